Background: an optimization exercise with open tools, aiming at small area. Do not read the settings as production practice.
Where RTL was checked, it was by simulation tests only, not by an equivalence proof against the original.
Runs are listed by start time; runs that overlapped did not see each other's results, and the first one shown may already differ from the original design.
Not every run is shown, and edits may drop behaviour that the tests do not exercise.
For runs 3 and 5 to 7, only the layout was checked, not whether the RTL still works.
In runs 11, 12, 15, 16 and 18 the design's own scripts or RTL, not TritonCTS, make the clock network.
No driver is modelled on the clock port, so clock power and skew are understated where the tree is cut down; a real chip needs a root buffer or a tree.

==> design/flow/design.v <==
`timescale  1 ns / 1 ns
module debounce (
	input				clk,				 
	input				rst,				 
	input 		[4:0]	pbtn_in,			 
	input 		[7:0]	switch_in,			 
	output reg	[4:0]	pbtn_db, 	 
	output reg	[7:0]	swtch_db		 
);
	parameter simulate = 0;
    localparam debounce_cnt = simulate ? 22'd5           
                                       : 22'd4_000_000;  
	reg [21:0]	db_count;	 
	reg [4:0]	shift_pb0, shift_pb1, shift_pb2, shift_pb3, shift_pb4;
	reg [3:0]	shift_swtch0, shift_swtch1, shift_swtch2, shift_swtch3;	
    reg [3:0]	shift_swtch4, shift_swtch5, shift_swtch6, shift_swtch7;
	always @(posedge clk)
	begin 
		if (rst || db_count == debounce_cnt)
			db_count <= 1'b0;	 
		else
			db_count <= db_count + 1'b1;
	end
	always @(posedge clk) 
	if (rst) begin
		pbtn_db <= 5'h0;
		swtch_db <= 8'h0;
		shift_pb0 <= 5'h0; shift_pb1 <= 5'h0; shift_pb2 <= 5'h0; shift_pb3 <= 5'h0; shift_pb4 <= 5'h0;
		shift_swtch0 <= 4'h0; shift_swtch1 <= 4'h0; shift_swtch2 <= 4'h0; shift_swtch3 <= 4'h0;
		shift_swtch4 <= 4'h0; shift_swtch5 <= 4'h0; shift_swtch6 <= 4'h0; shift_swtch7 <= 4'h0;
	end
	else begin
		if (db_count == debounce_cnt) begin	 
			shift_pb0	<= (shift_pb0 << 1) | pbtn_in[0];		
			shift_pb1	<= (shift_pb1 << 1) | pbtn_in[1];		
			shift_pb2	<= (shift_pb2 << 1) | pbtn_in[2];		
			shift_pb3	<= (shift_pb3 << 1) | pbtn_in[3];
			shift_pb4 	<= (shift_pb4 << 1) | pbtn_in[4]; 
			shift_swtch0 <= (shift_swtch0 << 1) | switch_in[0];
			shift_swtch1 <= (shift_swtch1 << 1) | switch_in[1];
			shift_swtch2 <= (shift_swtch2 << 1) | switch_in[2];
			shift_swtch3 <= (shift_swtch3 << 1) | switch_in[3];
			shift_swtch4 <= (shift_swtch4 << 1) | switch_in[4];
			shift_swtch5 <= (shift_swtch5 << 1) | switch_in[5];
			shift_swtch6 <= (shift_swtch6 << 1) | switch_in[6];
			shift_swtch7 <= (shift_swtch7 << 1) | switch_in[7];
		end
		case(shift_pb0) 4'b0000: pbtn_db[0] <= 0; 4'b1111: pbtn_db[0] <= 1; endcase
		case(shift_pb1) 4'b0000: pbtn_db[1] <= 0; 4'b1111: pbtn_db[1] <= 1; endcase
		case(shift_pb2) 4'b0000: pbtn_db[2] <= 0; 4'b1111: pbtn_db[2] <= 1; endcase
		case(shift_pb3) 4'b0000: pbtn_db[3] <= 0; 4'b1111: pbtn_db[3] <= 1; endcase
		case(shift_pb4) 4'b0000: pbtn_db[4] <= 0; 4'b1111: pbtn_db[4] <= 1; endcase
		case(shift_swtch0) 4'b0000: swtch_db[0] <= 0;  4'b1111: swtch_db[0] <= 1; endcase
		case(shift_swtch1) 4'b0000: swtch_db[1] <= 0;  4'b1111: swtch_db[1] <= 1; endcase
		case(shift_swtch2) 4'b0000: swtch_db[2] <= 0;  4'b1111: swtch_db[2] <= 1; endcase
		case(shift_swtch3) 4'b0000: swtch_db[3] <= 0;  4'b1111: swtch_db[3] <= 1; endcase	
		case(shift_swtch4) 4'b0000: swtch_db[4] <= 0;  4'b1111: swtch_db[4] <= 1; endcase
		case(shift_swtch5) 4'b0000: swtch_db[5] <= 0;  4'b1111: swtch_db[5] <= 1; endcase
		case(shift_swtch6) 4'b0000: swtch_db[6] <= 0;  4'b1111: swtch_db[6] <= 1; endcase
		case(shift_swtch7) 4'b0000: swtch_db[7] <= 0;  4'b1111: swtch_db[7] <= 1; endcase
	end
endmodule
module sevensegment (
	input 				clk,					 
	input 				rst,					 
	input 				reset,					 
	input		[4:0]	d0, d1, d2, d3,			 
	input		[3:0]	dp,						 
	output reg	[7:0]	seg,		 
	output reg	[3:0]	an,			 
	output	    [31:0]	digits_out		 
);
	reg [17:0]		clk_cnt;
	assign digits_out = 32'b0;	
	wire [7:0]		dig0, dig1, dig2, dig3;			 
    parameter simulate = 0;
    localparam clock_cnt = simulate ? 18'd5			 
                                    : 18'd200_000;	 
	localparam digit1 = 4'b1110;
	localparam digit2 = 4'b1101;
	localparam digit3 = 4'b1011;
	localparam digit4 = 4'b0111;
	always @ (posedge clk) begin
		if (rst || reset || (clk_cnt == clock_cnt))
			clk_cnt <= 1'b0;
		else 
			clk_cnt <= clk_cnt + 1'b1 ;
	end
	always @ (posedge clk) begin
		if (rst || reset) 
			an <= digit1;
		else if (clk_cnt == clock_cnt)
			case (an)
				digit1: an <= digit2;
				digit2: an <= digit3;
				digit3: an <= digit4;
				digit4: an <= digit1;
				default: an <= digit1;
			endcase
	end
	always @ (posedge clk) begin
		if (rst)
			seg <= 8'b11111111;
		else
		case (an) 
			digit1: seg <= dig0;
			digit2: seg <= dig1;
			digit3: seg <= dig2;
			digit4: seg <= dig3;
			default: seg <= 8'b0;
		endcase
	end
Digit Digit0 (
	.clk(clk),
	.rst(rst),
	.d(d0),
	.dp(dp[0]),
	.seg(dig0)
);
Digit Digit1 (
	.clk(clk),
	.rst(rst),
	.d(d1),
	.dp(dp[1]),
	.seg(dig1)
);
Digit Digit2 (
	.clk(clk),
	.rst(rst),
	.d(d2),
	.dp(dp[2]),
	.seg(dig2)
);
Digit Digit3 (
	.clk(clk),
	.rst(rst),
	.d(d3),
	.dp(dp[3]),
	.seg(dig3)
);
endmodule
module Digit (
	input 				clk,
	input 				rst,		 
	input 		[4:0]	d,			 
	input				dp,			 
	output reg	[7:0]	seg 		 
);
localparam zero	= 7'b1000000;
localparam one	= 7'b1111001;
localparam two	= 7'b0100100;
localparam three = 7'b0110000;
localparam four = 7'b0011001;
localparam five = 7'b0010010;
localparam six = 7'b0000010;
localparam seven = 7'b1111000;
localparam eight = 7'b0000000;
localparam nine = 7'b0010000;
localparam A = 7'b0001000;
localparam B = 7'b0000011;
localparam C = 7'b1000110;
localparam D = 7'b0100001;
localparam E = 7'b0000110;
localparam F = 7'b0001110;
localparam seg_a = 7'b1111110;
localparam seg_b = 7'b1111101;
localparam seg_c = 7'b1111011;
localparam seg_d = 7'b1110111;
localparam seg_e = 7'b1101111;
localparam seg_f = 7'b1011111;
localparam seg_g = 7'b0111111;
localparam upH = 7'b0001001;
localparam upL = 7'b1000111;
localparam upR = 7'b0001000;
localparam lol = 7'b1001111;
localparam lor = 7'b0101111;
localparam  blank = 7'b1111111;
always @ (posedge clk) begin
	if (rst)
		seg <= 8'b0;
	else
	case (d)
		5'd00: seg <= {~dp,zero};
		5'd01: seg <= {~dp,one};
		5'd02: seg <= {~dp,two};
		5'd03: seg <= {~dp,three};
		5'd04: seg <= {~dp,four};
		5'd05: seg <= {~dp,five};
		5'd06: seg <= {~dp,six};
		5'd07: seg <= {~dp,seven};
		5'd08: seg <= {~dp,eight};
		5'd09: seg <= {~dp,nine};
		5'd10: seg <= {~dp,A};
		5'd11: seg <= {~dp,B};
		5'd12: seg <= {~dp,C};
		5'd13: seg <= {~dp,D};
		5'd14: seg <= {~dp,E};
		5'd15: seg <= {~dp,F};
		5'd16: seg <= {~dp,seg_a};
		5'd17: seg <= {~dp,seg_b};
		5'd18: seg <= {~dp,seg_c};
		5'd19: seg <= {~dp,seg_d};
		5'd20: seg <= {~dp,seg_e};
		5'd21: seg <= {~dp,seg_f};
		5'd22: seg <= {~dp,seg_g};
		5'd24: seg <= {~dp,upH};
		5'd25: seg <= {~dp,upL};
		5'd26: seg <= {~dp,upR};
		5'd27: seg <= {~dp,lol};
		5'd28: seg <= {~dp,lor};		
		default: seg <= {~dp,blank};
	endcase
end
endmodule
`timescale  1 ns / 1 ns
module code_converter(
    input clk, rst, reset, left_fwd, left_rev, right_fwd, right_rev,
    output reg [2:0] motion_mode
    );
  parameter  STOP = 3'b000;
  parameter  R_1X = 3'b001;
  parameter  R_2X = 3'b010;
  parameter  L_1X = 3'b011;
  parameter  L_2X = 3'b100;
  parameter  FWD  = 3'b101;
  parameter  REV  = 3'b110;
  parameter  simulate = 0;
  localparam rojobot_cnt = simulate ? 26'd5			 
                                      : 26'd19_999_999;  
	reg [25:0]	ck_count;	 
	reg 		tick5hz;		 
	always @(posedge clk) begin
		if (rst) begin
		    tick5hz <= 1'b0;
		    ck_count <= 0;
		end
		else if (ck_count == rojobot_cnt) begin
		    tick5hz <= 1'b1;
		    ck_count <= 0;
		end
		else begin
		    ck_count <= ck_count + 1'b1;
		    tick5hz <= 0;
    end
  end    
	always @(posedge clk) begin
		if (rst || reset) begin
			motion_mode <= 3'b000;
		end
		else begin
			if (tick5hz) 
			begin
			  case ({left_fwd, left_rev, right_fwd, right_rev})					
						4'b0000: motion_mode <= STOP; 
						4'b1000: motion_mode <= R_1X;
						4'b0001: motion_mode <= R_1X;
						4'b1001: motion_mode <= R_2X;
						4'b0010: motion_mode <= L_1X;
						4'b0100: motion_mode <= L_1X;
						4'b0110: motion_mode <= L_2X;
						4'b1010: motion_mode <= FWD;
						4'b0101: motion_mode <= REV;
						default: motion_mode <= STOP;
				endcase
			end	 
	  end 
  end  
endmodule
`timescale  1 ns / 1 ns
module compass_indicator(
    input clk, rst, reset, 
    input [2:0] motion_mode , 
    output reg [4:0] d1,d2,d3    
    );
  parameter  STOP = 3'b000;
  parameter  R_1X = 3'b001;
  parameter  R_2X = 3'b010;
  parameter  L_1X = 3'b011;
  parameter  L_2X = 3'b100;
  parameter  FWD  = 3'b101;
  parameter  REV  = 3'b110;
  parameter  simulate = 0;
  localparam rojobot_cnt_5 = simulate ? 26'd5			 
                                      : 26'd19_999_999;  
  localparam rojobot_cnt_10 = simulate ? 26'd10			 
                                      : 26'd9_999_999;  
	reg [25:0]	ck_count;	 
	reg [25:0]	ck_count_2;
	reg 		tick5hz;		 
	reg 		tick10hz;		 
	always @(posedge clk) begin
		if (rst) begin
		    tick5hz <= 1'b0;
		    ck_count <= 0;
		end
		else if (ck_count == rojobot_cnt_5) begin
		    tick5hz <= 1'b1;
		    ck_count <= 0;
		end
		else begin
		    ck_count <= ck_count + 1'b1;
		    tick5hz <= 0;
    end
  end
	always @(posedge clk) begin
		if (rst) begin
		    tick10hz <= 1'b0;
		    ck_count_2 <= 0;
		end
		else if (ck_count_2 == rojobot_cnt_10) begin
		    tick10hz <= 1'b1;
		    ck_count_2 <= 0;
		end
		else begin
		    ck_count_2 <= ck_count_2 + 1'b1;
		    tick10hz <= 0;
    end 
  end
	always @(posedge clk) begin
		if (rst || reset) begin
			d1 <= 3'b000;
			d2 <= 3'b000;
			d3 <= 3'b000;
		end
		else begin			
				case (motion_mode)
					STOP | FWD | REV : begin
					      d1 <= d1;
					      d2 <= d2;
					      d3 <= d3;  
					  end
					R_1X : begin 
					   if (tick5hz) begin  
					     if (d1 == 0 && d2 == 0 && d3 == 0) begin
				           d3 <= 5'd3;
				           d2 <= 5'd5;
				           d1 <= 5'd9;
					       end
					      else begin
					         if (d1 == 0 && d2 == 0) begin
					           d3 <= d3 - 1'b1;
					           d2 <= 5'd9;
					           d1 <= 5'd9;
					         end
					         else begin
					           if(d1 == 0) begin
					             d3 <= d3;
					             d2 <= d2 - 1'b1;
					             d1 <= 5'd9;
					           end
					           else begin
					             d3 <= d3;
					             d2 <= d2;
					             d1<= d1 - 1'b1;
					           end
					          end
					      end
					   end
					end
					L_1X : begin
					  if (tick5hz) begin
					     if (d1 == 9 && d2 == 5 && d3 == 3) begin
				           d3 <= 5'd0;
				           d2 <= 5'd0;
				           d1 <= 5'd0;
					       end
					     else begin
					         if (d1 == 9 && d2 == 9) begin
					           d3 <= d3 + 1'b1;
					           d2 <= 5'd0;
					           d1 <= 5'd0;
					         end
					         else begin
					           if(d1 == 9) begin
					             d3 <= d3;
					             d2 <= d2 + 1'b1;
					             d1 <= 5'd0;
					           end
					           else begin
					             d3 <= d3;
					             d2 <= d2;
					             d1<= d1 + 1'b1;
					           end
					         end
					     end
					  end
					end				  
					R_2X : begin
					   if (tick10hz) begin   
					     if (d1 == 0 && d2 == 0 && d3 == 0) begin
				           d3 <= 5'd3;
				           d2 <= 5'd5;
				           d1 <= 5'd9;
					      end
					      else begin
					         if (d1 == 0 && d2 == 0) begin
					           d3 <= d3 - 1'b1;
					           d2 <= 5'd9;
					           d1 <= 5'd9;
					         end
					         else begin
					           if(d1 == 0) begin
					             d3 <= d3;
					             d2 <= d2 - 1'b1;
					             d1 <= 5'd9;
					           end
					           else begin
					             d3 <= d3;
					             d2 <= d2;
					             d1<= d1 - 1'b1;
					           end
					         end
					      end
					   end
					end
					L_2X : begin
					  if (tick10hz) begin
					     if (d1 == 9 && d2 == 5 && d3 == 3) begin
				           d3 <= 5'd0;
				           d2 <= 5'd0;
				           d1 <= 5'd0;
					       end
					     else begin
					         if (d1 == 9 && d2 == 9) begin
					           d3 <= d3 + 1'b1;
					           d2 <= 5'd0;
					           d1 <= 5'd0;
					         end
					         else begin
					           if(d1 == 9) begin
					             d3 <= d3;
					             d2 <= d2 + 1'b1;
					             d1 <= 5'd0;
					           end
					           else begin
					             d3 <= d3;
					             d2 <= d2;
					             d1<= d1 + 1'b1;
					           end
					         end
					     end
					  end
					end			  
				endcase				  
   	end
	end
	endmodule
`timescale  1 ns / 1 ns
module motion_FSM(
    input [2:0] motion_mode,
    input clk, rst, reset,
	output reg [4:0] LED
    );
  parameter  STOP = 3'b000;
  parameter  RIGHT_1x = 3'b001;
  parameter  RIGHT_2x = 3'b010;
  parameter  LEFT_1x = 3'b011;
  parameter  LEFT_2x = 3'b100;
  parameter  FORWARD  = 3'b101;
  parameter  REVERSE  = 3'b110;
  parameter simulate = 0;
	reg [25:0]	ck_count;	 
	reg [26:0] ck_count_2;
	reg 		tick5hz;		 
	reg 		tick2hz;		 
	reg [7:0] State, NextState;
localparam bot_cnt_5 = simulate ? 26'd5					 
                                  : 26'd19_999_999;		 
localparam bot_cnt_2 = simulate ? 26'd5					
                                  : 26'd49_999_999;		 
parameter 
		A 		= 5'd16,
		B 		= 5'd17,
		C 		= 5'd18,
		D 		= 5'd19,
		E 		= 5'd20,
		F 		= 5'd21,
		G 		= 5'd22,								  
		BLANK 	= 5'd23,
		segment_a 	=	8'b00000001,
		segment_b 	=	8'b00000010,
		segment_c 	=	8'b00000100,
		segment_d 	=	8'b00001000,
		segment_e 	=	8'b00010000,
		segment_f 	=	8'b00100000,
		segment_g 	=	8'b01000000,
		no_segment =	8'b10000000;
always @(posedge clk)
begin
if (rst)
	State <= 8'b0;
else if (reset)
	State <= no_segment;
else
	State <= NextState;
end	
	always @(posedge clk)
		if (rst) begin
		    tick5hz <= 1'b0;
		    ck_count <= 0;
		end
		else if (ck_count == bot_cnt_5) begin
		    tick5hz <= 1'b1;
		    ck_count <= 0;
		end
		else 
		begin
		    ck_count <= ck_count + 1'b1;
		    tick5hz <= 0;
      end
	always @(posedge clk)
		if (rst) begin
		    tick2hz <= 1'b0;
		    ck_count_2 <= 0;
		end
		else if (ck_count_2 == bot_cnt_2) begin
		    tick2hz <= 1'b1;
		    ck_count_2 <= 0;
		end
		else begin
		    ck_count_2 <= ck_count_2 + 1'b1;
		    tick2hz <= 0;
      end
	always @*
	begin
		case (State)
			segment_a: 	LED = A;
			segment_b: 	LED = B;
			segment_c: 	LED = C;
			segment_d: 	LED = D;
			segment_e: 	LED = E;
			segment_f: 	LED = F;
			segment_g: 	LED = G;
			no_segment: LED = BLANK;
			default:    LED = BLANK;
	  endcase
	end
	always @ (posedge clk)
	begin
		if (rst)
			NextState <= 8'b0;
		else
		case (State)
			segment_a:
			begin
				if		(STOP) 					NextState <= segment_g;
				else if (RIGHT_1x && tick5hz) 	NextState <= segment_b;
				else if (RIGHT_2x)				NextState <= segment_b;
				else if (LEFT_1x  && tick5hz) 	NextState <= segment_f;			
				else if (LEFT_2x)				NextState <= segment_f;
				else if (FORWARD) begin
					 if (tick2hz)    	NextState <= no_segment;
                     else                    	NextState <= segment_a;
            end
				else if (REVERSE) begin
                     if (tick2hz)  		NextState <= no_segment;
                     else                  		NextState <= segment_d;
                     end
				else 							NextState <= no_segment;	
			end
			segment_b:
			begin
				if		(STOP) 					NextState <= segment_g;
				else if (RIGHT_1x && tick5hz) 	NextState <= segment_c;
				else if (RIGHT_2x)				NextState <= segment_c;
				else if (LEFT_1x  && tick5hz) 	NextState <= segment_a;			
				else if (LEFT_2x)				NextState <= segment_a;
				else if (FORWARD) begin
					 if (tick2hz)    	NextState <= no_segment;
                     else                    	NextState <= segment_a;
              end
				else if (REVERSE) begin
                     if (tick2hz)  		NextState <= no_segment;
                     else                  		NextState <= segment_d;
                     end
				else 							NextState <= no_segment;	
			end
			segment_c:
			begin
				if		(STOP) 					NextState <= segment_g;
				else if (RIGHT_1x && tick5hz) 	NextState <= segment_d;
				else if (RIGHT_2x)				NextState <= segment_d;
				else if (LEFT_1x  && tick5hz) 	NextState <= segment_b;			
				else if (LEFT_2x)				NextState <= segment_b;
				else if (FORWARD) begin
					 if (tick2hz)    	NextState <= no_segment;
                     else                    	NextState <= segment_a;
              end
				else if (REVERSE) begin
                     if (tick2hz)  		NextState <= no_segment;
                     else                  		NextState <= segment_d;
                       end
				else 							NextState <= no_segment;	
			end
			segment_d:
			begin
				if		(STOP) 					NextState <= segment_g;
				else if (RIGHT_1x && tick5hz) 	NextState <= segment_e;
				else if (RIGHT_2x)				NextState <= segment_e;
				else if (LEFT_1x  && tick5hz) 	NextState <= segment_c;			
				else if (LEFT_2x)				NextState <= segment_c;
				else if (FORWARD) begin
					 if (tick2hz)    	NextState <= no_segment;
                     else                    	NextState <= segment_a;
              end
				else if (REVERSE) begin
                     if (tick2hz)  		NextState <= no_segment;
                     else                  		NextState <= segment_d;
                       end
				else 							NextState <= no_segment;
			end
			segment_e:
			begin
				if		(STOP) 					NextState <= segment_g;
				else if (RIGHT_1x && tick5hz) 	NextState <= segment_f;
				else if (RIGHT_2x)				NextState <= segment_f;
				else if (LEFT_1x  && tick5hz) 	NextState <= segment_d;			
				else if (LEFT_2x)				NextState <= segment_d;
				else if (FORWARD) begin
					 if (tick2hz)    	NextState <= no_segment;
                     else                    	NextState <= segment_a;
              end
				else if (REVERSE) begin
                     if (tick2hz)  		NextState <= no_segment;
                     else                  		NextState <= segment_d;
                       end
				else 							NextState <= no_segment;	
			end
			segment_f:
			begin
				if		(STOP) 					NextState <= segment_g;
				else if (RIGHT_1x && tick5hz) 	NextState <= segment_a;
				else if (RIGHT_2x)				NextState <= segment_a;
				else if (LEFT_1x  && tick5hz) 	NextState <= segment_e;			
				else if (LEFT_2x)				NextState <= segment_e;
				else if (FORWARD) begin
					 if (tick2hz)    	NextState <= no_segment;
                     else                    	NextState <= segment_a;
              end
				else if (REVERSE) begin
                     if (tick2hz)  		NextState <= no_segment;
                     else                  		NextState <= segment_d;
                       end
				else 							NextState <= no_segment;	
			end
			segment_g:
			begin
				if		(STOP) 					NextState <= segment_g;
				else if (RIGHT_1x && tick5hz) 	NextState <= segment_b;
				else if (RIGHT_2x)				NextState <= segment_b;
				else if (LEFT_1x  && tick5hz) 	NextState <= segment_f;			
				else if (LEFT_2x)				NextState <= segment_f;
				else if (FORWARD) begin
					 if (tick2hz)    	NextState <= no_segment;
                     else                    	NextState <= segment_a;
              end
				else if (REVERSE) begin
                     if (tick2hz)  		NextState <= no_segment;
                     else                  		NextState <= segment_d;
                       end
				else 							NextState <= no_segment;	
			end
			no_segment:
			begin
				if		(STOP) 					NextState <= segment_g;
				else if (RIGHT_1x && tick5hz) 	NextState <= segment_a;
				else if (RIGHT_2x)				NextState <= segment_a;
				else if (LEFT_1x  && tick5hz) 	NextState <= segment_f;			
				else if (LEFT_2x)				NextState <= segment_f;
				else if (FORWARD) begin
					 if (tick2hz)    	NextState <= no_segment;
                     else                    	NextState <= segment_a;
            end
				else if (REVERSE) begin
                     if (tick2hz)  		NextState <= no_segment;
                     else                  		NextState <= segment_d;
                     end
				else 							NextState <= no_segment;	
			end
	endcase
	end
endmodule	
module Nexys3fpga (
	input 				clk100,          		 
	input				rst,					 
	input				btnl, btnr,				 
	input				btnu, btnd,				 
	input				btns,					 
	input	[7:0]		sw,						 
	output	[7:0]		led,  					 
	output 	[7:0]		seg,					 
	output	[3:0]		an						 
); 
	wire 	[7:0]		db_sw;					 
	wire 	[4:0]		db_btns;				 
	wire				sysclk;					 
	wire				sysreset;				 
	wire 	[4:0]		dig3, dig2, 
						dig1, dig0;				 
	wire 	[3:0]		decpts;					 
	wire 	[7:0]		chase_segs;				 
  wire [2:0] motion_mode;
	wire 	[31:0]		digits_out;				 
	assign	decpts = 4'b0100;					 
	assign	led = db_sw;					 
	assign	sysclk = clk100;
	assign 	sysreset = db_btns[0];
	debounce 	#(.simulate(1)) DB (
		.clk(sysclk),
		.rst(rst),	
		.pbtn_in({btnl,btnu,btnr,btnd,btns}),
		.switch_in(sw),
		.pbtn_db(db_btns),
		.swtch_db(db_sw)
	);	
	sevensegment #(.simulate(1)) SSB (
		.d0(dig0),
		.d1(dig1),
 		.d2(dig2),
		.d3(dig3),
		.dp(decpts),
		.seg(seg),			
		.an(an),				
		.clk(sysclk),
		.rst(rst),
		.reset(sysreset),
		.digits_out(digits_out)
	);
		code_converter #(.simulate(1)) CC(
      .clk(sysclk),
      .rst(rst),
		  .reset(sysreset),
		  .left_fwd(db_btns[4]),
      .left_rev(db_btns[3]), 
      .right_fwd(db_btns[2]),
      .right_rev(db_btns[1]),
      .motion_mode (motion_mode)  
    );
    compass_indicator #(.simulate(1)) CI(
     .clk(sysclk),
     .rst(rst),
		 .reset(sysreset),
     .motion_mode (motion_mode),
  		 .d1(dig1),
 		 .d2(dig2),
		 .d3(dig3)
    );
    motion_FSM #(.simulate(1)) MS(
    .clk(sysclk),
    .rst(rst),
		 .reset(sysreset),
     .motion_mode (motion_mode),
  		 .LED(dig0)    
    );
endmodule
==> design/flow/run.sh <==
#!/bin/bash
# synth_recipe.tcl (not shown) runs the flow's synth.tcl, then flattens the netlist and writes it again
# the make line also repeats each setting of config.mk as NAME=value (left out here)
make -C /OpenROAD-flow-scripts/flow DESIGN_CONFIG=/design/flow/config.mk WORK_HOME=/design/flow/orfs CLKGATE_MAP_FILE= SYNTH_SCRIPT=/design/flow/synth_recipe.tcl finish
==> design/flow/config.mk <==
export PLATFORM = sky130hd
export DESIGN_NAME = Nexys3fpga
export DESIGN_NICKNAME = Nexys3fpga
export VERILOG_FILES = /design/flow/design.v
export SDC_FILE = /design/flow/constraint.sdc
export NUM_CORES = 4
export LEC_CHECK = 0
export CAP_MARGIN = 20
export CORE_MARGIN = 2
export CORE_UTILIZATION = 40
export SLEW_MARGIN = 20
==> design/flow/constraint.sdc <==
create_clock -name core_clock -period 10.0 [get_ports {clk100}]
set_input_delay 2.0000 -clock core_clock [delete_from_list [all_inputs] [get_ports {clk100}]]
set_output_delay 2.0000 -clock core_clock [all_outputs]
set_load 0.01 [all_outputs]
==> results of run 1 <==
sequential cells by signal, summed over array words and instances, names as in the netlist, 8 cells and up:
| name | count |
|---|---|
| SSB.clk_cnt | 18 |
| CC.ck_count | 26 |
| SSB.seg | 8 |
| DB.db_count | 22 |
| CI.ck_count | 26 |
| CI.ck_count_2 | 26 |
| DB.swtch_db | 8 |
| SSB.Digit3.seg | 8 |
through the flow:
stage	utilization (%)	instance area, sq um	cells
detailed placement	42.3	13400	1908
global placement	42.2	13400	1907
floorplan	-	12900	1555
finish	45.3	14300	1958
CTS	45.3	14300	1958
global route	45.3	14300	1958
area by class of cell:
cell class              count  area (sq um)
well taps                 402           503
multi-input cells        1158          7040
repair buffers             44           417
clock buffers              42           825
inverters                  41           154
flip-flops and latches    263          5270
fillers                  3039         17300
clock inverters             8           144
routing by layer:
layer / part of all wire [%] / global-route usage, % / up-vias
met4: 2.2 / 4.70 / 0
met1: 50 / 22.1 / 4868
li1: - / - / 5459
met5: 0 / 0 / -
met2: 44 / 26.0 / 201
met3: 3.9 / 2.26 / 48
cells in the final DEF (no fill, tap or decap), drive strengths merged, types with 41 or more instances in the layout:
master	netlist	final
o21ai	66	66
dfxtp	263	263
nand3	55	55
nand2	191	191
nor3	41	41
xor2	71	71
a21oi	119	119
xnor2	44	44
nor2	182	182
clkbuf	68	42
cell families after synthesis:
kind of cell	after synthesis
flip-flops	263
AO/OA/AOI/OAI	336
XOR/XNOR	115
multiplexers	7
adder cells (fa/ha/maj)	31
AND/OR/NAND/NOR	669
buffers and inverters	134
worst max-delay path by stage:
stage / cells after the start / slack (ps) / from / endpoint
4_1_cts: 1 / 6340 / SSB.an[2] / an[2]
2_1_floorplan: 5 / 6820 / rst / CI.ck_count_2[18]
3_3_place_gp: 4 / 6280 / rst / DB.db_count[19]
5_1_grt: 1 / 6280 / SSB.an[2] / an[2]
3_5_place_dp: 4 / 6260 / rst / DB.db_count[10]
6_report: 1 / 6350 / SSB.an[2] / an[2]
==> notes.md, run 1 <==
Worst Tran Pin Value: 1050 ps
Synth top area cells: dfxtp_1, nor2_1, nand2_1
Layout Area Growth over Synthesis: 11.5%
Minimum clock period: 3650 ps
# clock sinks: 263
Status: no timing/DRC/antenna violations
Hold depth: 2
Slew HR: 29.5%
Final Wtd Congestion: 0.836
Fraction of layout cells with a size suffix above 1: 7.46%
Die H: 183 um
HP Class: reg2reg
Setup TNS: 0 ps
Fin Hold WS: 450 ps
Die Wd: 183 um
Cell taking the most area after synthesis: dfxtp_1
Post-synth EDFFs: 0
Crit-path max FO: 8
R2R setup slack: 7120 ps
Initial antenna violation count: 0
RSZ-0062 raised after global routing: false
Largest family of logic cells by synthesized area: simple AND/OR/NAND/NOR gates
CTS H-tree depth: 1
R2R depth: 6
Fin crit share: 36.5%
Worst r2r src: DB.db_count[8]
Largest net degree at the start of global routing: 74
CTS tree: built
Delay-heaviest family, CP: buffers and inverters
TritonCTS Buffers: 28
Clk root buf: clkbuf_16
CTS clk-pin slew, worst paths: 60 ps
Syn. warnings: 6
Worst EP arrival: 1650 ps
Routed WL per cell: 13.9 um
Remaining Overflow, GRT: 0
Register area share after synthesis: 40.9%
Final setup margin: 6350 ps
HPWL after DPL: 17,800 um
Flops & latches, synth: 263
ANT cells: 0
Max_cap viols: 0
Ys flop type: dfxtp_1
Vias in the first global route: 9,764
WHS Endpoint: DB.shift_swtch1[3]
Post-CTS Setup Inserts: 0
Starting density of the core: 40.7%
Post-Route Skew: 13.3 ps
Fin. max-slew vios: 0
Pre-CTS setup slack: 6260 ps
Mapped Cells: 1,555
Yosys top cell area share: 40.9%
Core area: 31,600 sq um
Worst path slowest cell: clkdlybuf4s50_1
Simple-gate portion of the synthesized area: 26.1%
Req. time, crit path: 8000 ps
Drt first-iter violations: 768
FP Rows: 65
Final setup vio count: 0
Final-stage net count: 1,582
Gates resized, CTS repair: 0
Vias: 10,600
Reg2reg end: DB.db_count[2]
Endpoint type of the worst setup path: primary output
First-pass GRT wire length: 46,500 um
Cts hold-fix bufs: 0
Routed Wire Length: 27,300 um
Mapped Area: 12,900 sq um
Syn_area_per_cell: 8.27 sq um
Synth unique cells: 78
Fmax: 274 MHz
Vias per cell: 5.40
Complex-gate fraction of the synthesized area: 17.0%
Max Root-Sink Buffers: 3
Critical path class: reg2out
Remaining antenna violation count: 0
Syn Nets: 1,601
GRT Total Usage: 16.0%
Final Hold Viols: 0
Synth Area in Adders: 3.02%
Crit-path cells: clkdlybuf4s50_1
Port Buffers: 34
Drt pass-1 iters: 6
Worst skew pair latency: 540 ps
WP buf/inv: 1
Post-synth top cells: dfxtp_1, nor2_1, nand2_1
I/O Pins: 35
DRC: 0
Synth Area in XOR/XNOR: 7.83%
Asr flop ratio synth: 0%
Full die area: 33,600 sq um
Multiplexer share of the synthesized area: 0.652%
Startpoint type of the worst setup path: register
Most common cell in the netlist: dfxtp_1
Largest stage delay, worst path: 610 ps
Min-delay src: DB.shift_swtch1[3]
Power of run 1 is not shown: the default activity estimate is doubtful for this run.
==> run 2: changes to the inputs <==
==> design/flow/design.v (replaced) <==
module db_cell #(parameter HI = 4, parameter LO = 4) (
	input      clk,
	input      rst,
	input      samp,        
	input      apply,       
	input      in,
	output reg out
);
	reg [2:0] run;
	wire due = out ? (run == LO) : (run == HI);
	always @(posedge clk)
		if (rst) begin
			out <= 1'b0;
			run <= 3'd0;
		end else if (samp)
			run <= (in != out) ? run + 3'd1 : 3'd0;
		else if (apply && due) begin
			out <= ~out;
			run <= 3'd0;
		end
endmodule
module Nexys3fpga (
	input 				clk100,
	input				rst,
	input				btnl, btnr,
	input				btnu, btnd,
	input				btns,
	input	[7:0]		sw,
	output	[7:0]		led,
	output 	[7:0]		seg,
	output	[3:0]		an
);
	localparam X0 = 3'd6, X1 = 3'd7;
	reg [2:0] dc;
	always @(posedge clk100)
		if (rst)            dc <= X0;
		else case (dc)
			3'd5:    dc <= 3'd0;
			X0:      dc <= X1;
			X1:      dc <= 3'd2;
			default: dc <= dc + 3'd1;
		endcase
	wire samp  = (dc == 3'd5);       
	wire c0    = (dc == 3'd0);       
	wire c1    = (dc == 3'd1);       
	wire x0    = (dc == X0);         
	localparam E0 = 4'd14, E1 = 4'd15;
	reg [3:0] ec;
	always @(posedge clk100)
		if (rst)            ec <= E0;
		else case (ec)
			4'd10:   ec <= 4'd0;
			E0:      ec <= E1;
			E1:      ec <= 4'd2;
			default: ec <= ec + 4'd1;
		endcase
	wire t10_1 = (ec == 4'd1);       
	wire [7:0] sw_db;
	wire       b_s;                  
	wire       b_l, b_u, b_r, b_d;
	genvar gi;
	generate for (gi = 0; gi < 8; gi = gi + 1) begin : SWD
		db_cell #(.HI(4), .LO(4)) u (.clk(clk100), .rst(rst), .samp(samp),
			.apply(1'b1), .in(sw[gi]), .out(sw_db[gi]));
	end endgenerate
	db_cell #(.HI(4), .LO(5)) UBS (.clk(clk100), .rst(rst), .samp(samp),
		.apply(1'b1), .in(btns), .out(b_s));
	db_cell #(.HI(4), .LO(5)) UBL (.clk(clk100), .rst(rst), .samp(samp),
		.apply(~c0), .in(btnl), .out(b_l));
	db_cell #(.HI(4), .LO(5)) UBU (.clk(clk100), .rst(rst), .samp(samp),
		.apply(~c0), .in(btnu), .out(b_u));
	db_cell #(.HI(4), .LO(5)) UBR (.clk(clk100), .rst(rst), .samp(samp),
		.apply(~c0), .in(btnr), .out(b_r));
	db_cell #(.HI(4), .LO(5)) UBD (.clk(clk100), .rst(rst), .samp(samp),
		.apply(~c0), .in(btnd), .out(b_d));
	assign led = sw_db;
	reg rd, started;
	always @(posedge clk100)
		if (rst) begin
			rd <= 1'b0;
			started <= 1'b0;
		end else begin
			rd <= b_s;
			started <= started | b_s;
		end
	reg m_dn, m_up, m_fast;
	reg n_dn, n_up, n_fast;
	always @* begin
		{n_dn, n_up, n_fast} = 3'b000;
		case ({b_l, b_u, b_r, b_d})
			4'b1000, 4'b0001: {n_dn, n_up, n_fast} = 3'b100;
			4'b1001:          {n_dn, n_up, n_fast} = 3'b101;
			4'b0010, 4'b0100: {n_dn, n_up, n_fast} = 3'b010;
			4'b0110:          {n_dn, n_up, n_fast} = 3'b011;
			default:          {n_dn, n_up, n_fast} = 3'b000;
		endcase
	end
	always @(posedge clk100)
		if (rst || rd)
			{m_dn, m_up, m_fast} <= 3'b000;
		else if (c1)
			{m_dn, m_up, m_fast} <= {n_dn, n_up, n_fast};
	reg [1:0] h3;
	reg [3:0] h2, h1;
	wire step = (m_fast ? t10_1 : c1) & (m_dn | m_up);
	wire h1z = (h1 == 4'd0), h2z = (h2 == 4'd0), h3z = (h3 == 2'd0);
	wire h1n = h1[3] & h1[0];                    
	wire h2n = h2[3] & h2[0];                    
	wire top = h3[1] & h3[0] & h2[2] & h2[0] & h1n;    
	always @(posedge clk100)
		if (rst || rd) begin
			h3 <= 2'd0; h2 <= 4'd0; h1 <= 4'd0;
		end else if (step) begin
			if (m_dn) begin
				if (h1z & h2z & h3z) begin
					h3 <= 2'd3; h2 <= 4'd5; h1 <= 4'd9;
				end else if (h1z & h2z) begin
					h3 <= h3 - 2'd1; h2 <= 4'd9; h1 <= 4'd9;
				end else if (h1z) begin
					h2 <= h2 - 4'd1; h1 <= 4'd9;
				end else
					h1 <= h1 - 4'd1;
			end else begin
				if (top) begin
					h3 <= 2'd0; h2 <= 4'd0; h1 <= 4'd0;
				end else if (h1n & h2n) begin
					h3 <= h3 + 2'd1; h2 <= 4'd0; h1 <= 4'd0;
				end else if (h1n) begin
					h2 <= h2 + 4'd1; h1 <= 4'd0;
				end else
					h1 <= h1 + 4'd1;
			end
		end
	reg [1:0] di;
	wire adv = started ? c0 : samp;
	always @(posedge clk100)
		if (rst || b_s)
			di <= 2'd0;
		else if (adv)
			di <= di + 2'd1;
	assign an = ~(4'b0001 << di);
	reg [2:0] mg;
	reg [2:0] mg_n;
	always @* begin
		mg_n = 3'd0;
		if (started && !rd)
			case ({di, dc})
				{2'd0, 3'd1}: mg_n = 3'd4;           
				{2'd0, 3'd2}: mg_n = 3'd1;           
				{2'd0, 3'd3}: mg_n = 3'd1;           
				{2'd0, 3'd4}: mg_n = 3'd2;           
				{2'd0, 3'd5}: mg_n = 3'd2;           
				{2'd1, 3'd1}: mg_n = 3'd3;           
				{2'd2, 3'd1}: mg_n = 3'd4;           
				{2'd3, 3'd1}: mg_n = 3'd3;           
				{2'd3, 3'd0}: mg_n = 3'd4;           
				default:      mg_n = 3'd0;
			endcase
	end
	always @(posedge clk100)
		if (rst) mg <= 3'd0;
		else     mg <= mg_n;
	reg [3:0] code;
	always @* begin
		case (di)
			2'd0: code = {1'b1, mg};       
			2'd1: code = h1;
			2'd2: code = h2;
			default: code = {2'b00, h3};
		endcase
	end
	reg [6:0] gl;
	always @* begin
		case (code)
			4'd0:  gl = 7'b1000000;
			4'd1:  gl = 7'b1111001;
			4'd2:  gl = 7'b0100100;
			4'd3:  gl = 7'b0110000;
			4'd4:  gl = 7'b0011001;
			4'd5:  gl = 7'b0010010;
			4'd6:  gl = 7'b0000010;
			4'd7:  gl = 7'b1111000;
			4'd9:  gl = (di == 2'd0) ? 7'b1111110 : 7'b0010000;
			4'd10: gl = 7'b1111101;
			4'd11: gl = 7'b1111011;
			4'd12: gl = 7'b1011111;
			4'd8:  gl = (di == 2'd0) ? 7'b1111111 : 7'b0000000;
			default: gl = 7'b1111111;
		endcase
	end
	reg [7:0] sg;
	always @(posedge clk100)
		if (rst)     sg <= 8'hFF;
		else if (x0) sg <= 8'h00;
		else         sg <= {di != 2'd2, gl};
	assign seg = sg;
endmodule
==> notes.md, run 2 <==
Status: no timing/DRC/antenna violations
Clk root buf: clkbuf_16
Vias per cell: 5.47 (+1.3%)
Gates resized, CTS repair: 0 (unchanged)
Worst r2r src: di[0]
Register area share after synthesis: 35.5% (-5.5 points)
Drt pass-1 iters: 5 (-1)
Synth unique cells: 61 (-22%)
Final non-filler cell total: 767 (-61%)
Starting density of the core: 40.9% (+0.21 points)
Final setup vio count: 0 (unchanged)
Flops & latches, synth: 87 (-67%)
Slew HR: 28.4% (-1.1 points)
Fin. max-slew vios: 0 (unchanged)
Crit-path cells: inv_1, ha_1, inv_1, clkdlybuf4s50_1
Layout Area Growth over Synthesis: 14.4%
Layout filler cell count: 1,202 (-60%)
Hold depth: 2 (unchanged)
Max_cap viols: 0 (unchanged)
Syn Nets: 660 (-59%)
Die Wd: 115 um (-37%)
I/O Pins: 35 (unchanged)
# clock sinks: 87 (-67%)
Final Hold Viols: 0 (unchanged)
Syn. warnings: 3 (-3)
Fraction of layout cells with a size suffix above 1: 5.16% (-2.3 points)
Final-stage net count: 670 (-58%)
Fmax: 253 MHz (-7.6%)
HPWL after DPL: 6870 um (-62%)
Top Registers: SWD.u.run x24, SWD.u.out x8, sg x8
Post-Route Skew: 9.56 ps (-3.79 ps)
Crit-path max FO: 9 (+1)
Ys flop type: dfxtp_1
TritonCTS Buffers: 9 (-68%)
Largest register FFs: 24
Die H: 115 um (-37%)
Core area: 12,000 sq um (-62%)
GRT Total Usage: 16.1% (+0.12 points)
Mapped Cells: 605 (-61%)
DRC: 0 (unchanged)
Largest net degree at the start of global routing: 72 (-2.7%)
Mapped Area: 4910 sq um (-62%)
Yosys top cell area share: 35.5% (-5.5 points)
Routed Wire Length: 10,200 um (-62%)
Worst path slowest cell: clkdlybuf4s50_1
Critical path class: reg2out
Min-delay src: SWD[6].u.run[2]
Initial antenna violation count: 0 (unchanged)
Syn_area_per_cell: 8.12 sq um (-1.9%)
Delay-heaviest family, CP: buffers and inverters
Worst Tran Pin Value: 1070 ps (+26.3 ps)
FP Rows: 40 (-38%)
Most common cell after layout, fill and taps aside: dfxtp_1
Setup TNS: 0 ps (unchanged)
Synth top area cells: dfxtp_1, ha_1, a21oi_1
Asr flop ratio synth: 0% (unchanged)
Cts hold-fix bufs: 0 (unchanged)
CTS H-tree depth: 3 (+2)
Largest Register: SWD.u.run
R2R setup slack: 7540 ps (+420 ps)
CTS clk-pin slew, worst paths: 70 ps (about the same)
HP Class: reg2reg
Vias in the first global route: 3,851 (-61%)
First-pass GRT wire length: 17,300 um (-63%)
Cell taking the most area after synthesis: dfxtp_1
Routed WL per cell: 13.4 um (-4.1%)
Vias: 4,195 (-60%)
Post-synth EDFFs: 0 (unchanged)
Endpoint type of the worst setup path: primary output
Most frequent cells in the layout: dfxtp_1, nor2_1, nand2_1, a21oi_1, ha_1
Most common cell in the netlist: dfxtp_1
Post-CTS Setup Inserts: 0 (unchanged)
Fin crit share: 39.6% (+3.0 points)
Minimum clock period: 3960 ps (+303 ps)
Most used cell along the critical path: inv_1
Final Util: 46.8% (+1.4 points)
Placed insts: 749 (-61%)
Max Root-Sink Buffers: 2 (-1)
Remaining Overflow, GRT: 0 (unchanged)
Worst EP arrival: 1960 ps (+310 ps)
WHS Endpoint: SWD[6].u.run[2]
Req. time, crit path: 8000 ps (about the same)
Remaining antenna violation count: 0 (unchanged)
Full die area: 13,200 sq um (-61%)
R2R depth: 8 (+2)
CTS tree: built
WP buf/inv: 3 (+2)
ANT cells: 0 (unchanged)
Post-synth top cells: dfxtp_1, nor2_1, a21oi_1, nand2_1, ha_1
Drt first-iter violations: 262 (-66%)
Port Buffers: 34 (unchanged)
Final Wtd Congestion: 0.835 (about the same)
Startpoint type of the worst setup path: register
Largest stage delay, worst path: 540 ps (-70 ps)
Reg2reg end: sg[5]
RSZ-0062 raised after global routing: false
Worst skew pair latency: 340 ps (-200 ps)
[run 2: final cells by class]
cell class | instances | area, sq um | share of cell area (%)
multi-input combinational | 442 | 2840 | 50.5
sequential | 87 | 1740 | 31.0
timing repair buffer | 37 | 363 | 6.46
clock buffer | 10 | 229 | 4.08
tap | 147 | 184 | 3.28
inverter | 38 | 143 | 2.54
clock inverter | 6 | 118 | 2.09
[run 2: logic make-up after synthesis]
| logic type | after synthesis | synth area share, % |
|---|---|---|
| buf+inv | 76 | 6.75 |
| mux | 5 | 1.15 |
| xor+xnor | 22 | 3.92 |
| simple gates | 209 | 20.9 |
| compound gates | 166 | 21.6 |
| fa+ha+maj | 40 | 10.2 |
| flops | 87 | 35.5 |
[run 2: how the worst max path moves through the flow]
stage          endpoint  depth (start not counted)  start
6_report          an[0]                          4  di[0]
5_1_grt           an[0]                          4  di[0]
4_1_cts           an[0]                          4  di[0]
3_5_place_dp      an[0]                          4  di[0]
3_3_place_gp      an[0]                          4  di[0]
2_1_floorplan     an[0]                          4  di[0]
[run 2: worst min-delay path: stages (launching register included)]
cell     delay (ps)
dfxtp_1         320
nand2_1          50
a21oi_1          50
[run 2: layer usage]
metal / global-route usage [%] / routed length [um]
met3: 4.06 / 336
met2: 28.3 / 5020
met5: 0 / 0
met1: 19.2 / 4820
met4: 5.62 / 74
[run 2: stage by stage]
stage | cell area, sq um | setup slack, ps | hold WS (ps)
finish | 5620 | 6040 | 468
global route | 5620 | 5940 | 486
CTS | 5600 | 6060 | 470
detailed placement | 5250 | 6440 | 460
global placement | 5250 | 6500 | 448
floorplan | 4910 | 6990 | 440
Power of run 2 is not shown: the default activity estimate is doubtful for this run.
==> run 3: changes to the inputs <==
==> design/flow/design.v (replaced) <==
module db_sw (input clk, input rst, input samp, input in, output reg out);
	reg oe;
	reg [1:0] r;
	wire d = in ^ oe;
	always @(posedge clk) begin
		out <= oe & ~rst;
		if (rst) begin
			oe <= 1'b0; r <= 2'b00;
		end else if (samp) begin
			r <= d ? {r[0], ~r[1]} : 2'b00;
			if (d & r[1] & ~r[0]) oe <= ~oe;
		end
	end
endmodule
module db_btn (input clk, input rst, input samp, input apply, input in, output reg out);
	reg [2:0] j;
	wire S = samp | rst;
	wire d = (in ^ out) & ~rst;
	wire o = out & ~rst;
	wire due = out ? (j == 3'b111) : (j == 3'b110);
	wire flip = due & apply;
	always @(posedge clk) begin
		out <= (out ^ flip) & ~rst;
		if (S) j <= d ? {j[1:0], ~j[2]} : {o, o, 1'b0};
		else if (flip & out) j <= 3'b000;        
	end
endmodule
module Nexys3fpga (
	input 				clk100,
	input				rst,
	input				btnl, btnr,
	input				btnu, btnd,
	input				btns,
	input	[7:0]		sw,
	output	[7:0]		led,
	output 	[7:0]		seg,
	output	[3:0]		an
);
	reg [2:0] q;
	always @(posedge clk100) begin
		q[2] <= rst | q[1];
		q[1] <= ~rst & q[0];
		q[0] <= rst | (~q[2] & (~q[1] | q[0]));
	end
	wire samp = ~q[2] &  q[1] &  q[0];       
	wire c0   =  q[2] &  q[1] &  q[0];       
	wire c1   =  q[2] &  q[1] & ~q[0];       
	wire x0   =  q[2] & ~q[1] &  q[0];       
	wire s2   =  q[2] & ~q[1] & ~q[0];       
	wire s3   = ~q[2] & ~q[1] & ~q[0];       
	wire s4   = ~q[2] & ~q[1] &  q[0];       
	localparam E0 = 4'd14, E1 = 4'd15;
	reg [3:0] ec;
	always @(posedge clk100)
		if (rst)            ec <= E0;
		else case (ec)
			4'd0:  ec <= 4'd1;
			4'd1:  ec <= 4'd2;
			4'd2:  ec <= 4'd3;
			4'd3:  ec <= 4'd4;
			4'd4:  ec <= 4'd5;
			4'd5:  ec <= 4'd6;
			4'd6:  ec <= 4'd7;
			4'd7:  ec <= 4'd8;
			4'd8:  ec <= 4'd9;
			4'd9:  ec <= 4'd10;
			4'd10: ec <= 4'd0;
			E0:    ec <= E1;
			E1:    ec <= 4'd2;
			default: ec <= 4'd0;
		endcase
	wire t10_1 = (ec == 4'd1);       
	wire b_s, b_l, b_u, b_r, b_d;
	genvar gi;
	generate for (gi = 0; gi < 8; gi = gi + 1) begin : SWD
		db_sw u (.clk(clk100), .rst(rst), .samp(samp), .in(sw[gi]), .out(led[gi]));
	end endgenerate
	db_btn UBS (.clk(clk100), .rst(rst), .samp(samp), .apply(1'b1), .in(btns), .out(b_s));
	db_btn UBL (.clk(clk100), .rst(rst), .samp(samp), .apply(~c0), .in(btnl), .out(b_l));
	db_btn UBU (.clk(clk100), .rst(rst), .samp(samp), .apply(~c0), .in(btnu), .out(b_u));
	db_btn UBR (.clk(clk100), .rst(rst), .samp(samp), .apply(~c0), .in(btnr), .out(b_r));
	db_btn UBD (.clk(clk100), .rst(rst), .samp(samp), .apply(~c0), .in(btnd), .out(b_d));
	reg rd, started;
	always @(posedge clk100) begin
		rd      <= ~rst & b_s;
		started <= ~rst & (started | b_s);
	end
	reg m_dn, m_up, m_fast;
	reg n_dn, n_up, n_fast;
	always @* begin
		case ({b_l, b_u, b_r, b_d})
			4'b1000, 4'b0001: {n_dn, n_up, n_fast} = 3'b100;
			4'b1001:          {n_dn, n_up, n_fast} = 3'b101;
			4'b0010, 4'b0100: {n_dn, n_up, n_fast} = 3'b010;
			4'b0110:          {n_dn, n_up, n_fast} = 3'b011;
			default:          {n_dn, n_up, n_fast} = 3'b000;
		endcase
	end
	always @(posedge clk100)
		if (rst || rd)
			{m_dn, m_up, m_fast} <= 3'b000;
		else if (c1)
			{m_dn, m_up, m_fast} <= {n_dn, n_up, n_fast};
	reg [1:0] h3;
	reg [3:0] h2, h1;
	wire step = (m_fast ? t10_1 : c1) & (m_dn | m_up);
	wire h1z = ~|h1, h2z = ~|h2, h3z = ~|h3;
	wire h1n = h1[3] & h1[0];                    
	wire h2n = h2[3] & h2[0];                    
	wire top = h3[1] & h3[0] & h2[2] & h2[0];    
	always @(posedge clk100)
		if (rst || rd) begin
			h3 <= 2'd0; h2 <= 4'd0; h1 <= 4'd0;
		end else if (step) begin
			if (m_dn) begin
				h1 <= h1z ? 4'd9 : h1 - 4'd1;
				if (h1z) begin
					h2 <= h2z ? (h3z ? 4'd5 : 4'd9) : h2 - 4'd1;
					if (h2z) h3 <= h3 - 2'd1;
				end
			end else begin
				h1 <= h1n ? 4'd0 : h1 + 4'd1;
				if (h1n) begin
					h2 <= (h2n | top) ? 4'd0 : h2 + 4'd1;
					if (h2n | top) h3 <= top ? 2'd0 : h3 + 2'd1;
				end
			end
		end
	reg [1:0] di;
	wire adv = started ? c0 : samp;
	always @(posedge clk100)
		if (rst || b_s)
			di <= 2'd0;
		else if (adv)
			di <= di + 2'd1;
	assign an = ~(4'b0001 << di);
	localparam G_BLANK = 3'b010, G_A = 3'b011, G_B = 3'b100, G_C = 3'b101, G_F = 3'b110;
	reg [2:0] mg, mg_n;
	always @* begin
		if (!started || rd)       mg_n = G_BLANK;
		else if (c0)              mg_n = G_F;                  
		else if (c1)              mg_n = di[0] ? G_C : G_F;    
		else if (s2 || s3)        mg_n = G_A;                  
		else                      mg_n = G_B;                  
	end
	always @(posedge clk100)
		mg <= mg_n;
	reg [3:0] cr;
	reg       dpr;
	always @(posedge clk100)
		if (rst) begin
			cr <= 4'b1010; dpr <= 1'b1;          
		end else if (x0) begin
			cr <= 4'd8;    dpr <= 1'b0;          
		end else begin
			case (di)
				2'd0:    cr <= {1'b1, mg};
				2'd1:    cr <= h1;
				2'd2:    cr <= h2;
				default: cr <= {2'b00, h3};
			endcase
			dpr <= ~(di[1] & ~di[0]);
		end
	reg [6:0] gl;
	always @* begin
		case (cr)
			4'd0:  gl = 7'b1000000;
			4'd1:  gl = 7'b1111001;
			4'd2:  gl = 7'b0100100;
			4'd3:  gl = 7'b0110000;
			4'd4:  gl = 7'b0011001;
			4'd5:  gl = 7'b0010010;
			4'd6:  gl = 7'b0000010;
			4'd7:  gl = 7'b1111000;
			4'd8:  gl = 7'b0000000;
			4'd9:  gl = 7'b0010000;
			4'd10: gl = 7'b1111111;      
			4'd11: gl = 7'b1111110;      
			4'd12: gl = 7'b1111101;      
			4'd13: gl = 7'b1111011;      
			4'd14: gl = 7'b1011111;      
			default: gl = 7'b1111111;
		endcase
	end
	assign seg = {dpr, gl};
endmodule
--- a/design/flow/config.mk
+++ b/design/flow/config.mk
@@ -7,5 +7,7 @@
 export LEC_CHECK = 0
 export CAP_MARGIN = 20
 export CORE_MARGIN = 2
-export CORE_UTILIZATION = 40
+export CORE_UTILIZATION = 75
+export CTS_BUF_LIST = sky130_fd_sc_hd__clkbuf_8
+export PLACE_DENSITY = 0.8
 export SLEW_MARGIN = 20
==> notes.md, run 3 <==
Status: no timing/DRC/antenna violations
HPWL after DPL: 5730 um (-17%)
Crit-path cells: inv_1, ha_1, nand2b_1, o21ai_0, nor2_1, a31oi_1, clkdlybuf4s50_1
Syn. warnings: 3 (unchanged)
Die H: 80.4 um (-30%)
GRT Total Usage: 29.3% (+13 points)
# clock sinks: 84 (-3.4%)
Startpoint type of the worst setup path: register
Vias: 3,458 (-18%)
CTS clk-pin slew, worst paths: 90 ps (+20 ps)
Drt pass-1 iters: 5 (unchanged)
Endpoint type of the worst setup path: primary output
Full die area: 6460 sq um (-51%)
Req. time, crit path: 8000 ps (about the same)
Fin. max-slew vios: 0 (unchanged)
Final Wtd Congestion: 0.805 (-3.6%)
Most common cell in the netlist: dfxtp_1
Max_cap viols: 0 (unchanged)
R2R setup slack: 7800 ps (+260 ps)
Die Wd: 80.4 um (-30%)
Post-Route Skew: 12.0 ps (+2.44 ps)
Syn_area_per_cell: 9.06 sq um (+12%)
Minimum clock period: 4280 ps (+325 ps)
Cts hold-fix bufs: 0 (unchanged)
CTS H-tree depth: 3 (unchanged)
Slew HR: 33.8% (+5.3 points)
Routed WL per cell: 14.9 um (+12%)
Worst EP arrival: 2280 ps (+320 ps)
DRC: 0 (unchanged)
Cell taking the most area after synthesis: dfxtp_1
Fraction of layout cells with a size suffix above 1: 6.06% (+0.90 points)
WP buf/inv: 2 (-1)
Largest register FFs: 16 (-33%)
First-pass GRT wire length: 14,800 um (-14%)
Fin crit share: 42.8% (+3.3 points)
Critical path class: reg2out
Core area: 5570 sq um (-54%)
Worst skew pair latency: 360 ps (+20 ps)
Largest stage delay, worst path: 550 ps (about the same)
Post-CTS Setup Inserts: 0 (unchanged)
Fmax: 234 MHz (-7.6%)
Top Registers: SWD.u.r x16, SWD.u.oe x8, SWD.u.out x8
Worst path slowest cell: clkdlybuf4s50_1
Largest net degree at the start of global routing: 62 (-14%)
Post-synth top cells: dfxtp_1, nor2_1, a21oi_1
ANT cells: 0 (unchanged)
Asr flop ratio synth: 0% (unchanged)
CTS tree: built
Flops & latches, synth: 84 (-3.4%)
Setup TNS: 0 ps (unchanged)
Final setup vio count: 0 (unchanged)
Register area share after synthesis: 41.9% (+6.4 points)
Drt first-iter violations: 225 (-14%)
Worst Tran Pin Value: 994 ps (-80.0 ps)
Most common cell after layout, fill and taps aside: dfxtp_1
Yosys top cell area share: 31.6% (-3.9 points)
Max Root-Sink Buffers: 2 (unchanged)
Initial antenna violation count: 0 (unchanged)
I/O Pins: 35 (unchanged)
RSZ-0062 raised after global routing: false
Layout Area Growth over Synthesis: 9.55%
Mapped Cells: 483 (-20%)
Gates resized, CTS repair: 0 (unchanged)
Synth unique cells: 61 (unchanged)
Routed Wire Length: 8470 um (-17%)
Final-stage net count: 534 (-20%)
Delay-heaviest family, CP: buffers and inverters
Syn Nets: 527 (-20%)
Largest Register: SWD.u.r
Ys flop type: dfxtp_1
Remaining Overflow, GRT: 0 (unchanged)
TritonCTS Buffers: 9 (unchanged)
Crit-path max FO: 8 (-1)
HP Class: reg2reg
Vias in the first global route: 3,278 (-15%)
Mapped Area: 4370 sq um (-11%)
Most frequent cells in the layout: dfxtp_1, nor2_1, a21oi_1, clkdlybuf4s50_1, ha_1
Port Buffers: 34 (unchanged)
Final Hold Viols: 0 (unchanged)
Remaining antenna violation count: 0 (unchanged)
Post-synth EDFFs: 15 (+15)
Vias per cell: 6.10 (+12%)
Starting density of the core: 78.5% (+38 points)
FP Rows: 27 (-33%)
Clk root buf: clkbuf_8
Synth top area cells: dfxtp_1, edfxtp_1, ha_1
## run 3: cell count changes in the layout (fill, tap and decap cells not counted), sizes merged, moves of 11 or more
cell / change
nand2: -29
a21oi: -21
nor3: +19
dfxtp: -18
edfxtp: +15
inv: -13
nor2b: +13
nand3: -12
nor2: -12
xor2: -12
ha: -11
o21ai: -11
## run 3: area by class of cell
| cell class | count | area (sq um) |
|---|---|---|
| clock inverters | 7 | 78.8 |
| well taps | 72 | 90.1 |
| fillers | 330 | 782 |
| inverters | 21 | 78.8 |
| repair buffers | 35 | 343 |
| flip-flops and latches | 84 | 1830 |
| clock buffers | 9 | 124 |
| multi-input cells | 339 | 2250 |
## run 3: stage by stage
stage	hold slack [ps]	cell area, sq um	util (%)	setup WS [ps]	instances
6_report	496	4790	86.0	5720	567
5_1_grt	514	4790	86.0	5570	567
4_1_cts	497	4790	86.0	5720	567
3_5_place_dp	481	4590	82.3	6110	551
3_3_place_gp	468	4590	82.3	6240	551
2_1_floorplan	458	4370	-	6750	483
## run 3: cell families (layout without fill, tap and decap cells)
group                      count (synthesis)  count (layout)  share of synthesized area, %
DFF                                       84              84                          41.9
adders and majority gates                 29              29                          8.30
and+or+nand+nor                          169             169                          19.6
xor gates and xnor gates                  20              20                          4.00
buffers and inverters                     60              72                          6.78
AOI/OAI and AO/OA                        107             107                          16.0
muxes                                     14              14                          3.49
## run 3: routing by layer
layer  up-vias  global-route usage [%]  share of wire [%]
li1       1705                       -                  -
met1      1641                    35.1                 43
met2        96                    51.3                 51
met3        16                    5.73                4.5
met4         0                    11.7                2.0
met5         -                       0                  0
## run 3: final timing paths
kind / from / endpoint / cells after the start
setup / recovery: cr[1] / seg[4] / 7
hold / removal: SWD[2].u.oe / SWD[2].u.out / 1
setup reg to reg: h2[0] / h2[3] / 6
hold reg to reg: SWD[2].u.oe / SWD[2].u.out / 1
Power of run 3 is not shown: the default activity estimate is doubtful for this run.
==> run 4: changes to the inputs <==
==> design/flow/design.v (replaced) <==
`default_nettype none
module db_sw (input wire clk, input wire rst, input wire samp, input wire in, output reg out);
	reg oe;
	reg [1:0] r;
	wire d = in ^ oe;
	always @(posedge clk) begin
		out  <= oe & ~rst;
		oe   <= ~rst & (oe ^ (samp & d & r[1] & ~r[0]));
		r[1] <= ~rst & (samp ? d & r[0] : r[1]);
		r[0] <= ~rst & (samp ? d & ~r[1] : r[0]);
	end
endmodule
module db_btn (input wire clk, input wire rst, input wire samp, input wire apply, input wire in, output reg out);
	reg [2:0] j;
	wire d = in ^ out;
	wire due = j[2] & ~j[0] & (out ? ~j[1] : j[1]);
	wire flip = due & apply;
	always @(posedge clk) begin
		out  <= ~rst & (out ^ flip);
		j[0] <= ~rst & (samp ? d & ~j[2] : j[0]);
		j[1] <= ~rst & (samp ? d & j[0] : j[1] & ~flip);
		j[2] <= ~rst & (samp ? d & j[1] : j[2] & ~flip);
	end
endmodule
`default_nettype none
module glyph (input wire [3:0] c, output wire [6:0] g);
	assign g[0] = ~((c[1] & c[0]) | (~c[1] & ~c[0]) | (~c[3] & ~c[2] & ~c[0]) | (~c[3] & c[2] & c[0]));
	assign g[1] = (c[2] & c[0]) | (c[3] & c[1]);
	assign g[2] = (c[3] & c[1]) | (~c[2] & c[1] & c[0]) | (c[3] & ~c[2] & c[0]);
	assign g[3] = (c[3] & c[0]) | (c[3] & c[1]) | (~c[2] & ~c[1] & c[0]) | (~c[3] & c[2] & ~c[0]);
	assign g[4] = (c[3] & ~c[2]) | (c[2] & c[1]) | (c[3] & c[0]) | (c[1] & ~c[0]) | (~c[2] & ~c[1] & c[0]) | (~c[3] & c[2] & ~c[0]);
	assign g[5] = (c[3] & c[0]) | (~c[2] & c[0]) | (~c[2] & c[1]) | (~c[3] & c[2] & ~c[1] & ~c[0]);
	assign g[6] = ~((~c[3] & c[1]) | (~c[3] & c[2] & c[0]) | (c[3] & ~c[1] & ~c[0]));
endmodule
`default_nettype none
module dstep (input wire [3:0] h, input wire dn, output wire [3:0] t,
              output wire is0, output wire is5, output wire is9);
	assign t[0] = (~dn & ~h[2] & h[1] & h[0]) | (dn & ~h[2] & h[1] & ~h[0]) | (dn & h[2] & h[1] & h[0]) | (dn & ~h[2] & ~h[1] & h[0]) | (~dn & h[2] & ~h[1] & h[0]) | (~dn & h[2] & h[1] & ~h[0]) | (~dn & ~h[3] & ~h[2] & ~h[1] & ~h[0]) | (dn & ~h[3] & h[2] & ~h[1] & ~h[0]);
	assign t[1] = (~dn & ~h[2] & ~h[1] & h[0]) | (dn & h[2] & ~h[1] & h[0]) | (~dn & h[2] & h[1] & h[0]) | (dn & ~h[2] & h[1] & h[0]);
	assign t[2] = (dn & h[3] & ~h[2]) | (~dn & h[3] & h[2]) | (dn & h[2] & h[1] & ~h[0]) | (~dn & ~h[2] & h[1] & ~h[0]);
	assign t[3] = (~dn & h[3] & ~h[2]) | (dn & h[3] & h[2]) | (~dn & ~h[3] & h[2] & ~h[1] & ~h[0]) | (dn & ~h[3] & ~h[2] & ~h[1] & ~h[0]);
	assign is0 = (~h[3] & ~h[2] & ~h[1] & ~h[0]);
	assign is5 = (h[2] & h[1] & h[0]);
	assign is9 = (h[3] & ~h[2]);
endmodule
`default_nettype none
module Nexys3fpga (
	input 				clk100,
	input				rst,
	input				btnl, btnr,
	input				btnu, btnd,
	input				btns,
	input	[7:0]		sw,
	output	[7:0]		led,
	output 	[7:0]		seg,
	output	[3:0]		an
);
	reg [2:0] q;
	always @(posedge clk100) begin
		q[2] <= rst | q[1];
		q[1] <= ~rst & q[0];
		q[0] <= rst | (~q[2] & (~q[1] | q[0]));
	end
	wire samp = ~q[2] &  q[1] &  q[0];       
	wire c0   =  q[2] &  q[1] &  q[0];       
	wire c1   =  q[2] &  q[1] & ~q[0];       
	wire x0   =  q[2] & ~q[1] &  q[0];       
	wire s2   =  q[2] & ~q[1] & ~q[0];       
	wire s3   = ~q[2] & ~q[1] & ~q[0];       
	wire s4   = ~q[2] & ~q[1] &  q[0];       
	reg [3:0] ec;
	always @(posedge clk100) begin
		ec[3] <= rst | ec[2];
		ec[2] <= ~rst & ec[1];
		ec[1] <= rst | ec[0];
		ec[0] <= rst | (~ec[0] & ~ec[1] & ec[3]) | (~ec[2] & ~ec[3]);
	end
	wire t10_1 = ec[3] & ec[2] & ec[1];      
	wire b_s, b_l, b_u, b_r, b_d;
	genvar gi;
	generate for (gi = 0; gi < 8; gi = gi + 1) begin : SWD
		db_sw u (.clk(clk100), .rst(rst), .samp(samp), .in(sw[gi]), .out(led[gi]));
	end endgenerate
	db_btn UBS (.clk(clk100), .rst(rst), .samp(samp), .apply(1'b1), .in(btns), .out(b_s));
	db_btn UBL (.clk(clk100), .rst(rst), .samp(samp), .apply(~c0), .in(btnl), .out(b_l));
	db_btn UBU (.clk(clk100), .rst(rst), .samp(samp), .apply(~c0), .in(btnu), .out(b_u));
	db_btn UBR (.clk(clk100), .rst(rst), .samp(samp), .apply(~c0), .in(btnr), .out(b_r));
	db_btn UBD (.clk(clk100), .rst(rst), .samp(samp), .apply(~c0), .in(btnd), .out(b_d));
	reg rd, started;
	always @(posedge clk100) begin
		rd      <= ~rst & b_s;
		started <= ~rst & (started | b_s);
	end
	reg m_dn, m_up, m_fast;
	reg n_dn, n_up, n_fast;
	always @* begin
		case ({b_l, b_u, b_r, b_d})
			4'b1000, 4'b0001: {n_dn, n_up, n_fast} = 3'b100;
			4'b1001:          {n_dn, n_up, n_fast} = 3'b101;
			4'b0010, 4'b0100: {n_dn, n_up, n_fast} = 3'b010;
			4'b0110:          {n_dn, n_up, n_fast} = 3'b011;
			default:          {n_dn, n_up, n_fast} = 3'b000;
		endcase
	end
	always @(posedge clk100)
		if (rst || rd)
			{m_dn, m_up, m_fast} <= 3'b000;
		else if (c1)
			{m_dn, m_up, m_fast} <= {n_dn, n_up, n_fast};
	reg [1:0] h3;
	reg [3:0] h2, h1;
	wire [3:0] t1, t2;
	wire h1is0, h1is9, h2is0, h2is5, h2is9;
	dstep S1 (.h(h1), .dn(m_dn), .t(t1), .is0(h1is0), .is5(), .is9(h1is9));
	dstep S2 (.h(h2), .dn(m_dn), .t(t2), .is0(h2is0), .is5(h2is5), .is9(h2is9));
	wire h3z = ~h3[1] & ~h3[0];                  
	wire h3t =  h3[1] & ~h3[0];                  
	wire step = (m_fast ? t10_1 : c1) & (m_dn | m_up);
	wire en2  = step & (m_dn ? h1is0 : h1is9);
	wire wrap = m_dn ? (h2is0 & h3z) : (h2is5 & h3t);    
	wire en3  = en2 & (m_dn ? h2is0 : (h2is9 | wrap));
	wire [3:0] m2 = wrap ? 4'b0111 : t2;         
	wire [1:0] m3 = (h3[1] ^ h3[0] ^ m_dn) ? 2'b10 : 2'b01;
	wire hr = rst | rd;
	always @(posedge clk100) begin
		h1 <= {4{~hr}} & (h1 ^ ({4{step}} & t1));
		h2 <= {4{~hr}} & (h2 ^ ({4{en2}} & m2));
		h3 <= {2{~hr}} & (h3 ^ ({2{en3}} & m3));
	end
	reg [1:0] di;
	wire adv = started ? c0 : samp;
	always @(posedge clk100)
		if (rst || b_s)
			di <= 2'd0;
		else if (adv)
			di <= {di[1] ^ di[0], ~di[0]};
	assign an = ~(4'b0001 << di);
	localparam G_BLANK = 3'b010, G_A = 3'b011, G_B = 3'b001, G_C = 3'b101, G_F = 3'b110;
	reg [2:0] mg, mg_n;
	always @* begin
		if (!started || rd)       mg_n = G_BLANK;
		else if (c0)              mg_n = G_F;                  
		else if (c1)              mg_n = di[0] ? G_C : G_F;    
		else if (s2 || s3)        mg_n = G_A;                  
		else                      mg_n = G_B;                  
	end
	always @(posedge clk100)
		mg <= mg_n;
	reg [3:0] cr;
	reg       dpr;
	always @(posedge clk100)
		if (rst) begin
			cr <= 4'b1010; dpr <= 1'b1;          
		end else if (x0) begin
			cr <= 4'b1100; dpr <= 1'b0;          
		end else begin
			case (di)
				2'd0:    cr <= {1'b1, mg};
				2'd1:    cr <= h1;
				2'd2:    cr <= h2;
				default: cr <= {2'b00, h3};
			endcase
			dpr <= ~(di[1] & ~di[0]);
		end
	wire [6:0] gl;
	glyph GL (.c(cr), .g(gl));
	assign seg = {dpr, gl};
endmodule
`default_nettype wire
==> design/flow/flow/run.sh (new file) <==
#!/bin/bash
# The standard layout (standard.sh: the standard flow's config.mk, ORFS's own steps and
# synthesis script) with different arguments for three ORFS steps:
#  - synthesis leaves adders to abc (ADDER_MAP_FILE empty): Yosys's adder
#    extraction otherwise turns 2-input decodes into half-adder cells whose
#    sum output is unused.  Registers are untouched by this.
#  - port buffers use the smallest buffer, sky130_fd_sc_hd__buf_1 (every
#    input and output port still gets its own buffer);
#  - clock tree synthesis adds no dummy loads to balance the tree.
# Each tool's output is in the ORFS logs under orfs/logs/; make's output
# goes to standard.log.
set -euo pipefail
export ADDER_MAP_FILE=
export BUFFER_PORTS_ARGS="-buffer_cell sky130_fd_sc_hd__buf_1"
export CTS_ARGS="-sink_clustering_enable -repair_clock_nets -buf_list sky130_fd_sc_hd__clkbuf_8 -dont_use_dummy_load"
bash standard.sh finish > standard.log 2>&1
==> design/flow/standard.sh (new file) <==
#!/bin/bash
# synth_recipe.tcl (not shown) runs the flow's synth.tcl, then flattens the netlist and writes it again
# the make line also repeats each setting of config.mk as NAME=value (left out here)
make -C /OpenROAD-flow-scripts/flow DESIGN_CONFIG=/design/flow/config.mk WORK_HOME=/design/flow/orfs CLKGATE_MAP_FILE= SYNTH_SCRIPT=/design/flow/synth_recipe.tcl "${@:-finish}"
removed: design/flow/run.sh
==> notes.md, run 4 <==
Gates resized, CTS repair: 0 (unchanged)
Minimum clock period: 3520 ps (-760 ps)
Yosys top cell area share: 43.7% (+12 points)
ANT cells: 0 (unchanged)
Startpoint type of the worst setup path: register
Post-Route Skew: 21.9 ps (+9.92 ps)
Fin. max-slew vios: 0 (unchanged)
Final Wtd Congestion: 0.764 (-5.1%)
R2R setup slack: 7540 ps (-260 ps)
Slew HR: 39.8% (+6.1 points)
Crit-path cells: inv_1, nor2_1, nor2b_1, a221o_1, buf_1
Fraction of layout cells with a size suffix above 1: 5.66% (-0.40 points)
Cts hold-fix bufs: 0 (unchanged)
Max Root-Sink Buffers: 2 (unchanged)
Fin crit share: 35.2% (-7.6 points)
Post-synth top cells: dfxtp_1, nor2_1, a21oi_1
Drt pass-1 iters: 4 (-1)
HP Class: reg2reg
CTS tree: built
Asr flop ratio synth: 0% (unchanged)
Layout filler cell count: 369 (+12%)
Starting density of the core: 76.3% (-2.2 points)
GRT Total Usage: 23.9% (-5.4 points)
Req. time, crit path: 8000 ps (about the same)
Drt first-iter violations: 143 (-36%)
Synth unique cells: 47 (-23%)
# clock sinks: 84 (unchanged)
CTS clk-pin slew, worst paths: 70 ps (-20 ps)
Worst Tran Pin Value: 900 ps (-93.7 ps)
Die H: 75.6 um (-5.9%)
Remaining Overflow, GRT: 0 (unchanged)
Flops & latches, synth: 84 (unchanged)
Largest stage delay, worst path: 450 ps (-100 ps)
Mapped Area: 3840 sq um (-12%)
Critical path class: reg2out
CTS H-tree depth: 3 (unchanged)
Most frequent cells in the layout: dfxtp_1, nor2_1, a21oi_1, buf_1, nand2_1
Worst path slowest cell: dfxtp_1
Initial antenna violation count: 0 (unchanged)
RSZ-0062 raised after global routing: false
Syn_area_per_cell: 8.49 sq um (-6.3%)
Clk root buf: clkbuf_8
FP Rows: 26 (-3.7%)
Routed Wire Length: 6660 um (-21%)
Vias in the first global route: 2,548 (-22%)
Post-synth EDFFs: 0 (-15)
Syn. warnings: 3 (unchanged)
Final setup vio count: 0 (unchanged)
Crit-path max FO: 7 (-1)
Final Hold Viols: 0 (unchanged)
Remaining antenna violation count: 0 (unchanged)
Register area share after synthesis: 43.7% (+1.9 points)
HPWL after DPL: 4530 um (-21%)
Most common cell in the netlist: dfxtp_1
Full die area: 5720 sq um (-12%)
Core area: 5040 sq um (-9.5%)
Delay-heaviest family, CP: flip-flops
Largest net degree at the start of global routing: 70 (+13%)
Status: no timing/DRC/antenna violations
Final-stage net count: 476 (-11%)
Vias: 3,019 (-13%)
Mapped Cells: 453 (-6.2%)
Ys flop type: dfxtp_1
WP buf/inv: 2 (unchanged)
Worst EP arrival: 1520 ps (-760 ps)
Vias per cell: 5.71 (-6.4%)
I/O Pins: 35 (unchanged)
First-pass GRT wire length: 10,500 um (-29%)
Largest register FFs: 16 (unchanged)
Routed WL per cell: 12.6 um (-16%)
Largest Register: SWD.u.r
TritonCTS Buffers: 9 (unchanged)
Worst r2r src: q[1]
Endpoint type of the worst setup path: primary output
Syn Nets: 468 (-11%)
Synth top area cells: dfxtp_1, nor2_1, a21oi_1
Setup TNS: 0 ps (unchanged)
Max_cap viols: 0 (unchanged)
Fmax: 284 MHz (+22%)
R2R depth: 6 (unchanged)
Crit path from: cr[2]
Worst setup path end: seg[5]
Worst skew pair latency: 340 ps (-20 ps)
Reg2reg end: di[1]
Port Buffers: 34 (unchanged)
Layout Area Growth over Synthesis: 4.49%
Most common cell after layout, fill and taps aside: dfxtp_1
DRC: 0 (unchanged)
Cell taking the most area after synthesis: dfxtp_1
Post-CTS Setup Inserts: 0 (unchanged)
Top Registers: SWD.u.r x16, SWD.u.oe x8, SWD.u.out x8
Crit. path cell count: 5 (-2)
Die Wd: 75.6 um (-5.9%)
## run 4: changes by cell type after synthesis, moves of 5 or more
cell      delta
ha_1        -29
nor2_1      +19
dfxtp_1     +15
edfxtp_1    -15
inv_1       -12
nor3_1      -11
o21ai_0     -11
o211ai_1     +7
a21oi_1      +6
mux2i_1      +6
xnor2_1      +5
## run 4: layout make-up
type / instances / area [sq um] / area share [%]
flip-flops and latches: 84 / 1680 / 41.9
well taps: 70 / 87.6 / 2.18
multi-input cells: 321 / 1950 / 48.5
repair buffers: 36 / 144 / 3.58
clock buffers: 9 / 124 / 3.08
inverters: 9 / 33.8 / 0.841
## run 4: worst min path at each step
stage	startpoint	end	slack, ps	cells past startpoint
global route	ec[0]	ec[1]	490	1
detailed placement	ec[0]	ec[1]	440	1
CTS	ec[0]	ec[1]	460	1
global placement	ec[0]	ec[1]	420	1
floorplan	ec[0]	ec[1]	420	1
finish	ec[0]	ec[1]	450	1
## run 4: stage by stage
stage          instance area [sq um]  hold slack, ps  std cells  setup slack, ps  utilization (%)
6_report                        4020             453        529             6480             79.7
5_1_grt                         4020             486        529             6370             79.7
4_1_cts                         4020             458        529             6480             79.7
3_5_place_dp                    3890             439        520             6650             77.2
3_3_place_gp                    3890             421        520             6680             77.2
2_1_floorplan                   3840             415        453             6890                -
## run 4: kinds of logic (layout without fill, tap and decap cells)
kind of cell           after synthesis  in the layout  synth area share [%]
AND/OR/NAND/NOR                    182            182                  23.5
AO/OA/AOI/OAI                       91             91                  14.8
flip-flops                          84             84                  43.7
buffers and inverters               48             54                  5.63
XOR/XNOR                            26             26                  5.92
multiplexers                        22             22                  6.41
## run 4: per-layer routing
| layer | global-route usage [%] | wire length [um] |
|---|---|---|
| met5 | 0 | 0 |
| met4 | 10.5 | 72 |
| met3 | 6.08 | 226 |
| met2 | 39.9 | 3200 |
| met1 | 29.2 | 3150 |
Power of run 4 is not shown: the default activity estimate is doubtful for this run.
==> run 5: changes to the inputs <==
--- a/design/flow/design.v
+++ b/design/flow/design.v
@@ -24,24 +24,43 @@
 endmodule
 `default_nettype none
 module glyph (input wire [3:0] c, output wire [6:0] g);
-	assign g[0] = ~((c[1] & c[0]) | (~c[1] & ~c[0]) | (~c[3] & ~c[2] & ~c[0]) | (~c[3] & c[2] & c[0]));
-	assign g[1] = (c[2] & c[0]) | (c[3] & c[1]);
-	assign g[2] = (c[3] & c[1]) | (~c[2] & c[1] & c[0]) | (c[3] & ~c[2] & c[0]);
-	assign g[3] = (c[3] & c[0]) | (c[3] & c[1]) | (~c[2] & ~c[1] & c[0]) | (~c[3] & c[2] & ~c[0]);
-	assign g[4] = (c[3] & ~c[2]) | (c[2] & c[1]) | (c[3] & c[0]) | (c[1] & ~c[0]) | (~c[2] & ~c[1] & c[0]) | (~c[3] & c[2] & ~c[0]);
-	assign g[5] = (c[3] & c[0]) | (~c[2] & c[0]) | (~c[2] & c[1]) | (~c[3] & c[2] & ~c[1] & ~c[0]);
-	assign g[6] = ~((~c[3] & c[1]) | (~c[3] & c[2] & c[0]) | (c[3] & ~c[1] & ~c[0]));
+	assign g[0] = (c[3] & ~c[2]) | (~c[2] & c[1] & c[0]) | (c[3] & c[1] & ~c[0]);
+	assign g[1] = (c[3] & ~c[1]) | (c[3] & c[2] & ~c[0]) | (c[2] & ~c[1] & ~c[0]) | (~c[3] & c[2] & c[1] & c[0]);
+	assign g[2] = (c[3] & ~c[1]) | (~c[2] & c[1] & ~c[0]);
+	assign g[3] = ~((~c[3] & ~c[1]) | (c[2] & c[0]) | (~c[3] & ~c[2] & ~c[0]));
+	assign g[4] = (c[3]) | (c[2] & ~c[0]) | (~c[2] & c[0]);
+	assign g[5] = (c[1] & ~c[0]) | (c[3] & ~c[0]) | (~c[3] & ~c[2] & c[0]);
+	assign g[6] = (c[3] & ~c[0]) | (c[3] & ~c[1]) | (~c[2] & ~c[1] & ~c[0]) | (c[2] & c[1] & ~c[0]) | (~c[3] & ~c[2] & c[1] & c[0]);
 endmodule
 `default_nettype none
 module dstep (input wire [3:0] h, input wire dn, output wire [3:0] t,
               output wire is0, output wire is5, output wire is9);
-	assign t[0] = (~dn & ~h[2] & h[1] & h[0]) | (dn & ~h[2] & h[1] & ~h[0]) | (dn & h[2] & h[1] & h[0]) | (dn & ~h[2] & ~h[1] & h[0]) | (~dn & h[2] & ~h[1] & h[0]) | (~dn & h[2] & h[1] & ~h[0]) | (~dn & ~h[3] & ~h[2] & ~h[1] & ~h[0]) | (dn & ~h[3] & h[2] & ~h[1] & ~h[0]);
-	assign t[1] = (~dn & ~h[2] & ~h[1] & h[0]) | (dn & h[2] & ~h[1] & h[0]) | (~dn & h[2] & h[1] & h[0]) | (dn & ~h[2] & h[1] & h[0]);
-	assign t[2] = (dn & h[3] & ~h[2]) | (~dn & h[3] & h[2]) | (dn & h[2] & h[1] & ~h[0]) | (~dn & ~h[2] & h[1] & ~h[0]);
-	assign t[3] = (~dn & h[3] & ~h[2]) | (dn & h[3] & h[2]) | (~dn & ~h[3] & h[2] & ~h[1] & ~h[0]) | (dn & ~h[3] & ~h[2] & ~h[1] & ~h[0]);
-	assign is0 = (~h[3] & ~h[2] & ~h[1] & ~h[0]);
-	assign is5 = (h[2] & h[1] & h[0]);
-	assign is9 = (h[3] & ~h[2]);
+	assign t[0] = (~h[0]) | (~dn & h[1]) | (dn & ~h[3]);
+	assign t[1] = (~h[1]) | (h[3]) | (~dn & ~h[0]) | (dn & h[0]);
+	assign t[2] = (~dn & h[3]) | (dn & ~h[1] & ~h[0]);
+	assign t[3] = (h[3]) | (dn & ~h[1] & ~h[0]) | (~dn & ~h[1] & h[0]);
+	assign is0 = (~h[2] & ~h[1] & ~h[0]);
+	assign is5 = (h[2] & ~h[1] & ~h[0]);
+	assign is9 = (h[3] & h[2]);
+endmodule
+module dstep3 (input wire [1:0] h, input wire dn, output wire [1:0] t);
+	assign t[0] = 1'b1;
+	assign t[1] = (~dn & ~h[0]) | (dn & h[0]);
+endmodule
+module dcode3 (input wire [1:0] h, output wire is0, output wire is3);
+	assign is0 = h == 2'b00;
+	assign is3 = h == 2'b01;
+endmodule
+module dcodes (output wire [3:0] blank, output wire [3:0] seg_a, output wire [3:0] seg_b,
+               output wire [3:0] seg_c, output wire [3:0] seg_f, output wire [3:0] eight,
+               output wire [3:0] w05);
+	assign blank = 4'b1000;
+	assign seg_a = 4'b1100;
+	assign seg_b = 4'b1010;
+	assign seg_c = 4'b1110;
+	assign seg_f = 4'b1001;
+	assign eight = 4'b0101;
+	assign w05 = 4'b0100;
 endmodule
 `default_nettype none
 module Nexys3fpga (
@@ -107,20 +126,24 @@
 			{m_dn, m_up, m_fast} <= 3'b000;
 		else if (c1)
 			{m_dn, m_up, m_fast} <= {n_dn, n_up, n_fast};
+	wire [3:0] K_BLANK, K_A, K_B, K_C, K_F, K_EIGHT, K_W05;
+	dcodes DC (.blank(K_BLANK), .seg_a(K_A), .seg_b(K_B), .seg_c(K_C), .seg_f(K_F),
+	           .eight(K_EIGHT), .w05(K_W05));
 	reg [1:0] h3;
 	reg [3:0] h2, h1;
 	wire [3:0] t1, t2;
 	wire h1is0, h1is9, h2is0, h2is5, h2is9;
 	dstep S1 (.h(h1), .dn(m_dn), .t(t1), .is0(h1is0), .is5(), .is9(h1is9));
 	dstep S2 (.h(h2), .dn(m_dn), .t(t2), .is0(h2is0), .is5(h2is5), .is9(h2is9));
-	wire h3z = ~h3[1] & ~h3[0];                  
-	wire h3t =  h3[1] & ~h3[0];                  
+	wire h3z, h3t;                               
+	dcode3 D3 (.h(h3), .is0(h3z), .is3(h3t));
 	wire step = (m_fast ? t10_1 : c1) & (m_dn | m_up);
 	wire en2  = step & (m_dn ? h1is0 : h1is9);
 	wire wrap = m_dn ? (h2is0 & h3z) : (h2is5 & h3t);    
 	wire en3  = en2 & (m_dn ? h2is0 : (h2is9 | wrap));
-	wire [3:0] m2 = wrap ? 4'b0111 : t2;         
-	wire [1:0] m3 = (h3[1] ^ h3[0] ^ m_dn) ? 2'b10 : 2'b01;
+	wire [3:0] m2 = wrap ? K_W05 : t2;           
+	wire [1:0] m3;
+	dstep3 S3 (.h(h3), .dn(m_dn), .t(m3));
 	wire hr = rst | rd;
 	always @(posedge clk100) begin
 		h1 <= {4{~hr}} & (h1 ^ ({4{step}} & t1));
@@ -135,7 +158,8 @@
 		else if (adv)
 			di <= {di[1] ^ di[0], ~di[0]};
 	assign an = ~(4'b0001 << di);
-	localparam G_BLANK = 3'b010, G_A = 3'b011, G_B = 3'b001, G_C = 3'b101, G_F = 3'b110;
+	wire [2:0] G_BLANK = K_BLANK[2:0], G_A = K_A[2:0], G_B = K_B[2:0],
+	           G_C = K_C[2:0], G_F = K_F[2:0];
 	reg [2:0] mg, mg_n;
 	always @* begin
 		if (!started || rd)       mg_n = G_BLANK;
@@ -150,9 +174,9 @@
 	reg       dpr;
 	always @(posedge clk100)
 		if (rst) begin
-			cr <= 4'b1010; dpr <= 1'b1;          
+			cr <= K_BLANK;  dpr <= 1'b1;         
 		end else if (x0) begin
-			cr <= 4'b1100; dpr <= 1'b0;          
+			cr <= K_EIGHT;  dpr <= 1'b0;         
 		end else begin
 			case (di)
 				2'd0:    cr <= {1'b1, mg};
--- a/design/flow/flow/run.sh
+++ b/design/flow/flow/run.sh
@@ -12,5 +12,5 @@
 set -euo pipefail
 export ADDER_MAP_FILE=
 export BUFFER_PORTS_ARGS="-buffer_cell sky130_fd_sc_hd__buf_1"
-export CTS_ARGS="-sink_clustering_enable -repair_clock_nets -buf_list sky130_fd_sc_hd__clkbuf_8 -dont_use_dummy_load"
+export CTS_ARGS="-sink_clustering_enable -repair_clock_nets -buf_list sky130_fd_sc_hd__clkbuf_8 -dont_use_dummy_load -sink_clustering_size 25 -sink_clustering_max_diameter 100"
 bash standard.sh finish > standard.log 2>&1
--- a/design/flow/config.mk
+++ b/design/flow/config.mk
@@ -7,7 +7,6 @@
 export LEC_CHECK = 0
 export CAP_MARGIN = 20
 export CORE_MARGIN = 2
-export CORE_UTILIZATION = 75
-export CTS_BUF_LIST = sky130_fd_sc_hd__clkbuf_8
-export PLACE_DENSITY = 0.8
+export CORE_UTILIZATION = 85
+export PLACE_DENSITY = 0.88
 export SLEW_MARGIN = 20
==> notes.md, run 5 <==
Fraction of layout cells with a size suffix above 1: 6.26% (+0.60 points)
Syn Nets: 457 (-2.4%)
Ys flop type: dfxtp_1
Vias in the first global route: 3,121 (+22%)
FP Rows: 24 (-7.7%)
Startpoint type of the worst setup path: register
Post-synth top cells: dfxtp_1, nor2_1, a21oi_1
Endpoint type of the worst setup path: primary output
Worst skew pair latency: 360 ps (+20 ps)
HP Class: reg2reg
Routed WL per cell: 18.2 um (+44%)
Fin. max-slew vios: 0 (unchanged)
Port Buffers: 34 (unchanged)
Largest Register: SWD.u.r
Cts hold-fix bufs: 0 (unchanged)
Minimum clock period: 3660 ps (+138 ps)
Mapped Area: 3790 sq um (-1.4%)
HPWL after DPL: 5360 um (+18%)
Starting density of the core: 87.6% (+11 points)
Worst EP arrival: 1660 ps (+140 ps)
Crit-path max FO: 8 (+1)
Worst Tran Pin Value: 672 ps (-228 ps)
Final Hold Viols: 0 (unchanged)
Yosys top cell area share: 44.4% (+0.64 points)
ANT cells: 0 (unchanged)
Layout filler cell count: 190 (-49%)
Cell taking the most area after synthesis: dfxtp_1
Largest net degree at the start of global routing: 72 (+2.9%)
Asr flop ratio synth: 0% (unchanged)
CTS clk-pin slew, worst paths: 80 ps (about the same)
Critical path class: reg2out
Final setup vio count: 0 (unchanged)
Syn_area_per_cell: 8.57 sq um (+1.0%)
Final instance area: 3920 sq um (-2.5%)
Synth top area cells: dfxtp_1, nor2_1, mux2i_1
TritonCTS Buffers: 9 (unchanged)
# clock sinks: 84 (unchanged)
Post-synth EDFFs: 0 (unchanged)
Synth unique cells: 51 (+8.5%)
Largest register FFs: 16 (unchanged)
Dpl cell area: 3790 sq um (-2.5%)
Full die area: 5010 sq um (-12%)
Met1 wire length: 3320 um (+5.3%)
Fin crit share: 36.6% (+1.4 points)
Pre-CTS setup slack: 6540 ps (-116 ps)
Status: no timing/DRC/antenna violations
DR top layer: met4
Post-CTS Setup Inserts: 0 (unchanged)
Met3 routed WL: 566 um (+150%)
Worst r2r src: m_dn
Final setup margin: 6340 ps (-138 ps)
Drt pass-1 iters: 5 (+1)
Met2 wire length: 4610 um (+44%)
Flops & latches, synth: 84 (unchanged)
Area of the multi-input gates: 1870 sq um (-3.7%)
Vias: 3,244 (+7.5%)
Initial antenna violation count: 0 (unchanged)
Most common cell after layout, fill and taps aside: dfxtp_1
Register area share after synthesis: 44.4% (+0.64 points)
Placed insts: 490 (-5.8%)
Final non-filler cell total: 499 (-5.7%)
Req. time, crit path: 8000 ps (about the same)
Slew HR: 55.2% (+15 points)
GRT Total Usage: 37.0% (+13 points)
Post-Route Skew: 20.8 ps (-1.15 ps)
Remaining Overflow, GRT: 0 (unchanged)
I/O Pins: 35 (unchanged)
Fmax: 273 MHz (-3.8%)
Syn. warnings: 3 (unchanged)
Die Wd: 70.8 um (-6.4%)
Final Wtd Congestion: 0.794 (+3.9%)
Remaining antenna violation count: 0 (unchanged)
DRC: 0 (unchanged)
Drt first-iter violations: 425 (+200%)
Mapped Cells: 442 (-2.4%)
Max_cap viols: 0 (unchanged)
Setup TNS: 0 ps (unchanged)
Vias per cell: 6.50 (+14%)
Crit path from: cr[0]
Most frequent cells in the layout: dfxtp_1, nor2_1, buf_1, a21oi_1, nand2_1
RSZ-0062 raised after global routing: false
Top Registers: SWD.u.r x16, SWD.u.oe x8, SWD.u.out x8
First-pass GRT wire length: 14,500 um (+38%)
Gates resized, CTS repair: 0 (unchanged)
Die H: 70.8 um (-6.4%)
Most common cell in the netlist: dfxtp_1
Clk root buf: clkbuf_8
Max Root-Sink Buffers: 2 (unchanged)
Routed Wire Length: 9060 um (+36%)
Core area: 4320 sq um (-14%)
R2R setup slack: 7640 ps (+100 ps)
Final-stage net count: 464 (-2.5%)
Register Area: 1680 sq um (unchanged)
Min-delay src: ec[2]
Layout Area Growth over Synthesis: 3.40%
CTS H-tree depth: 3 (unchanged)
CTS tree: built
run 5: cell count changes after synthesis, sizes merged, moves of 3 or more:
| cell | before | now |
|---|---|---|
| o21ai | 11 | 16 |
| nand3b | 7 | 2 |
| a22oi | 8 | 13 |
| nand2 | 31 | 25 |
| o31ai | 0 | 3 |
| or3 | 5 | 8 |
| a21oi | 41 | 31 |
run 5: cell type report:
cell class	instances	area share (%)
flip-flops and latches	84	42.9
multi-input cells	310	47.8
clock buffers	9	3.16
repair buffers	36	3.67
well taps	52	1.66
inverters	8	0.766
run 5: metrics by stage:
step / hold WS (ps) / util, %
global route: 488 / 90.6
finish: 468 / 90.6
CTS: 469 / 90.6
detailed placement: 453 / 87.8
floorplan: 415 / -
global placement: 424 / 87.8
run 5: cell families after synthesis:
logic type | Yosys count | share of synthesized area (%)
AND/OR/NAND/NOR | 175 | 22.9
AO/OA/AOI/OAI | 93 | 15.8
flip-flops | 84 | 44.4
buffers and inverters | 48 | 6.17
XOR/XNOR | 22 | 5.08
multiplexers | 20 | 5.65
run 5: worst max-delay path: stages, from the launching register on:
cell	delay, ps
dfxtp_1	450
inv_1	130
or3_1	330
nand3_1	90
o31ai_1	60
o21ai_0	80
buf_1	170
run 5: worst paths after layout:
| path | end | depth (start not counted) |
|---|---|---|
| worst max-delay path | seg[6] | 6 |
| worst min register to register | ec[3] | 1 |
| worst min-delay path | ec[3] | 1 |
| worst max register to register | h3[1] | 5 |
run 5: routing by layer:
metal  track usage [%]  vias up
met1              38.4     1493
met4              23.3        0
met3              6.13       63
met2              68.4      178
met5                 0        -
li1                  -     1510
Power of run 5 is not shown: the default activity estimate is doubtful for this run.
==> run 6: changes to the inputs <==
--- a/design/flow/flow/run.sh
+++ b/design/flow/flow/run.sh
@@ -12,5 +12,5 @@
 set -euo pipefail
 export ADDER_MAP_FILE=
 export BUFFER_PORTS_ARGS="-buffer_cell sky130_fd_sc_hd__buf_1"
-export CTS_ARGS="-sink_clustering_enable -repair_clock_nets -buf_list sky130_fd_sc_hd__clkbuf_8 -dont_use_dummy_load -sink_clustering_size 25 -sink_clustering_max_diameter 100"
+export CTS_ARGS="-repair_clock_nets -buf_list sky130_fd_sc_hd__clkbuf_16 -dont_use_dummy_load"
 bash standard.sh finish > standard.log 2>&1
==> notes.md, run 6 <==
Layout filler cell count: 153 (-19%)
Remaining Overflow, GRT: 0 (unchanged)
Synth top area cells: dfxtp_1, nor2_1, mux2i_1
Port Buffers: 34 (unchanged)
Routed Wire Length: 10,700 um (+18%)
Die H: 70.8 um (unchanged)
Worst skew pair latency: 330 ps (-30 ps)
ANT cells: 0 (unchanged)
Cell taking the most area after synthesis: dfxtp_1
GRT Total Usage: 43.9% (+7.0 points)
Crit-path max FO: 8 (unchanged)
Synth unique cells: 51 (unchanged)
Yosys top cell area share: 44.4% (unchanged)
Syn Nets: 457 (unchanged)
Remaining antenna violation count: 0 (unchanged)
Vias in the first global route: 3,411 (+9.3%)
Post-CTS Setup Inserts: 0 (unchanged)
Register area share after synthesis: 44.4% (unchanged)
Largest Register: SWD.u.r
Cts hold-fix bufs: 0 (unchanged)
Ys flop type: dfxtp_1
Most common cell in the netlist: dfxtp_1
Syn_area_per_cell: 8.57 sq um (unchanged)
Post-Route Skew: 13.8 ps (-7.01 ps)
Final setup vio count: 0 (unchanged)
Fin. max-slew vios: 0 (unchanged)
TritonCTS Buffers: 9 (unchanged)
Setup TNS: 0 ps (unchanged)
CTS tree: built
HPWL after DPL: 5360 um (unchanged)
WP buf/inv: 2 (unchanged)
Full die area: 5010 sq um (unchanged)
Largest stage delay, worst path: 430 ps (-20 ps)
Critical path class: reg2out
Startpoint type of the worst setup path: register
Grt met3 use: 9.97% (+3.8 points)
Starting density of the core: 87.6% (unchanged)
Status: no timing/DRC/antenna violations
Gates resized, CTS repair: 0 (unchanged)
Flops & latches, synth: 84 (unchanged)
Largest net degree at the start of global routing: 72 (unchanged)
CTS H-tree depth: 3 (unchanged)
Core area: 4320 sq um (unchanged)
Post-synth top cells: dfxtp_1, nor2_1, a21oi_1
HP Class: reg2reg
Syn. warnings: 3 (unchanged)
FP Rows: 24 (unchanged)
Routed WL per cell: 21.5 um (+18%)
Largest register FFs: 16 (unchanged)
Top Registers: SWD.u.r x16, SWD.u.oe x8, SWD.u.out x8
First-pass GRT wire length: 17,100 um (+18%)
Worst EP arrival: 1620 ps (-40 ps)
Final Wtd Congestion: 0.794 (unchanged)
CTS clk-pin slew, worst paths: 60 ps (-20 ps)
Slew HR: 52.2% (-3.0 points)
Clk root buf: clkbuf_16
Final Hold Viols: 0 (unchanged)
Mapped Cells: 442 (unchanged)
Fraction of layout cells with a size suffix above 1: 6.26% (unchanged)
Crit-path cells: inv_1, or3_1, nand3_1, o31ai_1, o21ai_0, buf_1
Initial antenna violation count: 0 (unchanged)
Worst Tran Pin Value: 717 ps (+45.3 ps)
Most frequent cells in the layout: dfxtp_1, nor2_1, buf_1, a21oi_1, nand2_1
Worst path slowest cell: dfxtp_1
GR Layer Usage met2: 75.6% (+7.2 points)
Req. time, crit path: 8000 ps (about the same)
Fmax: 277 MHz (+1.2%)
Endpoint type of the worst setup path: primary output
Max_cap viols: 0 (unchanged)
Delay-heaviest family, CP: simple AND/OR/NAND/NOR gates
RSZ-0062 raised after global routing: false
I/O Pins: 35 (unchanged)
Drt pass-1 iters: 7 (+2)
# clock sinks: 84 (unchanged)
Mapped Area: 3790 sq um (unchanged)
Most common cell after layout, fill and taps aside: dfxtp_1
Vias: 3,499 (+7.9%)
Drt first-iter violations: 489 (+15%)
Post-synth EDFFs: 0 (unchanged)
Gr busiest metal: met2
Asr flop ratio synth: 0% (unchanged)
Layout Area Growth over Synthesis: 6.07%
Vias per cell: 7.01 (+7.9%)
Max Root-Sink Buffers: 2 (unchanged)
Final-stage net count: 464 (unchanged)
Minimum clock period: 3620 ps (-42.1 ps)
Die Wd: 70.8 um (unchanged)
Fin crit share: 36.2% (-0.42 points)
Met1 usage: 48.2% (+9.8 points)
DRC: 0 (unchanged)
-- run 6: changes by cell type in the layout (fill, tap and decap cells not counted) --
cell	delta
clkbuf_16	+9
clkbuf_8	-9
-- run 6: area by class of cell --
cell class	count	area (sq um)	share of cell area [%]
multi-input combinational	310	1870	46.6
sequential	84	1680	41.8
tap	52	65.1	1.62
clock buffer	9	225	5.60
timing repair buffer	36	144	3.58
inverter	8	30.0	0.747
-- run 6: worst register-to-register path, cell delays in order (launching register included) --
cell,delay [ps]
dfxtp_1,730
or4b_1,510
o21ai_1,170
nand3_1,220
or4_1,520
a21oi_1,180
-- run 6: stage by stage --
| step | cells | cell area [sq um] | setup slack (ps) | utilization [%] | hold slack (ps) |
|---|---|---|---|---|---|
| after global routing | 499 | 4020 | 6240 | 93.0 | 493 |
| after detailed placement | 490 | 3790 | 6540 | 87.8 | 453 |
| final | 499 | 4020 | 6380 | 93.0 | 486 |
| after global placement | 490 | 3790 | 6620 | 87.8 | 424 |
| after CTS | 499 | 4020 | 6400 | 93.0 | 488 |
| after floorplan | 442 | 3790 | 6910 | - | 415 |
-- run 6: layer usage --
| layer | part of all wire (%) | vias to the layer above |
|---|---|---|
| met5 | 0 | - |
| met4 | 7.3 | 0 |
| met1 | 36 | 1597 |
| met3 | 8.5 | 93 |
| li1 | - | 1518 |
| met2 | 49 | 291 |
-- run 6: logic make-up (layout without fill, tap and decap cells) --
group,count (synthesis),in the layout,synth area share [%]
simple gates,175,175,22.9
compound gates,93,93,15.8
flops,84,84,44.4
buf+inv,48,53,6.17
xor+xnor,22,22,5.08
mux,20,20,5.65
-- run 6: final timing paths --
check / start / to / slack (ps) / cells past startpoint
max: cr[0] / seg[6] / 6380 / 6
min: ec[0] / ec[1] / 490 / 1
max reg2reg: m_dn / h3[1] / 7600 / 5
min reg2reg: ec[0] / ec[1] / 490 / 1
Power of run 6 is not shown: the default activity estimate is doubtful for this run.
==> run 7: changes to the inputs <==
--- a/design/flow/flow/run.sh
+++ b/design/flow/flow/run.sh
@@ -12,5 +12,5 @@
 set -euo pipefail
 export ADDER_MAP_FILE=
 export BUFFER_PORTS_ARGS="-buffer_cell sky130_fd_sc_hd__buf_1"
-export CTS_ARGS="-repair_clock_nets -buf_list sky130_fd_sc_hd__clkbuf_16 -dont_use_dummy_load"
+export CTS_ARGS="-sink_clustering_enable -repair_clock_nets -buf_list sky130_fd_sc_hd__clkbuf_16 -dont_use_dummy_load -sink_clustering_size 50 -sink_clustering_max_diameter 300"
 bash standard.sh finish > standard.log 2>&1
==> notes.md, run 7 <==
CTS H-tree depth: 3 (unchanged)
Endpoint type of the worst setup path: primary output
Starting density of the core: 87.6% (unchanged)
Largest register FFs: 16 (unchanged)
Flops & latches, synth: 84 (unchanged)
Post-Route Skew: 13.8 ps (unchanged)
Fmax: 277 MHz (unchanged)
Register area share after synthesis: 44.4% (unchanged)
Top Registers: SWD.u.r x16, SWD.u.oe x8, SWD.u.out x8
Gates resized, CTS repair: 0 (unchanged)
Final Util: 93.0% (unchanged)
Synth top area cells: dfxtp_1, nor2_1, mux2i_1
Layout Area Growth over Synthesis: 6.07% (unchanged)
Minimum clock period: 3620 ps (unchanged)
Die H: 70.8 um (unchanged)
Yosys top cell area share: 44.4% (unchanged)
Drt first-iter violations: 489 (unchanged)
Routed WL per cell: 21.5 um (unchanged)
Req. time, crit path: 8000 ps (about the same)
Port Buffers: 34 (unchanged)
Final setup vio count: 0 (unchanged)
Vias per cell: 7.01 (unchanged)
Clk root buf: clkbuf_16
Syn. warnings: 3 (unchanged)
Post-CTS Setup Inserts: 0 (unchanged)
Largest Register: SWD.u.r
Fin crit share: 36.2% (unchanged)
Crit-path max FO: 8 (unchanged)
Register Area: 1680 sq um (unchanged)
Remaining Overflow, GRT: 0 (unchanged)
Initial antenna violation count: 0 (unchanged)
Most common cell after layout, fill and taps aside: dfxtp_1
RSZ-0062 raised after global routing: false
Die Wd: 70.8 um (unchanged)
Critical path class: reg2out
Asr flop ratio synth: 0% (unchanged)
Status: no timing/DRC/antenna violations
# clock sinks: 84 (unchanged)
Vias: 3,499 (unchanged)
Largest net degree at the start of global routing: 72 (unchanged)
ANT cells: 0 (unchanged)
Startpoint type of the worst setup path: register
Drt pass-1 iters: 7 (unchanged)
HPWL after DPL: 5360 um (unchanged)
Most common cell in the netlist: dfxtp_1
Synth unique cells: 51 (unchanged)
Ys flop type: dfxtp_1
Most frequent cells in the layout: dfxtp_1, nor2_1, buf_1, a21oi_1, nand2_1
Worst Tran Pin Value: 717 ps (unchanged)
TritonCTS Buffers: 9 (unchanged)
Syn Nets: 457 (unchanged)
CTS clk-pin slew, worst paths: 60 ps (about the same)
Cell taking the most area after synthesis: dfxtp_1
Fraction of layout cells with a size suffix above 1: 6.26% (unchanged)
HP Class: reg2reg
Final-stage net count: 464 (unchanged)
Worst path slowest cell: dfxtp_1
Area of the multi-input gates: 1870 sq um (unchanged)
Final Wtd Congestion: 0.794 (unchanged)
Full die area: 5010 sq um (unchanged)
Crit-path cells: inv_1, or3_1, nand3_1, o31ai_1, o21ai_0, buf_1
Worst skew pair latency: 330 ps (about the same)
GRT Total Usage: 43.9% (unchanged)
Syn_area_per_cell: 8.57 sq um (unchanged)
Setup TNS: 0 ps (unchanged)
DRC: 0 (unchanged)
Final Hold Viols: 0 (unchanged)
Layout filler cell count: 153 (unchanged)
Largest stage delay, worst path: 430 ps (about the same)
Max Root-Sink Buffers: 2 (unchanged)
Cts hold-fix bufs: 0 (unchanged)
Post-synth EDFFs: 0 (unchanged)
Mapped Cells: 442 (unchanged)
FP Rows: 24 (unchanged)
CTS tree: built
Core area: 4320 sq um (unchanged)
Slew HR: 52.2% (unchanged)
Post-synth top cells: dfxtp_1, nor2_1, a21oi_1
Worst EP arrival: 1620 ps (about the same)
Max_cap viols: 0 (unchanged)
Remaining antenna violation count: 0 (unchanged)
Fin. max-slew vios: 0 (unchanged)
Vias in the first global route: 3,411 (unchanged)
Routed Wire Length: 10,700 um (unchanged)
First-pass GRT wire length: 17,100 um (unchanged)
I/O Pins: 35 (unchanged)
Mapped Area: 3790 sq um (unchanged)
run 7: worst paths after layout:
path | startpoint | endpoint | slack (ps) | cells past startpoint
max | cr[0] | seg[6] | 6380 | 6
min | ec[0] | ec[1] | 490 | 1
max reg2reg | m_dn | h3[1] | 7600 | 5
min reg2reg | ec[0] | ec[1] | 490 | 1
run 7: area by class of cell:
cell class | instances | share of cell area (%)
repair buffers | 36 | 3.58
clock buffers | 9 | 5.60
inverters | 8 | 0.747
well taps | 52 | 1.62
flip-flops and latches | 84 | 41.8
multi-input cells | 310 | 46.6
run 7: logic make-up (layout without fill, tap and decap cells):
group                     Yosys count  in the layout  share of synthesized area, %
xor gates and xnor gates           22             22                          5.08
muxes                              20             20                          5.65
buffers and inverters              48             53                          6.17
and+or+nand+nor                   175            175                          22.9
AOI/OAI and AO/OA                  93             93                          15.8
DFF                                84             84                          44.4
run 7: per-layer routing:
metal  track usage, %  up-vias  share of wire, %
met2             75.6      291                49
met5                0        -                 0
met3             9.97       93               8.5
met1             48.2     1597                36
met4             29.6        0               7.3
li1                 -     1518                 -
run 7: critical path, delay by kind of cell, from the launching register on:
family | cells | cell delay, ps
DFF | 1 | 430
and+or+nand+nor | 2 | 430
AOI/OAI and AO/OA | 2 | 130
buffers and inverters | 2 | 290
run 7: through the flow:
stage                     hold slack [ps]  std cells  worst slack [ps]  cell area (sq um)
after CTS                             488        499              6400               4020
after detailed placement              453        490              6540               3790
final                                 486        499              6380               4020
after global placement                424        490              6620               3790
after floorplan                       415        442              6910               3790
after global routing                  493        499              6240               4020
Power of run 7 is not shown: the default activity estimate is doubtful for this run.
==> run 8: changes to the inputs <==
--- a/design/flow/design.v
+++ b/design/flow/design.v
@@ -24,13 +24,13 @@
 endmodule
 `default_nettype none
 module glyph (input wire [3:0] c, output wire [6:0] g);
-	assign g[0] = (c[3] & ~c[2]) | (~c[2] & c[1] & c[0]) | (c[3] & c[1] & ~c[0]);
-	assign g[1] = (c[3] & ~c[1]) | (c[3] & c[2] & ~c[0]) | (c[2] & ~c[1] & ~c[0]) | (~c[3] & c[2] & c[1] & c[0]);
-	assign g[2] = (c[3] & ~c[1]) | (~c[2] & c[1] & ~c[0]);
-	assign g[3] = ~((~c[3] & ~c[1]) | (c[2] & c[0]) | (~c[3] & ~c[2] & ~c[0]));
-	assign g[4] = (c[3]) | (c[2] & ~c[0]) | (~c[2] & c[0]);
-	assign g[5] = (c[1] & ~c[0]) | (c[3] & ~c[0]) | (~c[3] & ~c[2] & c[0]);
-	assign g[6] = (c[3] & ~c[0]) | (c[3] & ~c[1]) | (~c[2] & ~c[1] & ~c[0]) | (c[2] & c[1] & ~c[0]) | (~c[3] & ~c[2] & c[1] & c[0]);
+	assign g[0] = ~((~c[3] & ~c[0]) | (~c[3] & ~c[1]) | (c[2] & ~c[1] & ~c[0]) | (c[2] & c[1] & c[0]));
+	assign g[1] = (c[3] & ~c[1]) | (c[2] & ~c[1] & ~c[0]) | (~c[3] & c[2] & c[1] & c[0]);
+	assign g[2] = (c[3] & ~c[0]) | (c[3] & c[2] & ~c[1]) | (~c[2] & c[1] & ~c[0]);
+	assign g[3] = (c[3] & ~c[1]) | (~c[2] & c[1] & c[0]) | (c[2] & c[1] & ~c[0]);
+	assign g[4] = (c[3]) | (~c[2] & c[0]) | (c[2] & ~c[0]);
+	assign g[5] = ~((c[2] & c[0]) | (c[3] & c[1] & c[0]) | (~c[3] & ~c[1] & ~c[0]));
+	assign g[6] = (c[3] & ~c[1]) | (~c[2] & ~c[1] & ~c[0]) | (c[2] & c[1] & ~c[0]) | (~c[3] & ~c[2] & c[1] & c[0]);
 endmodule
 `default_nettype none
 module dstep (input wire [3:0] h, input wire dn, output wire [3:0] t,
@@ -38,7 +38,7 @@
 	assign t[0] = (~h[0]) | (~dn & h[1]) | (dn & ~h[3]);
 	assign t[1] = (~h[1]) | (h[3]) | (~dn & ~h[0]) | (dn & h[0]);
 	assign t[2] = (~dn & h[3]) | (dn & ~h[1] & ~h[0]);
-	assign t[3] = (h[3]) | (dn & ~h[1] & ~h[0]) | (~dn & ~h[1] & h[0]);
+	assign t[3] = (h[3]) | (~dn & ~h[1] & h[0]) | (dn & ~h[1] & ~h[0]);
 	assign is0 = (~h[2] & ~h[1] & ~h[0]);
 	assign is5 = (h[2] & ~h[1] & ~h[0]);
 	assign is9 = (h[3] & h[2]);
@@ -56,9 +56,9 @@
                output wire [3:0] w05);
 	assign blank = 4'b1000;
 	assign seg_a = 4'b1100;
-	assign seg_b = 4'b1010;
-	assign seg_c = 4'b1110;
-	assign seg_f = 4'b1001;
+	assign seg_b = 4'b1110;
+	assign seg_c = 4'b1001;
+	assign seg_f = 4'b1101;
 	assign eight = 4'b0101;
 	assign w05 = 4'b0100;
 endmodule
@@ -108,7 +108,7 @@
 	reg rd, started;
 	always @(posedge clk100) begin
 		rd      <= ~rst & b_s;
-		started <= ~rst & (started | b_s);
+		started <= ~rst & (started | rd);
 	end
 	reg m_dn, m_up, m_fast;
 	reg n_dn, n_up, n_fast;
@@ -153,23 +153,25 @@
 	reg [1:0] di;
 	wire adv = started ? c0 : samp;
 	always @(posedge clk100)
-		if (rst || b_s)
+		if (rst || rd)
 			di <= 2'd0;
 		else if (adv)
 			di <= {di[1] ^ di[0], ~di[0]};
-	assign an = ~(4'b0001 << di);
+	assign an = rd ? 4'b1110 : ~(4'b0001 << di);
+	wire [1:0] sel = rd ? 2'd0 : di;             
+	reg rd2;
+	always @(posedge clk100)
+		rd2 <= ~rst & rd;
 	wire [2:0] G_BLANK = K_BLANK[2:0], G_A = K_A[2:0], G_B = K_B[2:0],
 	           G_C = K_C[2:0], G_F = K_F[2:0];
-	reg [2:0] mg, mg_n;
+	reg [2:0] mg;
 	always @* begin
-		if (!started || rd)       mg_n = G_BLANK;
-		else if (c0)              mg_n = G_F;                  
-		else if (c1)              mg_n = di[0] ? G_C : G_F;    
-		else if (s2 || s3)        mg_n = G_A;                  
-		else                      mg_n = G_B;                  
+		if (rd && !rd2)               mg = !started ? G_BLANK : di[0] ? G_C : G_F;
+		else if (!started || rd || rd2) mg = G_BLANK;
+		else if (c1 || s2)            mg = G_F;
+		else if (s3 || s4)            mg = G_A;
+		else                          mg = G_B;
 	end
-	always @(posedge clk100)
-		mg <= mg_n;
 	reg [3:0] cr;
 	reg       dpr;
 	always @(posedge clk100)
@@ -178,13 +180,13 @@
 		end else if (x0) begin
 			cr <= K_EIGHT;  dpr <= 1'b0;         
 		end else begin
-			case (di)
+			case (sel)
 				2'd0:    cr <= {1'b1, mg};
 				2'd1:    cr <= h1;
 				2'd2:    cr <= h2;
 				default: cr <= {2'b00, h3};
 			endcase
-			dpr <= ~(di[1] & ~di[0]);
+			dpr <= ~(sel[1] & ~sel[0]);
 		end
 	wire [6:0] gl;
 	glyph GL (.c(cr), .g(gl));
--- a/design/flow/flow/run.sh
+++ b/design/flow/flow/run.sh
@@ -12,5 +12,5 @@
 set -euo pipefail
 export ADDER_MAP_FILE=
 export BUFFER_PORTS_ARGS="-buffer_cell sky130_fd_sc_hd__buf_1"
-export CTS_ARGS="-sink_clustering_enable -repair_clock_nets -buf_list sky130_fd_sc_hd__clkbuf_16 -dont_use_dummy_load -sink_clustering_size 50 -sink_clustering_max_diameter 300"
+export CTS_ARGS="-sink_clustering_enable -repair_clock_nets -buf_list sky130_fd_sc_hd__clkbuf_8 -dont_use_dummy_load -sink_clustering_size 30 -sink_clustering_max_diameter 200 -sink_buffer_max_cap_derate 1.0"
 bash standard.sh finish > standard.log 2>&1
==> notes.md, run 8 <==
Status: no timing/DRC/antenna violations
RSZ-0062 raised after global routing: false
ANT cells: 0 (unchanged)
CTS H-tree depth: 3 (unchanged)
Clk root buf: clkbuf_8
Gates resized, CTS repair: 0 (unchanged)
Final-stage net count: 473 (+1.9%)
Final instance area: 3910 sq um (-2.8%)
HP Class: reg2reg
Worst Tran Pin Value: 962 ps (+245 ps)
Asr flop ratio synth: 0% (unchanged)
Layout Area Growth over Synthesis: 3.41%
Setup TNS: 0 ps (unchanged)
Most frequent cells in the layout: dfxtp_1, nor2_1, a21oi_1, nand2_1, buf_1
Startpoint type of the worst setup path: register
Largest stage delay, worst path: 600 ps (+170 ps)
Synth top area cells: dfxtp_1, nor2_1, xnor2_1
Mapped Cells: 453 (+2.5%)
Routed WL per cell: 16.0 um (-26%)
Post-synth top cells: dfxtp_1, nor2_1, a21oi_1
I/O Pins: 35 (unchanged)
CTS clk-pin slew, worst paths: 70 ps (about the same)
Worst EP arrival: 1610 ps (about the same)
Largest register FFs: 16 (unchanged)
Cell taking the most area after synthesis: dfxtp_1
Fin. max-slew vios: 0 (unchanged)
First-pass GRT wire length: 13,200 um (-23%)
Req. time, crit path: 8000 ps (about the same)
Most common cell after layout, fill and taps aside: dfxtp_1
CTS tree: built
Die H: 70.7 um (-0.14%)
Crit-path cells: inv_1, or3_1, buf_1
Minimum clock period: 3610 ps (-10.8 ps)
Cts hold-fix bufs: 0 (unchanged)
Routed Wire Length: 8130 um (-24%)
Fin crit share: 36.1% (-0.11 points)
Remaining Overflow, GRT: 0 (unchanged)
Vias per cell: 6.25 (-11%)
Most common cell in the netlist: dfxtp_1
Drt first-iter violations: 289 (-41%)
Critical path class: reg2out
Register area share after synthesis: 43.4% (-0.93 points)
Yosys top cell area share: 43.4% (-0.93 points)
Initial antenna violation count: 0 (unchanged)
DRC: 0 (unchanged)
Mapped Area: 3780 sq um (-0.30%)
Largest Register: SWD.u.r
FP Rows: 24 (unchanged)
Endpoint type of the worst setup path: primary output
Post-synth EDFFs: 0 (unchanged)
Dpl cell area: 3780 sq um (-0.30%)
Worst path slowest cell: dfxtp_1
Drt pass-1 iters: 5 (-2)
Top Registers: SWD.u.r x16, SWD.u.oe x8, SWD.u.out x8
Port Buffers: 34 (unchanged)
Max_cap viols: 0 (unchanged)
Final Wtd Congestion: 0.852 (+7.3%)
Flops & latches, synth: 82 (-2.4%)
Remaining antenna violation count: 0 (unchanged)
Syn. warnings: 3 (unchanged)
Post-CTS Setup Inserts: 0 (unchanged)
Fmax: 277 MHz (+0.30%)
Post-Route Skew: 14.9 ps (+1.10 ps)
Crit-path max FO: 12 (+4)
HPWL after DPL: 4980 um (-7.0%)
Fraction of layout cells with a size suffix above 1: 4.39% (-1.9 points)
GRT Total Usage: 33.6% (-10 points)
Syn Nets: 468 (+2.4%)
Max Root-Sink Buffers: 2 (unchanged)
Final setup vio count: 0 (unchanged)
Slew HR: 35.9% (-16 points)
Core area: 4320 sq um (unchanged)
Largest net degree at the start of global routing: 70 (-2.8%)
Worst skew pair latency: 350 ps (+20 ps)
# clock sinks: 82 (-2.4%)
Final Hold Viols: 0 (unchanged)
Syn_area_per_cell: 8.34 sq um (-2.7%)
Full die area: 4990 sq um (-0.28%)
Die Wd: 70.7 um (-0.14%)
Synth unique cells: 52 (+2.0%)
Vias: 3,173 (-9.3%)
Ys flop type: dfxtp_1
Vias in the first global route: 2,883 (-15%)
TritonCTS Buffers: 9 (unchanged)
Starting density of the core: 87.4% (-0.26 points)
Layout filler cell count: 204 (+33%)
## run 8: cell count changes after synthesis, moves of 5 or more
cell	delta
nor3b_1	-8
a21oi_1	+8
nand3b_1	+9
nand2_1	+9
nor2b_1	+6
a22oi_1	-5
nor2_1	-5
## run 8: path summary, 6_finish.rpt
check	start	end	slack [ps]	cells after the start
max	di[0]	an[1]	6390	3
min	UBU.j[0]	UBU.j[1]	470	2
max reg2reg	q[0]	UBS.j[1]	7700	4
min reg2reg	UBU.j[0]	UBU.j[1]	470	2
## run 8: area by class of cell
cell class                 count  area (sq um)  area share (%)
tap                           52          65.1            1.67
multi-input combinational    325          1920            49.2
timing repair buffer          35           136            3.49
clock buffer                   9           124            3.17
sequential                    82          1640            42.0
inverter                       5          18.8           0.480
## run 8: per-layer routing
layer / vias to the layer above / global-route usage [%] / routed length (um)
met1: 1487 / 38.8 / 3300
li1: 1542 / - / -
met3: 32 / 4.84 / 346
met5: - / 0 / 0
met4: 0 / 19.5 / 351
met2: 112 / 59.3 / 4130
## run 8: stage by stage
step	setup slack, ps	hold slack, ps	cells	util [%]
after floorplan	6910	415	453	-
after global placement	6590	425	499	87.5
after detailed placement	6570	456	499	87.5
after CTS	6420	473	508	90.4
after global routing	6270	496	508	90.4
final	6390	472	508	90.4
## run 8: cell families after synthesis
| family | Yosys count | synth area share, % |
|---|---|---|
| AND/OR/NAND/NOR | 184 | 23.5 |
| AO/OA/AOI/OAI | 96 | 16.3 |
| flip-flops | 82 | 43.4 |
| buffers and inverters | 46 | 5.70 |
| XOR/XNOR | 27 | 6.26 |
| multiplexers | 18 | 4.80 |
## run 8: worst max-delay path: cells and delay by family (launching register included)
family                 cells  cell delay [ps]
buffers and inverters      2              290
flip-flops                 1              600
AND/OR/NAND/NOR            1              360
Power of run 8 is not shown: the default activity estimate is doubtful for this run.
==> run 9: changes to the inputs <==
--- a/design/flow/flow/run.sh
+++ b/design/flow/flow/run.sh
@@ -12,5 +12,5 @@
 set -euo pipefail
 export ADDER_MAP_FILE=
 export BUFFER_PORTS_ARGS="-buffer_cell sky130_fd_sc_hd__buf_1"
-export CTS_ARGS="-sink_clustering_enable -repair_clock_nets -buf_list sky130_fd_sc_hd__clkbuf_8 -dont_use_dummy_load -sink_clustering_size 30 -sink_clustering_max_diameter 200 -sink_buffer_max_cap_derate 1.0"
+export CTS_ARGS="-sink_clustering_enable -repair_clock_nets -buf_list sky130_fd_sc_hd__clkbuf_8 -dont_use_dummy_load -sink_clustering_size 30 -sink_clustering_max_diameter 200 -sink_clustering_levels 1"
 bash standard.sh finish > standard.log 2>&1
==> notes.md, run 9 <==
Final setup vio count: 0 (unchanged)
Req. time, crit path: 8000 ps (about the same)
Most frequent cells in the layout: dfxtp_1, nor2_1, a21oi_1, nand2_1, buf_1
Startpoint type of the worst setup path: register
Endpoint type of the worst setup path: primary output
Fmax: 277 MHz (unchanged)
Crit-path cells: inv_1, or3_1, buf_1
Initial antenna violation count: 0 (unchanged)
Setup TNS: 0 ps (unchanged)
WHS Endpoint: UBU.j[1]
Final-stage net count: 473 (unchanged)
HPWL after DPL: 4980 um (unchanged)
Met1 wire length: 3300 um (unchanged)
Most common cell after layout, fill and taps aside: dfxtp_1
Slew HR: 35.9% (unchanged)
Gates resized, CTS repair: 0 (unchanged)
Largest register FFs: 16 (unchanged)
Remaining Overflow, GRT: 0 (unchanged)
Fraction of layout cells with a size suffix above 1: 4.39% (unchanged)
Die Wd: 70.7 um (unchanged)
Worst path slowest cell: dfxtp_1
Mapped Cells: 453 (unchanged)
Reg2reg end: UBS.j[1]
Port Buffers: 34 (unchanged)
CTS clk-pin slew, worst paths: 70 ps (about the same)
Critical path class: reg2out
Drt pass-1 iters: 5 (unchanged)
RSZ-0062 raised after global routing: false
Yosys top cell area share: 43.4% (unchanged)
Synth unique cells: 52 (unchanged)
Mapped Area: 3780 sq um (unchanged)
CTS H-tree depth: 3 (unchanged)
First-pass GRT wire length: 13,200 um (unchanged)
Die H: 70.7 um (unchanged)
Full die area: 4990 sq um (unchanged)
ANT cells: 0 (unchanged)
Post-Route Skew: 14.9 ps (unchanged)
Clk root buf: clkbuf_8
Cts hold-fix bufs: 0 (unchanged)
Flops & latches, synth: 82 (unchanged)
Starting density of the core: 87.4% (unchanged)
I/O Pins: 35 (unchanged)
Remaining antenna violation count: 0 (unchanged)
Core area: 4320 sq um (unchanged)
Post-CTS Setup Inserts: 0 (unchanged)
Fin crit share: 36.1% (unchanged)
Ys flop type: dfxtp_1
Cell taking the most area after synthesis: dfxtp_1
Max_cap viols: 0 (unchanged)
Syn Nets: 468 (unchanged)
Synth top area cells: dfxtp_1, nor2_1, xnor2_1
Top Registers: SWD.u.r x16, SWD.u.oe x8, SWD.u.out x8
Vias: 3,173 (unchanged)
Largest stage delay, worst path: 600 ps (about the same)
CTS tree: built
Final Wtd Congestion: 0.852 (unchanged)
Most common cell in the netlist: dfxtp_1
Max Root-Sink Buffers: 2 (unchanged)
Drt first-iter violations: 289 (unchanged)
Worst Tran Pin Value: 962 ps (unchanged)
Crit-path max FO: 12 (unchanged)
Largest net degree at the start of global routing: 70 (unchanged)
# clock sinks: 82 (unchanged)
TritonCTS Buffers: 9 (unchanged)
Worst r2r src: q[0]
Syn_area_per_cell: 8.34 sq um (unchanged)
HP Class: reg2reg
Hold depth: 2 (unchanged)
Vias in the first global route: 2,883 (unchanged)
R2R depth: 4 (unchanged)
Post-synth EDFFs: 0 (unchanged)
DRC: 0 (unchanged)
Routed WL per cell: 16.0 um (unchanged)
Final Hold Viols: 0 (unchanged)
GRT Total Usage: 33.6% (unchanged)
Status: no timing/DRC/antenna violations
Fin. max-slew vios: 0 (unchanged)
Asr flop ratio synth: 0% (unchanged)
R2R setup slack: 7700 ps (about the same)
Post-synth top cells: dfxtp_1, nor2_1, a21oi_1
Worst skew pair latency: 350 ps (about the same)
Vias per cell: 6.25 (unchanged)
Register area share after synthesis: 43.4% (unchanged)
Largest Register: SWD.u.r
Minimum clock period: 3610 ps (unchanged)
Worst EP arrival: 1610 ps (about the same)
Met3 routed WL: 346 um (unchanged)
Layout Area Growth over Synthesis: 3.41% (unchanged)
DR top layer: met4
Routed Wire Length: 8130 um (unchanged)
Syn. warnings: 3 (unchanged)
Met2 wire length: 4130 um (unchanged)
Min-delay src: UBU.j[0]
FP Rows: 24 (unchanged)
## run 9: stage by stage
| stage | instances | area, sq um | hold WS (ps) | utilization (%) | setup slack [ps] |
|---|---|---|---|---|---|
| 2_1_floorplan | 453 | 3780 | 415 | - | 6910 |
| 3_3_place_gp | 499 | 3780 | 425 | 87.5 | 6590 |
| 3_5_place_dp | 499 | 3780 | 456 | 87.5 | 6570 |
| 4_1_cts | 508 | 3910 | 473 | 90.4 | 6420 |
| 5_1_grt | 508 | 3910 | 496 | 90.4 | 6270 |
| 6_report | 508 | 3910 | 472 | 90.4 | 6390 |
## run 9: kinds of logic after synthesis
group                  after synthesis  synth area share, %
AND/OR/NAND/NOR                    184                 23.5
AO/OA/AOI/OAI                       96                 16.3
flip-flops                          82                 43.4
buffers and inverters               46                 5.70
XOR/XNOR                            27                 6.26
multiplexers                        18                 4.80
## run 9: worst max-delay path, delay by kind of cell (launching register included)
family / cells / cell delay (ps)
flip-flops: 1 / 600
AND/OR/NAND/NOR: 1 / 360
buffers and inverters: 2 / 290
## run 9: worst max path at each step
stage / cells after the start / end / from
floorplan: 5 / seg[6] / cr[1]
global placement: 5 / h2[3] / rst
detailed placement: 5 / h2[3] / rst
CTS: 3 / an[1] / di[0]
global route: 5 / seg[6] / cr[0]
finish: 3 / an[1] / di[0]
## run 9: layout make-up
| class | count | area (sq um) |
|---|---|---|
| multi-input cells | 325 | 1920 |
| flip-flops and latches | 82 | 1640 |
| fillers | 204 | 417 |
| inverters | 5 | 18.8 |
| well taps | 52 | 65.1 |
| clock buffers | 9 | 124 |
| repair buffers | 35 | 136 |
## run 9: per-layer routing
layer | up-vias | GRT usage [%]
li1 | 1542 | -
met1 | 1487 | 38.8
met2 | 112 | 59.3
met3 | 32 | 4.84
met4 | 0 | 19.5
met5 | - | 0
Power of run 9 is not shown: the default activity estimate is doubtful for this run.
==> run 10: changes to the inputs <==
--- a/design/flow/flow/run.sh
+++ b/design/flow/flow/run.sh
@@ -12,5 +12,5 @@
 set -euo pipefail
 export ADDER_MAP_FILE=
 export BUFFER_PORTS_ARGS="-buffer_cell sky130_fd_sc_hd__buf_1"
-export CTS_ARGS="-sink_clustering_enable -repair_clock_nets -buf_list sky130_fd_sc_hd__clkbuf_8 -dont_use_dummy_load -sink_clustering_size 30 -sink_clustering_max_diameter 200 -sink_clustering_levels 1"
+export CTS_ARGS="-sink_clustering_enable -repair_clock_nets -buf_list sky130_fd_sc_hd__clkbuf_8 -dont_use_dummy_load"
 bash standard.sh finish > standard.log 2>&1
==> notes.md, run 10 <==
Final Util: 90.4% (unchanged)
Slew HR: 35.9% (unchanged)
Layout filler cell count: 204 (unchanged)
Hold depth: 2 (unchanged)
RSZ-0062 raised after global routing: false
FP Rows: 24 (unchanged)
Drt first-iter violations: 289 (unchanged)
Vias in the first global route: 2,883 (unchanged)
Largest register FFs: 16 (unchanged)
Fin. max-slew vios: 0 (unchanged)
Final setup vio count: 0 (unchanged)
GRT Total Usage: 33.6% (unchanged)
Core area: 4320 sq um (unchanged)
Most common cell after layout, fill and taps aside: dfxtp_1
Worst r2r src: q[0]
Post-synth EDFFs: 0 (unchanged)
CTS clk-pin slew, worst paths: 70 ps (about the same)
Syn. warnings: 3 (unchanged)
R2R depth: 4 (unchanged)
Most frequent cells in the layout: dfxtp_1, nor2_1, a21oi_1, nand2_1, buf_1
CTS H-tree depth: 3 (unchanged)
Post-CTS Setup Inserts: 0 (unchanged)
ANT cells: 0 (unchanged)
First-pass GRT wire length: 13,200 um (unchanged)
Post-Route Skew: 14.9 ps (unchanged)
HP Class: reg2reg
Flops & latches, synth: 82 (unchanged)
Final-stage net count: 473 (unchanged)
Endpoint type of the worst setup path: primary output
TritonCTS Buffers: 9 (unchanged)
Asr flop ratio synth: 0% (unchanged)
Starting density of the core: 87.4% (unchanged)
Layout Area Growth over Synthesis: 3.41% (unchanged)
Gates resized, CTS repair: 0 (unchanged)
Startpoint type of the worst setup path: register
I/O Pins: 35 (unchanged)
Vias per cell: 6.25 (unchanged)
R2R setup slack: 7700 ps (about the same)
Clk root buf: clkbuf_8
Max_cap viols: 0 (unchanged)
Final Wtd Congestion: 0.852 (unchanged)
Crit-path max FO: 12 (unchanged)
Min-delay src: UBU.j[0]
Port Buffers: 34 (unchanged)
Die Wd: 70.7 um (unchanged)
Req. time, crit path: 8000 ps (about the same)
Setup TNS: 0 ps (unchanged)
Max Root-Sink Buffers: 2 (unchanged)
Die H: 70.7 um (unchanged)
Final Hold Viols: 0 (unchanged)
Syn_area_per_cell: 8.34 sq um (unchanged)
CTS tree: built
Critical path class: reg2out
Minimum clock period: 3610 ps (unchanged)
# clock sinks: 82 (unchanged)
Synth unique cells: 52 (unchanged)
Register area share after synthesis: 43.4% (unchanged)
Fin crit share: 36.1% (unchanged)
Largest net degree at the start of global routing: 70 (unchanged)
Vias: 3,173 (unchanged)
Routed WL per cell: 16.0 um (unchanged)
GR Layer Usage met2: 59.3% (unchanged)
HPWL after DPL: 4980 um (unchanged)
Post-synth top cells: dfxtp_1, nor2_1, a21oi_1
Ys flop type: dfxtp_1
Largest Register: SWD.u.r
Drt pass-1 iters: 5 (unchanged)
Fraction of layout cells with a size suffix above 1: 4.39% (unchanged)
Grt met3 use: 4.84% (unchanged)
Mapped Cells: 453 (unchanged)
Status: no timing/DRC/antenna violations
Routed Wire Length: 8130 um (unchanged)
Mapped Area: 3780 sq um (unchanged)
Most common cell in the netlist: dfxtp_1
Initial antenna violation count: 0 (unchanged)
Register Area: 1640 sq um (unchanged)
Synth top area cells: dfxtp_1, nor2_1, xnor2_1
WHS Endpoint: UBU.j[1]
Remaining Overflow, GRT: 0 (unchanged)
Cts hold-fix bufs: 0 (unchanged)
Area of the multi-input gates: 1920 sq um (unchanged)
Yosys top cell area share: 43.4% (unchanged)
Reg2reg end: UBS.j[1]
Syn Nets: 468 (unchanged)
Top Registers: SWD.u.r x16, SWD.u.oe x8, SWD.u.out x8
Worst EP arrival: 1610 ps (about the same)
Worst skew pair latency: 350 ps (about the same)
Met1 usage: 38.8% (unchanged)
Worst Tran Pin Value: 962 ps (unchanged)
Fmax: 277 MHz (unchanged)
Full die area: 4990 sq um (unchanged)
DRC: 0 (unchanged)
Cell taking the most area after synthesis: dfxtp_1
Remaining antenna violation count: 0 (unchanged)
Gr busiest metal: met2
-- run 10: worst max path at each step --
stage | from | endpoint | slack [ps] | cells past startpoint
after global routing | cr[0] | seg[6] | 6270 | 5
final | di[0] | an[1] | 6390 | 3
after floorplan | cr[1] | seg[6] | 6910 | 5
after global placement | rst | h2[3] | 6590 | 5
after CTS | di[0] | an[1] | 6420 | 3
after detailed placement | rst | h2[3] | 6570 | 5
-- run 10: cell families after synthesis --
| logic type | Yosys count | synth area share (%) |
|---|---|---|
| flip-flops | 82 | 43.4 |
| AO/OA/AOI/OAI | 96 | 16.3 |
| buffers and inverters | 46 | 5.70 |
| XOR/XNOR | 27 | 6.26 |
| AND/OR/NAND/NOR | 184 | 23.5 |
| multiplexers | 18 | 4.80 |
-- run 10: final cells by class --
cell class	instances	share of cell area (%)
repair buffers	35	3.49
multi-input cells	325	49.2
well taps	52	1.67
clock buffers	9	3.17
inverters	5	0.480
flip-flops and latches	82	42.0
-- run 10: metrics by stage --
stage / instance area (sq um) / hold WS, ps / std cells / worst slack (ps)
after floorplan: 3780 / 415 / 453 / 6910
after global placement: 3780 / 425 / 499 / 6590
after detailed placement: 3780 / 456 / 499 / 6570
after CTS: 3910 / 473 / 508 / 6420
after global routing: 3910 / 496 / 508 / 6270
final: 3910 / 472 / 508 / 6390
-- run 10: per-layer routing --
layer	share of wire, %	vias up	routed length, um
met5	0	-	0
met1	41	1487	3300
met2	51	112	4130
met3	4.3	32	346
met4	4.3	0	351
li1	-	1542	-
-- run 10: critical path: stages, from the launching register on --
cell     delay (ps)
dfxtp_1         600
inv_1           160
or3_1           360
buf_1           130
Power of run 10 is not shown: the default activity estimate is doubtful for this run.
==> run 11: changes to the inputs <==
--- a/design/flow/flow/run.sh
+++ b/design/flow/flow/run.sh
@@ -12,5 +12,8 @@
 set -euo pipefail
 export ADDER_MAP_FILE=
 export BUFFER_PORTS_ARGS="-buffer_cell sky130_fd_sc_hd__buf_1"
-export CTS_ARGS="-sink_clustering_enable -repair_clock_nets -buf_list sky130_fd_sc_hd__clkbuf_8 -dont_use_dummy_load"
+export PRE_CTS_TCL="$PWD/flow/clock_buffers.tcl"
+export MY_CLOCK_PORT=clk100
+export MY_CLKBUF_CELL=sky130_fd_sc_hd__clkbuf_8
+export MY_CLKBUF_COUNT=4
 bash standard.sh finish > standard.log 2>&1
==> design/flow/flow/clock_buffers.tcl (new file) <==
set ::my_nbuf $::env(MY_CLKBUF_COUNT)
set ::my_buf $::env(MY_CLKBUF_CELL)
rename clock_tree_synthesis orfs_clock_tree_synthesis
proc clock_tree_synthesis { args } {
  set block [ord::get_db_block]
  set db [ord::get_db]
  set port [$block findBTerm $::env(MY_CLOCK_PORT)]
  set net [$port getNet]
  set master [$db findMaster $::my_buf]
  set sinks {}
  foreach it [$net getITerms] {
    set inst [$it getInst]
    set bb [$inst getBBox]
    lappend sinks [list $it [expr {([$bb xMin] + [$bb xMax]) / 2.0}] [expr {([$bb yMin] + [$bb yMax]) / 2.0}]]
  }
  set n [llength $sinks]
  set k $::my_nbuf
  # k-means on the register locations, started from sinks spread along x
  set sorted [lsort -real -index 1 $sinks]
  set cent {}
  for {set i 0} {$i < $k} {incr i} {
    set s [lindex $sorted [expr {int(($i + 0.5) * $n / $k)}]]
    lappend cent [list [lindex $s 1] [lindex $s 2]]
  }
  for {set iter 0} {$iter < 50} {incr iter} {
    set groups {}
    for {set i 0} {$i < $k} {incr i} { lappend groups {} }
    foreach s $sinks {
      set best 0; set bd 1e30
      for {set i 0} {$i < $k} {incr i} {
        set c [lindex $cent $i]
        set d [expr {abs([lindex $s 1] - [lindex $c 0]) + abs([lindex $s 2] - [lindex $c 1])}]
        if {$d < $bd} { set bd $d; set best $i }
      }
      lset groups $best [concat [lindex $groups $best] [list $s]]
    }
    set cent {}
    foreach g $groups {
      set sx 0.0; set sy 0.0
      foreach s $g { set sx [expr {$sx + [lindex $s 1]}]; set sy [expr {$sy + [lindex $s 2]}] }
      set m [expr {max(1, [llength $g])}]
      lappend cent [list [expr {$sx / $m}] [expr {$sy / $m}]]
    }
  }
  set i 0
  foreach g $groups c $cent {
    if {[llength $g] == 0} { continue }
    set inst [odb::dbInst_create $block $master "clkbuf_reg_$i"]
    set onet [odb::dbNet_create $block "clknet_reg_$i"]
    $onet setSigType CLOCK
    [$inst findITerm A] connect $net
    [$inst findITerm X] connect $onet
    foreach s $g {
      set it [lindex $s 0]
      $it disconnect
      $it connect $onet
    }
    $inst setLocation [expr {int([lindex $c 0])}] [expr {int([lindex $c 1])}]
    $inst setPlacementStatus PLACED
    puts "clock buffer clkbuf_reg_$i ($::my_buf) drives [llength $g] registers"
    incr i
  }
  $net setSigType CLOCK
  set_propagated_clock [all_clocks]
}
==> notes.md, run 11 <==
Post-CTS Setup Inserts: 0 (unchanged)
Worst skew pair latency: 170 ps (-180 ps)
Post-synth EDFFs: 0 (unchanged)
Cell taking the most area after synthesis: dfxtp_1
Endpoint type of the worst setup path: primary output
Slew HR: 37.0% (+1.1 points)
Largest family of logic cells by synthesized area: simple AND/OR/NAND/NOR gates
Register area share after synthesis: 43.4% (unchanged)
Final Wtd Congestion: 0.852 (unchanged)
Mapped Area: 3780 sq um (unchanged)
Port Buffers: 34 (unchanged)
Fin. max-slew vios: 0 (unchanged)
FP Rows: 24 (unchanged)
Met1 usage: 34.4% (-4.4 points)
Syn Nets: 468 (unchanged)
Drt first-iter violations: 249 (-14%)
Most frequent cells in the layout: dfxtp_1, nor2_1, a21oi_1, nand2_1, buf_1
Final Hold Viols: 0 (unchanged)
Gates resized, CTS repair: 0 (unchanged)
Syn_area_per_cell: 8.34 sq um (unchanged)
Simple-gate portion of the synthesized area: 23.5% (unchanged)
HPWL after DPL: 4980 um (unchanged)
RSZ-0062 raised after global routing: false
Routed WL per cell: 14.1 um (-12%)
Worst Tran Pin Value: 945 ps (-17.2 ps)
GR Layer Usage met2: 52.0% (-7.3 points)
First-pass GRT wire length: 11,900 um (-9.5%)
Asr flop ratio synth: 0% (unchanged)
Syn. warnings: 3 (unchanged)
Worst EP arrival: 1410 ps (-200 ps)
CTS clk-pin slew, worst paths: 120 ps (+50 ps)
Final-stage net count: 468 (-1.1%)
Final instance area: 3840 sq um (-1.8%)
Routed Wire Length: 7100 um (-13%)
Fin crit share: 34.1% (-1.9 points)
Die H: 70.7 um (unchanged)
R2R setup slack: 7790 ps (+90 ps)
Dpl cell area: 3780 sq um (unchanged)
Ys flop type: dfxtp_1
Multiplexer share of the synthesized area: 4.80% (unchanged)
Largest net degree at the start of global routing: 70 (unchanged)
Core area: 4320 sq um (unchanged)
Setup TNS: 0 ps (unchanged)
Vias: 2,995 (-5.6%)
Post-synth top cells: dfxtp_1, nor2_1, a21oi_1
ANT cells: 0 (unchanged)
Largest register FFs: 16 (unchanged)
Layout filler cell count: 226 (+11%)
Final setup vio count: 0 (unchanged)
Final non-filler cell total: 503 (-0.98%)
Mapped Cells: 453 (unchanged)
Most common cell after layout, fill and taps aside: dfxtp_1
Synth Area in XOR/XNOR: 6.26% (unchanged)
HP Class: reg2reg
Startpoint type of the worst setup path: register
Gr busiest metal: met2
I/O Pins: 35 (unchanged)
DRC: 0 (unchanged)
Most common cell in the netlist: dfxtp_1
Critical path class: reg2out
Vias per cell: 5.95 (-4.7%)
Reg2reg end: h2[2]
R2R depth: 5 (+1)
Top Registers: SWD.u.r x16, SWD.u.oe x8, SWD.u.out x8
Status: no timing/DRC/antenna violations
Crit-path max FO: 12 (unchanged)
Grt met3 use: 2.85% (-2.0 points)
Remaining antenna violation count: 0 (unchanged)
Max_cap viols: 0 (unchanged)
GRT Total Usage: 28.1% (-5.5 points)
Drt pass-1 iters: 5 (unchanged)
Register Area: 1640 sq um (unchanged)
Vias in the first global route: 2,792 (-3.2%)
Placed insts: 499 (unchanged)
Minimum clock period: 3410 ps (-191 ps)
Flops & latches, synth: 82 (unchanged)
Fin Hold WS: 480 ps (+8.77 ps)
Crit path from: di[0]
Post-Route Skew: 19.4 ps (+4.55 ps)
Worst r2r src: m_dn
Fmax: 293 MHz (+5.6%)
Die Wd: 70.7 um (unchanged)
Complex-gate fraction of the synthesized area: 16.3% (unchanged)
Fraction of layout cells with a size suffix above 1: 3.33% (-1.1 points)
Synth Area in Adders: 0% (unchanged)
Worst setup path end: an[1]
Min-delay src: UBU.j[0]
Initial antenna violation count: 0 (unchanged)
Starting density of the core: 87.4% (unchanged)
Synth top area cells: dfxtp_1, nor2_1, xnor2_1
Yosys top cell area share: 43.4% (unchanged)
Area of the multi-input gates: 1920 sq um (unchanged)
Layout Area Growth over Synthesis: 1.59%
Cts hold-fix bufs: 0 (unchanged)
Synth unique cells: 52 (unchanged)
Largest Register: SWD.u.r
Req. time, crit path: 8000 ps (about the same)
Remaining Overflow, GRT: 0 (unchanged)
Full die area: 4990 sq um (unchanged)
## run 11: cell counts after synthesis
No cell type changed its count.
## run 11: cell type report
| class | count | area share [%] |
|---|---|---|
| Tap cell | 52 | 1.69 |
| Multi-Input combinational cell | 325 | 50.1 |
| Timing Repair Buffer | 35 | 3.55 |
| Buffer | 4 | 1.43 |
| Inverter | 5 | 0.489 |
| Sequential cell | 82 | 42.8 |
## run 11: logic make-up after synthesis
logic type | count (synthesis)
buffers and inverters | 46
AND/OR/NAND/NOR | 184
XOR/XNOR | 27
AO/OA/AOI/OAI | 96
flip-flops | 82
multiplexers | 18
## run 11: worst max-delay path, stage by stage, from the launching register on
cell and delay [ps]:
dfxtp_1 600, inv_1 160, or3_1 360, buf_1 130
## run 11: how the worst min path moves through the flow
stage | cells past startpoint | end
2_1_floorplan | 1 | ec[1]
3_3_place_gp | 1 | ec[1]
3_5_place_dp | 1 | ec[1]
4_1_cts | 2 | UBU.j[1]
5_1_grt | 2 | UBL.j[1]
6_report | 2 | UBU.j[1]
## run 11: layer usage
metal	vias up	wire, um
met3	15	277
li1	1537	-
met5	-	0
met4	0	187
met2	78	3570
met1	1365	3060
## run 11: stage by stage
| stage | setup WS (ps) | utilization [%] |
|---|---|---|
| 3_5_place_dp | 6570 | 87.5 |
| 6_report | 6590 | 88.8 |
| 3_3_place_gp | 6590 | 87.5 |
| 5_1_grt | 6420 | 88.8 |
| 2_1_floorplan | 6910 | - |
| 4_1_cts | 6600 | 88.8 |
Power of run 11 is not shown: the default activity estimate is doubtful for this run.
==> run 12: changes to the inputs <==
--- a/design/flow/flow/run.sh
+++ b/design/flow/flow/run.sh
@@ -14,6 +14,6 @@
 export BUFFER_PORTS_ARGS="-buffer_cell sky130_fd_sc_hd__buf_1"
 export PRE_CTS_TCL="$PWD/flow/clock_buffers.tcl"
 export MY_CLOCK_PORT=clk100
-export MY_CLKBUF_CELL=sky130_fd_sc_hd__clkbuf_8
-export MY_CLKBUF_COUNT=4
+export MY_CLKBUF_CELL=sky130_fd_sc_hd__clkbuf_16
+export MY_CLKBUF_COUNT=3
 bash standard.sh finish > standard.log 2>&1
==> notes.md, run 12 <==
Layout Area Growth over Synthesis: 2.12%
Critical path class: reg2out
Core area: 4320 sq um (unchanged)
Cell taking the most area after synthesis: dfxtp_1
Flops & latches, synth: 82 (unchanged)
Post-synth EDFFs: 0 (unchanged)
Full die area: 4990 sq um (unchanged)
R2R depth: 5 (unchanged)
Reg2reg end: h2[2]
Status: no timing/DRC/antenna violations
R2R setup slack: 7780 ps (about the same)
Vias in the first global route: 2,791 (-0.036%)
Syn_area_per_cell: 8.34 sq um (unchanged)
Delay-heaviest family, CP: flip-flops
Die Wd: 70.7 um (unchanged)
Worst Tran Pin Value: 949 ps (+4.23 ps)
Final setup vio count: 0 (unchanged)
Startpoint type of the worst setup path: register
Largest net degree at the start of global routing: 70 (unchanged)
Most common cell in the netlist: dfxtp_1
Area of the multi-input gates: 1920 sq um (unchanged)
Register Area: 1640 sq um (unchanged)
Largest stage delay, worst path: 590 ps (about the same)
DRC: 0 (unchanged)
Port Buffers: 34 (unchanged)
Endpoint type of the worst setup path: primary output
Final-stage net count: 467 (-0.21%)
Layout filler cell count: 218 (-3.5%)
Drt first-iter violations: 220 (-12%)
Initial antenna violation count: 0 (unchanged)
Fin. max-slew vios: 0 (unchanged)
Largest register FFs: 16 (unchanged)
Vias per cell: 6.09 (+2.3%)
Drt pass-1 iters: 5 (unchanged)
HPWL after DPL: 4980 um (unchanged)
Remaining Overflow, GRT: 0 (unchanged)
Remaining antenna violation count: 0 (unchanged)
Vias: 3,057 (+2.1%)
Req. time, crit path: 8000 ps (about the same)
Fraction of layout cells with a size suffix above 1: 3.11% (-0.21 points)
RSZ-0062 raised after global routing: false
Post-synth top cells: dfxtp_1, nor2_1, a21oi_1
Setup TNS: 0 ps (unchanged)
I/O Pins: 35 (unchanged)
Asr flop ratio synth: 0% (unchanged)
Starting density of the core: 87.4% (unchanged)
First-pass GRT wire length: 12,000 um (+1.0%)
FP Rows: 24 (unchanged)
Yosys top cell area share: 43.4% (unchanged)
Die H: 70.7 um (unchanged)
Worst EP arrival: 1400 ps (about the same)
CTS clk-pin slew, worst paths: 100 ps (-20 ps)
Ys flop type: dfxtp_1
Mapped Cells: 453 (unchanged)
Slew HR: 36.7% (-0.28 points)
Largest Register: SWD.u.r
Worst path slowest cell: dfxtp_1
Minimum clock period: 3400 ps (-18.4 ps)
Routed WL per cell: 14.2 um (+0.27%)
Synth top area cells: dfxtp_1, nor2_1, xnor2_1
WHS Endpoint: ec[1]
HP Class: reg2reg
Syn. warnings: 3 (unchanged)
Top Registers: SWD.u.r x16, SWD.u.oe x8, SWD.u.out x8
Register area share after synthesis: 43.4% (unchanged)
Post-CTS Setup Inserts: 0 (unchanged)
Final Wtd Congestion: 0.852 (unchanged)
Cts hold-fix bufs: 0 (unchanged)
Syn Nets: 468 (unchanged)
GRT Total Usage: 28.2% (+0.13 points)
Fmax: 294 MHz (+0.54%)
Synth unique cells: 52 (unchanged)
Final Hold Viols: 0 (unchanged)
Worst r2r src: m_dn
ANT cells: 0 (unchanged)
WP buf/inv: 2 (unchanged)
Post-Route Skew: 21.5 ps (+2.08 ps)
Worst skew pair latency: 170 ps (about the same)
Mapped Area: 3780 sq um (unchanged)
Hold depth: 1 (-1)
Max_cap viols: 0 (unchanged)
Crit-path max FO: 12 (unchanged)
Crit-path cells: inv_1, or3_1, buf_1
Routed Wire Length: 7110 um (about the same)
Most common cell after layout, fill and taps aside: dfxtp_1
Most frequent cells in the layout: dfxtp_1, nor2_1, a21oi_1, nand2_1, buf_1
Min-delay src: ec[0]
Gates resized, CTS repair: 0 (unchanged)
Fin crit share: 34.0% (-0.18 points)
Crit path from: di[0]
-- run 12: cell counts after synthesis --
No cell type changed its count.
-- run 12: through the flow --
step                area [sq um]  setup slack, ps  utilization [%]  hold WS, ps  std cells
floorplan                   3780             6910                -          415        453
global placement            3780             6590             87.5          425        499
detailed placement          3780             6570             87.5          456        499
CTS                         3860             6620             89.2          476        502
global route                3860             6440             89.2          498        502
finish                      3860             6600             89.2          469        502
-- run 12: kinds of logic after synthesis --
family	Yosys count	synth area share, %
xor gates and xnor gates	27	6.26
buffers and inverters	46	5.70
and+or+nand+nor	184	23.5
muxes	18	4.80
DFF	82	43.4
AOI/OAI and AO/OA	96	16.3
-- run 12: layout make-up --
type	count	share of cell area [%]
Sequential cell	82	42.5
Buffer	3	1.95
Multi-Input combinational cell	325	49.8
Timing Repair Buffer	35	3.53
Inverter	5	0.486
Tap cell	52	1.69
-- run 12: how the worst max path moves through the flow --
| stage | cells after the start | to |
|---|---|---|
| after floorplan | 5 | seg[6] |
| after CTS | 5 | seg[6] |
| after global routing | 5 | seg[6] |
| final | 3 | an[1] |
| after detailed placement | 5 | h2[3] |
| after global placement | 5 | h2[3] |
-- run 12: layer usage --
| metal | GRT usage [%] | share of wire [%] | wire, um |
|---|---|---|---|
| met5 | 0 | 0 | 0 |
| met4 | 7.97 | 2.5 | 178 |
| met3 | 2.28 | 4.3 | 309 |
| met2 | 51.6 | 50 | 3570 |
| met1 | 36.1 | 43 | 3050 |
Power of run 12 is not shown: the default activity estimate is doubtful for this run.
==> run 13: changes to the inputs <==
--- a/design/flow/config.mk
+++ b/design/flow/config.mk
@@ -7,6 +7,6 @@
 export LEC_CHECK = 0
 export CAP_MARGIN = 20
 export CORE_MARGIN = 2
-export CORE_UTILIZATION = 85
-export PLACE_DENSITY = 0.88
+export CORE_UTILIZATION = 90
+export PLACE_DENSITY = 0.92
 export SLEW_MARGIN = 20
==> notes.md, run 13 <==
Die Wd: 68.8 um (-2.7%)
Asr flop ratio synth: 0% (unchanged)
Starting density of the core: 93.8% (+6.4 points)
Die H: 68.8 um (-2.7%)
Stage reached: 3_1_place_gp_skip_io
Status: aborted with a tool error
Register area share after synthesis: 43.4% (unchanged)
Syn. warnings: 3 (unchanged)
Mapped Cells: 453 (unchanged)
Mapped Area: 3780 sq um (unchanged)
Yosys top cell area share: 43.4% (unchanged)
Syn_area_per_cell: 8.34 sq um (unchanged)
Synth unique cells: 52 (unchanged)
Syn Nets: 468 (unchanged)
FP Rows: 23 (-4.2%)
Most common cell in the netlist: dfxtp_1
Synth top area cells: dfxtp_1, nor2_1, xnor2_1
Ys flop type: dfxtp_1
Post-synth EDFFs: 0 (unchanged)
Post-synth top cells: dfxtp_1, nor2_1, a21oi_1
Cell taking the most area after synthesis: dfxtp_1
Flops & latches, synth: 82 (unchanged)
Run Error: [ERROR GPL-0301] Utilization 104.869 % exceeds 100%.
[run 13: cell counts after synthesis]
Identical to the previous run, type by type.
[run 13: cells by family after synthesis]
logic type | count (synthesis) | share of synthesized area (%)
buf+inv | 46 | 5.70
mux | 18 | 4.80
compound gates | 96 | 16.3
flops | 82 | 43.4
xor+xnor | 27 | 6.26
simple gates | 184 | 23.5
==> run 14: changes to the inputs <==
--- a/design/flow/flow/run.sh
+++ b/design/flow/flow/run.sh
@@ -14,6 +14,6 @@
 export BUFFER_PORTS_ARGS="-buffer_cell sky130_fd_sc_hd__buf_1"
 export PRE_CTS_TCL="$PWD/flow/clock_buffers.tcl"
 export MY_CLOCK_PORT=clk100
-export MY_CLKBUF_CELL=sky130_fd_sc_hd__clkbuf_16
-export MY_CLKBUF_COUNT=3
+export MY_CLKBUF_CELL=sky130_fd_sc_hd__clkbuf_8
+export MY_CLKBUF_COUNT=4
 bash standard.sh finish > standard.log 2>&1
==> notes.md, run 14 <==
Status: aborted with a tool error
Stage reached: 3_1_place_gp_skip_io
Run Error: [ERROR GPL-0301] Utilization 104.869 % exceeds 100%.
Post-synth top cells: dfxtp_1, nor2_1, a21oi_1
Die Wd: 68.8 um (unchanged)
Cell taking the most area after synthesis: dfxtp_1
Post-synth EDFFs: 0 (unchanged)
Ys flop type: dfxtp_1
Die H: 68.8 um (unchanged)
Mapped Cells: 453 (unchanged)
Synth unique cells: 52 (unchanged)
Yosys top cell area share: 43.4% (unchanged)
Most common cell in the netlist: dfxtp_1
FP Rows: 23 (unchanged)
Register area share after synthesis: 43.4% (unchanged)
Flops & latches, synth: 82 (unchanged)
Asr flop ratio synth: 0% (unchanged)
Syn. warnings: 3 (unchanged)
Synth top area cells: dfxtp_1, nor2_1, xnor2_1
Syn_area_per_cell: 8.34 sq um (unchanged)
Mapped Area: 3780 sq um (unchanged)
Starting density of the core: 93.8% (unchanged)
Syn Nets: 468 (unchanged)
run 14: cell counts after synthesis:
Identical to the previous run, type by type.
run 14: cell families after synthesis:
logic type	Yosys count	synth area share, %
compound gates	96	16.3
xor+xnor	27	6.26
buf+inv	46	5.70
flops	82	43.4
mux	18	4.80
simple gates	184	23.5
==> run 15: changes to the inputs <==
--- a/design/flow/design.v
+++ b/design/flow/design.v
@@ -2,41 +2,43 @@
 module db_sw (input wire clk, input wire rst, input wire samp, input wire in, output reg out);
 	reg oe;
 	reg [1:0] r;
-	wire d = in ^ oe;
+	wire sr = samp | rst;                    
+	wire d = (in ^ oe) & ~rst;
 	always @(posedge clk) begin
 		out  <= oe & ~rst;
 		oe   <= ~rst & (oe ^ (samp & d & r[1] & ~r[0]));
-		r[1] <= ~rst & (samp ? d & r[0] : r[1]);
-		r[0] <= ~rst & (samp ? d & ~r[1] : r[0]);
+		r[1] <= (sr & d & r[0])  | (~sr & r[1]);
+		r[0] <= (sr & d & ~r[1]) | (~sr & r[0]);
 	end
 endmodule
 module db_btn (input wire clk, input wire rst, input wire samp, input wire apply, input wire in, output reg out);
 	reg [2:0] j;
-	wire d = in ^ out;
+	wire sr = samp | rst;                    
+	wire d = (in ^ out) & ~rst;
 	wire due = j[2] & ~j[0] & (out ? ~j[1] : j[1]);
 	wire flip = due & apply;
 	always @(posedge clk) begin
 		out  <= ~rst & (out ^ flip);
-		j[0] <= ~rst & (samp ? d & ~j[2] : j[0]);
-		j[1] <= ~rst & (samp ? d & j[0] : j[1] & ~flip);
-		j[2] <= ~rst & (samp ? d & j[1] : j[2] & ~flip);
+		j[0] <= (sr & d & ~j[2]) | (~sr & j[0]);
+		j[1] <= (sr & d & j[0])  | (~sr & j[1] & ~flip);
+		j[2] <= (sr & d & j[1])  | (~sr & j[2] & ~flip);
 	end
 endmodule
 `default_nettype none
 module glyph (input wire [3:0] c, output wire [6:0] g);
-	assign g[0] = ~((~c[3] & ~c[0]) | (~c[3] & ~c[1]) | (c[2] & ~c[1] & ~c[0]) | (c[2] & c[1] & c[0]));
-	assign g[1] = (c[3] & ~c[1]) | (c[2] & ~c[1] & ~c[0]) | (~c[3] & c[2] & c[1] & c[0]);
-	assign g[2] = (c[3] & ~c[0]) | (c[3] & c[2] & ~c[1]) | (~c[2] & c[1] & ~c[0]);
-	assign g[3] = (c[3] & ~c[1]) | (~c[2] & c[1] & c[0]) | (c[2] & c[1] & ~c[0]);
+	assign g[0] = (c[3] & ~c[1]) | (c[3] & c[2] & ~c[0]) | (~c[2] & c[1] & c[0]);
+	assign g[1] = ~((~c[3] & ~c[2]) | (c[3] & c[1] & c[0]) | (c[2] & c[1] & ~c[0]) | (~c[3] & ~c[1] & c[0]));
+	assign g[2] = (c[3] & ~c[0]) | (~c[2] & c[1] & ~c[0]) | (c[3] & c[2] & ~c[1]);
+	assign g[3] = ~((~c[3] & ~c[1]) | (~c[3] & ~c[2] & ~c[0]) | (c[2] & c[1] & c[0]));
 	assign g[4] = (c[3]) | (~c[2] & c[0]) | (c[2] & ~c[0]);
-	assign g[5] = ~((c[2] & c[0]) | (c[3] & c[1] & c[0]) | (~c[3] & ~c[1] & ~c[0]));
-	assign g[6] = (c[3] & ~c[1]) | (~c[2] & ~c[1] & ~c[0]) | (c[2] & c[1] & ~c[0]) | (~c[3] & ~c[2] & c[1] & c[0]);
+	assign g[5] = (c[1] & ~c[0]) | (c[3] & ~c[2] & ~c[1]) | (~c[3] & ~c[2] & c[0]);
+	assign g[6] = (c[3] & ~c[0]) | (c[3] & ~c[1]) | (c[2] & c[1] & ~c[0]) | (~c[2] & ~c[1] & ~c[0]) | (~c[3] & ~c[2] & c[1] & c[0]);
 endmodule
 `default_nettype none
 module dstep (input wire [3:0] h, input wire dn, output wire [3:0] t,
               output wire is0, output wire is5, output wire is9);
 	assign t[0] = (~h[0]) | (~dn & h[1]) | (dn & ~h[3]);
-	assign t[1] = (~h[1]) | (h[3]) | (~dn & ~h[0]) | (dn & h[0]);
+	assign t[1] = (h[3]) | (~h[1]) | (~dn & ~h[0]) | (dn & h[0]);
 	assign t[2] = (~dn & h[3]) | (dn & ~h[1] & ~h[0]);
 	assign t[3] = (h[3]) | (~dn & ~h[1] & h[0]) | (dn & ~h[1] & ~h[0]);
 	assign is0 = (~h[2] & ~h[1] & ~h[0]);
@@ -55,7 +57,7 @@
                output wire [3:0] seg_c, output wire [3:0] seg_f, output wire [3:0] eight,
                output wire [3:0] w05);
 	assign blank = 4'b1000;
-	assign seg_a = 4'b1100;
+	assign seg_a = 4'b1010;
 	assign seg_b = 4'b1110;
 	assign seg_c = 4'b1001;
 	assign seg_f = 4'b1101;
==> design/flow/flow/run.sh (replaced) <==
#!/bin/bash
# The standard layout (standard.sh: the standard flow's config.mk, ORFS's own steps and
# its synthesis script) with different arguments for three ORFS steps:
#  - synthesis leaves adders to abc (ADDER_MAP_FILE empty): Yosys's adder
#    extraction otherwise turns 2-input decodes into half-adder cells whose
#    sum output is unused.  The registers and their names are the same.
#  - port buffers use the smallest buffer, sky130_fd_sc_hd__buf_1 (every
#    input and output port still gets its own buffer);
#  - clock tree: clock_buffers.tcl (sourced by ORFS's cts.tcl as its
#    PRE_CTS_TCL) replaces the tree synthesis call with MY_CLKBUF_COUNT
#    buffers fed by the clock port, each driving one group of nearby
#    registers; cts.tcl then legalises and repairs timing as usual.
# Each tool's output is in the ORFS logs under orfs/logs/; make's output
# goes to standard.log.
set -euo pipefail
export ADDER_MAP_FILE=
export BUFFER_PORTS_ARGS="-buffer_cell sky130_fd_sc_hd__buf_1"
export PRE_CTS_TCL="$PWD/flow/clock_buffers.tcl"
export MY_CLOCK_PORT=clk100
export MY_CLKBUF_CELL=sky130_fd_sc_hd__clkbuf_16
export MY_CLKBUF_COUNT=3
bash standard.sh finish > standard.log 2>&1
--- a/design/flow/config.mk
+++ b/design/flow/config.mk
@@ -7,6 +7,6 @@
 export LEC_CHECK = 0
 export CAP_MARGIN = 20
 export CORE_MARGIN = 2
-export CORE_UTILIZATION = 90
-export PLACE_DENSITY = 0.92
+export CORE_UTILIZATION = 85
+export PLACE_DENSITY = 0.88
 export SLEW_MARGIN = 20
==> notes.md, run 15 <==
Vias per cell: 6.74
Largest net degree at the start of global routing: 39
Initial antenna violation count: 0
Post-Route Skew: 22.6 ps
Worst skew pair latency: 170 ps
Syn Nets: 432 (-7.7%)
First-pass GRT wire length: 14,900 um
Critical path class: in2reg
Largest register FFs: 16
DRC: 0
Syn_area_per_cell: 8.67 sq um (+3.9%)
Synth top area cells: dfxtp_1, nor2_1, nand2_1
Die H: 69.2 um (+0.59%)
Final Hold Viols: 0
Layout Area Growth over Synthesis: 3.50%
HP Class: reg2reg
Final Wtd Congestion: 0.850
Cts hold-fix bufs: 0
Final setup vio count: 0
Routed Wire Length: 8830 um
Mapped Cells: 417 (-7.9%)
Max_cap viols: 0
Remaining Overflow, GRT: 0
Top Registers: SWD.u.r x16, SWD.u.oe x8, SWD.u.out x8
Post-synth EDFFs: 0 (unchanged)
Worst Tran Pin Value: 615 ps
Startpoint type of the worst setup path: primary input
Mapped Area: 3610 sq um (-4.4%)
Crit-path max FO: 38
Yosys top cell area share: 45.4% (+2.0 points)
Post-CTS Setup Inserts: 0
Final Util: 92.2%
HPWL after DPL: 5240 um
Syn. warnings: 3 (unchanged)
Asr flop ratio synth: 0% (unchanged)
Final-stage net count: 443
Most frequent cells in the layout: dfxtp_1, nor2_1, nand2_1, buf_1, o21ai_0
Fin Hold WS: 450 ps
CTS clk-pin slew, worst paths: 110 ps
Fmax: 265 MHz
Post-synth top cells: dfxtp_1, nor2_1, nand2_1
Worst EP arrival: 3800 ps
Ys flop type: dfxtp_1
Drt first-iter violations: 461
Register area share after synthesis: 45.4% (+2.0 points)
FP Rows: 23 (unchanged)
Final instance area: 3740 sq um
Status: no timing/DRC/antenna violations
I/O Pins: 35
Drt pass-1 iters: 5
Flops & latches, synth: 82 (unchanged)
ANT cells: 0
Remaining antenna violation count: 0
Req. time, crit path: 10,030 ps
Setup TNS: 0 ps
Most common cell after layout, fill and taps aside: dfxtp_1
Full die area: 4790 sq um
Synth unique cells: 46 (-12%)
GRT Total Usage: 37.3%
Vias: 3,209
Vias in the first global route: 3,147
Dpl cell area: 3660 sq um
Die Wd: 69.2 um (+0.59%)
Endpoint type of the worst setup path: register
Routed WL per cell: 18.5 um
Fraction of layout cells with a size suffix above 1: 3.29%
R2R depth: 5
Layout filler cell count: 154
Fin crit share: 37.8%
Fin. max-slew vios: 0
Minimum clock period: 3780 ps
Most common cell in the netlist: dfxtp_1
Slew HR: 58.9%
RSZ-0062 raised after global routing: false
Port Buffers: 34
Gates resized, CTS repair: 0
Core area: 4060 sq um
Hold depth: 1
Cell taking the most area after synthesis: dfxtp_1
Largest Register: SWD.u.r
Starting density of the core: 89.1% (-4.7 points)
[run 15: cell count changes after synthesis, sizes merged, moves of 11 or more]
cell and delta:
a21oi -25, clkbuf -14, nor2 -19, nor3 -11
xnor2 -12
[run 15: routing by layer]
metal	vias to the layer above	track usage, %	part of all wire, %
met5	-	0	0
met4	0	20.3	5.9
met3	58	4.80	8.5
met2	240	64.2	48
met1	1469	45.2	37
li1	1442	-	-
[run 15: final timing paths]
kind / from / endpoint / slack, ps
hold reg to reg: SWD[7].u.r[1] / SWD[7].u.r[0] / 450
hold / removal: SWD[7].u.r[1] / SWD[7].u.r[0] / 450
setup reg to reg: q[0] / SWD[0].u.oe / 7870
setup / recovery: rst / SWD[0].u.oe / 6220
[run 15: cell families (layout without fill, tap and decap cells)]
family / Yosys count / after routing / synth area share, %
AO/OA/AOI/OAI: 88 / 88 / 16.7
multiplexers: 13 / 13 / 3.60
flip-flops: 82 / 82 / 45.4
buffers and inverters: 44 / 53 / 5.82
XOR/XNOR: 24 / 24 / 5.82
AND/OR/NAND/NOR: 166 / 166 / 22.7
[run 15: area by class of cell]
type                       count  area (sq um)  share of cell area, %
inverter                      13          48.8                   1.30
multi-input combinational    291          1760                   47.1
buffer                         3          75.1                   2.01
timing repair buffer          37           150                   4.01
tap                           50          62.6                   1.67
sequential                    82          1640                   43.9
[run 15: critical path, cell delays in order]
cell and delay [ps]:
buf_1 70, buf_4 250, nor2b_1 220, nand3_1 440, nor3b_1 490, mux2i_1 250
nor2_1 80
[run 15: stage by stage]
stage / worst slack, ps / std cells
after floorplan: 6820 / 417
after global placement: 6290 / 473
after detailed placement: 6160 / 473
after CTS: 6230 / 476
after global routing: 6130 / 476
final: 6220 / 476
Power of run 15 is not shown: the default activity estimate is doubtful for this run.
==> run 16: changes to the inputs <==
--- a/design/flow/flow/run.sh
+++ b/design/flow/flow/run.sh
@@ -17,6 +17,6 @@
 export BUFFER_PORTS_ARGS="-buffer_cell sky130_fd_sc_hd__buf_1"
 export PRE_CTS_TCL="$PWD/flow/clock_buffers.tcl"
 export MY_CLOCK_PORT=clk100
-export MY_CLKBUF_CELL=sky130_fd_sc_hd__clkbuf_16
+export MY_CLKBUF_CELL=sky130_fd_sc_hd__buf_12
 export MY_CLKBUF_COUNT=3
 bash standard.sh finish > standard.log 2>&1
==> notes.md, run 16 <==
Final Hold Viols: 0 (unchanged)
Slew HR: 59.6% (+0.70 points)
Flops & latches, synth: 82 (unchanged)
Most common cell after layout, fill and taps aside: dfxtp_1
Dpl cell area: 3660 sq um (unchanged)
Largest net degree at the start of global routing: 39 (unchanged)
RSZ-0062 raised after global routing: false
Remaining Overflow, GRT: 0 (unchanged)
Most frequent cells in the layout: dfxtp_1, nor2_1, nand2_1, buf_1, o21ai_0
Fmax: 270 MHz (+1.8%)
ANT cells: 0 (unchanged)
HPWL after DPL: 5240 um (unchanged)
R2R setup slack: 7970 ps (+100 ps)
FP Rows: 23 (unchanged)
Gr busiest metal: met2
Syn. warnings: 3 (unchanged)
Fin crit share: 37.1% (-0.67 points)
Final-stage net count: 443 (unchanged)
Drt pass-1 iters: 7 (+2)
Final setup vio count: 0 (unchanged)
Initial antenna violation count: 0 (unchanged)
Routed Wire Length: 8690 um (-1.6%)
Mapped Cells: 417 (unchanged)
Ys flop type: dfxtp_1
Crit-path max FO: 38 (unchanged)
Fin. max-slew vios: 0 (unchanged)
Worst skew pair latency: 150 ps (-20 ps)
Startpoint type of the worst setup path: primary input
Die H: 69.2 um (unchanged)
Post-Route Skew: 26.0 ps (+3.43 ps)
CTS clk-pin slew, worst paths: 120 ps (about the same)
First-pass GRT wire length: 14,800 um (-0.88%)
Req. time, crit path: 10,020 ps (about the same)
Final instance area: 3720 sq um (-0.40%)
Routed WL per cell: 18.2 um (-1.6%)
Syn Nets: 432 (unchanged)
Synth unique cells: 46 (unchanged)
Vias per cell: 6.63 (-1.7%)
Endpoint type of the worst setup path: register
Largest register FFs: 16 (unchanged)
Setup TNS: 0 ps (unchanged)
Synth top area cells: dfxtp_1, nor2_1, nand2_1
Post-CTS Setup Inserts: 0 (unchanged)
Gates resized, CTS repair: 0 (unchanged)
DRC: 0 (unchanged)
Remaining antenna violation count: 0 (unchanged)
Vias: 3,154 (-1.7%)
Yosys top cell area share: 45.4% (unchanged)
Final setup margin: 6290 ps (+66.9 ps)
Post-synth EDFFs: 0 (unchanged)
Cell taking the most area after synthesis: dfxtp_1
Status: no timing/DRC/antenna violations
Layout filler cell count: 158 (+2.6%)
Syn_area_per_cell: 8.67 sq um (unchanged)
Port Buffers: 34 (unchanged)
Worst EP arrival: 3730 ps (-70 ps)
Drt first-iter violations: 398 (-14%)
Top Registers: SWD.u.r x16, SWD.u.oe x8, SWD.u.out x8
Asr flop ratio synth: 0% (unchanged)
Largest Register: SWD.u.r
Critical path class: in2reg
Minimum clock period: 3710 ps (-66.9 ps)
Layout Area Growth over Synthesis: 3.08%
HP Class: reg2reg
GRT Total Usage: 36.8% (-0.49 points)
Starting density of the core: 89.1% (unchanged)
Core area: 4060 sq um (unchanged)
Pre-CTS setup slack: 6160 ps (unchanged)
Most common cell in the netlist: dfxtp_1
Vias in the first global route: 3,144 (-0.095%)
Met1 usage: 45.9% (+0.71 points)
Register area share after synthesis: 45.4% (unchanged)
Die Wd: 69.2 um (unchanged)
Final Util: 91.8% (-0.37 points)
Grt met3 use: 4.51% (-0.29 points)
Worst Tran Pin Value: 605 ps (-10.4 ps)
Cts hold-fix bufs: 0 (unchanged)
Post-synth top cells: dfxtp_1, nor2_1, nand2_1
Mapped Area: 3610 sq um (unchanged)
Full die area: 4790 sq um (unchanged)
Final Wtd Congestion: 0.850 (unchanged)
Max_cap viols: 0 (unchanged)
GR Layer Usage met2: 62.6% (-1.6 points)
I/O Pins: 35 (unchanged)
Fraction of layout cells with a size suffix above 1: 3.29% (unchanged)
## run 16: metal layers
layer	up-vias	share of wire, %	routed length, um
met4	0	5.2	449
li1	1436	-	-
met5	-	0	0
met2	231	48	4210
met1	1430	38	3330
met3	57	8.0	692
## run 16: worst paths after layout
path | startpoint | endpoint | depth (start not counted)
worst max-delay path | rst | SWD[3].u.oe | 7
worst min-delay path | SWD[7].u.r[1] | SWD[7].u.r[0] | 1
worst max register to register | m_dn | h2[3] | 5
worst min register to register | SWD[7].u.r[1] | SWD[7].u.r[0] | 1
## run 16: cell families after synthesis
kind of cell	Yosys count	synth area share, %
AO/OA/AOI/OAI	88	16.7
XOR/XNOR	24	5.82
buffers and inverters	44	5.82
flip-flops	82	45.4
multiplexers	13	3.60
AND/OR/NAND/NOR	166	22.7
## run 16: final cells by class
type / count / area (sq um) / area share (%)
Multi-Input combinational cell: 291 / 1760 / 47.3
Sequential cell: 82 / 1640 / 44.1
Timing Repair Buffer: 37 / 150 / 4.03
Tap cell: 50 / 62.6 / 1.68
Buffer: 3 / 60.1 / 1.61
Inverter: 13 / 48.8 / 1.31
## run 16: per-stage QoR
step / instances / hold WS [ps]
after floorplan: 417 / 415
after global placement: 473 / 423
after detailed placement: 473 / 436
after CTS: 476 / 455
after global routing: 476 / 502
final: 476 / 453
## run 16: worst max-delay path, stage by stage
cell	delay [ps]
buf_1	70
buf_4	240
nor2b_1	200
nand3_1	440
nor3b_1	420
mux2i_1	270
nor2_1	60
Power of run 16 is not shown: the default activity estimate is doubtful for this run.
==> run 17: changes to the inputs <==
--- a/design/flow/design.v
+++ b/design/flow/design.v
@@ -26,24 +26,24 @@
 endmodule
 `default_nettype none
 module glyph (input wire [3:0] c, output wire [6:0] g);
-	assign g[0] = (c[3] & ~c[1]) | (c[3] & c[2] & ~c[0]) | (~c[2] & c[1] & c[0]);
-	assign g[1] = ~((~c[3] & ~c[2]) | (c[3] & c[1] & c[0]) | (c[2] & c[1] & ~c[0]) | (~c[3] & ~c[1] & c[0]));
-	assign g[2] = (c[3] & ~c[0]) | (~c[2] & c[1] & ~c[0]) | (c[3] & c[2] & ~c[1]);
-	assign g[3] = ~((~c[3] & ~c[1]) | (~c[3] & ~c[2] & ~c[0]) | (c[2] & c[1] & c[0]));
+	assign g[0] = (c[3] & ~c[1]) | (c[3] & c[2]) | (~c[3] & ~c[2] & c[1] & c[0]);
+	assign g[1] = ~((~c[3] & ~c[2]) | (c[2] & ~c[1] & c[0]) | (c[2] & c[1] & ~c[0]) | (c[3] & c[1] & c[0]));
+	assign g[2] = (c[3] & ~c[0]) | (~c[2] & c[1] & ~c[0]);
+	assign g[3] = ~((~c[3] & ~c[1]) | (~c[3] & ~c[2] & ~c[0]) | (~c[3] & c[2] & c[0]) | (c[3] & ~c[2] & c[1] & c[0]));
 	assign g[4] = (c[3]) | (~c[2] & c[0]) | (c[2] & ~c[0]);
-	assign g[5] = (c[1] & ~c[0]) | (c[3] & ~c[2] & ~c[1]) | (~c[3] & ~c[2] & c[0]);
-	assign g[6] = (c[3] & ~c[0]) | (c[3] & ~c[1]) | (c[2] & c[1] & ~c[0]) | (~c[2] & ~c[1] & ~c[0]) | (~c[3] & ~c[2] & c[1] & c[0]);
+	assign g[5] = (c[1] & ~c[0]) | (~c[3] & ~c[2] & c[0]) | (c[3] & ~c[2] & ~c[1]);
+	assign g[6] = (c[3] & ~c[0]) | (c[3] & ~c[1]) | (~c[2] & ~c[1] & ~c[0]) | (c[2] & c[1] & ~c[0]) | (~c[3] & ~c[2] & c[1] & c[0]);
 endmodule
 `default_nettype none
 module dstep (input wire [3:0] h, input wire dn, output wire [3:0] t,
               output wire is0, output wire is5, output wire is9);
 	assign t[0] = (~h[0]) | (~dn & h[1]) | (dn & ~h[3]);
-	assign t[1] = (h[3]) | (~h[1]) | (~dn & ~h[0]) | (dn & h[0]);
-	assign t[2] = (~dn & h[3]) | (dn & ~h[1] & ~h[0]);
+	assign t[1] = (~h[1]) | (h[3]) | (~dn & ~h[0]) | (dn & h[0]);
+	assign t[2] = (dn & h[3]) | (~dn & ~h[1] & h[0]);
 	assign t[3] = (h[3]) | (~dn & ~h[1] & h[0]) | (dn & ~h[1] & ~h[0]);
 	assign is0 = (~h[2] & ~h[1] & ~h[0]);
 	assign is5 = (h[2] & ~h[1] & ~h[0]);
-	assign is9 = (h[3] & h[2]);
+	assign is9 = (h[3] & ~h[2]);
 endmodule
 module dstep3 (input wire [1:0] h, input wire dn, output wire [1:0] t);
 	assign t[0] = 1'b1;
@@ -60,7 +60,7 @@
 	assign seg_a = 4'b1010;
 	assign seg_b = 4'b1110;
 	assign seg_c = 4'b1001;
-	assign seg_f = 4'b1101;
+	assign seg_f = 4'b1100;
 	assign eight = 4'b0101;
 	assign w05 = 4'b0100;
 endmodule
--- a/design/flow/flow/run.sh
+++ b/design/flow/flow/run.sh
@@ -17,6 +17,6 @@
 export BUFFER_PORTS_ARGS="-buffer_cell sky130_fd_sc_hd__buf_1"
 export PRE_CTS_TCL="$PWD/flow/clock_buffers.tcl"
 export MY_CLOCK_PORT=clk100
-export MY_CLKBUF_CELL=sky130_fd_sc_hd__buf_12
+export MY_CLKBUF_CELL=sky130_fd_sc_hd__clkbuf_16
 export MY_CLKBUF_COUNT=3
 bash standard.sh finish > standard.log 2>&1
==> notes.md, run 17 <==
Post-synth top cells: dfxtp_1, nor2_1, nand2_1
FP Rows: 23 (unchanged)
Syn_area_per_cell: 8.65 sq um (-0.14%)
Most common cell in the netlist: dfxtp_1
Syn Nets: 431 (-0.23%)
Stage reached: 3_1_place_gp_skip_io
Synth top area cells: dfxtp_1, nor2_1, nand2_1
Asr flop ratio synth: 0% (unchanged)
Cell taking the most area after synthesis: dfxtp_1
Yosys top cell area share: 45.6% (+0.17 points)
Status: aborted with a tool error
Die Wd: 69.1 um (-0.18%)
Synth unique cells: 51 (+11%)
Mapped Cells: 416 (-0.24%)
Ys flop type: dfxtp_1
Syn. warnings: 3 (unchanged)
Flops & latches, synth: 82 (unchanged)
Register area share after synthesis: 45.6% (+0.17 points)
Post-synth EDFFs: 0 (unchanged)
Starting density of the core: 89.3% (+0.29 points)
Die H: 69.1 um (-0.18%)
Run Error: [ERROR GPL-0301] Utilization 100.489 % exceeds 100%.
Mapped Area: 3600 sq um (-0.38%)
[run 17: logic make-up after synthesis]
group                     Yosys count  share of synthesized area [%]
xor gates and xnor gates           21                           5.11
buffers and inverters              41                           5.35
and+or+nand+nor                   171                           23.6
muxes                              14                           3.93
AOI/OAI and AO/OA                  87                           16.4
DFF                                82                           45.6
==> run 18: changes to the inputs <==
--- a/design/flow/config.mk
+++ b/design/flow/config.mk
@@ -7,6 +7,6 @@
 export LEC_CHECK = 0
 export CAP_MARGIN = 20
 export CORE_MARGIN = 2
-export CORE_UTILIZATION = 85
-export PLACE_DENSITY = 0.88
+export CORE_UTILIZATION = 80
+export PLACE_DENSITY = 0.85
 export SLEW_MARGIN = 20
==> notes.md, run 18 <==
Status: no timing/DRC/antenna violations
Full die area: 5050 sq um
Syn Nets: 431 (unchanged)
Most frequent cells in the layout: dfxtp_1, nor2_1, nand2_1, buf_1, o21ai_0
I/O Pins: 35
Largest net degree at the start of global routing: 41
RSZ-0062 raised after global routing: false
Most common cell after layout, fill and taps aside: dfxtp_1
Setup TNS: 0 ps
Synth top area cells: dfxtp_1, nor2_1, nand2_1
Critical path class: in2reg
Cell taking the most area after synthesis: dfxtp_1
Cts hold-fix bufs: 0
Largest register FFs: 16
Req. time, crit path: 10,040 ps
Worst skew pair latency: 180 ps
Crit-path max FO: 40
Max_cap viols: 0
ANT cells: 0
Remaining antenna violation count: 0
Die Wd: 71.1 um (+2.9%)
Slew HR: 63.3%
Final setup vio count: 0
Top Registers: SWD.u.r x16, SWD.u.oe x8, SWD.u.out x8
HP Class: reg2reg
Routed WL per cell: 15.1 um
Worst Tran Pin Value: 550 ps
Final-stage net count: 442
Post-synth top cells: dfxtp_1, nor2_1, nand2_1
Drt pass-1 iters: 5
DRC: 0
CTS clk-pin slew, worst paths: 120 ps
Routed Wire Length: 7190 um
GRT Total Usage: 28.8%
Fmax: 278 MHz
Vias: 2,949
Min-delay src: ec[0]
Initial antenna violation count: 0
Flops & latches, synth: 82 (unchanged)
Register Area: 1640 sq um
Syn. warnings: 3 (unchanged)
Crit path from: rst
Minimum clock period: 3600 ps
Core area: 4350 sq um
Layout filler cell count: 260
Endpoint type of the worst setup path: register
Vias per cell: 6.18
Post-Route Skew: 30.5 ps
Vias in the first global route: 2,914
First-pass GRT wire length: 12,400 um
Port Buffers: 34
Yosys top cell area share: 45.6% (unchanged)
Drt first-iter violations: 209
Starting density of the core: 82.7% (-6.7 points)
HPWL after DPL: 5000 um
Most common cell in the netlist: dfxtp_1
Post-CTS Setup Inserts: 0
Mapped Cells: 416 (unchanged)
Worst EP arrival: 3640 ps
Remaining Overflow, GRT: 0
Post-synth EDFFs: 0 (unchanged)
Fraction of layout cells with a size suffix above 1: 4.00%
Ys flop type: dfxtp_1
Syn_area_per_cell: 8.65 sq um (unchanged)
FP Rows: 24 (+4.3%)
Startpoint type of the worst setup path: primary input
Layout Area Growth over Synthesis: 3.93%
Gates resized, CTS repair: 0
Synth unique cells: 51 (unchanged)
Register area share after synthesis: 45.6% (unchanged)
Fin Hold WS: 431 ps
Fin crit share: 36.0%
Largest Register: SWD.u.r
Mapped Area: 3600 sq um (unchanged)
Asr flop ratio synth: 0% (unchanged)
Final Hold Viols: 0
Final Wtd Congestion: 0.777
Die H: 71.1 um (+2.9%)
Fin. max-slew vios: 0
Worst r2r src: m_dn
Area of the multi-input gates: 1770 sq um
[run 18: cell counts after synthesis]
Identical to the previous run, type by type.
[run 18: worst paths after layout]
check | end | cells after the start | slack [ps]
worst max-delay path | SWD[3].u.oe | 6 | 6400
worst min-delay path | ec[1] | 1 | 430
worst max register to register | h3[1] | 5 | 7870
worst min register to register | ec[1] | 1 | 430
[run 18: layer usage]
layer	track usage, %	share of wire [%]	wire (um)	vias to the layer above
met3	1.85	3.8	272	10
met5	0	0	0	-
met2	54.2	52	3710	98
met1	35.3	43	3110	1390
li1	-	-	-	1451
met4	8.60	1.4	103	0
[run 18: logic make-up (layout without fill, tap and decap cells)]
| group | after synthesis | in the layout | synth area share (%) |
|---|---|---|---|
| AND/OR/NAND/NOR | 171 | 171 | 23.6 |
| AO/OA/AOI/OAI | 87 | 87 | 16.4 |
| flip-flops | 82 | 82 | 45.6 |
| buffers and inverters | 41 | 50 | 5.35 |
| XOR/XNOR | 21 | 21 | 5.11 |
| multiplexers | 14 | 14 | 3.93 |
[run 18: stage by stage]
| step | setup WS (ps) | util (%) | cell area [sq um] | instances |
|---|---|---|---|---|
| 2_1_floorplan | 6810 | - | 3600 | 416 |
| 3_3_place_gp | 6360 | 84.2 | 3670 | 474 |
| 3_5_place_dp | 6210 | 84.2 | 3670 | 474 |
| 4_1_cts | 6410 | 85.9 | 3740 | 477 |
| 5_1_grt | 6280 | 85.9 | 3740 | 477 |
| 6_report | 6400 | 85.9 | 3740 | 477 |
[run 18: final cells by class]
class / instances / area share, %
Buffer: 3 / 2.01
Inverter: 10 / 1.00
Multi-Input combinational cell: 293 / 47.4
Sequential cell: 82 / 43.9
Tap cell: 52 / 1.74
Timing Repair Buffer: 37 / 4.01
[run 18: worst max-delay path, stage by stage]
cell and delay (ps):
buf_1 70, buf_4 250, or3_1 640, nor3b_1 360
mux2i_1 250, nor2_1 60
Power of run 18 is not shown: the default activity estimate is doubtful for this run.

separate check: timing with driven ports:
No port has a modelled driver above. Below, the same layouts with a new extraction and two added sets of constraints. Step 1: set_driving_cell puts a clkbuf_16 on clk100 and a buf_2 on each other input, an assumption about the parent block. Step 2 also shifts input and output timing later by t, the mid clock arrival at the registers, as if the neighbouring blocks saw the same clock. Three values: ideal ports, drivers, drivers and shift; two values: the first two.
run	shift t [ns]	setup WS [ns]	worst hold slack (ns)	slew at the worst register clock pin (ns)	pins driven straight from the clock port
run 1	0.577	6.347 / 6.299 / 6.233	0.450 / 0.450 / 0.450	0.07 / 0.07	1
run 2	0.373	6.045 / 6.005 / 6.379	0.468 / 0.468 / 0.468	0.07 / 0.07	1
run 3	0.387	5.719 / 5.689 / 6.076	0.496 / 0.496 / 0.496	0.09 / 0.09	1
run 4	0.360	6.480 / 6.453 / 6.645	0.453 / 0.453 / 0.453	0.08 / 0.08	1
run 5	0.379	6.342 / 6.315 / 6.517	0.468 / 0.468 / 0.468	0.09 / 0.09	1
run 6	0.361	6.384 / 6.350 / 6.449	0.486 / 0.486 / 0.486	0.06 / 0.06	1
run 7	0.361	6.384 / 6.350 / 6.449	0.486 / 0.486 / 0.486	0.06 / 0.06	1
run 8	0.374	6.395 / 6.366 / 6.538	0.472 / 0.472 / 0.472	0.08 / 0.08	1
run 9	0.374	6.395 / 6.366 / 6.538	0.472 / 0.472 / 0.472	0.08 / 0.08	1
run 10	0.374	6.395 / 6.366 / 6.538	0.472 / 0.472 / 0.472	0.08 / 0.08	1
run 11	0.221	6.586 / 6.528 / 6.533	0.480 / 0.480 / 0.480	0.12 / 0.12	4
run 12	0.217	6.604 / 6.544 / 6.579	0.469 / 0.469 / 0.469	0.11 / 0.11	3
run 15	0.223	6.224 / 6.267 / 6.044	0.450 / 0.450 / 0.450	0.11 / 0.11	3
run 16	0.204	6.291 / 6.338 / 6.134	0.453 / 0.453 / 0.453	0.12 / 0.12	3
run 18	0.220	6.402 / 6.440 / 6.220	0.431 / 0.431 / 0.431	0.12 / 0.12	3
After both steps every run listed still meets setup and hold. For run 18, which loses most, drivers alone change the setup slack by +0.038 ns; drivers and shift together by -0.182 ns.
